This is an optimization exercise on Yosys and OpenROAD, whose aim is small area, not a production implementation.
In this exercise RTL edits were held to simulation tests only and were not proved equivalent to the original.
Runs are listed by start time; runs that overlapped did not see each other's results, and the first one shown may already differ from the original design.
Some runs may be left out. An edit can pass the tests and still lose a function that they never use.

**run.sh**
```bash
#!/bin/bash
# synth_recipe.tcl (not shown) runs the flow's synth.tcl, then flattens the netlist and writes it again
# the make line also repeats each setting of config.mk as NAME=value (left out here)
make -C /OpenROAD-flow-scripts/flow DESIGN_CONFIG=/design/flow/config.mk WORK_HOME=/design/flow/orfs CLKGATE_MAP_FILE= SYNTH_SCRIPT=/design/flow/synth_recipe.tcl finish
```
**design.v**
```verilog
module rover_dff (
    input  wire clk,
    input  wire rst_n,
    input  wire d,
    output reg  q
);
  always @(posedge clk) begin
    if (!rst_n) q <= 1'b0;
    else        q <= d;
  end
endmodule
module mux_4bit #(
    parameter BITS = 8
) (
    input  wire [BITS-1:0] a,
    input  wire [BITS-1:0] b,
    input  wire [BITS-1:0] c,
    input  wire [BITS-1:0] d,
    input  wire [BITS-1:0] e,
    input  wire [BITS-1:0] f,
    input  wire [BITS-1:0] g,
    input  wire [3:0]      sel,
    output reg  [BITS-1:0] out
);
  always @(*) begin
    case (sel)
      4'b0000: out = a;
      4'b0001: out = b;
      4'b0010: out = c;
      4'b0011: out = d;
      4'b0100: out = e;
      4'b0101: out = f;
      4'b0110: out = g;
      default: out = {BITS{1'b0}};
    endcase
  end
endmodule
module heartbeat_counter (
    input  wire clk,
    input  wire rst_n,
    output wire counter_out
);
  reg [31:0] counter_data;
  always @(posedge clk) begin
    if (!rst_n) counter_data <= 32'd0;
    else        counter_data <= counter_data + 1'b1;
  end
  assign counter_out = counter_data[21];
endmodule
module pulse_width_measure #(
    parameter W = 20
) (
    input  wire         clk,
    input  wire         rst_n,
    input  wire         pulse_signal,
    output reg  [W-1:0] pulse_width
);
  localparam S_RESET = 2'd0, S_START = 2'd1, S_COUNT = 2'd2, S_STOP = 2'd3;
  reg  [1:0]   measurement_state;
  reg  [W-1:0] pulse_counter;
  wire         q1, q2;
  rover_dff inst_dff1 (.clk(clk), .rst_n(rst_n), .d(pulse_signal), .q(q1));
  rover_dff inst_dff2 (.clk(clk), .rst_n(rst_n), .d(q1),           .q(q2));
  always @(posedge clk) begin
    if (!rst_n) begin
      measurement_state <= S_RESET;
      pulse_counter     <= {W{1'b0}};
      pulse_width       <= {W{1'b0}};
    end else begin
      case (measurement_state)
        S_RESET: begin
          if (q1 && !q2) measurement_state <= S_START;
        end
        S_START: begin
          if (q1 && q2) measurement_state <= S_COUNT;
          pulse_counter <= {W{1'b0}};
        end
        S_COUNT: begin
          if (!q1 && q2) measurement_state <= S_STOP;
          pulse_counter <= pulse_counter + 1'b1;
        end
        default: begin  
          if (!q1 && !q2) measurement_state <= S_RESET;
          pulse_width <= pulse_counter + 1'b1;
        end
      endcase
    end
  end
endmodule
module pulse_width_measure_toggle #(
    parameter W = 20
) (
    input  wire         clk,
    input  wire         rst_n,
    input  wire         pulse_signal,
    output reg  [W-1:0] pulse_width,
    output reg          digital_output
);
  localparam S_RESET = 2'd0, S_START = 2'd1, S_COUNT = 2'd2, S_STOP = 2'd3;
  reg  [1:0]   measurement_state;
  reg  [W-1:0] pulse_counter;
  wire         q1, q2;
  rover_dff inst_dff1 (.clk(clk), .rst_n(rst_n), .d(pulse_signal), .q(q1));
  rover_dff inst_dff2 (.clk(clk), .rst_n(rst_n), .d(q1),           .q(q2));
  always @(posedge clk) begin
    if (!rst_n) begin
      measurement_state <= S_RESET;
      pulse_counter     <= {W{1'b0}};
      pulse_width       <= {W{1'b0}};
      digital_output    <= 1'b0;
    end else begin
      case (measurement_state)
        S_RESET: begin
          if (q1 && !q2) measurement_state <= S_START;
        end
        S_START: begin
          if (q1 && q2) measurement_state <= S_COUNT;
          pulse_counter <= {W{1'b0}};
        end
        S_COUNT: begin
          if (!q1 && q2) measurement_state <= S_STOP;
          pulse_counter <= pulse_counter + 1'b1;
        end
        default: begin  
          if (!q1 && !q2) measurement_state <= S_RESET;
          pulse_width    <= pulse_counter + 1'b1;
          digital_output <= (pulse_counter <= 75000);
        end
      endcase
    end
  end
endmodule
module he_counter #(
    parameter W = 16
) (
    input  wire         clk,
    input  wire         rst_n,
    input  wire         pulse_signal,
    output reg  [W-1:0] pulse_counts
);
  localparam S_RISING = 2'd0, S_HIGH = 2'd1, S_FALLING = 2'd2, S_LOW = 2'd3;
  reg  [1:0]   measurement_state;
  reg  [W-1:0] sig_pulse_counter;
  wire         q1, q2;
  rover_dff inst_dff1 (.clk(clk), .rst_n(rst_n), .d(pulse_signal), .q(q1));
  rover_dff inst_dff2 (.clk(clk), .rst_n(rst_n), .d(q1),           .q(q2));
  always @(posedge clk) begin
    if (!rst_n) begin
      measurement_state <= S_RISING;
      sig_pulse_counter <= {W{1'b0}};
      pulse_counts      <= {W{1'b0}};
    end else begin
      case (measurement_state)
        S_RISING: begin
          if (q1 && !q2) measurement_state <= S_HIGH;
        end
        S_HIGH: begin
          if (q1 && q2) begin
            measurement_state <= S_FALLING;
            sig_pulse_counter <= sig_pulse_counter + 1'b1;
            pulse_counts      <= sig_pulse_counter;
          end
        end
        S_FALLING: begin
          if (!q1 && q2) measurement_state <= S_LOW;
        end
        default: begin  
          if (!q1 && !q2) measurement_state <= S_RISING;
        end
      endcase
    end
  end
endmodule
module pwm #(
    parameter integer SYS_CLK         = 50000000,
    parameter integer PWM_FREQ        = 50,
    parameter integer BITS_RESOLUTION = 15
) (
    input  wire                       clk,
    input  wire                       rst_n,
    input  wire                       ena,
    input  wire [BITS_RESOLUTION-1:0] duty,
    output reg                        pwm_out
);
  localparam integer PERIOD = SYS_CLK / PWM_FREQ;
  localparam integer CW     = $clog2(PERIOD);
  localparam integer HW     = $clog2(PERIOD / 2 + 1);
  localparam integer PW     = BITS_RESOLUTION + CW;
  reg  [CW-1:0] count;
  reg  [HW-1:0] half_duty;
  wire [PW-1:0] duty_x_period = duty * PERIOD;
  always @(posedge clk) begin
    if (!rst_n) begin
      count     <= {CW{1'b0}};
      half_duty <= {HW{1'b0}};
      pwm_out   <= 1'b0;
    end else begin
      if (ena)
        half_duty <= duty_x_period >> (BITS_RESOLUTION + 1);
      if (count == PERIOD - 1)
        count <= {CW{1'b0}};
      else
        count <= count + 1'b1;
      if (count == half_duty)
        pwm_out <= 1'b0;
      else if (count == PERIOD - half_duty)
        pwm_out <= 1'b1;
    end
  end
endmodule
module rover_io (
    input  wire        clk,               
    input  wire        rst_n,             
    input  wire [5:0]  rc_in,             
    input  wire        hall_in,           
    input  wire [3:0]  dip_sw,            
    input  wire [15:0] steer_duty,        
    input  wire [14:0] throttle_duty,     
    input  wire [15:0] led_value,         
    output wire [19:0] pulse_width0,
    output wire [19:0] pulse_width1,
    output wire [19:0] pulse_width2,
    output wire [19:0] pulse_width3,
    output wire [19:0] pulse_width4,
    output wire [19:0] pulse_width5,
    output wire [15:0] hall_count,
    output wire        pwm_steering,
    output wire        pwm_throttle,
    output wire        digital_output1,
    output wire [7:0]  led
);
  wire       heartbeat;
  wire       pwm_steering_gen;
  wire       pwm_throttle_gen;
  wire [19:0] toggle_width_unused;
  he_counter #(.W(16)) inst_HE_sensor (
      .clk(clk), .rst_n(rst_n), .pulse_signal(hall_in), .pulse_counts(hall_count));
  mux_4bit #(.BITS(8)) inst_mux_LED (
      .a({1'b1, 1'b1, heartbeat, heartbeat, heartbeat, 1'b1, heartbeat, 1'b1}),
      .b(led_value[7:0]),
      .c(led_value[15:8]),
      .d({1'b1, 1'b1, heartbeat, heartbeat, heartbeat, 1'b1, heartbeat, 1'b1}),
      .e(steer_duty[7:0]),
      .f(steer_duty[15:8]),
      .g({hall_count[6:0], hall_in}),
      .sel(dip_sw),
      .out(led));
  mux_4bit #(.BITS(1)) inst_mux_steering (
      .a(pwm_steering_gen), .b(rc_in[3]), .c(1'b0), .d(1'b0),
      .e(pwm_steering_gen), .f(pwm_steering_gen), .g(1'b0),
      .sel(dip_sw), .out(pwm_steering));
  mux_4bit #(.BITS(1)) inst_mux_throttle (
      .a(pwm_throttle_gen), .b(rc_in[2]), .c(1'b0), .d(1'b0),
      .e(1'b0), .f(1'b0), .g(1'b0),
      .sel(dip_sw), .out(pwm_throttle));
  pwm #(.SYS_CLK(50000000), .PWM_FREQ(50), .BITS_RESOLUTION(15)) inst_pwmGen_steering (
      .clk(clk), .rst_n(rst_n), .ena(1'b1), .duty(steer_duty[14:0]),
      .pwm_out(pwm_steering_gen));
  pwm #(.SYS_CLK(50000000), .PWM_FREQ(50), .BITS_RESOLUTION(15)) inst_pwmGen_Throttle (
      .clk(clk), .rst_n(rst_n), .ena(1'b1), .duty(throttle_duty),
      .pwm_out(pwm_throttle_gen));
  heartbeat_counter inst_counter (.clk(clk), .rst_n(rst_n), .counter_out(heartbeat));
  pulse_width_measure #(.W(20)) inst_pwM1 (
      .clk(clk), .rst_n(rst_n), .pulse_signal(rc_in[0]), .pulse_width(pulse_width0));
  pulse_width_measure #(.W(20)) inst_pwM2 (
      .clk(clk), .rst_n(rst_n), .pulse_signal(rc_in[1]), .pulse_width(pulse_width1));
  pulse_width_measure #(.W(20)) inst_pwM3 (
      .clk(clk), .rst_n(rst_n), .pulse_signal(rc_in[2]), .pulse_width(pulse_width2));
  pulse_width_measure #(.W(20)) inst_pwM4 (
      .clk(clk), .rst_n(rst_n), .pulse_signal(rc_in[3]), .pulse_width(pulse_width3));
  pulse_width_measure #(.W(20)) inst_pwM5 (
      .clk(clk), .rst_n(rst_n), .pulse_signal(rc_in[4]), .pulse_width(pulse_width4));
  pulse_width_measure #(.W(20)) inst_pwM6 (
      .clk(clk), .rst_n(rst_n), .pulse_signal(rc_in[5]), .pulse_width(pulse_width5));
  pulse_width_measure_toggle #(.W(20)) inst_pwMt (
      .clk(clk), .rst_n(rst_n), .pulse_signal(rc_in[5]),
      .pulse_width(toggle_width_unused), .digital_output(digital_output1));
endmodule
```
**constraint.sdc**
```tcl
create_clock -name core_clock -period 20.0 [get_ports {clk}]
set_input_delay 4.0000 -clock core_clock [delete_from_list [all_inputs] [get_ports {clk}]]
set_output_delay 4.0000 -clock core_clock [all_outputs]
set_load 0.01 [all_outputs]
```
**config.mk**
```make
export PLATFORM = sky130hd
export DESIGN_NAME = rover_io
export DESIGN_NICKNAME = rover_io
export VERILOG_FILES = /design/flow/design.v
export SDC_FILE = /design/flow/constraint.sdc
export NUM_CORES = 4
export LEC_CHECK = 0
export CAP_MARGIN = 20
export CORE_MARGIN = 2
export CORE_UTILIZATION = 40
export SLEW_MARGIN = 20
```
==> results.toml, run 1 <==
[timing]
layout_setup_ws_ns = 9.58
fin_worst_skew_ns = 0.0346
slew_headroom = 0.250
fmax_mhz = 95.9
setup_tns_ns = 0
period_share = 0.521
rsz0062_at_grt = "false"
fin_crit_ns = 10.42
setup_viol_count_final = 0
final-max-slew-violation-count = 0
worst_pin_slew_ns = 1.12
hold_viol = 0

[synthesis]
synth_largest_area_cell = "dfxtp_1"
synthCells = 3146
synthArstFlopShare = 0
synth-seq-cells = 425
yosysMostFrequentCell = "nor2_1"
synth_top_area_frac = 0.320
ys_types = 79
synth_flop_cell = "dfxtp_1"
syn-num-nets = 3556
synth_edf_count = 0
synth_area_sq_um = 26600
synth.area.top_cells = "dfxtp_1, ha_1, fa_1"
yosysWarnings = 8
synthTopCellsByCount = "nor2_1, dfxtp_1, ha_1, inv_1, nand2_1"
avgSynthCellArea_sq_um = 8.45
yosysSeqAreaShare = 0.320

[clock_network]
cts_buffer_depth = 3
cts_max_level = 2
cts_tree = "done"
hold_buffers = 0
clkTransAtPathRegs_ns = 0.06
postCtsSetupBuffers = 0
clock-sinks = 425
cts_root_buffer = "clkbuf_16"
post_cts_resized = 0
numCtsBuffers = 50
clk_latency_ns = 0.60

[setup_path]
critPathKind = "input port to primary output"
reg2reg_depth = 8
crit_start = "dip_sw[2]"
cp.arrival_ns = 6.42
r2r_end = "inst_HE_sensor.sig_pulse_counter[15]"
worst-path-max-fanout = 28
critPathCaptureType = "primary output"
r2r_start = "inst_HE_sensor.measurement_state[1]"
reg2reg_setup_slack_ns = 17.18
crit_required_ns = 16.00
crit_end = "led[4]"
startpoint_type = "input port"

[die]
die_y_um = 262
core_sq_um = 65700
fp-row-count = 94
design.die.area_sq_um = 68500
ios = 207
initial_utilization = 0.404
die_w_um = 262

[final_layout]
multi_input_area_sq_um = 16600
seqCellArea_sq_um = 8510
num-nets-final = 3689
area_growth_pct = 17.1
num-fill-cells = 6458
final_area_sq_um = 31100
final_layout_size_suffix_gt1_frac = 0.0398
largest_reg_flops = 22
antenna_cells = 0
max_flop_register = "inst_counter.counter_data"

[min_path]
hold_path_class = "register to register"
min_path_cells = 1

[drt]
antenna_left = 0
vias = 21000
drt-pass1-iter-count = 5
drt_iter0_drc = 963
routed_via_density = 5.01
routed_wl_um = 58600
drc = 0
drt-wirelength-per-cell_um = 14.0

[global_route]
antenna_found_initial = 1
grt_pass1_vias = 19900
grt_max_degree = 167
grt_use_total = 0.170
overflow = 0
grt_pass1_wl_um = 98200

[run]
maxCapViolations = 0

[place]
routabilityCongestion = 0.852
placed_cell_area_sq_um = 29300
dp_slack_ns = 9.60
port_buffers = 206
dp.final_hpwl_um = 42100

[outcome]
outcome = "no timing/DRC/antenna violations"
-- worst min-delay path by stage --
stage | startpoint | endpoint | slack (ns)
finish | inst_counter.counter_data[0] | inst_counter.counter_data[0] | 0.44
global route | inst_HE_sensor.pulse_counts[9] | inst_HE_sensor.pulse_counts[9] | 0.48
CTS | inst_counter.counter_data[0] | inst_counter.counter_data[0] | 0.45
detailed placement | inst_counter.counter_data[0] | inst_counter.counter_data[0] | 0.44
global placement | inst_counter.counter_data[0] | inst_counter.counter_data[0] | 0.43
floorplan | inst_counter.counter_data[0] | inst_counter.counter_data[0] | 0.41
-- cell usage in the layout (no fill, tap or decap), types with 10 or more instances in the layout --
cell type	n
nor2_1	468
dfxtp_1	425
ha_1	252
inv_1	245
nand2_1	217
clkdlybuf4s50_1	205
a21oi_1	164
xor2_1	148
xnor2_1	139
nand3_1	126
a211oi_1	115
fa_1	98
o21ai_0	97
nor3_1	82
and3_1	51
clkbuf_16	50
and2_1	35
a22oi_1	30
nand4_1	27
mux2i_1	26
or3_1	22
nand2b_1	21
nor4_1	19
a21o_1	19
nor2b_1	18
clkbuf_8	13
a31oi_1	12
buf_4	12
nand3b_1	11
o22ai_1	11
clkinv_2	10
-- per-stage QoR --
stage / utilization / std cells / hold WS (ns)
final: 0.473 / 4183 / 0.438
after global routing: 0.473 / 4183 / 0.479
after CTS: 0.473 / 4183 / 0.445
after floorplan: - / 3146 / 0.413
after detailed placement: 0.445 / 4091 / 0.437
after global placement: 0.445 / 4091 / 0.427
-- kinds of logic (layout without fill, tap and decap cells) --
group	Yosys count	in the layout	synth area share
AO/OA/AOI/OAI	529	529	0.128
adder cells (fa/ha/maj)	350	350	0.192
multiplexers	31	31	0.0119
flip-flops	425	425	0.320
AND/OR/NAND/NOR	1141	1141	0.199
buffers and inverters	383	556	0.0546
XOR/XNOR	287	287	0.0946
-- per-layer routing --
layer | vias up | GRT usage | part of all wire
met5 | - | 0 | 0.00020
li1 | 11000 | - | -
met4 | 2 | 0.0407 | 0.017
met1 | 9685 | 0.238 | 0.50
met2 | 256 | 0.279 | 0.45
met3 | 64 | 0.0224 | 0.032
-- critical path, stage by stage --
cell and delay, ns:
clkdlybuf4s50_1 0.97, nor2b_1 0.52, a22o_1 0.21, nand2_1 0.05
o221ai_1 0.08, clkdlybuf4s50_1 0.59
-- area by class of cell --
class,count,area share
sequential,425,0.273
clock buffer,67,0.0464
multi-input combinational,2338,0.534
inverter,246,0.0299
tap,864,0.0347
clock inverter,25,0.0122
timing repair buffer,218,0.0690
Power of run 1 is not shown: the default activity estimate is doubtful for this run.
==> inputs of run 2 (changes only) <==
==> design.v (replaced) <==
module rover_dff (
    input  wire clk,
    input  wire rst_n,
    input  wire d,
    output reg  q
);
  always @(posedge clk) begin
    if (!rst_n) q <= 1'b0;
    else        q <= d;
  end
endmodule
module mux_4bit #(
    parameter BITS = 8
) (
    input  wire [BITS-1:0] a,
    input  wire [BITS-1:0] b,
    input  wire [BITS-1:0] c,
    input  wire [BITS-1:0] d,
    input  wire [BITS-1:0] e,
    input  wire [BITS-1:0] f,
    input  wire [BITS-1:0] g,
    input  wire [3:0]      sel,
    output reg  [BITS-1:0] out
);
  always @(*) begin
    case (sel)
      4'b0000: out = a;
      4'b0001: out = b;
      4'b0010: out = c;
      4'b0011: out = d;
      4'b0100: out = e;
      4'b0101: out = f;
      4'b0110: out = g;
      default: out = {BITS{1'b0}};
    endcase
  end
endmodule
module heartbeat_counter (
    input  wire clk,
    input  wire rst_n,
    output wire counter_out
);
  reg [21:0] counter_data;
  always @(posedge clk) begin
    if (!rst_n) counter_data <= 22'd0;
    else        counter_data <= counter_data + 1'b1;
  end
  assign counter_out = counter_data[21];
endmodule
module pulse_width_measure #(
    parameter W = 20
) (
    input  wire         clk,
    input  wire         rst_n,
    input  wire         pulse_signal,
    output reg  [W-1:0] pulse_width
);
  reg  [1:0]   st;
  reg  [W-1:0] cp;
  wire         q1, q2;
  rover_dff inst_dff1 (.clk(clk), .rst_n(rst_n), .d(pulse_signal), .q(q1));
  rover_dff inst_dff2 (.clk(clk), .rst_n(rst_n), .d(q1),           .q(q2));
  always @(posedge clk) begin
    if (!rst_n) st <= 2'b00;
    else case (st)
      2'b00: if (q1 && !q2)  st <= 2'b01;
      2'b01: if (q1 && q2)   st <= 2'b11;
      2'b11: if (!q1 && q2)  st <= 2'b10;
      default: if (!q1 && !q2) st <= 2'b00;
    endcase
  end
  always @(posedge clk) begin
    if (!st[1])     cp <= {{(W-1){1'b0}}, 1'b1};
    else if (st[0]) cp <= cp + 1'b1;
  end
  always @(posedge clk) begin
    if (!rst_n)              pulse_width <= {W{1'b0}};
    else if (st == 2'b10)    pulse_width <= cp;
  end
endmodule
module pulse_width_measure_toggle #(
    parameter W = 20
) (
    input  wire         clk,
    input  wire         rst_n,
    input  wire         pulse_signal,
    output reg  [W-1:0] pulse_width,
    output reg          digital_output
);
  reg  [1:0]   st;
  reg  [W-1:0] cp;
  wire         q1, q2;
  rover_dff inst_dff1 (.clk(clk), .rst_n(rst_n), .d(pulse_signal), .q(q1));
  rover_dff inst_dff2 (.clk(clk), .rst_n(rst_n), .d(q1),           .q(q2));
  always @(posedge clk) begin
    if (!rst_n) st <= 2'b00;
    else case (st)
      2'b00: if (q1 && !q2)  st <= 2'b01;
      2'b01: if (q1 && q2)   st <= 2'b11;
      2'b11: if (!q1 && q2)  st <= 2'b10;
      default: if (!q1 && !q2) st <= 2'b00;
    endcase
  end
  always @(posedge clk) begin
    if (!st[1])     cp <= {{(W-1){1'b0}}, 1'b1};
    else if (st[0]) cp <= cp + 1'b1;
  end
  always @(posedge clk) begin
    if (!rst_n) begin
      pulse_width    <= {W{1'b0}};
      digital_output <= 1'b0;
    end else if (st == 2'b10) begin
      pulse_width    <= cp;
      digital_output <= (cp != {W{1'b0}}) && (cp <= 75001);
    end
  end
endmodule
module he_counter #(
    parameter W = 16
) (
    input  wire         clk,
    input  wire         rst_n,
    input  wire         pulse_signal,
    output reg  [W-1:0] pulse_counts
);
  localparam S_RISING = 2'd0, S_HIGH = 2'd1, S_FALLING = 2'd3, S_LOW = 2'd2;
  reg  [1:0] measurement_state;
  reg        seen;
  wire       q1, q2;
  rover_dff inst_dff1 (.clk(clk), .rst_n(rst_n), .d(pulse_signal), .q(q1));
  rover_dff inst_dff2 (.clk(clk), .rst_n(rst_n), .d(q1),           .q(q2));
  always @(posedge clk) begin
    if (!rst_n) begin
      measurement_state <= S_RISING;
      seen              <= 1'b0;
      pulse_counts      <= {W{1'b0}};
    end else begin
      case (measurement_state)
        S_RISING: begin
          if (q1 && !q2) measurement_state <= S_HIGH;
        end
        S_HIGH: begin
          if (q1 && q2) begin
            measurement_state <= S_FALLING;
            seen              <= 1'b1;
            pulse_counts      <= pulse_counts + seen;
          end
        end
        S_FALLING: begin
          if (!q1 && q2) measurement_state <= S_LOW;
        end
        default: begin  
          if (!q1 && !q2) measurement_state <= S_RISING;
        end
      endcase
    end
  end
endmodule
module pwm_timebase (
    input  wire        clk,
    input  wire        rst_n,
    output wire [15:0] t,
    output wire        valid,    
    output wire        down      
);
  reg [15:0] T;
  reg [3:0]  hi;    
  reg [9:0]  lo;    
  reg        dn;
  wire up_wrap = (hi == 4'd0);
  wire dn_wrap = (hi == 4'd15) || (hi == 4'd14 && lo >= 10'd265);
  wire [10:0] lo_add = {1'b0, lo} + 11'd265;
  always @(posedge clk) begin
    if (!rst_n) begin
      T  <= 16'd1;
      hi <= 4'd14;
      lo <= 10'd265;
      dn <= 1'b0;
    end else if (!dn) begin
      if (up_wrap) begin
        T  <= T + 1'b1;
        lo <= lo_add[9:0];
        hi <= {3'b111, lo_add[10]};
      end else begin
        hi <= hi - 1'b1;
      end
      if (T[15] && hi == 4'd1) dn <= 1'b1;
    end else begin
      if (dn_wrap) begin
        T  <= T - 1'b1;
        lo <= lo - 10'd265;
        hi <= 4'd0;
      end else begin
        hi <= hi + 1'b1;
      end
      if (dn_wrap && T == 16'd1) dn <= 1'b0;
    end
  end
  assign t     = T;
  assign valid = (hi == 4'd0);
  assign down  = dn;
endmodule
module pwm #(
    parameter integer BITS_RESOLUTION = 15
) (
    input  wire                       clk,
    input  wire                       rst_n,
    input  wire [BITS_RESOLUTION-1:0] duty,
    input  wire [15:0]                t,
    input  wire                       valid,
    input  wire                       down,
    output reg                        pwm_out
);
  reg  nxt;   
  wire hit = valid && (t == {1'b0, duty});
  always @(posedge clk) begin
    if (!rst_n) begin
      nxt     <= 1'b0;
      pwm_out <= 1'b0;
    end else begin
      if (hit) nxt <= down;
      pwm_out <= nxt;
    end
  end
endmodule
module rover_io (
    input  wire        clk,               
    input  wire        rst_n,             
    input  wire [5:0]  rc_in,             
    input  wire        hall_in,           
    input  wire [3:0]  dip_sw,            
    input  wire [15:0] steer_duty,        
    input  wire [14:0] throttle_duty,     
    input  wire [15:0] led_value,         
    output wire [19:0] pulse_width0,
    output wire [19:0] pulse_width1,
    output wire [19:0] pulse_width2,
    output wire [19:0] pulse_width3,
    output wire [19:0] pulse_width4,
    output wire [19:0] pulse_width5,
    output wire [15:0] hall_count,
    output wire        pwm_steering,
    output wire        pwm_throttle,
    output wire        digital_output1,
    output wire [7:0]  led
);
  wire       heartbeat;
  wire       pwm_steering_gen;
  wire       pwm_throttle_gen;
  he_counter #(.W(16)) inst_HE_sensor (
      .clk(clk), .rst_n(rst_n), .pulse_signal(hall_in), .pulse_counts(hall_count));
  mux_4bit #(.BITS(8)) inst_mux_LED (
      .a({1'b1, 1'b1, heartbeat, heartbeat, heartbeat, 1'b1, heartbeat, 1'b1}),
      .b(led_value[7:0]),
      .c(led_value[15:8]),
      .d({1'b1, 1'b1, heartbeat, heartbeat, heartbeat, 1'b1, heartbeat, 1'b1}),
      .e(steer_duty[7:0]),
      .f(steer_duty[15:8]),
      .g({hall_count[6:0], hall_in}),
      .sel(dip_sw),
      .out(led));
  mux_4bit #(.BITS(1)) inst_mux_steering (
      .a(pwm_steering_gen), .b(rc_in[3]), .c(1'b0), .d(1'b0),
      .e(pwm_steering_gen), .f(pwm_steering_gen), .g(1'b0),
      .sel(dip_sw), .out(pwm_steering));
  mux_4bit #(.BITS(1)) inst_mux_throttle (
      .a(pwm_throttle_gen), .b(rc_in[2]), .c(1'b0), .d(1'b0),
      .e(1'b0), .f(1'b0), .g(1'b0),
      .sel(dip_sw), .out(pwm_throttle));
  wire [15:0] pwm_t;
  wire        pwm_valid, pwm_down;
  pwm_timebase inst_pwm_timebase (
      .clk(clk), .rst_n(rst_n), .t(pwm_t), .valid(pwm_valid), .down(pwm_down));
  pwm #(.BITS_RESOLUTION(15)) inst_pwmGen_steering (
      .clk(clk), .rst_n(rst_n), .duty(steer_duty[14:0]),
      .t(pwm_t), .valid(pwm_valid), .down(pwm_down), .pwm_out(pwm_steering_gen));
  pwm #(.BITS_RESOLUTION(15)) inst_pwmGen_Throttle (
      .clk(clk), .rst_n(rst_n), .duty(throttle_duty),
      .t(pwm_t), .valid(pwm_valid), .down(pwm_down), .pwm_out(pwm_throttle_gen));
  heartbeat_counter inst_counter (.clk(clk), .rst_n(rst_n), .counter_out(heartbeat));
  pulse_width_measure #(.W(20)) inst_pwM1 (
      .clk(clk), .rst_n(rst_n), .pulse_signal(rc_in[0]), .pulse_width(pulse_width0));
  pulse_width_measure #(.W(20)) inst_pwM2 (
      .clk(clk), .rst_n(rst_n), .pulse_signal(rc_in[1]), .pulse_width(pulse_width1));
  pulse_width_measure #(.W(20)) inst_pwM3 (
      .clk(clk), .rst_n(rst_n), .pulse_signal(rc_in[2]), .pulse_width(pulse_width2));
  pulse_width_measure #(.W(20)) inst_pwM4 (
      .clk(clk), .rst_n(rst_n), .pulse_signal(rc_in[3]), .pulse_width(pulse_width3));
  pulse_width_measure #(.W(20)) inst_pwM5 (
      .clk(clk), .rst_n(rst_n), .pulse_signal(rc_in[4]), .pulse_width(pulse_width4));
  pulse_width_measure_toggle #(.W(20)) inst_pwM6 (
      .clk(clk), .rst_n(rst_n), .pulse_signal(rc_in[5]),
      .pulse_width(pulse_width5), .digital_output(digital_output1));
endmodule
==> results.toml, run 2 <==
[die]
die_w_um = 200
die_y_um = 200
ios = 207
initial_utilization = 0.407
core_sq_um = 37800
fp-row-count = 71
design.die.area_sq_um = 40100

[place]
routabilityCongestion = 0.857
dp.cells = 2472
port_buffers = 206
dp_slack_ns = 8.79
dp.final_hpwl_um = 28000

[synthesis]
synth.area.top_cells = "dfxtp_1, nand2_1, a21oi_1"
synthTopCellsByCount = "nand2_1, dfxtp_1, a21oi_1, and2_1, clkbuf_1"
synthArstFlopShare = 0
synth_flop_cell = "dfxtp_1"
yosysWarnings = 9
syn-num-nets = 1941
synth-seq-cells = 343
synth_area_sq_um = 15400
synth_largest_area_cell = "dfxtp_1"
yosysSeqAreaShare = 0.446
ys_types = 63
synth_top_area_frac = 0.446
yosysMostFrequentCell = "nand2_1"
synthCells = 1855
synth_edf_count = 0
avgSynthCellArea_sq_um = 8.31

[drt]
drt_iter0_drc = 651
drc = 0
routed_via_density = 5.14
drt-pass1-iter-count = 5
vias = 13000
drt-wirelength-per-cell_um = 15.5
antenna_left = 0
routed_wl_um = 39400

[setup_path]
worst-path-max-fanout = 16
crit_path_frequent_cell = "clkdlybuf4s50_1"
startpoint_type = "input port"
r2r_end = "inst_pwm_timebase.lo[9]"
cp_slowest_stage_delay_ns = 0.78
cp_slowest_cell = "clkdlybuf4s50_1"
reg2reg_depth = 7
r2r_start = "inst_pwm_timebase.lo[0]"
critPathKind = "input port to primary output"
critPathCaptureType = "primary output"
cp.arrival_ns = 7.33
crit_required_ns = 16.00
crit_start = "dip_sw[1]"
crit_chain = "clkdlybuf4s50_1, nor2b_1, buf_4, nor3b_1, nor3_1, a211oi_1, clkdlybuf4s50_1"
reg2reg_setup_slack_ns = 17.28

[clock_network]
cts_max_level = 2
clock-sinks = 343
numCtsBuffers = 38
cts_root_buffer = "clkbuf_16"
clk_latency_ns = 0.53
cts_tree = "done"
post_cts_resized = 0
hold_buffers = 0
cts_buffer_depth = 3
clkTransAtPathRegs_ns = 0.06
postCtsSetupBuffers = 0

[min_path]
hold_path_end = "inst_pwmGen_Throttle.pwm_out"
min_path_cells = 1
hp-start = "inst_pwmGen_Throttle.nxt"
hold_path_class = "register to register"

[timing]
fin_worst_skew_ns = 0.0206
setup_viol_count_final = 0
rsz0062_at_grt = "false"
setup_tns_ns = 0
slew_headroom = 0.319
final-max-slew-violation-count = 0
period_share = 0.567
fmax_mhz = 88.2
layout_setup_ws_ns = 8.67
hold_viol = 0
worst_pin_slew_ns = 1.02
fin_crit_ns = 11.33

[final_layout]
max_flop_register = "inst_counter.counter_data"
largest_reg_flops = 22
layout_commonest_cell = "nand2_1"
num-fill-cells = 3677
final_cell_mix = "nand2_1, dfxtp_1, clkdlybuf4s50_1, a21oi_1, and2_1"
antenna_cells = 0
area_growth_pct = 23.0
final_layout_size_suffix_gt1_frac = 0.0415
finish.utilization = 0.501
num-nets-final = 2087
finalNonFillerCells = 2537

[global_route]
grt_max_degree = 95
grt_use_total = 0.191
antenna_found_initial = 1
overflow = 0
grt_pass1_vias = 12200
grt_pass1_wl_um = 63700

[run]
maxCapViolations = 0

[outcome]
outcome = "no timing/DRC/antenna violations"
run 2: cell types whose count changed after synthesis, moves of 58 or more:
cell | before | now
inv_1 | 246 | 40
a211oi_1 | 115 | 2
xor2_1 | 148 | 74
xnor2_1 | 139 | 81
ha_1 | 252 | 26
fa_1 | 98 | 0
and2_1 | 35 | 107
nand3_1 | 126 | 51
dfxtp_1 | 425 | 343
nand2_1 | 217 | 349
nor2_1 | 468 | 65
run 2: cell families after synthesis:
group,Yosys count,share of synthesized area
AOI/OAI and AO/OA,323,0.120
muxes,23,0.0153
and+or+nand+nor,835,0.273
DFF,343,0.446
adders and majority gates,26,0.0211
xor gates and xnor gates,155,0.0881
buffers and inverters,150,0.0372
run 2: per-stage QoR:
| stage | hold slack [ns] | area, sq um |
|---|---|---|
| 5_1_grt | 0.466 | 19000 |
| 4_1_cts | 0.440 | 19000 |
| 3_3_place_gp | 0.437 | 17800 |
| 3_5_place_dp | 0.438 | 17800 |
| 2_1_floorplan | 0.422 | 15400 |
| 6_report | 0.438 | 19000 |
run 2: worst max path at each step:
| stage | to | slack [ns] | cells after the start |
|---|---|---|---|
| finish | led[5] | 8.67 | 7 |
| global route | led[5] | 8.66 | 7 |
| CTS | led[5] | 8.78 | 7 |
| detailed placement | led[5] | 8.79 | 7 |
| global placement | led[5] | 8.76 | 7 |
| floorplan | led[5] | 10.90 | 5 |
run 2: routing by layer:
layer  track usage  part of all wire  routed length [um]
met2         0.322              0.47               18400
met3        0.0288             0.039                1520
met5             0           0.00033                  13
met1         0.248              0.46               18000
met4        0.0735             0.038                1500
run 2: critical path, delay by kind of cell:
| family | cells | cell delay [ns] |
|---|---|---|
| buffers and inverters | 3 | 1.64 |
| AND/OR/NAND/NOR | 3 | 1.14 |
| AO/OA/AOI/OAI | 1 | 0.55 |
run 2: area by class of cell:
cell class              instances  area (sq um)  share of cell area
inverters                      41           159             0.00838
well taps                     511           639              0.0337
clock buffers                  59          1160              0.0612
clock inverters                 6          33.8             0.00178
flip-flops and latches        343          6870               0.362
repair buffers                215          2120               0.112
multi-input cells            1362          7980               0.421
Power of run 2 is not shown: the default activity estimate is doubtful for this run.
==> inputs of run 3 (changes only) <==
--- a/design.v
+++ b/design.v
@@ -41,10 +41,20 @@
     output wire counter_out
 );
-  reg [21:0] counter_data;
+  reg [21:0] q;
+  reg [22:0] c;
+  reg [21:0] d;
+  integer i;
+  always @(*) begin
+    c[0] = 1'b1;
+    for (i = 0; i < 22; i = i + 1) begin
+      d[i]   = q[i] ^ c[i];
+      c[i+1] = q[i] & c[i];
+    end
+  end
   always @(posedge clk) begin
-    if (!rst_n) counter_data <= 22'd0;
-    else        counter_data <= counter_data + 1'b1;
+    if (!rst_n) q <= 22'd0;
+    else        q <= d;
   end
-  assign counter_out = counter_data[21];
+  assign counter_out = q[21];
 endmodule
 module pulse_width_measure #(
@@ -70,7 +80,17 @@
     endcase
   end
+  reg [W:0]   c;
+  reg [W-1:0] inc;
+  integer i;
+  always @(*) begin
+    c[0] = st[0];
+    for (i = 0; i < W; i = i + 1) begin
+      inc[i] = cp[i] ^ c[i];
+      c[i+1] = cp[i] & c[i];
+    end
+  end
   always @(posedge clk) begin
-    if (!st[1])     cp <= {{(W-1){1'b0}}, 1'b1};
-    else if (st[0]) cp <= cp + 1'b1;
+    if (!st[1]) cp <= {{(W-1){1'b0}}, 1'b1};
+    else        cp <= inc;
   end
   always @(posedge clk) begin
@@ -102,7 +122,24 @@
     endcase
   end
+  reg [W:0]   c;
+  reg [W-1:0] inc;
+  integer i;
+  always @(*) begin
+    c[0] = st[0];
+    for (i = 0; i < W; i = i + 1) begin
+      inc[i] = cp[i] ^ c[i];
+      c[i+1] = cp[i] & c[i];
+    end
+  end
   always @(posedge clk) begin
-    if (!st[1])     cp <= {{(W-1){1'b0}}, 1'b1};
-    else if (st[0]) cp <= cp + 1'b1;
+    if (!st[1]) cp <= {{(W-1){1'b0}}, 1'b1};
+    else        cp <= inc;
+  end
+  localparam [W-1:0] K = 75002;
+  reg lt;
+  always @(*) begin
+    lt = 1'b0;
+    for (i = 0; i < W; i = i + 1)
+      lt = K[i] ? (!cp[i] | lt) : (!cp[i] & lt);
   end
   always @(posedge clk) begin
@@ -112,5 +149,5 @@
     end else if (st == 2'b10) begin
       pulse_width    <= cp;
-      digital_output <= (cp != {W{1'b0}}) && (cp <= 75001);
+      digital_output <= (|cp) && lt;
     end
   end
@@ -130,4 +167,15 @@
   rover_dff inst_dff1 (.clk(clk), .rst_n(rst_n), .d(pulse_signal), .q(q1));
   rover_dff inst_dff2 (.clk(clk), .rst_n(rst_n), .d(q1),           .q(q2));
+  wire count = (measurement_state == S_HIGH) && q1 && q2;
+  reg [W:0]   c;
+  reg [W-1:0] nxt;
+  integer i;
+  always @(*) begin
+    c[0] = count & seen;
+    for (i = 0; i < W; i = i + 1) begin
+      nxt[i] = pulse_counts[i] ^ c[i];
+      c[i+1] = pulse_counts[i] & c[i];
+    end
+  end
   always @(posedge clk) begin
     if (!rst_n) begin
@@ -136,21 +184,11 @@
       pulse_counts      <= {W{1'b0}};
     end else begin
+      pulse_counts <= nxt;
+      if (count) seen <= 1'b1;
       case (measurement_state)
-        S_RISING: begin
-          if (q1 && !q2) measurement_state <= S_HIGH;
-        end
-        S_HIGH: begin
-          if (q1 && q2) begin
-            measurement_state <= S_FALLING;
-            seen              <= 1'b1;
-            pulse_counts      <= pulse_counts + seen;
-          end
-        end
-        S_FALLING: begin
-          if (!q1 && q2) measurement_state <= S_LOW;
-        end
-        default: begin  
-          if (!q1 && !q2) measurement_state <= S_RISING;
-        end
+        S_RISING:  if (q1 && !q2)  measurement_state <= S_HIGH;
+        S_HIGH:    if (q1 && q2)   measurement_state <= S_FALLING;
+        S_FALLING: if (!q1 && q2)  measurement_state <= S_LOW;
+        default:   if (!q1 && !q2) measurement_state <= S_RISING;
       endcase
     end
@@ -165,34 +203,59 @@
 );
   reg [15:0] T;
-  reg [3:0]  hi;    
-  reg [9:0]  lo;    
+  reg [3:0]  hi;
   reg        dn;
+  reg [9:0]  s1, lo;
+  reg [10:0] cy;
+  reg        lt_up, lt_dn;
+  integer i;
+  always @(*) begin
+    cy[0] = 1'b0;
+    for (i = 0; i < 10; i = i + 1) begin
+      if (i < 3) begin
+        s1[i]   = T[i];
+        cy[i+1] = 1'b0;
+      end else begin
+        s1[i]   = T[i] ^ T[i-3] ^ cy[i];
+        cy[i+1] = (T[i] & T[i-3]) | (T[i] & cy[i]) | (T[i-3] & cy[i]);
+      end
+    end
+    lo      = s1;
+    lo[8]   = s1[8] ^ T[0];
+    lo[9]   = s1[9] ^ T[1] ^ (s1[8] & T[0]);
+    lt_up = 1'b0;
+    lt_dn = 1'b0;
+    for (i = 0; i < 10; i = i + 1) begin
+      lt_up = (10'd759 >> i) & 1 ? (!lo[i] | lt_up) : (!lo[i] & lt_up);
+      lt_dn = (10'd265 >> i) & 1 ? (!lo[i] | lt_dn) : (!lo[i] & lt_dn);
+    end
+  end
+  wire f_up = !lt_up;    
+  wire f_dn = !lt_dn;    
   wire up_wrap = (hi == 4'd0);
-  wire dn_wrap = (hi == 4'd15) || (hi == 4'd14 && lo >= 10'd265);
-  wire [10:0] lo_add = {1'b0, lo} + 11'd265;
+  wire dn_wrap = (hi == 4'd15) || (hi == 4'd14 && f_dn);
+  wire wrap    = dn ? dn_wrap : up_wrap;
+  reg [16:0] tc;
+  reg [15:0] tn;
+  always @(*) begin
+    tc[0] = wrap;
+    for (i = 0; i < 16; i = i + 1) begin
+      tn[i]   = T[i] ^ tc[i];
+      tc[i+1] = (T[i] ^ dn) & tc[i];
+    end
+  end
   always @(posedge clk) begin
     if (!rst_n) begin
       T  <= 16'd1;
       hi <= 4'd14;
-      lo <= 10'd265;
       dn <= 1'b0;
-    end else if (!dn) begin
-      if (up_wrap) begin
-        T  <= T + 1'b1;
-        lo <= lo_add[9:0];
-        hi <= {3'b111, lo_add[10]};
-      end else begin
-        hi <= hi - 1'b1;
-      end
-      if (T[15] && hi == 4'd1) dn <= 1'b1;
     end else begin
-      if (dn_wrap) begin
-        T  <= T - 1'b1;
-        lo <= lo - 10'd265;
-        hi <= 4'd0;
+      T <= tn;
+      if (!dn) begin
+        hi <= up_wrap ? {3'b111, f_up} : hi - 1'b1;
+        if (T[15] && hi == 4'd1) dn <= 1'b1;
       end else begin
-        hi <= hi + 1'b1;
+        hi <= dn_wrap ? 4'd0 : hi + 1'b1;
+        if (dn_wrap && T == 16'd1) dn <= 1'b0;
       end
-      if (dn_wrap && T == 16'd1) dn <= 1'b0;
     end
   end
--- a/config.mk
+++ b/config.mk
@@ -8,4 +8,5 @@
 export CAP_MARGIN = 20
 export CORE_MARGIN = 2
-export CORE_UTILIZATION = 40
+export CORE_UTILIZATION = 65
+export CTS_BUF_LIST = sky130_fd_sc_hd__clkbuf_4
 export SLEW_MARGIN = 20
==> results.toml, run 3 <==
[final_layout]
max_flop_register = "inst_counter.q"
final_cell_mix = "dfxtp_1, nand2_1, clkdlybuf4s50_1, and2_1, ha_1"
final_area_sq_um = 17200
final_layout_size_suffix_gt1_frac = 0.0860
layout_commonest_cell = "dfxtp_1"
area_growth_pct = 22.3
num-nets-final = 1923
largest_reg_flops = 22

[die]
die_y_um = 151
ios = 207
die_w_um = 151
core_sq_um = 21200
initial_utilization = 0.665
design.die.area_sq_um = 22800
fp-row-count = 53

[setup_path]
worst-path-max-fanout = 17
cp.arrival_ns = 6.54
critPathKind = "input port to primary output"
startpoint_type = "input port"
critPathCaptureType = "primary output"
crit_required_ns = 16.00

[timing]
hold_viol = 0
rsz0062_at_grt = "false"
setup_viol_count_final = 0
final-max-slew-violation-count = 0
setup_tns_ns = 0
worst_pin_slew_ns = 0.951
period_share = 0.527
fin_crit_ns = 10.54
fin_worst_skew_ns = 0.0426
fmax_mhz = 94.9
slew_headroom = 0.366

[synthesis]
synth_top_area_frac = 0.474
synth-seq-cells = 333
synth_area_sq_um = 14100
synthTopCellsByCount = "dfxtp_1, nand2_1, and2_1, ha_1, a21oi_1"
synth_largest_area_cell = "dfxtp_1"
syn-num-nets = 1705
synthCells = 1481
yosysSeqAreaShare = 0.474
synthArstFlopShare = 0
yosysWarnings = 9
synth_flop_cell = "dfxtp_1"
avgSynthCellArea_sq_um = 9.50
synth.area.top_cells = "dfxtp_1, ha_1, and2_1"
synth_edf_count = 0
ys_types = 59
yosysMostFrequentCell = "dfxtp_1"

[drt]
routed_via_density = 5.34
routed_wl_um = 28700
drt-pass1-iter-count = 4
drt_iter0_drc = 425
drc = 0
vias = 10800
drt-wirelength-per-cell_um = 14.2
antenna_left = 0

[clock_network]
clk_latency_ns = 0.67
cts_root_buffer = "clkbuf_4"
post_cts_resized = 0
hold_buffers = 0
postCtsSetupBuffers = 0
numCtsBuffers = 85
cts_tree = "done"
clock-sinks = 333
clkTransAtPathRegs_ns = 0.06
cts_max_level = 3
cts_buffer_depth = 3

[global_route]
busiest_layer = "met2"
grt_pass1_vias = 10400
antenna_found_initial = 1
use_met2 = 0.451
met1_usage = 0.300
overflow = 0
grt_pass1_wl_um = 47300
grt_use_total = 0.254
grt_max_degree = 88
grt_util_met3 = 0.0602

[outcome]
outcome = "no timing/DRC/antenna violations"

[min_path]
hold_path_class = "register to register"

[place]
routabilityCongestion = 0.880
dp.final_hpwl_um = 19900
placed_cell_area_sq_um = 16200
port_buffers = 206

[run]
maxCapViolations = 0
-- run 3: changes by cell type after synthesis, sizes merged, moves of 22 or more --
cell | previous run | this run
ha | 26 | 159
nand2 | 349 | 263
and2 | 107 | 172
xor2 | 74 | 17
o21ai | 72 | 25
nand3 | 51 | 7
or3 | 43 | 1
xnor2 | 81 | 43
nand4 | 40 | 7
nor3 | 38 | 5
clkbuf | 99 | 74
a21oi | 173 | 151
-- run 3: final cells by class --
type | count | area (sq um)
Tap cell | 275 | 344
Antenna cell | 1 | 2.50
Clock inverter | 11 | 80.1
Clock buffer | 122 | 916
Sequential cell | 333 | 6670
Timing Repair Buffer | 217 | 2140
Inverter | 23 | 88.8
Fill cell | 1418 | 3960
Multi-Input combinational cell | 1039 | 6960
-- run 3: kinds of logic after synthesis --
logic type	share of synthesized area
AOI/OAI and AO/OA	0.0996
xor gates and xnor gates	0.0390
adders and majority gates	0.149
buffers and inverters	0.0311
DFF	0.474
muxes	0.0144
and+or+nand+nor	0.193
-- run 3: path summary, 6_finish.rpt --
check | start | to | slack [ns] | depth (start not counted)
hold reg to reg | inst_counter.q[0] | inst_counter.q[0] | 0.42 | 1
setup / recovery | dip_sw[2] | led[0] | 9.46 | 6
hold / removal | inst_counter.q[0] | inst_counter.q[0] | 0.42 | 1
setup reg to reg | inst_pwm_timebase.T[0] | inst_pwm_timebase.T[12] | 14.48 | 15
-- run 3: critical path, stage by stage --
cell             delay [ns]
clkdlybuf4s50_1        0.45
buf_4                  0.25
nor2b_1                0.65
a21oi_1                0.26
a211oi_1               0.32
clkdlybuf4s50_1        0.60
-- run 3: through the flow --
| step | util | setup slack, ns | hold slack, ns | std cells |
|---|---|---|---|---|
| after floorplan | - | 10.80 | 0.399 | 1481 |
| after global placement | 0.766 | 9.57 | 0.409 | 1887 |
| after detailed placement | 0.766 | 9.52 | 0.413 | 1887 |
| after CTS | 0.813 | 9.53 | 0.427 | 2020 |
| after global routing | 0.813 | 9.41 | 0.462 | 2021 |
| final | 0.813 | 9.46 | 0.421 | 2021 |
-- run 3: per-layer routing --
metal	wire, um	vias to the layer above	share of wire
met2	14300	285	0.50
met4	568	0	0.020
met3	1600	45	0.056
li1	-	5429	-
met5	0	-	0
met1	12200	5025	0.43
Power of run 3 is not shown: the default activity estimate is doubtful for this run.
==> inputs of run 4 (changes only) <==
--- a/config.mk
+++ b/config.mk
@@ -8,5 +8,4 @@
 export CAP_MARGIN = 20
 export CORE_MARGIN = 2
-export CORE_UTILIZATION = 65
-export CTS_BUF_LIST = sky130_fd_sc_hd__clkbuf_4
+export CORE_UTILIZATION = 40
 export SLEW_MARGIN = 20
==> results.toml, run 4 <==
[clock_network]
cts_max_level = 2
clkTransAtPathRegs_ns = 0.05
postCtsSetupBuffers = 0
cts_tree = "done"
cts_buffer_depth = 3
hold_buffers = 0
post_cts_resized = 0
cts_root_buffer = "clkbuf_16"
clock-sinks = 333
numCtsBuffers = 39
clk_latency_ns = 0.51

[final_layout]
antenna_cells = 0
final_cell_mix = "dfxtp_1, nand2_1, clkdlybuf4s50_1, and2_1, ha_1"
num-nets-final = 1875
area_growth_pct = 26.3
max_flop_register = "inst_counter.q"
layout_commonest_cell = "dfxtp_1"
final_layout_size_suffix_gt1_frac = 0.0482
largest_reg_flops = 22

[drt]
drt-wirelength-per-cell_um = 14.1
antenna_left = 0
drt_iter0_drc = 422
routed_wl_um = 30100
drc = 0
vias = 10300
drt-pass1-iter-count = 4
routed_via_density = 4.81

[timing]
fmax_mhz = 93.2
setup_tns_ns = 0
hold_viol = 0
rsz0062_at_grt = "false"
final-max-slew-violation-count = 0
setup_viol_count_final = 0
fin_worst_skew_ns = 0.00987
worst_pin_slew_ns = 1.09
slew_headroom = 0.272
period_share = 0.537
fin_crit_ns = 10.73

[setup_path]
crit_family = "buffers and inverters"
critPathCaptureType = "primary output"
path_depth = 7
crit_end = "led[3]"
reg2reg_setup_slack_ns = 14.45
startpoint_type = "input port"
reg2reg_depth = 15
cp.buffers_inverters = 2
worst-path-max-fanout = 25
crit_start = "dip_sw[0]"
crit_chain = "clkdlybuf4s50_1, nor2b_1, a211oi_1, a211oi_1, a31oi_1, o22ai_1, clkdlybuf4s50_1"
r2r_start = "inst_pwm_timebase.T[3]"
cp_slowest_cell = "clkdlybuf4s50_1"
cp_slowest_stage_delay_ns = 0.97
crit_required_ns = 16.00
r2r_end = "inst_pwm_timebase.T[12]"
critPathKind = "input port to primary output"
cp.arrival_ns = 6.73

[synthesis]
synth_flop_cell = "dfxtp_1"
syn-num-nets = 1705
synthTopCellsByCount = "dfxtp_1, nand2_1, and2_1, ha_1, a21oi_1"
synth_edf_count = 0
avgSynthCellArea_sq_um = 9.50
synthCells = 1481
synthArstFlopShare = 0
yosysMostFrequentCell = "dfxtp_1"
synth-seq-cells = 333
yosysSeqAreaShare = 0.474
synth.area.top_cells = "dfxtp_1, ha_1, and2_1"
synth_top_area_frac = 0.474
synth_largest_area_cell = "dfxtp_1"
synth_area_sq_um = 14100
ys_types = 59
yosysWarnings = 9

[die]
initial_utilization = 0.407
fp-row-count = 68
die_y_um = 192
ios = 207
die_w_um = 192
core_sq_um = 34500
design.die.area_sq_um = 36700

[global_route]
grt_use_total = 0.167
overflow = 0
grt_pass1_vias = 10200
antenna_found_initial = 0
grt_max_degree = 81
grt_pass1_wl_um = 50500

[min_path]
hold_path_class = "register to register"

[outcome]
outcome = "no timing/DRC/antenna violations"

[run]
maxCapViolations = 0

[place]
port_buffers = 206
dp.final_hpwl_um = 21200
routabilityCongestion = 0.859
[run 4: worst min-delay path by stage]
stage | cells past startpoint | endpoint | startpoint
after floorplan | 1 | inst_counter.q[0] | inst_counter.q[0]
after CTS | 1 | inst_counter.q[0] | inst_counter.q[0]
after global placement | 1 | inst_counter.q[0] | inst_counter.q[0]
after global routing | 1 | inst_counter.q[0] | inst_counter.q[0]
final | 1 | inst_counter.q[0] | inst_counter.q[0]
after detailed placement | 1 | inst_counter.q[0] | inst_counter.q[0]
[run 4: cell families after synthesis]
kind of cell    Yosys count  share of synthesized area
mux                      20                     0.0144
buf+inv                 109                     0.0311
fa+ha+maj               164                      0.149
flops                   333                      0.474
compound gates          238                     0.0996
xor+xnor                 61                     0.0390
simple gates            556                      0.193
[run 4: metal layers]
layer	global-route usage	share of wire	vias to the layer above
li1	-	-	5301
met3	0.0292	0.041	63
met4	0.0512	0.028	0
met5	0	0	-
met1	0.218	0.47	4737
met2	0.281	0.46	179
[run 4: layout make-up]
class                   count  area, sq um
clock inverters            12          175
repair buffers            215         2120
well taps                 455          569
multi-input cells        1039         6960
clock buffers              59         1170
fillers                  3261        16800
flip-flops and latches    333         6670
inverters                  23         88.8
[run 4: stage by stage]
stage	instance area, sq um	instances	setup WS [ns]	util	hold WS (ns)
floorplan	14100	1481	10.80	-	0.399
finish	17800	2136	9.27	0.514	0.420
global route	17800	2136	9.04	0.514	0.422
detailed placement	16400	2065	9.31	0.475	0.411
global placement	16400	2065	9.35	0.475	0.407
CTS	17800	2136	9.31	0.514	0.420
[run 4: worst reg2reg max path, stage by stage, from the launching register on]
cell and delay [ns]:
dfxtp_1 0.53, ha_1 0.22, inv_1 0.05, fa_1 0.45, fa_1 0.48, fa_1 0.48
fa_1 0.48, fa_1 0.56, inv_1 0.04, ha_1 0.20, xnor3_1 0.39, or3b_1 0.39
a21o_1 0.39, a211oi_2 0.31, or3b_1 0.37, a21oi_1 0.14
Power of run 4 is not shown: the default activity estimate is doubtful for this run.
==> inputs of run 5 (changes only) <==
==> flow/run.sh (new file) <==
#!/bin/bash
# Standard layout with smaller port buffers and a clock tree without dummy loads.
set -euo pipefail
bash standard.sh \
  "BUFFER_PORTS_ARGS=-buffer_cell sky130_fd_sc_hd__buf_1" \
  "CTS_ARGS=-sink_clustering_enable -repair_clock_nets -dont_use_dummy_load -buf_list sky130_fd_sc_hd__clkbuf_4" \
  finish > standard_flow.log 2>&1
==> standard.sh (new file) <==
#!/bin/bash
# synth_recipe.tcl (not shown) runs the flow's synth.tcl, then flattens the netlist and writes it again
# the make line also repeats each setting of config.mk as NAME=value (left out here)
make -C /OpenROAD-flow-scripts/flow DESIGN_CONFIG=/design/flow/config.mk WORK_HOME=/design/flow/orfs CLKGATE_MAP_FILE= SYNTH_SCRIPT=/design/flow/synth_recipe.tcl "${@:-finish}"
--- a/config.mk
+++ b/config.mk
@@ -8,4 +8,4 @@
 export CAP_MARGIN = 20
 export CORE_MARGIN = 2
-export CORE_UTILIZATION = 40
+export CORE_UTILIZATION = 65
 export SLEW_MARGIN = 20
removed: run.sh
==> results.toml, run 5 <==
[clock_network]
cts_buffer_depth = 3
cts_tree = "done"
clock-sinks = 333
cts_root_buffer = "clkbuf_4"
post_cts_resized = 0
clkTransAtPathRegs_ns = 0.06
cts_max_level = 3
clk_latency_ns = 0.64
hold_buffers = 0
numCtsBuffers = 83
postCtsSetupBuffers = 0

[timing]
whs_ns = 0.402
final-max-slew-violation-count = 0
rsz0062_at_grt = "false"
period_share = 0.486
setup_tns_ns = 0
worst_pin_slew_ns = 0.997
slew_headroom = 0.335
fin_worst_skew_ns = 0.0723
fin_crit_ns = 9.72
setup_viol_count_final = 0
fmax_mhz = 103
hold_viol = 0

[synthesis]
synth_largest_area_cell = "dfxtp_1"
synthTopCellsByCount = "dfxtp_1, nand2_1, and2_1, ha_1, a21oi_1"
ys_types = 59
synth.area.top_cells = "dfxtp_1, ha_1, and2_1"
synth-seq-cells = 333
yosysWarnings = 9
synth_edf_count = 0
synth_flop_cell = "dfxtp_1"
synth_top_area_frac = 0.474
synthCells = 1481
syn-num-nets = 1705
synth_area_sq_um = 14100
avgSynthCellArea_sq_um = 9.50
synthArstFlopShare = 0
yosysMostFrequentCell = "dfxtp_1"
yosysSeqAreaShare = 0.474

[drt]
drt-wirelength-per-cell_um = 13.5
drt-pass1-iter-count = 5
antenna_left = 0
vias = 10400
routed_via_density = 5.28
drc = 0
drt_iter0_drc = 422
routed_wl_um = 26700

[die]
core_sq_um = 21200
die_y_um = 151
initial_utilization = 0.665
design.die.area_sq_um = 22800
fp-row-count = 53
ios = 207
die_w_um = 151

[global_route]
grt_pass1_vias = 9719
grt_max_degree = 93
overflow = 0
grt_use_total = 0.236
grt_pass1_wl_um = 44000
antenna_found_initial = 1

[final_layout]
final_cell_mix = "dfxtp_1, nand2_1, buf_1, and2_1, ha_1"
layout_commonest_cell = "dfxtp_1"
num-fill-cells = 1737
area_growth_pct = 10.5
largest_reg_flops = 22
num-nets-final = 1921
final_layout_size_suffix_gt1_frac = 0.0619
final_area_sq_um = 15500
max_flop_register = "inst_counter.q"

[place]
routabilityCongestion = 0.895
dp.final_hpwl_um = 18700
placed_cell_area_sq_um = 14900
port_buffers = 206

[setup_path]
crit_path_frequent_cell = "buf_1"
cp_slowest_cell = "nor2b_1"
cp.arrival_ns = 5.72
startpoint_type = "input port"
crit_required_ns = 16.00
crit_chain = "buf_1, buf_4, nor2b_1, a21oi_1, a211oi_1, buf_1"
critPathCaptureType = "primary output"
critPathKind = "input port to primary output"
worst-path-max-fanout = 17
cp_slowest_stage_delay_ns = 0.63

[outcome]
outcome = "no timing/DRC/antenna violations"

[min_path]
hold_path_class = "register to register"

[run]
maxCapViolations = 0
[run 5: per-layer routing]
layer | GRT usage | up-vias | share of wire
met5 | 0 | - | 0
met3 | 0.0503 | 42 | 0.047
met4 | 0.0944 | 0 | 0.021
met2 | 0.401 | 243 | 0.48
met1 | 0.293 | 4754 | 0.45
li1 | - | 5376 | -
[run 5: metrics by stage]
step,util,cells,setup WS [ns]
floorplan,-,1481,10.80
global placement,0.705,1887,10.29
detailed placement,0.705,1887,10.31
CTS,0.735,1970,10.31
global route,0.735,1971,10.22
finish,0.735,1971,10.28
[run 5: worst max-delay path: cells and delay by family]
family	cells	cell delay, ns
buf+inv	3	0.50
simple gates	1	0.63
compound gates	2	0.58
[run 5: cell type report]
class / instances / area (sq um) / share of cell area
antenna: 1 / 2.50 / 0.000161
clock buffer: 83 / 623 / 0.0401
inverter: 23 / 88.8 / 0.00572
multi-input combinational: 1039 / 6960 / 0.448
sequential: 333 / 6670 / 0.429
tap: 275 / 344 / 0.0221
timing repair buffer: 217 / 857 / 0.0551
[run 5: worst paths after layout]
| kind | to | startpoint | cells after the start | slack [ns] |
|---|---|---|---|---|
| worst min register to register | inst_pwM2.pulse_width[16] | inst_pwM2.cp[16] | 2 | 0.40 |
| worst max-delay path | led[0] | dip_sw[2] | 6 | 10.28 |
| worst min-delay path | inst_pwM2.pulse_width[16] | inst_pwM2.cp[16] | 2 | 0.40 |
| worst max register to register | inst_pwm_timebase.T[12] | inst_pwm_timebase.T[0] | 15 | 14.54 |
[run 5: cell families after synthesis]
logic type	synth area share
mux	0.0144
flops	0.474
fa+ha+maj	0.149
buf+inv	0.0311
xor+xnor	0.0390
simple gates	0.193
compound gates	0.0996
Power of run 5 is not shown: the default activity estimate is doubtful for this run.
==> inputs of run 6 (changes only) <==
==> flow/run.sh (replaced) <==
#!/bin/bash
# Standard layout with smaller port buffers and a clock tree without dummy loads.
set -euo pipefail
bash standard.sh \
  "BUFFER_PORTS_ARGS=-buffer_cell sky130_fd_sc_hd__buf_1" \
  "CTS_ARGS=-sink_clustering_enable -repair_clock_nets -dont_use_dummy_load -buf_list sky130_fd_sc_hd__clkbuf_4 -sink_clustering_size 12 -sink_clustering_max_diameter 60" \
  finish > standard_flow.log 2>&1
==> results.toml, run 6 <==
[clock_network]
postCtsSetupBuffers = 0
cts_root_buffer = "clkbuf_4"
clk_latency_ns = 0.64
cts_tree = "done"
clock-sinks = 333
clkTransAtPathRegs_ns = 0.11
cts_buffer_depth = 3
post_cts_resized = 0
numCtsBuffers = 34
hold_buffers = 0
cts_max_level = 2

[synthesis]
synthSimpleGateAreaFrac = 0.193
synth_edf_count = 0
synthCells = 1481
synth_compound_area_frac = 0.0996
synth.area.top_cells = "dfxtp_1, ha_1, and2_1"
synth_flop_cell = "dfxtp_1"
yosysMostFrequentCell = "dfxtp_1"
avgSynthCellArea_sq_um = 9.50
ys_types = 59
synth_top_area_frac = 0.474
synth_largest_area_cell = "dfxtp_1"
synthTopCellsByCount = "dfxtp_1, nand2_1, and2_1, ha_1, a21oi_1"
synth_top_family_by_area = "simple AND/OR/NAND/NOR gates"
syn-num-nets = 1705
synthArstFlopShare = 0
synth_adder_area_share = 0.149
synth_mux_area_frac = 0.0144
yosysSeqAreaShare = 0.474
synth_area_sq_um = 14100
yosysWarnings = 9
synth-seq-cells = 333
synth-xor-area-share = 0.0390

[final_layout]
layout_commonest_cell = "dfxtp_1"
final_cell_mix = "dfxtp_1, nand2_1, buf_1, and2_1, ha_1"
max_flop_register = "inst_counter.q"
final_layout_size_suffix_gt1_frac = 0.0340
area_growth_pct = 7.89
num-nets-final = 1872
largest_reg_flops = 22

[timing]
final-max-slew-violation-count = 0
setup_tns_ns = 0
worst_pin_slew_ns = 1.01
layout_setup_ws_ns = 10.30
setup_viol_count_final = 0
period_share = 0.485
fin_crit_ns = 9.70
fmax_mhz = 103
fin_worst_skew_ns = 0.0756
rsz0062_at_grt = "false"
whs_ns = 0.414
hold_viol = 0
slew_headroom = 0.327

[global_route]
grt_pass1_wl_um = 43200
grt_pass1_vias = 9245
grt_use_total = 0.231
grt_max_degree = 93
overflow = 0
antenna_found_initial = 1

[outcome]
outcome = "no timing/DRC/antenna violations"

[die]
die_w_um = 151
core_sq_um = 21200
initial_utilization = 0.665
ios = 207
design.die.area_sq_um = 22800
fp-row-count = 53
die_y_um = 151

[setup_path]
startpoint_type = "input port"
critPathCaptureType = "primary output"
crit_required_ns = 16.00
critPathKind = "input port to primary output"
worst-path-max-fanout = 17
cp.arrival_ns = 5.70

[place]
dp_slack_ns = 10.31
routabilityCongestion = 0.895
port_buffers = 206
dp.final_hpwl_um = 18700

[drt]
antenna_left = 0
routed_wl_um = 26300
vias = 10200
drt-wirelength-per-cell_um = 13.7
drt-pass1-iter-count = 5
drc = 0
routed_via_density = 5.28
drt_iter0_drc = 400

[run]
maxCapViolations = 0

[min_path]
hold_path_class = "register to register"
-- run 6: cell counts after synthesis --
No cell type changed its count.
-- run 6: path summary, 6_finish.rpt --
kind                                              from                         to  slack [ns]  cells after the start
worst max register to register  inst_pwm_timebase.T[0]    inst_pwm_timebase.T[12]       14.50                     15
worst min register to register        inst_pwM5.cp[12]  inst_pwM5.pulse_width[12]        0.41                      2
worst max-delay path                         dip_sw[2]                     led[0]       10.30                      6
worst min-delay path                  inst_pwM5.cp[12]  inst_pwM5.pulse_width[12]        0.41                      2
-- run 6: final cells by class --
class                   instances  area (sq um)
multi-input cells            1039          6960
flip-flops and latches        333          6670
fillers                      1753          5980
repair buffers                217           857
well taps                     275           344
clock buffers                  34           255
inverters                      23          88.8
diodes                          1          2.50
-- run 6: cells by family after synthesis --
| kind of cell | after synthesis |
|---|---|
| buf+inv | 109 |
| flops | 333 |
| mux | 20 |
| compound gates | 238 |
| fa+ha+maj | 164 |
| xor+xnor | 61 |
| simple gates | 556 |
-- run 6: metrics by stage --
stage	utilization	cell area, sq um	std cells
3_5_place_dp	0.705	14900	1887
4_1_cts	0.717	15200	1921
2_1_floorplan	-	14100	1481
3_3_place_gp	0.705	14900	1887
5_1_grt	0.717	15200	1922
6_report	0.717	15200	1922
-- run 6: critical path, stage by stage --
cell and delay (ns):
buf_1 0.07, buf_4 0.24, nor2b_1 0.63, a21oi_1 0.27, a211oi_1 0.30, buf_1 0.19
-- run 6: metal layers --
metal  global-route usage  share of wire  vias to the layer above
li1                     -              -                     5265
met1                0.298           0.46                     4624
met2                0.394           0.47                      214
met5                    0              0                        -
met3               0.0407          0.045                       50
met4               0.0738          0.026                        0
Power of run 6 is not shown: the default activity estimate is doubtful for this run.
==> inputs of run 7 (changes only) <==
==> flow/run.sh (replaced) <==
#!/bin/bash
# The standard layout (standard.sh) with three changes:
#  - synthesis leaves adders to abc (no ADDER_MAP_FILE) and runs abc with the
#    area-oriented script flow/abc_area.script instead of ORFS's;
#  - ports are buffered with buf_1;
#  - the clock tree uses clkbuf_4 leaf clusters of 10 sinks and no dummy loads.
# Everything else (registers, floorplan, power grid, routing) is the standard flow.
# The output of the whole run goes to standard_flow.log; ORFS keeps each
# step's own log under orfs/logs/.
set -euo pipefail
W=$(pwd)
cat > "$W/area_synth.tcl" <<EOF
proc abc {args} {
  set i [lsearch -exact \$args -script]
  if { \$i >= 0 } { set args [lreplace \$args [expr {\$i + 1}] [expr {\$i + 1}] $W/flow/abc_area.script] }
  yosys abc {*}\$args
}
source $W/synth_recipe.tcl
EOF
bash standard.sh \
  "SYNTH_SCRIPT=$W/area_synth.tcl" \
  "ADDER_MAP_FILE=" \
  "BUFFER_PORTS_ARGS=-buffer_cell sky130_fd_sc_hd__buf_1" \
  "CTS_ARGS=-sink_clustering_enable -repair_clock_nets -dont_use_dummy_load -buf_list sky130_fd_sc_hd__clkbuf_4 -sink_clustering_size 10 -sink_clustering_max_diameter 60" \
  finish > standard_flow.log 2>&1
==> flow/abc_area.script (new file) <==
strash
balance
rewrite
refactor
balance
rewrite
rewrite -z
balance
refactor -z
rewrite -z
balance
&get -n
&st
&dch -f
&nf -a -R 1000
&put
strash
balance
rewrite
refactor
balance
rewrite
rewrite -z
balance
refactor -z
rewrite -z
balance
&get -n
&st
&dch -f
&nf -a -R 1000
&put
strash
balance
rewrite
refactor
balance
rewrite
rewrite -z
balance
refactor -z
rewrite -z
balance
&get -n
&st
&dch -f
&nf -a -R 1000
&put
strash
balance
rewrite
refactor
balance
rewrite
rewrite -z
balance
refactor -z
rewrite -z
balance
&get -n
&st
&dch -f
&nf -a -R 1000
&put
strash
balance
rewrite
refactor
balance
rewrite
rewrite -z
balance
refactor -z
rewrite -z
balance
&get -n
&st
&dch -f
&nf -a -R 1000
&put
==> results.toml, run 7 <==
[clock_network]
clk_latency_ns = 0.64
cts_max_level = 2
cts_root_buffer = "clkbuf_4"
post_cts_resized = 0
cts_buffer_depth = 3
clock-sinks = 333
numCtsBuffers = 39
hold_buffers = 0
cts_tree = "done"
clkTransAtPathRegs_ns = 0.10
postCtsSetupBuffers = 0

[die]
core_sq_um = 18700
fp-row-count = 50
die_y_um = 142
initial_utilization = 0.662
design.die.area_sq_um = 20200
ios = 207
die_w_um = 142

[timing]
rsz0062_at_grt = "false"
fin_crit_ns = 9.57
fin_worst_skew_ns = 0.0427
worst_pin_slew_ns = 1.07
slew_headroom = 0.285
fmax_mhz = 104
hold_viol = 0
setup_tns_ns = 0
setup_viol_count_final = 0
period_share = 0.479
final-max-slew-violation-count = 0

[setup_path]
critPathCaptureType = "primary output"
r2r_end = "inst_pwm_timebase.T[15]"
critPathKind = "input port to primary output"
reg2reg_setup_slack_ns = 14.39
reg2reg_depth = 25
cp.arrival_ns = 5.57
r2r_start = "inst_pwm_timebase.T[0]"
worst-path-max-fanout = 8
startpoint_type = "input port"
crit_required_ns = 16.00

[synthesis]
yosysSeqAreaShare = 0.538
synth_flop_cell = "dfxtp_1"
yosysMostFrequentCell = "dfxtp_1"
synth.area.top_cells = "dfxtp_1, o21ai_0, nor2_1"
synthTopCellsByCount = "dfxtp_1, nor2_1, o21ai_0, a21oi_1, and2_0"
synth_area_sq_um = 12400
avgSynthCellArea_sq_um = 8.58
synth_top_area_frac = 0.538
syn-num-nets = 1504
synth-seq-cells = 333
synth_largest_area_cell = "dfxtp_1"
synth_edf_count = 0
synthCells = 1444
ys_types = 43
yosysWarnings = 9
synthArstFlopShare = 0

[run]
maxCapViolations = 0

[min_path]
hold_path_class = "register to register"
hp-start = "inst_pwM4.cp[19]"
min_path_cells = 1
hold_path_end = "inst_pwM4.cp[19]"

[drt]
routed_via_density = 5.78
drt_iter0_drc = 676
vias = 11100
drc = 0
wl_met2_um = 13100
routed_wl_um = 27900
met3_length_um = 1720
wl_met1_um = 12400
top_layer = "met4"
drt-pass1-iter-count = 5
drt-wirelength-per-cell_um = 14.5
antenna_left = 0

[final_layout]
final_area_sq_um = 13800
final_cell_mix = "dfxtp_1, nor2_1, o21ai_0, buf_1, a21oi_1"
num-fill-cells = 1500
layout_commonest_cell = "dfxtp_1"
largest_reg_flops = 22
multi_input_area_sq_um = 5620
final_layout_size_suffix_gt1_frac = 0.0272
max_flop_register = "inst_counter.q"
area_growth_pct = 11.3
seqCellArea_sq_um = 6670
num-nets-final = 1753
finalNonFillerCells = 1926
finish.utilization = 0.737

[place]
dp.cells = 1886
dp.final_hpwl_um = 19100
placed_cell_area_sq_um = 13500
port_buffers = 206
routabilityCongestion = 0.953

[outcome]
outcome = "no timing/DRC/antenna violations"

[global_route]
grt_use_total = 0.271
grt_max_degree = 132
overflow = 0
grt_pass1_vias = 10100
antenna_found_initial = 1
grt_pass1_wl_um = 45700
-- run 7: cell types whose count changed after synthesis, sizes merged, moves of 47 or more --
cell / previous run / this run
nor2: 50 / 306
nand2: 263 / 34
o21ai: 25 / 250
ha: 159 / 0
and2: 172 / 61
clkbuf: 74 / 0
and3: 2 / 56
nor3: 5 / 52
-- run 7: logic make-up after synthesis --
| family | Yosys count | share of synthesized area |
|---|---|---|
| mux | 1 | 0.000808 |
| buf+inv | 29 | 0.00879 |
| compound gates | 465 | 0.206 |
| xor+xnor | 38 | 0.0269 |
| fa+ha+maj | 1 | 0.000808 |
| simple gates | 577 | 0.219 |
| flops | 333 | 0.538 |
-- run 7: per-stage QoR --
step | hold slack [ns] | worst slack (ns)
global placement | 0.437 | 10.30
floorplan | 0.414 | 10.91
detailed placement | 0.446 | 10.20
finish | 0.456 | 10.43
global route | 0.474 | 10.30
CTS | 0.461 | 10.19
-- run 7: worst max-delay path, cell delays in order --
cell,delay (ns)
buf_1,0.12
nand2b_1,0.20
nor3_1,0.67
a221oi_1,0.27
nand3_1,0.15
buf_1,0.16
-- run 7: layer usage --
layer	GRT usage	vias up
met3	0.0501	54
met4	0.101	0
met1	0.348	5117
met5	0	-
li1	-	5627
met2	0.458	325
-- run 7: cell type report --
cell class,instances,area share
antenna,1,0.000182
clock buffer,39,0.0212
inverter,29,0.00790
multi-input combinational,1082,0.408
sequential,333,0.484
tap,234,0.0212
timing repair buffer,208,0.0577
-- run 7: worst max-delay path by stage --
stage | slack [ns] | cells after the start | from | end
floorplan | 10.91 | 4 | dip_sw[1] | led[0]
global placement | 10.30 | 6 | dip_sw[1] | led[0]
detailed placement | 10.20 | 6 | dip_sw[1] | led[0]
CTS | 10.19 | 6 | dip_sw[1] | led[0]
global route | 10.30 | 6 | dip_sw[3] | led[1]
finish | 10.43 | 6 | dip_sw[3] | led[4]
Power of run 7 is not shown: the default activity estimate is doubtful for this run.
==> inputs of run 8 (changes only) <==
--- a/design.v
+++ b/design.v
@@ -41,20 +41,18 @@
     output wire counter_out
 );
-  reg [21:0] q;
-  reg [22:0] c;
-  reg [21:0] d;
-  integer i;
-  always @(*) begin
-    c[0] = 1'b1;
-    for (i = 0; i < 22; i = i + 1) begin
-      d[i]   = q[i] ^ c[i];
-      c[i+1] = q[i] & c[i];
-    end
-  end
+  reg  [20:0] s;
+  reg         hb;
+  wire        z  = (s[19:0] == 20'd0);
+  wire        fb = s[20] ^ s[18] ^ z;
   always @(posedge clk) begin
-    if (!rst_n) q <= 22'd0;
-    else        q <= d;
+    if (!rst_n) begin
+      s  <= 21'd0;
+      hb <= 1'b0;
+    end else begin
+      s  <= {s[19:0], fb};
+      hb <= hb ^ (s[20] & z);
+    end
   end
-  assign counter_out = q[21];
+  assign counter_out = hb;
 endmodule
 module pulse_width_measure #(
@@ -70,5 +68,7 @@
   wire         q1, q2;
   rover_dff inst_dff1 (.clk(clk), .rst_n(rst_n), .d(pulse_signal), .q(q1));
-  rover_dff inst_dff2 (.clk(clk), .rst_n(rst_n), .d(q1),           .q(q2));
+  reg q2_r;
+  always @(posedge clk) q2_r <= q1;
+  assign q2 = q2_r;
   always @(posedge clk) begin
     if (!rst_n) st <= 2'b00;
@@ -94,8 +94,7 @@
     else        cp <= inc;
   end
-  always @(posedge clk) begin
-    if (!rst_n)              pulse_width <= {W{1'b0}};
-    else if (st == 2'b10)    pulse_width <= cp;
-  end
+  wire ld = rst_n & st[1] & !st[0];
+  wire hd = rst_n & !(st[1] & !st[0]);
+  always @(posedge clk) pulse_width <= ({W{ld}} & cp) | ({W{hd}} & pulse_width);
 endmodule
 module pulse_width_measure_toggle #(
@@ -112,5 +111,7 @@
   wire         q1, q2;
   rover_dff inst_dff1 (.clk(clk), .rst_n(rst_n), .d(pulse_signal), .q(q1));
-  rover_dff inst_dff2 (.clk(clk), .rst_n(rst_n), .d(q1),           .q(q2));
+  reg q2_r;
+  always @(posedge clk) q2_r <= q1;
+  assign q2 = q2_r;
   always @(posedge clk) begin
     if (!rst_n) st <= 2'b00;
@@ -143,12 +144,9 @@
       lt = K[i] ? (!cp[i] | lt) : (!cp[i] & lt);
   end
+  wire ld = rst_n & st[1] & !st[0];
+  wire hd = rst_n & !(st[1] & !st[0]);
   always @(posedge clk) begin
-    if (!rst_n) begin
-      pulse_width    <= {W{1'b0}};
-      digital_output <= 1'b0;
-    end else if (st == 2'b10) begin
-      pulse_width    <= cp;
-      digital_output <= (|cp) && lt;
-    end
+    pulse_width    <= ({W{ld}} & cp) | ({W{hd}} & pulse_width);
+    digital_output <= (ld & (|cp) & lt) | (hd & digital_output);
   end
 endmodule
@@ -166,5 +164,7 @@
   wire       q1, q2;
   rover_dff inst_dff1 (.clk(clk), .rst_n(rst_n), .d(pulse_signal), .q(q1));
-  rover_dff inst_dff2 (.clk(clk), .rst_n(rst_n), .d(q1),           .q(q2));
+  reg q2_r;
+  always @(posedge clk) q2_r <= q1;
+  assign q2 = q2_r;
   wire count = (measurement_state == S_HIGH) && q1 && q2;
   reg [W:0]   c;
@@ -202,10 +202,10 @@
     output wire        down      
 );
-  reg [15:0] T;
-  reg [3:0]  hi;
+  reg [15:0] U;
+  reg [3:0]  x;
   reg        dn;
   reg [9:0]  s1, lo;
   reg [10:0] cy;
-  reg        lt_up, lt_dn;
+  reg        lt;
   integer i;
   always @(*) begin
@@ -213,53 +213,45 @@
     for (i = 0; i < 10; i = i + 1) begin
       if (i < 3) begin
-        s1[i]   = T[i];
+        s1[i]   = U[i];
         cy[i+1] = 1'b0;
       end else begin
-        s1[i]   = T[i] ^ T[i-3] ^ cy[i];
-        cy[i+1] = (T[i] & T[i-3]) | (T[i] & cy[i]) | (T[i-3] & cy[i]);
+        s1[i]   = U[i] ^ U[i-3] ^ cy[i];
+        cy[i+1] = (U[i] & U[i-3]) | (U[i] & cy[i]) | (U[i-3] & cy[i]);
       end
     end
-    lo      = s1;
-    lo[8]   = s1[8] ^ T[0];
-    lo[9]   = s1[9] ^ T[1] ^ (s1[8] & T[0]);
-    lt_up = 1'b0;
-    lt_dn = 1'b0;
-    for (i = 0; i < 10; i = i + 1) begin
-      lt_up = (10'd759 >> i) & 1 ? (!lo[i] | lt_up) : (!lo[i] & lt_up);
-      lt_dn = (10'd265 >> i) & 1 ? (!lo[i] | lt_dn) : (!lo[i] & lt_dn);
-    end
+    lo    = s1;
+    lo[8] = s1[8] ^ U[0];
+    lo[9] = s1[9] ^ U[1] ^ (s1[8] & U[0]);
+    lt = 1'b0;
+    for (i = 0; i < 10; i = i + 1)
+      lt = (10'd759 >> i) & 1 ? (!lo[i] | lt) : (!lo[i] & lt);
   end
-  wire f_up = !lt_up;    
-  wire f_dn = !lt_dn;    
-  wire up_wrap = (hi == 4'd0);
-  wire dn_wrap = (hi == 4'd15) || (hi == 4'd14 && f_dn);
-  wire wrap    = dn ? dn_wrap : up_wrap;
-  reg [16:0] tc;
-  reg [15:0] tn;
+  wire f = !lt;
+  wire last = (x[3:1] == 3'b111) && (x[0] == f);    
+  wire top  = U[15];                                
+  wire bot  = dn && (U == 16'd0) && (x == 4'd13);   
+  wire wrap = last | top;
+  reg [16:0] uc;
+  reg [15:0] un;
   always @(*) begin
-    tc[0] = wrap;
+    uc[0] = wrap;
     for (i = 0; i < 16; i = i + 1) begin
-      tn[i]   = T[i] ^ tc[i];
-      tc[i+1] = (T[i] ^ dn) & tc[i];
+      un[i]   = U[i] ^ uc[i];
+      uc[i+1] = (U[i] ^ dn) & uc[i];
     end
   end
   always @(posedge clk) begin
     if (!rst_n) begin
-      T  <= 16'd1;
-      hi <= 4'd14;
+      U  <= 16'd0;
+      x  <= 4'd1;
       dn <= 1'b0;
     end else begin
-      T <= tn;
-      if (!dn) begin
-        hi <= up_wrap ? {3'b111, f_up} : hi - 1'b1;
-        if (T[15] && hi == 4'd1) dn <= 1'b1;
-      end else begin
-        hi <= dn_wrap ? 4'd0 : hi + 1'b1;
-        if (dn_wrap && T == 16'd1) dn <= 1'b0;
-      end
+      U  <= un;
+      x  <= (wrap | bot) ? 4'd0 : x + 1'b1;
+      dn <= !bot & (dn | un[15]);
     end
   end
-  assign t     = T;
-  assign valid = (hi == 4'd0);
+  assign t     = U;
+  assign valid = dn ? last : (x == 4'd0);
   assign down  = dn;
 endmodule
==> results.toml, run 8 <==
[outcome]
outcome = "no timing/DRC/antenna violations"

[clock_network]
clk_latency_ns = 0.65
clkTransAtPathRegs_ns = 0.10
cts_max_level = 2
post_cts_resized = 0
clock-sinks = 333
cts_root_buffer = "clkbuf_4"
cts_tree = "done"
hold_buffers = 0
postCtsSetupBuffers = 0
cts_buffer_depth = 3
numCtsBuffers = 39

[setup_path]
critPathKind = "input port to primary output"
reg2reg_setup_slack_ns = 14.89
critPathCaptureType = "primary output"
cp.arrival_ns = 5.66
crit_end = "led[4]"
worst-path-max-fanout = 8
r2r_end = "inst_pwm_timebase.dn"
crit_start = "dip_sw[3]"
r2r_start = "inst_pwm_timebase.U[4]"
crit_required_ns = 16.00
startpoint_type = "input port"
reg2reg_depth = 24

[timing]
rsz0062_at_grt = "false"
fmax_mhz = 104
fin_worst_skew_ns = 0.0449
worst_pin_slew_ns = 0.872
period_share = 0.483
hold_viol = 0
final-max-slew-violation-count = 0
setup_tns_ns = 0
fin_crit_ns = 9.66
setup_viol_count_final = 0
slew_headroom = 0.414

[synthesis]
synth_edf_count = 0
yosysWarnings = 9
synth-seq-cells = 333
synth_area_sq_um = 11600
synth_flop_cell = "dfxtp_1"
ys_types = 40
synthCells = 1154
avgSynthCellArea_sq_um = 10.1
synthTopCellsByCount = "dfxtp_1, a21oi_1, a22o_1, o21ai_0, nor2_1"
synthArstFlopShare = 0
synth_largest_area_cell = "dfxtp_1"
syn-num-nets = 1214
yosysSeqAreaShare = 0.573
synth.area.top_cells = "dfxtp_1, a22o_1, a21oi_1"
yosysMostFrequentCell = "dfxtp_1"
synth_top_area_frac = 0.573

[place]
routabilityCongestion = 0.956
port_buffers = 206
dp.final_hpwl_um = 18100

[final_layout]
largest_reg_flops = 21
final_cell_mix = "dfxtp_1, buf_1, a21oi_1, a22o_1, o21ai_0"
layout_commonest_cell = "dfxtp_1"
final_layout_size_suffix_gt1_frac = 0.0391
num-nets-final = 1469
area_growth_pct = 12.4
max_flop_register = "inst_counter.s"

[global_route]
grt_pass1_wl_um = 42100
antenna_found_initial = 1
overflow = 0
grt_max_degree = 58
grt_use_total = 0.272
grt_pass1_vias = 9131

[drt]
drc = 0
routed_via_density = 5.99
drt_iter0_drc = 510
vias = 9782
drt-pass1-iter-count = 6
antenna_left = 0
drt-wirelength-per-cell_um = 16.1
routed_wl_um = 26300

[die]
fp-row-count = 48
die_w_um = 138
die_y_um = 138
initial_utilization = 0.668
core_sq_um = 17400
design.die.area_sq_um = 19000
ios = 207

[min_path]
hold_path_class = "register to register"
min_path_cells = 0

[run]
maxCapViolations = 0
==> run 8: changes by cell type in the layout (fill, tap and decap cells not counted), sizes merged, moves of 7 or more <==
cell	before	now
nor2	306	68
o21ai	250	109
a22o	2	122
a21oi	141	124
nor3	52	67
nor3b	13	0
nand2b	14	3
a221oi	11	2
o211ai	8	1
xor2	11	18
==> run 8: worst min path at each step <==
stage,slack (ns),end,startpoint
after floorplan,0.37,inst_pwM5.q2_r,inst_pwM5.inst_dff1.q
after detailed placement,0.38,inst_pwM1.q2_r,inst_pwM1.inst_dff1.q
after CTS,0.39,inst_pwM1.q2_r,inst_pwM1.inst_dff1.q
after global placement,0.38,inst_pwM1.q2_r,inst_pwM1.inst_dff1.q
after global routing,0.41,inst_pwM5.q2_r,inst_pwM5.inst_dff1.q
final,0.40,inst_pwM1.q2_r,inst_pwM1.inst_dff1.q
==> run 8: per-layer routing <==
| layer | track usage | wire, um | vias to the layer above |
|---|---|---|---|
| li1 | - | - | 4830 |
| met1 | 0.346 | 11600 | 4541 |
| met2 | 0.457 | 12300 | 340 |
| met3 | 0.0530 | 1610 | 71 |
| met4 | 0.105 | 779 | 0 |
| met5 | 0 | 0 | - |
==> run 8: final cells by class <==
| class | instances | area (sq um) |
|---|---|---|
| Tap cell | 225 | 282 |
| Clock buffer | 39 | 293 |
| Timing Repair Buffer | 214 | 835 |
| Sequential cell | 333 | 6670 |
| Inverter | 30 | 113 |
| Antenna cell | 1 | 2.50 |
| Multi-Input combinational cell | 791 | 4880 |
| Fill cell | 1320 | 4340 |
==> run 8: kinds of logic after synthesis <==
logic type               count (synthesis)  share of synthesized area
AO/OA/AOI/OAI                          417                      0.236
AND/OR/NAND/NOR                        328                      0.146
XOR/XNOR                                45                     0.0339
buffers and inverters                   30                    0.00968
adder cells (fa/ha/maj)                  1                   0.000861
flip-flops                             333                      0.573
==> run 8: critical path, stage by stage <==
cell and delay, ns:
buf_1 0.17, nand2b_1 0.23, nor3_1 0.68, a22oi_1 0.21, nand3_1 0.19, buf_1 0.17
==> run 8: through the flow <==
step,util,area [sq um],instances,hold slack (ns),setup WS (ns)
after CTS,0.750,13100,1632,0.393,10.03
after floorplan,-,11600,1154,0.370,10.90
final,0.751,13100,1633,0.397,10.34
after global placement,0.733,12800,1592,0.381,10.15
after global routing,0.751,13100,1633,0.412,10.23
after detailed placement,0.733,12800,1593,0.385,10.03
Power of run 8 is not shown: the default activity estimate is doubtful for this run.
==> inputs of run 9 (changes only) <==
--- a/design.v
+++ b/design.v
@@ -142,12 +142,10 @@
     lt = 1'b0;
     for (i = 0; i < W; i = i + 1)
-      lt = K[i] ? (!cp[i] | lt) : (!cp[i] & lt);
+      lt = K[i] ? (!pulse_width[i] | lt) : (!pulse_width[i] & lt);
+    digital_output = (|pulse_width) & lt;
   end
   wire ld = rst_n & st[1] & !st[0];
   wire hd = rst_n & !(st[1] & !st[0]);
-  always @(posedge clk) begin
-    pulse_width    <= ({W{ld}} & cp) | ({W{hd}} & pulse_width);
-    digital_output <= (ld & (|cp) & lt) | (hd & digital_output);
-  end
+  always @(posedge clk) pulse_width <= ({W{ld}} & cp) | ({W{hd}} & pulse_width);
 endmodule
 module he_counter #(
@@ -202,5 +200,5 @@
     output wire        down      
 );
-  reg [15:0] U;
+  reg [14:0] U;
   reg [3:0]  x;
   reg        dn;
@@ -228,29 +226,31 @@
   end
   wire f = !lt;
+  wire u0   = (U == 15'd0);
   wire last = (x[3:1] == 3'b111) && (x[0] == f);    
-  wire top  = U[15];                                
-  wire bot  = dn && (U == 16'd0) && (x == 4'd13);   
+  wire top  = u0 && (x == 4'd15);                   
+  wire bot  = dn && u0 && (x == 4'd13);             
   wire wrap = last | top;
-  reg [16:0] uc;
-  reg [15:0] un;
+  reg [15:0] uc;
+  reg [14:0] un;
   always @(*) begin
     uc[0] = wrap;
-    for (i = 0; i < 16; i = i + 1) begin
+    for (i = 0; i < 15; i = i + 1) begin
       un[i]   = U[i] ^ uc[i];
       uc[i+1] = (U[i] ^ dn) & uc[i];
     end
   end
+  wire reach_top = !dn && uc[15];    
   always @(posedge clk) begin
     if (!rst_n) begin
-      U  <= 16'd0;
+      U  <= 15'd0;
       x  <= 4'd1;
       dn <= 1'b0;
     end else begin
       U  <= un;
-      x  <= (wrap | bot) ? 4'd0 : x + 1'b1;
-      dn <= !bot & (dn | un[15]);
+      x  <= reach_top ? 4'd15 : (wrap | bot) ? 4'd0 : x + 1'b1;
+      dn <= !bot & (dn | reach_top);
     end
   end
-  assign t     = U;
+  assign t     = {1'b0, U};
   assign valid = dn ? last : (x == 4'd0);
   assign down  = dn;
==> results.toml, run 9 <==
[synthesis]
ys_types = 39
synthCells = 1162
synth_flop_cell = "dfxtp_1"
synth.area.top_cells = "dfxtp_1, a22o_1, a21oi_1"
synth_edf_count = 0
synthTopCellsByCount = "dfxtp_1, a21oi_1, a22o_1, o21ai_0, and2_0"
synth_area_sq_um = 11700
synth-seq-cells = 331
synthArstFlopShare = 0
yosysWarnings = 9
synth_largest_area_cell = "dfxtp_1"
synth_top_area_frac = 0.568
syn-num-nets = 1222
yosysMostFrequentCell = "dfxtp_1"
yosysSeqAreaShare = 0.568
avgSynthCellArea_sq_um = 10.0

[drt]
antenna_left = 0
drt_iter0_drc = 613
drt-wirelength-per-cell_um = 15.4
routed_via_density = 5.95
drc = 0
vias = 9752
routed_wl_um = 25200
drt-pass1-iter-count = 6

[setup_path]
cp.arrival_ns = 5.54
r2r_end = "inst_pwm_timebase.x[3]"
reg2reg_setup_slack_ns = 14.98
reg2reg_depth = 24
r2r_start = "inst_pwm_timebase.U[5]"
crit_required_ns = 16.00
critPathCaptureType = "primary output"
startpoint_type = "input port"
critPathKind = "input port to primary output"
worst-path-max-fanout = 8

[outcome]
outcome = "no timing/DRC/antenna violations"

[global_route]
grt_max_degree = 91
antenna_found_initial = 1
grt_pass1_vias = 8739
grt_pass1_wl_um = 40200
grt_use_total = 0.257
overflow = 0

[place]
port_buffers = 206
dp.final_hpwl_um = 17500
routabilityCongestion = 0.881

[die]
fp-row-count = 48
ios = 207
core_sq_um = 17400
design.die.area_sq_um = 19000
initial_utilization = 0.669
die_w_um = 138
die_y_um = 138

[timing]
fin_crit_ns = 9.54
setup_tns_ns = 0
fin_worst_skew_ns = 0.0734
rsz0062_at_grt = "false"
period_share = 0.477
hold_viol = 0
fmax_mhz = 105
slew_headroom = 0.380
setup_viol_count_final = 0
final-max-slew-violation-count = 0
worst_pin_slew_ns = 0.924

[clock_network]
clock-sinks = 331
postCtsSetupBuffers = 0
cts_max_level = 2
cts_buffer_depth = 3
numCtsBuffers = 39
cts_root_buffer = "clkbuf_4"
clkTransAtPathRegs_ns = 0.10
clk_latency_ns = 0.61
cts_tree = "done"
post_cts_resized = 0
hold_buffers = 0

[min_path]
hold_path_end = "inst_pwM2.q2_r"
min_path_cells = 0
hold_path_class = "register to register"
hp-start = "inst_pwM2.inst_dff1.q"

[final_layout]
num-nets-final = 1475
layout_commonest_cell = "dfxtp_1"
area_growth_pct = 12.1
final_cell_mix = "dfxtp_1, buf_1, a21oi_1, a22o_1, o21ai_0"
max_flop_register = "inst_counter.s"
largest_reg_flops = 21
final_layout_size_suffix_gt1_frac = 0.0340

[run]
maxCapViolations = 0
run 9: layout make-up:
| class | instances | area (sq um) |
|---|---|---|
| flip-flops and latches | 331 | 6630 |
| inverters | 35 | 131 |
| diodes | 1 | 2.50 |
| fillers | 1317 | 4350 |
| multi-input cells | 796 | 4910 |
| repair buffers | 212 | 820 |
| clock buffers | 39 | 293 |
| well taps | 225 | 282 |
run 9: critical path, stage by stage:
cell	delay (ns)
buf_1	0.13
nand2b_1	0.19
nor3_1	0.69
a222oi_1	0.26
nand2_1	0.11
buf_1	0.15
run 9: per-stage QoR:
step | utilization | instances | area [sq um] | worst slack (ns) | hold WS, ns
global placement | 0.733 | 1599 | 12800 | 10.42 | 0.380
floorplan | - | 1162 | 11700 | 10.94 | 0.371
CTS | 0.750 | 1638 | 13100 | 10.30 | 0.400
global route | 0.750 | 1639 | 13100 | 10.29 | 0.419
finish | 0.750 | 1639 | 13100 | 10.46 | 0.398
detailed placement | 0.733 | 1599 | 12800 | 10.29 | 0.386
run 9: worst max-delay path by stage:
stage                          from  endpoint  slack, ns  cells past startpoint
after floorplan           dip_sw[1]    led[1]      10.94                      4
after global placement    dip_sw[1]    led[1]      10.42                      6
after detailed placement  dip_sw[1]    led[3]      10.29                      6
after CTS                 dip_sw[1]    led[3]      10.30                      6
after global routing      dip_sw[3]    led[0]      10.29                      6
final                     dip_sw[3]    led[0]      10.46                      6
run 9: layer usage:
layer / wire (um) / global-route usage
met5: 0 / 0
met4: 562 / 0.0918
met3: 1700 / 0.0501
met2: 11900 / 0.424
met1: 11100 / 0.336
run 9: logic make-up after synthesis:
family,after synthesis,share of synthesized area
xor+xnor,35,0.0263
buf+inv,35,0.0113
compound gates,432,0.243
fa+ha+maj,1,0.000859
simple gates,327,0.150
flops,331,0.568
mux,1,0.000859
Power of run 9 is not shown: the default activity estimate is doubtful for this run.
==> inputs of run 10 (changes only) <==
--- a/flow/run.sh
+++ b/flow/run.sh
@@ -22,4 +22,4 @@
   "ADDER_MAP_FILE=" \
   "BUFFER_PORTS_ARGS=-buffer_cell sky130_fd_sc_hd__buf_1" \
-  "CTS_ARGS=-sink_clustering_enable -repair_clock_nets -dont_use_dummy_load -buf_list sky130_fd_sc_hd__clkbuf_4 -sink_clustering_size 10 -sink_clustering_max_diameter 60" \
+  "CTS_ARGS=-sink_clustering_enable -repair_clock_nets -dont_use_dummy_load -buf_list sky130_fd_sc_hd__clkbuf_8 -sink_clustering_size 18 -sink_clustering_max_diameter 60" \
   finish > standard_flow.log 2>&1
==> results.toml, run 10 <==
[min_path]
hold_path_class = "register to register"

[synthesis]
synth_compound_area_frac = 0.243
synth_top_family_by_area = "compound AO/OA/AOI/OAI gates"
yosysWarnings = 9
ys_types = 39
yosysSeqAreaShare = 0.568
synthSimpleGateAreaFrac = 0.150
synth_adder_area_share = 0.000859
synth-seq-cells = 331
synth_edf_count = 0
synthCells = 1162
yosysMostFrequentCell = "dfxtp_1"
synth-xor-area-share = 0.0263
synth_mux_area_frac = 0.000859
synth.area.top_cells = "dfxtp_1, a22o_1, a21oi_1"
synth_top_area_frac = 0.568
syn-num-nets = 1222
avgSynthCellArea_sq_um = 10.0
synth_area_sq_um = 11700
synth_largest_area_cell = "dfxtp_1"
synthTopCellsByCount = "dfxtp_1, a21oi_1, a22o_1, o21ai_0, and2_0"
synth_flop_cell = "dfxtp_1"
synthArstFlopShare = 0

[clock_network]
post_cts_resized = 0
cts_buffer_depth = 3
clock-sinks = 331
clkTransAtPathRegs_ns = 0.11
hold_buffers = 0
cts_tree = "done"
clk_latency_ns = 0.55
cts_max_level = 1
postCtsSetupBuffers = 0
cts_root_buffer = "clkbuf_8"
numCtsBuffers = 22

[setup_path]
crit_chain = "buf_1, nand2b_1, nor3_1, a222oi_1, nand2_1, buf_1"
worst-path-max-fanout = 8
cp.buffers_inverters = 2
crit_required_ns = 16.00
cp_slowest_stage_delay_ns = 0.66
critPathKind = "input port to primary output"
cp_slowest_cell = "nor3_1"
critPathCaptureType = "primary output"
crit_family = "simple AND/OR/NAND/NOR gates"
startpoint_type = "input port"
crit_path_frequent_cell = "buf_1"
cp.arrival_ns = 5.51

[die]
die_y_um = 138
ios = 207
fp-row-count = 48
die_w_um = 138
initial_utilization = 0.669
core_sq_um = 17400
design.die.area_sq_um = 19000

[timing]
worst_pin_slew_ns = 0.930
fin_crit_ns = 9.51
period_share = 0.476
setup_tns_ns = 0
whs_ns = 0.369
fmax_mhz = 105
slew_headroom = 0.377
rsz0062_at_grt = "false"
fin_worst_skew_ns = 0.0714
final-max-slew-violation-count = 0
setup_viol_count_final = 0
hold_viol = 0

[place]
dp.final_hpwl_um = 17500
placed_cell_area_sq_um = 12800
routabilityCongestion = 0.881
port_buffers = 206

[final_layout]
final_layout_size_suffix_gt1_frac = 0.0222
final_area_sq_um = 13100
largest_reg_flops = 21
num-nets-final = 1458
max_flop_register = "inst_counter.s"
antenna_cells = 0
finish.utilization = 0.751
layout_commonest_cell = "dfxtp_1"
area_growth_pct = 12.1
final_cell_mix = "dfxtp_1, buf_1, a21oi_1, a22o_1, o21ai_0"

[drt]
drt_iter0_drc = 605
antenna_left = 0
drt-pass1-iter-count = 7
drt-wirelength-per-cell_um = 15.4
vias = 9610
routed_via_density = 5.93
routed_wl_um = 25000
drc = 0

[global_route]
grt_pass1_vias = 8623
grt_max_degree = 91
grt_pass1_wl_um = 40000
overflow = 0
grt_use_total = 0.253
antenna_found_initial = 0

[outcome]
outcome = "no timing/DRC/antenna violations"

[run]
maxCapViolations = 0
run 10: cell types whose count changed in the layout (fill, tap and decap cells not counted):
cell      change
clkbuf_8     +22
diode_2       -1
clkbuf_4     -39
run 10: cells by family (layout without fill, tap and decap cells):
group           count (synthesis)  after routing
compound gates                432            432
xor+xnor                       35             35
fa+ha+maj                       1              1
buf+inv                        35            269
flops                         331            331
mux                             1              1
simple gates                  327            327
run 10: per-stage QoR:
step	setup slack (ns)	std cells
after floorplan	10.94	1162
after global placement	10.42	1599
after detailed placement	10.29	1599
after CTS	10.30	1621
after global routing	10.29	1621
final	10.49	1621
run 10: routing by layer:
metal  up-vias  wire (um)  global-route usage  part of all wire
li1       4812          -                   -                 -
met1      4435      11200               0.337              0.45
met2       312      11600               0.426              0.46
met3        51       1540              0.0373             0.062
met4         0        627              0.0822             0.025
met5         -          0                   0                 0
run 10: area by class of cell:
class                      count  area [sq um]
clock buffer                  22           303
tap                          225           282
inverter                      35           131
timing repair buffer         212           820
multi-input combinational    796          4910
fill                        1298          4350
sequential                   331          6630
run 10: final timing paths:
check,startpoint,to,slack [ns],cells past startpoint
min reg2reg,inst_pwM1.inst_dff1.q,inst_pwM1.q2_r,0.37,0
max reg2reg,inst_pwm_timebase.U[5],inst_pwm_timebase.x[3],15.02,24
min,inst_pwM1.inst_dff1.q,inst_pwM1.q2_r,0.37,0
max,dip_sw[3],led[2],10.49,6
run 10: worst register-to-register path: cells and delay by family (launching register included):
kind / cells / cell delay [ns]
simple gates: 13 / 2.56
compound gates: 7 / 1.05
flops: 1 / 0.67
xor+xnor: 4 / 0.66
Power of run 10 is not shown: the default activity estimate is doubtful for this run.
==> inputs of run 11 (changes only) <==
--- a/flow/run.sh
+++ b/flow/run.sh
@@ -22,4 +22,4 @@
   "ADDER_MAP_FILE=" \
   "BUFFER_PORTS_ARGS=-buffer_cell sky130_fd_sc_hd__buf_1" \
-  "CTS_ARGS=-sink_clustering_enable -repair_clock_nets -dont_use_dummy_load -buf_list sky130_fd_sc_hd__clkbuf_8 -sink_clustering_size 18 -sink_clustering_max_diameter 60" \
+  "CTS_ARGS=-sink_clustering_enable -repair_clock_nets -dont_use_dummy_load -buf_list sky130_fd_sc_hd__clkbuf_16 -sink_clustering_size 36 -sink_clustering_max_diameter 60" \
   finish > standard_flow.log 2>&1
==> results.toml, run 11 <==
[synthesis]
yosysWarnings = 9
synthTopCellsByCount = "dfxtp_1, a21oi_1, a22o_1, o21ai_0, and2_0"
synth_area_sq_um = 11700
synthArstFlopShare = 0
avgSynthCellArea_sq_um = 10.0
syn-num-nets = 1222
ys_types = 39
synth_flop_cell = "dfxtp_1"
yosysSeqAreaShare = 0.568
synth.area.top_cells = "dfxtp_1, a22o_1, a21oi_1"
synthCells = 1162
synth_edf_count = 0
synth_largest_area_cell = "dfxtp_1"
synth-seq-cells = 331
yosysMostFrequentCell = "dfxtp_1"
synth_top_area_frac = 0.568

[clock_network]
cts_buffer_depth = 3
hold_buffers = 0
cts_tree = "done"
numCtsBuffers = 17
clock-sinks = 331
postCtsSetupBuffers = 0
post_cts_resized = 0
clkTransAtPathRegs_ns = 0.06
cts_max_level = 1
cts_root_buffer = "clkbuf_16"
clk_latency_ns = 0.51

[final_layout]
multi_input_area_sq_um = 4910
seqCellArea_sq_um = 6630
area_growth_pct = 13.2
largest_reg_flops = 21
num-nets-final = 1453
layout_commonest_cell = "dfxtp_1"
final_cell_mix = "dfxtp_1, buf_1, a21oi_1, a22o_1, o21ai_0"
max_flop_register = "inst_counter.s"
finalNonFillerCells = 1616
num-fill-cells = 1262
final_layout_size_suffix_gt1_frac = 0.0187
antenna_cells = 0

[drt]
drt-wirelength-per-cell_um = 15.5
antenna_left = 0
drc = 0
vias = 9654
routed_wl_um = 25100
drt-pass1-iter-count = 7
routed_via_density = 5.97
drt_iter0_drc = 594

[setup_path]
critPathCaptureType = "primary output"
crit_required_ns = 16.00
cp.arrival_ns = 5.52
startpoint_type = "input port"
critPathKind = "input port to primary output"
worst-path-max-fanout = 8

[global_route]
grt_pass1_vias = 8668
grt_max_degree = 91
grt_use_total = 0.257
antenna_found_initial = 0
grt_pass1_wl_um = 40400
overflow = 0

[die]
core_sq_um = 17400
die_w_um = 138
fp-row-count = 48
design.die.area_sq_um = 19000
die_y_um = 138
initial_utilization = 0.669
ios = 207

[timing]
setup_viol_count_final = 0
hold_viol = 0
period_share = 0.476
final-max-slew-violation-count = 0
rsz0062_at_grt = "false"
whs_ns = 0.395
slew_headroom = 0.371
fin_worst_skew_ns = 0.0357
fin_crit_ns = 9.52
fmax_mhz = 105
worst_pin_slew_ns = 0.938
setup_tns_ns = 0

[outcome]
outcome = "no timing/DRC/antenna violations"

[place]
port_buffers = 206
dp.final_hpwl_um = 17500
dp.cells = 1599
routabilityCongestion = 0.881

[run]
maxCapViolations = 0

[min_path]
hold_path_class = "register to register"
## run 11: final timing paths
kind                               start                endpoint  slack, ns  cells past startpoint
setup / recovery               dip_sw[3]                  led[0]      10.48                      6
hold / removal     inst_pwM6.inst_dff1.q          inst_pwM6.q2_r       0.39                      0
setup reg to reg  inst_pwm_timebase.U[5]  inst_pwm_timebase.x[3]      15.00                     24
hold reg to reg    inst_pwM6.inst_dff1.q          inst_pwM6.q2_r       0.39                      0
## run 11: logic make-up (layout without fill, tap and decap cells)
family	count (synthesis)	after routing	synth area share
compound gates	432	432	0.243
xor+xnor	35	35	0.0263
fa+ha+maj	1	1	0.000859
buf+inv	35	264	0.0113
flops	331	331	0.568
mux	1	1	0.000859
simple gates	327	327	0.150
## run 11: critical path, stage by stage
cell	delay, ns
buf_1	0.13
nand2b_1	0.19
nor3_1	0.68
a222oi_1	0.26
nand2_1	0.11
buf_1	0.15
## run 11: layer usage
layer	vias up	routed length [um]	track usage
met5	-	0	0
li1	4804	-	-
met2	281	11900	0.435
met1	4518	11200	0.337
met4	0	628	0.0839
met3	51	1420	0.0384
## run 11: per-stage QoR
step	util	worst slack [ns]	cell area (sq um)
after global placement	0.733	10.42	12800
after global routing	0.758	10.29	13200
after floorplan	-	10.94	11700
after CTS	0.757	10.30	13200
final	0.758	10.48	13200
after detailed placement	0.733	10.29	12800
## run 11: area by class of cell
cell class,count,area share
Clock buffer,17,0.0322
Inverter,35,0.00996
Multi-Input combinational cell,796,0.372
Sequential cell,331,0.502
Tap cell,225,0.0213
Timing Repair Buffer,212,0.0621
Power of run 11 is not shown: the default activity estimate is doubtful for this run.
==> inputs of run 12 (changes only) <==
--- a/flow/run.sh
+++ b/flow/run.sh
@@ -22,4 +22,4 @@
   "ADDER_MAP_FILE=" \
   "BUFFER_PORTS_ARGS=-buffer_cell sky130_fd_sc_hd__buf_1" \
-  "CTS_ARGS=-sink_clustering_enable -repair_clock_nets -dont_use_dummy_load -buf_list sky130_fd_sc_hd__clkbuf_16 -sink_clustering_size 36 -sink_clustering_max_diameter 60" \
+  "CTS_ARGS=-sink_clustering_enable -repair_clock_nets -dont_use_dummy_load -buf_list sky130_fd_sc_hd__clkbuf_4 -sink_clustering_size 10 -sink_clustering_max_diameter 60" \
   finish > standard_flow.log 2>&1
--- a/config.mk
+++ b/config.mk
@@ -6,6 +6,6 @@
 export NUM_CORES = 4
 export LEC_CHECK = 0
-export CAP_MARGIN = 20
+export CAP_MARGIN = 0
 export CORE_MARGIN = 2
 export CORE_UTILIZATION = 65
-export SLEW_MARGIN = 20
+export SLEW_MARGIN = 0
==> results.toml, run 12 <==
[drt]
drt-wirelength-per-cell_um = 15.4
drc = 0
drt-pass1-iter-count = 5
antenna_left = 0
drt_iter0_drc = 603
routed_via_density = 5.94
vias = 9736
routed_wl_um = 25200

[synthesis]
avgSynthCellArea_sq_um = 10.0
synth_edf_count = 0
synth.area.top_cells = "dfxtp_1, a22o_1, a21oi_1"
synthTopCellsByCount = "dfxtp_1, a21oi_1, a22o_1, o21ai_0, and2_0"
ys_types = 39
synthCells = 1162
synth_flop_cell = "dfxtp_1"
yosysWarnings = 9
yosysSeqAreaShare = 0.568
synth_largest_area_cell = "dfxtp_1"
synth-seq-cells = 331
yosysMostFrequentCell = "dfxtp_1"
synthArstFlopShare = 0
synth_area_sq_um = 11700
syn-num-nets = 1222
synth_top_area_frac = 0.568

[setup_path]
cp_slowest_cell = "nor3_1"
critPathCaptureType = "primary output"
critPathKind = "input port to primary output"
r2r_end = "inst_pwm_timebase.x[3]"
startpoint_type = "input port"
crit_path_frequent_cell = "buf_1"
cp_slowest_stage_delay_ns = 0.83
cp.arrival_ns = 5.69
r2r_start = "inst_pwm_timebase.U[5]"
crit_required_ns = 16.00
crit_chain = "buf_1, nand2b_1, nor3_1, a22oi_1, nand3_1, buf_1"
crit_end = "led[1]"
worst-path-max-fanout = 10
reg2reg_setup_slack_ns = 15.00
reg2reg_depth = 24
crit_start = "dip_sw[1]"

[clock_network]
clkTransAtPathRegs_ns = 0.10
postCtsSetupBuffers = 0
hold_buffers = 0
cts_buffer_depth = 3
cts_root_buffer = "clkbuf_4"
post_cts_resized = 0
clk_latency_ns = 0.61
numCtsBuffers = 39
clock-sinks = 331
cts_max_level = 2
cts_tree = "done"

[final_layout]
final_cell_mix = "dfxtp_1, buf_1, a21oi_1, a22o_1, o21ai_0"
area_growth_pct = 12.0
num-nets-final = 1475
layout_commonest_cell = "dfxtp_1"
max_flop_register = "inst_counter.s"
largest_reg_flops = 21
final_layout_size_suffix_gt1_frac = 0.0333

[global_route]
grt_max_degree = 91
grt_pass1_vias = 8739
grt_pass1_wl_um = 40200
antenna_found_initial = 1
grt_use_total = 0.257
overflow = 0

[die]
die_w_um = 138
initial_utilization = 0.669
ios = 207
fp-row-count = 48
core_sq_um = 17400
design.die.area_sq_um = 19000
die_y_um = 138

[timing]
fin_crit_ns = 9.69
fmax_mhz = 103
period_share = 0.484
worst_pin_slew_ns = 1.07
setup_tns_ns = 0
hold_viol = 0
slew_headroom = 0.284
final-max-slew-violation-count = 0
setup_viol_count_final = 0
fin_worst_skew_ns = 0.0760
rsz0062_at_grt = "false"

[min_path]
hold_path_class = "register to register"

[place]
dp.final_hpwl_um = 17500
port_buffers = 206
routabilityCongestion = 0.881

[run]
maxCapViolations = 0

[outcome]
outcome = "no timing/DRC/antenna violations"
-- run 12: cell types whose count changed in the layout (fill, tap and decap cells not counted), sizes merged --
cell    delta
clkbuf    +22
diode      +1
-- run 12: worst max-delay path, delay by kind of cell --
kind	cells	cell delay, ns
buf+inv	2	0.28
simple gates	3	1.20
compound gates	1	0.21
-- run 12: worst min-delay path by stage --
stage               cells past startpoint              to                  start
floorplan                               0  inst_pwM1.q2_r  inst_pwM1.inst_dff1.q
global placement                        0  inst_pwM5.q2_r  inst_pwM5.inst_dff1.q
detailed placement                      0  inst_pwM6.q2_r  inst_pwM6.inst_dff1.q
CTS                                     0  inst_pwM2.q2_r  inst_pwM2.inst_dff1.q
global route                            0  inst_pwM2.q2_r  inst_pwM2.inst_dff1.q
finish                                  0  inst_pwM2.q2_r  inst_pwM2.inst_dff1.q
-- run 12: cells by family (layout without fill, tap and decap cells) --
group,count (synthesis),in the layout,share of synthesized area
compound gates,432,432,0.243
xor+xnor,35,35,0.0263
fa+ha+maj,1,1,0.000859
buf+inv,35,286,0.0113
flops,331,331,0.568
mux,1,1,0.000859
other cells,0,1,0
simple gates,327,327,0.150
-- run 12: final cells by class --
class,instances,area (sq um)
antenna,1,2.50
clock buffer,39,293
fill,1317,4360
inverter,35,131
multi-input combinational,796,4900
sequential,331,6630
tap,225,282
timing repair buffer,212,820
-- run 12: metal layers --
metal | share of wire | vias up | GRT usage
met3 | 0.068 | 53 | 0.0501
met1 | 0.44 | 4496 | 0.336
met4 | 0.022 | 0 | 0.0918
met5 | 0 | - | 0
met2 | 0.47 | 320 | 0.424
li1 | - | 4867 | -
-- run 12: stage by stage --
step / instances / hold slack, ns / instance area, sq um / setup slack [ns] / utilization
finish: 1639 / 0.398 / 13100 / 10.32 / 0.750
global route: 1639 / 0.419 / 13100 / 10.05 / 0.750
CTS: 1638 / 0.400 / 13100 / 10.30 / 0.750
detailed placement: 1599 / 0.386 / 12800 / 10.29 / 0.733
global placement: 1599 / 0.380 / 12800 / 10.42 / 0.733
floorplan: 1162 / 0.371 / 11700 / 10.94 / -
Power of run 12 is not shown: the default activity estimate is doubtful for this run.
==> inputs of run 13 (changes only) <==
--- a/flow/run.sh
+++ b/flow/run.sh
@@ -4,5 +4,5 @@
 #    area-oriented script flow/abc_area.script instead of ORFS's;
 #  - ports are buffered with buf_1;
-#  - the clock tree uses clkbuf_4 leaf clusters of 10 sinks and no dummy loads.
+#  - the clock tree uses clkbuf_8 leaf clusters of 18 sinks and no dummy loads.
 # Everything else (registers, floorplan, power grid, routing) is the standard flow.
 # The output of the whole run goes to standard_flow.log; ORFS keeps each
@@ -22,4 +22,4 @@
   "ADDER_MAP_FILE=" \
   "BUFFER_PORTS_ARGS=-buffer_cell sky130_fd_sc_hd__buf_1" \
-  "CTS_ARGS=-sink_clustering_enable -repair_clock_nets -dont_use_dummy_load -buf_list sky130_fd_sc_hd__clkbuf_4 -sink_clustering_size 10 -sink_clustering_max_diameter 60" \
+  "CTS_ARGS=-sink_clustering_enable -repair_clock_nets -dont_use_dummy_load -buf_list sky130_fd_sc_hd__clkbuf_8 -sink_clustering_size 18 -sink_clustering_max_diameter 60" \
   finish > standard_flow.log 2>&1
--- a/flow/abc_area.script
+++ b/flow/abc_area.script
@@ -79,2 +79,50 @@
 &nf -a -R 1000
 &put
+strash
+balance
+rewrite
+refactor
+balance
+rewrite
+rewrite -z
+balance
+refactor -z
+rewrite -z
+balance
+&get -n
+&st
+&dch -f
+&nf -a -R 1000
+&put
+strash
+balance
+rewrite
+refactor
+balance
+rewrite
+rewrite -z
+balance
+refactor -z
+rewrite -z
+balance
+&get -n
+&st
+&dch -f
+&nf -a -R 1000
+&put
+strash
+balance
+rewrite
+refactor
+balance
+rewrite
+rewrite -z
+balance
+refactor -z
+rewrite -z
+balance
+&get -n
+&st
+&dch -f
+&nf -a -R 1000
+&put
--- a/config.mk
+++ b/config.mk
@@ -6,6 +6,6 @@
 export NUM_CORES = 4
 export LEC_CHECK = 0
-export CAP_MARGIN = 0
+export CAP_MARGIN = 20
 export CORE_MARGIN = 2
-export CORE_UTILIZATION = 65
-export SLEW_MARGIN = 0
+export CORE_UTILIZATION = 80
+export SLEW_MARGIN = 20
==> results.toml, run 13 <==
[setup_path]
critPathKind = "input port to primary output"
crit_path_frequent_cell = "buf_1"
crit_end = "led[3]"
critPathCaptureType = "primary output"
crit_required_ns = 16.00
r2r_start = "inst_pwm_timebase.U[1]"
cp.arrival_ns = 5.70
crit_chain = "buf_1, nand2b_1, nor3_1, a222oi_1, nand3_1, buf_1"
reg2reg_setup_slack_ns = 14.36
cp_slowest_cell = "nor3_1"
startpoint_type = "input port"
crit_start = "dip_sw[0]"
r2r_end = "inst_pwm_timebase.x[2]"
reg2reg_depth = 23
worst-path-max-fanout = 5
cp_slowest_stage_delay_ns = 0.75

[place]
port_buffers = 206
routabilityCongestion = 0.944
dp_slack_ns = 10.16
dp.final_hpwl_um = 21000
placed_cell_area_sq_um = 12700

[clock_network]
cts_buffer_depth = 3
clock-sinks = 331
clk_latency_ns = 0.55
post_cts_resized = 0
numCtsBuffers = 22
hold_buffers = 0
cts_root_buffer = "clkbuf_8"
clkTransAtPathRegs_ns = 0.11
postCtsSetupBuffers = 0
cts_tree = "done"
cts_max_level = 1

[die]
fp-row-count = 43
ios = 207
die_w_um = 124
core_sq_um = 14000
initial_utilization = 0.827
design.die.area_sq_um = 15400
die_y_um = 124

[final_layout]
num-nets-final = 1446
layout_commonest_cell = "dfxtp_1"
area_growth_pct = 12.2
final_layout_size_suffix_gt1_frac = 0.0253
final_area_sq_um = 13000
largest_reg_flops = 21
finish.utilization = 0.928
max_flop_register = "inst_counter.s"
num-fill-cells = 530
antenna_cells = 0
final_cell_mix = "dfxtp_1, buf_1, a21oi_1, a22o_1, o21ai_0"

[synthesis]
syn-num-nets = 1211
avgSynthCellArea_sq_um = 10.0
synthTopCellsByCount = "dfxtp_1, a21oi_1, a22o_1, o21ai_0, nor2_1"
synthCells = 1151
yosysWarnings = 9
synth.area.top_cells = "dfxtp_1, a22o_1, a21oi_1"
ys_types = 39
synth-seq-cells = 331
synth_largest_area_cell = "dfxtp_1"
synth_top_area_frac = 0.573
synth_edf_count = 0
synth_flop_cell = "dfxtp_1"
yosysSeqAreaShare = 0.573
yosysMostFrequentCell = "dfxtp_1"
synthArstFlopShare = 0
synth_area_sq_um = 11600

[global_route]
grt_max_degree = 59
grt_pass1_wl_um = 53600
overflow = 0
grt_use_total = 0.414
grt_pass1_vias = 10500
antenna_found_initial = 0

[timing]
rsz0062_at_grt = "false"
hold_viol = 0
setup_tns_ns = 0
fmax_mhz = 103
layout_setup_ws_ns = 10.31
worst_pin_slew_ns = 0.941
fin_crit_ns = 9.70
slew_headroom = 0.368
setup_viol_count_final = 0
period_share = 0.485
final-max-slew-violation-count = 0
fin_worst_skew_ns = 0.0450

[run]
maxCapViolations = 0

[drt]
routed_wl_um = 33500
drt-pass1-iter-count = 8
vias = 11000
antenna_left = 0
drt-wirelength-per-cell_um = 21.4
routed_via_density = 7.02
drc = 0
drt_iter0_drc = 1768

[min_path]
hold_path_class = "register to register"

[outcome]
outcome = "no timing/DRC/antenna violations"
-- run 13: metal layers --
layer | routed length, um | global-route usage
met1 | 12000 | 0.507
met2 | 16500 | 0.722
met3 | 3360 | 0.0637
met5 | 0 | 0
met4 | 1680 | 0.191
-- run 13: layout make-up --
| cell class | count | area (sq um) | area share |
|---|---|---|---|
| Sequential cell | 331 | 6630 | 0.511 |
| Multi-Input combinational cell | 792 | 4900 | 0.377 |
| Timing Repair Buffer | 211 | 820 | 0.0632 |
| Clock buffer | 22 | 303 | 0.0233 |
| Tap cell | 180 | 225 | 0.0174 |
| Inverter | 28 | 105 | 0.00810 |
-- run 13: cell families (layout without fill, tap and decap cells) --
| logic type | after synthesis | count (layout) | share of synthesized area |
|---|---|---|---|
| AO/OA/AOI/OAI | 421 | 421 | 0.239 |
| XOR/XNOR | 40 | 40 | 0.0303 |
| adder cells (fa/ha/maj) | 1 | 1 | 0.000865 |
| buffers and inverters | 28 | 261 | 0.00909 |
| flip-flops | 331 | 331 | 0.573 |
| multiplexers | 1 | 1 | 0.000865 |
| AND/OR/NAND/NOR | 329 | 329 | 0.148 |
-- run 13: worst min-delay path by stage --
stage,start,endpoint,cells after the start
2_1_floorplan,inst_pwM5.inst_dff1.q,inst_pwM5.q2_r,0
3_3_place_gp,inst_pwM5.inst_dff1.q,inst_pwM5.q2_r,0
3_5_place_dp,inst_pwM1.inst_dff1.q,inst_pwM1.q2_r,0
4_1_cts,inst_pwM1.inst_dff1.q,inst_pwM1.q2_r,0
5_1_grt,inst_pwM1.inst_dff1.q,inst_pwM1.q2_r,0
6_report,inst_pwM1.inst_dff1.q,inst_pwM1.q2_r,0
-- run 13: metrics by stage --
step / instances / hold slack (ns)
after floorplan: 1151 / 0.370
after global placement: 1540 / 0.377
after detailed placement: 1542 / 0.385
after CTS: 1564 / 0.405
after global routing: 1564 / 0.413
final: 1564 / 0.407
-- run 13: critical path: cells and delay by family --
| kind | cells | cell delay, ns |
|---|---|---|
| buffers and inverters | 2 | 0.31 |
| AND/OR/NAND/NOR | 3 | 1.16 |
| AO/OA/AOI/OAI | 1 | 0.22 |
Power of run 13 is not shown: the default activity estimate is doubtful for this run.
==> inputs of run 14 (changes only) <==
--- a/config.mk
+++ b/config.mk
@@ -8,4 +8,4 @@
 export CAP_MARGIN = 20
 export CORE_MARGIN = 2
-export CORE_UTILIZATION = 80
+export CORE_UTILIZATION = 65
 export SLEW_MARGIN = 20
==> results.toml, run 14 <==
[synthesis]
synth_top_area_frac = 0.573
synthTopCellsByCount = "dfxtp_1, a21oi_1, a22o_1, o21ai_0, nor2_1"
synth_flop_cell = "dfxtp_1"
synth-seq-cells = 331
yosysSeqAreaShare = 0.573
yosysWarnings = 9
synthCells = 1151
yosysMostFrequentCell = "dfxtp_1"
synthArstFlopShare = 0
synth_area_sq_um = 11600
synth.area.top_cells = "dfxtp_1, a22o_1, a21oi_1"
avgSynthCellArea_sq_um = 10.0
synth_largest_area_cell = "dfxtp_1"
syn-num-nets = 1211
synth_edf_count = 0
ys_types = 39

[run]
maxCapViolations = 0

[timing]
final-max-slew-violation-count = 0
fin_crit_ns = 9.65
rsz0062_at_grt = "false"
fmax_mhz = 104
worst_pin_slew_ns = 0.977
layout_setup_ws_ns = 10.35
slew_headroom = 0.343
setup_tns_ns = 0
hold_viol = 0
fin_worst_skew_ns = 0.0318
period_share = 0.482
setup_viol_count_final = 0

[min_path]
hold_path_class = "register to register"

[die]
die_w_um = 137
die_y_um = 137
core_sq_um = 17400
ios = 207
initial_utilization = 0.666
fp-row-count = 48
design.die.area_sq_um = 18900

[clock_network]
cts_buffer_depth = 3
cts_root_buffer = "clkbuf_8"
hold_buffers = 0
postCtsSetupBuffers = 0
cts_max_level = 1
cts_tree = "done"
clk_latency_ns = 0.54
post_cts_resized = 0
numCtsBuffers = 22
clkTransAtPathRegs_ns = 0.10
clock-sinks = 331

[setup_path]
critPathCaptureType = "primary output"
crit_required_ns = 16.00
worst-path-max-fanout = 9
cp.arrival_ns = 5.65
startpoint_type = "input port"
critPathKind = "input port to primary output"

[final_layout]
final_cell_mix = "dfxtp_1, buf_1, a21oi_1, a22o_1, o21ai_0"
largest_reg_flops = 21
max_flop_register = "inst_counter.s"
final_layout_size_suffix_gt1_frac = 0.0267
layout_commonest_cell = "dfxtp_1"
finish.utilization = 0.751
area_growth_pct = 12.6
num-nets-final = 1449
antenna_cells = 0

[drt]
drt-pass1-iter-count = 6
drc = 0
drt-wirelength-per-cell_um = 16.2
vias = 9710
drt_iter0_drc = 724
routed_via_density = 6.02
routed_wl_um = 26200
antenna_left = 0

[place]
port_buffers = 206
dp_slack_ns = 10.39
routabilityCongestion = 0.933
dp.final_hpwl_um = 18400

[global_route]
grt_max_degree = 59
grt_use_total = 0.270
antenna_found_initial = 0
grt_pass1_wl_um = 41500
overflow = 0
grt_pass1_vias = 8561

[outcome]
outcome = "no timing/DRC/antenna violations"
[run 14: layout make-up]
class / instances / area, sq um
clock buffers: 22 / 303
fillers: 1317 / 4330
inverters: 28 / 105
multi-input cells: 792 / 4880
flip-flops and latches: 331 / 6630
well taps: 225 / 282
repair buffers: 214 / 835
[run 14: worst paths after layout]
kind	end	slack, ns	cells after the start	from
max reg2reg	inst_pwm_timebase.x[1]	14.70	23	inst_pwm_timebase.U[1]
min reg2reg	inst_pwM5.q2_r	0.40	0	inst_pwM5.inst_dff1.q
max	led[6]	10.35	6	dip_sw[1]
min	inst_pwM5.q2_r	0.40	0	inst_pwM5.inst_dff1.q
[run 14: critical path: stages]
cell and delay, ns:
buf_1 0.12, nand2b_1 0.20, nor2_1 0.63, a222oi_1 0.38, nand3_1 0.16, buf_1 0.16
[run 14: logic make-up after synthesis]
| group | synth area share |
|---|---|
| AOI/OAI and AO/OA | 0.239 |
| xor gates and xnor gates | 0.0303 |
| adders and majority gates | 0.000865 |
| buffers and inverters | 0.00909 |
| DFF | 0.573 |
| muxes | 0.000865 |
| and+or+nand+nor | 0.148 |
[run 14: per-layer routing]
layer	global-route usage	vias up	routed length [um]
li1	-	4774	-
met1	0.370	4541	11700
met2	0.435	339	11900
met3	0.0394	56	1860
met4	0.0991	0	776
met5	0	-	0
[run 14: stage by stage]
step                instances  hold WS [ns]  cell area, sq um
floorplan                1151         0.370             11600
global placement         1590         0.380             12700
detailed placement       1590         0.387             12700
CTS                      1612         0.402             13000
global route             1612         0.418             13000
finish                   1612         0.397             13000
Power of run 14 is not shown: the default activity estimate is doubtful for this run.
==> inputs of run 15 (changes only) <==
--- a/flow/run.sh
+++ b/flow/run.sh
@@ -22,4 +22,4 @@
   "ADDER_MAP_FILE=" \
   "BUFFER_PORTS_ARGS=-buffer_cell sky130_fd_sc_hd__buf_1" \
-  "CTS_ARGS=-sink_clustering_enable -repair_clock_nets -dont_use_dummy_load -buf_list sky130_fd_sc_hd__clkbuf_8 -sink_clustering_size 18 -sink_clustering_max_diameter 60" \
+  "CTS_ARGS=-sink_clustering_enable -repair_clock_nets -dont_use_dummy_load -buf_list sky130_fd_sc_hd__clkbuf_4 -sink_clustering_size 12 -sink_clustering_max_diameter 35" \
   finish > standard_flow.log 2>&1
==> results.toml, run 15 <==
[timing]
slew_headroom = 0.314
fin_crit_ns = 9.68
period_share = 0.484
final-max-slew-violation-count = 0
setup_tns_ns = 0
fin_worst_skew_ns = 0.0630
fmax_mhz = 103
rsz0062_at_grt = "false"
setup_viol_count_final = 0
hold_viol = 0
worst_pin_slew_ns = 1.02

[synthesis]
synth.area.top_cells = "dfxtp_1, a22o_1, a21oi_1"
synth_mux_area_frac = 0.000865
synth_adder_area_share = 0.000865
synth_top_family_by_area = "compound AO/OA/AOI/OAI gates"
synthCells = 1151
synthArstFlopShare = 0
yosysWarnings = 9
synth_flop_cell = "dfxtp_1"
yosysSeqAreaShare = 0.573
ys_types = 39
synthSimpleGateAreaFrac = 0.148
avgSynthCellArea_sq_um = 10.0
synth_edf_count = 0
syn-num-nets = 1211
synth_compound_area_frac = 0.239
synth-xor-area-share = 0.0303
synthTopCellsByCount = "dfxtp_1, a21oi_1, a22o_1, o21ai_0, nor2_1"
synth_top_area_frac = 0.573
synth-seq-cells = 331
yosysMostFrequentCell = "dfxtp_1"
synth_area_sq_um = 11600
synth_largest_area_cell = "dfxtp_1"

[final_layout]
final_layout_size_suffix_gt1_frac = 0.0398
num-fill-cells = 1335
multi_input_area_sq_um = 4880
final_cell_mix = "dfxtp_1, buf_1, a21oi_1, a22o_1, o21ai_0"
area_growth_pct = 12.7
max_flop_register = "inst_counter.s"
num-nets-final = 1468
largest_reg_flops = 21
layout_commonest_cell = "dfxtp_1"
seqCellArea_sq_um = 6630

[global_route]
grt_pass1_wl_um = 42000
grt_max_degree = 59
grt_pass1_vias = 8718
overflow = 0
antenna_found_initial = 1
grt_use_total = 0.276

[clock_network]
clk_latency_ns = 0.67
cts_buffer_depth = 3
hold_buffers = 0
cts_tree = "done"
postCtsSetupBuffers = 0
post_cts_resized = 0
clock-sinks = 331
cts_max_level = 2
cts_root_buffer = "clkbuf_4"
numCtsBuffers = 41
clkTransAtPathRegs_ns = 0.11

[drt]
wl_met2_um = 11900
drt-wirelength-per-cell_um = 16.3
routed_wl_um = 26600
drt-pass1-iter-count = 5
drc = 0
antenna_left = 0
vias = 9898
top_layer = "met4"
met3_length_um = 1990
wl_met1_um = 11800
drt_iter0_drc = 661
routed_via_density = 6.06

[setup_path]
critPathCaptureType = "primary output"
critPathKind = "input port to primary output"
worst-path-max-fanout = 5
startpoint_type = "input port"
cp.arrival_ns = 5.68
crit_required_ns = 16.00

[die]
fp-row-count = 48
ios = 207
die_w_um = 137
core_sq_um = 17400
initial_utilization = 0.666
die_y_um = 137
design.die.area_sq_um = 18900

[outcome]
outcome = "no timing/DRC/antenna violations"

[min_path]
hold_path_class = "register to register"

[place]
dp.final_hpwl_um = 18400
routabilityCongestion = 0.933
port_buffers = 206

[run]
maxCapViolations = 0
run 15: cell counts after synthesis:
No cell type changed its count.
run 15: cell families after synthesis:
logic type                 count (synthesis)
DFF                                      331
adders and majority gates                  1
muxes                                      1
buffers and inverters                     28
AOI/OAI and AO/OA                        421
xor gates and xnor gates                  40
and+or+nand+nor                          329
run 15: cell type report:
class                           count  area share
Antenna cell                        2    0.000384
Timing Repair Buffer              214      0.0640
Tap cell                          225      0.0216
Clock buffer                       41      0.0236
Multi-Input combinational cell    792       0.374
Sequential cell                   331       0.508
Inverter                           28     0.00806
run 15: stage by stage:
| stage | instances | utilization | worst slack, ns | hold WS (ns) | instance area, sq um |
|---|---|---|---|---|---|
| global route | 1632 | 0.751 | 10.16 | 0.381 | 13000 |
| CTS | 1631 | 0.751 | 10.38 | 0.376 | 13000 |
| finish | 1633 | 0.751 | 10.32 | 0.389 | 13000 |
| detailed placement | 1590 | 0.733 | 10.39 | 0.387 | 12700 |
| global placement | 1590 | 0.732 | 10.42 | 0.380 | 12700 |
| floorplan | 1151 | - | 10.89 | 0.370 | 11600 |
run 15: path summary, 6_finish.rpt:
kind / from / to / slack, ns / cells past startpoint
max: dip_sw[0] / led[4] / 10.32 / 6
min: inst_pwM4.inst_dff1.q / inst_pwM4.q2_r / 0.39 / 0
max reg2reg: inst_pwm_timebase.U[1] / inst_pwm_timebase.x[3] / 14.67 / 23
min reg2reg: inst_pwM4.inst_dff1.q / inst_pwM4.q2_r / 0.39 / 0
run 15: worst max-delay path: stages:
cell	delay, ns
buf_1	0.12
nand2b_1	0.21
nor3_1	0.80
a222oi_1	0.20
nand3_1	0.14
buf_1	0.21
run 15: metal layers:
| layer | vias to the layer above | GRT usage |
|---|---|---|
| met5 | - | 0 |
| met4 | 0 | 0.112 |
| met3 | 66 | 0.0585 |
| met2 | 371 | 0.434 |
| met1 | 4629 | 0.371 |
| li1 | 4832 | - |
Power of run 15 is not shown: the default activity estimate is doubtful for this run.
==> inputs of run 16 (changes only) <==
--- a/flow/run.sh
+++ b/flow/run.sh
@@ -22,4 +22,4 @@
   "ADDER_MAP_FILE=" \
   "BUFFER_PORTS_ARGS=-buffer_cell sky130_fd_sc_hd__buf_1" \
-  "CTS_ARGS=-sink_clustering_enable -repair_clock_nets -dont_use_dummy_load -buf_list sky130_fd_sc_hd__clkbuf_4 -sink_clustering_size 12 -sink_clustering_max_diameter 35" \
+  "CTS_ARGS=-sink_clustering_enable -repair_clock_nets -dont_use_dummy_load -buf_list sky130_fd_sc_hd__clkbuf_8 -sink_clustering_size 22 -sink_clustering_max_diameter 40" \
   finish > standard_flow.log 2>&1
==> results.toml, run 16 <==
[outcome]
outcome = "no timing/DRC/antenna violations"

[synthesis]
synth_top_family_by_area = "compound AO/OA/AOI/OAI gates"
synth_largest_area_cell = "dfxtp_1"
avgSynthCellArea_sq_um = 10.0
synthCells = 1151
syn-num-nets = 1211
synth-seq-cells = 331
synth_top_area_frac = 0.573
synth_flop_cell = "dfxtp_1"
synthSimpleGateAreaFrac = 0.148
synthArstFlopShare = 0
yosysSeqAreaShare = 0.573
synthTopCellsByCount = "dfxtp_1, a21oi_1, a22o_1, o21ai_0, nor2_1"
yosysWarnings = 9
synth_mux_area_frac = 0.000865
ys_types = 39
synth-xor-area-share = 0.0303
synth_edf_count = 0
synth_area_sq_um = 11600
synth_compound_area_frac = 0.239
synth_adder_area_share = 0.000865
synth.area.top_cells = "dfxtp_1, a22o_1, a21oi_1"
yosysMostFrequentCell = "dfxtp_1"

[clock_network]
cts_root_buffer = "clkbuf_8"
clkTransAtPathRegs_ns = 0.09
postCtsSetupBuffers = 0
cts_tree = "done"
numCtsBuffers = 36
clk_latency_ns = 0.54
cts_max_level = 2
cts_buffer_depth = 3
clock-sinks = 331
post_cts_resized = 0
hold_buffers = 0

[setup_path]
cp.arrival_ns = 5.74
crit_path_frequent_cell = "buf_1"
critPathCaptureType = "primary output"
critPathKind = "input port to primary output"
worst-path-max-fanout = 5
cp_slowest_cell = "nor3_1"
crit_chain = "buf_1, nand2b_1, nor3_1, a222oi_1, nand3_1, buf_1"
cp_slowest_stage_delay_ns = 0.85
crit_required_ns = 16.00
startpoint_type = "input port"

[final_layout]
multi_input_area_sq_um = 4880
largest_reg_flops = 21
num-nets-final = 1463
num-fill-cells = 1295
layout_commonest_cell = "dfxtp_1"
seqCellArea_sq_um = 6630
area_growth_pct = 14.3
final_cell_mix = "dfxtp_1, buf_1, a21oi_1, a22o_1, o21ai_0"
antenna_cells = 0
finish.utilization = 0.762
final_layout_size_suffix_gt1_frac = 0.0364
max_flop_register = "inst_counter.s"

[die]
initial_utilization = 0.666
die_w_um = 137
design.die.area_sq_um = 18900
core_sq_um = 17400
ios = 207
fp-row-count = 48
die_y_um = 137

[global_route]
use_met2 = 0.447
busiest_layer = "met2"
grt_pass1_vias = 8729
grt_use_total = 0.278
grt_util_met3 = 0.0545
grt_max_degree = 59
overflow = 0
grt_pass1_wl_um = 42300
met1_usage = 0.373
antenna_found_initial = 0

[timing]
setup_tns_ns = 0
slew_headroom = 0.266
final-max-slew-violation-count = 0
setup_viol_count_final = 0
fin_worst_skew_ns = 0.0494
fin_crit_ns = 9.74
rsz0062_at_grt = "false"
worst_pin_slew_ns = 1.09
period_share = 0.487
fmax_mhz = 103
hold_viol = 0

[drt]
vias = 9801
routed_wl_um = 26700
routed_via_density = 6.03
drt-wirelength-per-cell_um = 16.4
drt-pass1-iter-count = 6
antenna_left = 0
drc = 0
drt_iter0_drc = 777

[place]
dp.final_hpwl_um = 18400
port_buffers = 206
routabilityCongestion = 0.933

[run]
maxCapViolations = 0

[min_path]
hold_path_class = "register to register"
==> run 16: cell count changes in the layout (fill, tap and decap cells not counted), sizes merged <==
cell and delta:
diode -2, clkbuf -5
==> run 16: worst paths after layout <==
| check | cells past startpoint | slack (ns) | from | to |
|---|---|---|---|---|
| max | 6 | 10.26 | dip_sw[0] | led[4] |
| max reg2reg | 23 | 14.68 | inst_pwm_timebase.U[1] | inst_pwm_timebase.x[1] |
| min | 0 | 0.36 | inst_pwM2.inst_dff1.q | inst_pwM2.q2_r |
| min reg2reg | 0 | 0.36 | inst_pwM2.inst_dff1.q | inst_pwM2.q2_r |
==> run 16: worst max-delay path, delay by kind of cell <==
kind	cells	cell delay (ns)
buf+inv	2	0.33
compound gates	1	0.20
simple gates	3	1.21
==> run 16: layer usage <==
metal  wire [um]  part of all wire
met1       12000              0.45
met2       12200              0.46
met3        1790             0.067
met4         763             0.029
met5           0                 0
==> run 16: kinds of logic after synthesis <==
kind of cell             after synthesis
AO/OA/AOI/OAI                        421
XOR/XNOR                              40
adder cells (fa/ha/maj)                1
buffers and inverters                 28
flip-flops                           331
multiplexers                           1
AND/OR/NAND/NOR                      329
==> run 16: cell type report <==
type,count,area share
tap,225,0.0213
inverter,28,0.00795
sequential,331,0.501
timing repair buffer,214,0.0631
multi-input combinational,792,0.369
clock buffer,36,0.0375
==> run 16: metrics by stage <==
step                cell area (sq um)  cells  hold slack, ns  setup WS [ns]
global placement                12700   1590           0.380          10.42
detailed placement              12700   1590           0.387          10.39
floorplan                       11600   1151           0.370          10.89
CTS                             13200   1626           0.370          10.38
finish                          13200   1626           0.364          10.26
global route                    13200   1626           0.385          10.16
Power of run 16 is not shown: the default activity estimate is doubtful for this run.
==> inputs of run 17 (changes only) <==
--- a/flow/run.sh
+++ b/flow/run.sh
@@ -22,4 +22,4 @@
   "ADDER_MAP_FILE=" \
   "BUFFER_PORTS_ARGS=-buffer_cell sky130_fd_sc_hd__buf_1" \
-  "CTS_ARGS=-sink_clustering_enable -repair_clock_nets -dont_use_dummy_load -buf_list sky130_fd_sc_hd__clkbuf_8 -sink_clustering_size 22 -sink_clustering_max_diameter 40" \
+  "CTS_ARGS=-sink_clustering_enable -repair_clock_nets -dont_use_dummy_load -buf_list sky130_fd_sc_hd__clkbuf_8 -sink_clustering_size 18 -sink_clustering_max_diameter 60" \
   finish > standard_flow.log 2>&1
--- a/config.mk
+++ b/config.mk
@@ -9,3 +9,4 @@
 export CORE_MARGIN = 2
 export CORE_UTILIZATION = 65
+export GPL_TIMING_DRIVEN = 0
 export SLEW_MARGIN = 20
==> results.toml, run 17 <==
[outcome]
outcome = "no timing/DRC/antenna violations"

[die]
fp-row-count = 48
initial_utilization = 0.666
die_w_um = 137
die_y_um = 137
design.die.area_sq_um = 18900
ios = 207
core_sq_um = 17400

[setup_path]
crit_path_frequent_cell = "buf_1"
r2r_end = "inst_pwm_timebase.x[3]"
startpoint_type = "input port"
crit_family = "simple AND/OR/NAND/NOR gates"
crit_required_ns = 16.00
cp_slowest_cell = "nor3_1"
cp.buffers_inverters = 2
crit_chain = "buf_1, nand2b_1, nor3_1, a222oi_1, nand3_1, buf_1"
r2r_start = "inst_pwm_timebase.U[1]"
critPathCaptureType = "primary output"
reg2reg_setup_slack_ns = 14.81
critPathKind = "input port to primary output"
cp.arrival_ns = 5.74
path_depth = 6
reg2reg_depth = 23
worst-path-max-fanout = 5
cp_slowest_stage_delay_ns = 0.81

[timing]
setup_viol_count_final = 0
fmax_mhz = 103
rsz0062_at_grt = "false"
fin_crit_ns = 9.74
hold_viol = 0
period_share = 0.487
setup_tns_ns = 0
worst_pin_slew_ns = 1.04
fin_worst_skew_ns = 0.0407
slew_headroom = 0.300
final-max-slew-violation-count = 0

[clock_network]
cts_buffer_depth = 3
postCtsSetupBuffers = 0
post_cts_resized = 0
cts_max_level = 1
clkTransAtPathRegs_ns = 0.11
numCtsBuffers = 22
cts_root_buffer = "clkbuf_8"
clk_latency_ns = 0.54
clock-sinks = 331
hold_buffers = 0
cts_tree = "done"

[synthesis]
synth_compound_area_frac = 0.239
synth_flop_cell = "dfxtp_1"
yosysMostFrequentCell = "dfxtp_1"
synth.area.top_cells = "dfxtp_1, a22o_1, a21oi_1"
synth_edf_count = 0
yosysSeqAreaShare = 0.573
avgSynthCellArea_sq_um = 10.0
yosysWarnings = 9
synth-xor-area-share = 0.0303
synth-seq-cells = 331
syn-num-nets = 1211
synth_top_area_frac = 0.573
ys_types = 39
synthTopCellsByCount = "dfxtp_1, a21oi_1, a22o_1, o21ai_0, nor2_1"
synth_adder_area_share = 0.000865
synth_largest_area_cell = "dfxtp_1"
synth_area_sq_um = 11600
synthArstFlopShare = 0
synthCells = 1151
synth_mux_area_frac = 0.000865
synthSimpleGateAreaFrac = 0.148
synth_top_family_by_area = "compound AO/OA/AOI/OAI gates"

[min_path]
hp-start = "inst_pwM6.inst_dff1.q"
min_path_cells = 0
hold_path_class = "register to register"
hold_path_end = "inst_pwM6.q2_r"

[drt]
antenna_left = 0
routed_wl_um = 25900
routed_via_density = 6.03
drt-wirelength-per-cell_um = 16.1
vias = 9710
drc = 0
drt-pass1-iter-count = 5
drt_iter0_drc = 524

[final_layout]
largest_reg_flops = 21
layout_commonest_cell = "dfxtp_1"
area_growth_pct = 12.9
final_layout_size_suffix_gt1_frac = 0.0281
num-fill-cells = 1280
num-nets-final = 1448
final_cell_mix = "dfxtp_1, buf_1, a21oi_1, a22o_1, o21ai_0"
antenna_cells = 0
max_flop_register = "inst_counter.s"

[run]
maxCapViolations = 0

[place]
port_buffers = 206
dp.final_hpwl_um = 18500
routabilityCongestion = 0.920

[global_route]
grt_use_total = 0.265
grt_max_degree = 34
grt_pass1_vias = 8581
antenna_found_initial = 0
grt_pass1_wl_um = 40900
overflow = 0
## run 17: changes by cell type in the layout (fill, tap and decap cells not counted), sizes merged
cell,previous run,this run
clkbuf,37,22
## run 17: how the worst max path moves through the flow
stage              to  startpoint  slack (ns)
2_1_floorplan  led[7]   dip_sw[1]       10.89
3_3_place_gp   led[4]   dip_sw[1]        9.98
3_5_place_dp   led[6]   dip_sw[3]       10.14
4_1_cts        led[6]   dip_sw[3]       10.14
5_1_grt        led[5]   dip_sw[1]       10.20
6_report       led[5]   dip_sw[0]       10.26
## run 17: layout make-up
type,instances,area (sq um),share of cell area
clock buffer,22,303,0.0232
sequential,331,6630,0.507
inverter,28,106,0.00814
multi-input combinational,792,4880,0.373
timing repair buffer,213,866,0.0663
tap,225,282,0.0216
## run 17: through the flow
stage | setup WS, ns | cell area [sq um] | util | hold slack, ns | std cells
CTS | 10.14 | 13100 | 0.752 | 0.395 | 1611
detailed placement | 10.14 | 12800 | 0.735 | 0.383 | 1589
floorplan | 10.89 | 11600 | - | 0.370 | 1151
global placement | 9.98 | 12600 | 0.727 | 0.378 | 1582
finish | 10.26 | 13100 | 0.752 | 0.397 | 1611
global route | 10.20 | 13100 | 0.752 | 0.409 | 1611
## run 17: worst register-to-register path, stage by stage (launching register included)
cell,delay [ns]
dfxtp_1,0.64
o22ai_1,0.20
o211ai_1,0.21
o221ai_1,0.13
nand2_1,0.13
xor2_1,0.18
xnor2_1,0.18
nand2_1,0.10
xnor2_1,0.15
a31oi_1,0.23
nand2b_1,0.09
a21o_1,0.21
nand2_1,0.13
nand3_1,0.12
nor2_1,0.22
and3_1,0.23
nand2_1,0.13
a211oi_1,0.35
nand2_1,0.20
nor4_1,0.56
nand3_1,0.28
nor2_1,0.29
nor2_1,0.09
nor2_1,0.08
## run 17: layer usage
metal  up-vias  GRT usage  wire length [um]
li1       4783          -                 -
met1      4574      0.369             11800
met2       296      0.433             11800
met3        57     0.0408              1530
met4         0     0.0733               651
met5         -          0                 0
## run 17: cell families (layout without fill, tap and decap cells)
kind of cell | after synthesis | after routing
DFF | 331 | 331
AOI/OAI and AO/OA | 421 | 421
xor gates and xnor gates | 40 | 40
muxes | 1 | 1
and+or+nand+nor | 329 | 329
adders and majority gates | 1 | 1
buffers and inverters | 28 | 263
Power of run 17 is not shown: the default activity estimate is doubtful for this run.
==> inputs of run 18 (changes only) <==
--- a/config.mk
+++ b/config.mk
@@ -9,4 +9,4 @@
 export CORE_MARGIN = 2
 export CORE_UTILIZATION = 65
-export GPL_TIMING_DRIVEN = 0
+export PLACE_DENSITY = 0.85
 export SLEW_MARGIN = 20
==> results.toml, run 18 <==
[drt]
vias = 9686
drt-pass1-iter-count = 5
routed_wl_um = 25600
drt-wirelength-per-cell_um = 15.9
drc = 0
drt_iter0_drc = 642
routed_via_density = 6.01
antenna_left = 0

[setup_path]
cp.arrival_ns = 5.52
critPathCaptureType = "primary output"
startpoint_type = "input port"
reg2reg_depth = 23
reg2reg_setup_slack_ns = 14.98
r2r_end = "inst_pwm_timebase.x[3]"
critPathKind = "input port to primary output"
r2r_start = "inst_pwm_timebase.U[1]"
worst-path-max-fanout = 8
crit_required_ns = 16.00

[clock_network]
post_cts_resized = 0
clock-sinks = 331
numCtsBuffers = 23
cts_tree = "done"
cts_buffer_depth = 3
postCtsSetupBuffers = 0
cts_max_level = 1
hold_buffers = 0
clkTransAtPathRegs_ns = 0.10
clk_latency_ns = 0.55
cts_root_buffer = "clkbuf_8"

[synthesis]
syn-num-nets = 1211
synthCells = 1151
synth.area.top_cells = "dfxtp_1, a22o_1, a21oi_1"
synthTopCellsByCount = "dfxtp_1, a21oi_1, a22o_1, o21ai_0, nor2_1"
synth_flop_cell = "dfxtp_1"
synth-seq-cells = 331
synthArstFlopShare = 0
ys_types = 39
synth_edf_count = 0
yosysSeqAreaShare = 0.573
avgSynthCellArea_sq_um = 10.0
synth_area_sq_um = 11600
synth_largest_area_cell = "dfxtp_1"
synth_top_area_frac = 0.573
yosysMostFrequentCell = "dfxtp_1"
yosysWarnings = 9

[min_path]
min_path_cells = 0
hold_path_end = "inst_pwM6.q2_r"
hp-start = "inst_pwM6.inst_dff1.q"
hold_path_class = "register to register"

[timing]
fin_crit_ns = 9.52
slew_headroom = 0.386
rsz0062_at_grt = "false"
hold_viol = 0
fin_worst_skew_ns = 0.0532
fmax_mhz = 105
whs_ns = 0.402
setup_viol_count_final = 0
final-max-slew-violation-count = 0
setup_tns_ns = 0
worst_pin_slew_ns = 0.898
period_share = 0.476

[final_layout]
num-nets-final = 1449
area_growth_pct = 12.7
finish.utilization = 0.751
max_flop_register = "inst_counter.s"
antenna_cells = 0
num-fill-cells = 1270
final_cell_mix = "dfxtp_1, buf_1, a21oi_1, a22o_1, o21ai_0"
layout_commonest_cell = "dfxtp_1"
final_layout_size_suffix_gt1_frac = 0.0274
seqCellArea_sq_um = 6630
largest_reg_flops = 21
multi_input_area_sq_um = 4880

[global_route]
grt_pass1_vias = 8723
grt_max_degree = 59
overflow = 0
antenna_found_initial = 0
grt_use_total = 0.263
grt_pass1_wl_um = 41200

[die]
ios = 207
fp-row-count = 48
die_y_um = 137
design.die.area_sq_um = 18900
die_w_um = 137
core_sq_um = 17400
initial_utilization = 0.666

[place]
port_buffers = 206
routabilityCongestion = 0.869
dp.final_hpwl_um = 17800

[outcome]
outcome = "no timing/DRC/antenna violations"

[run]
maxCapViolations = 0
run 18: cell type report:
class | instances | area share
flip-flops and latches | 331 | 0.508
multi-input cells | 792 | 0.374
clock buffers | 23 | 0.0243
well taps | 225 | 0.0216
inverters | 28 | 0.00806
repair buffers | 213 | 0.0635
run 18: kinds of logic (layout without fill, tap and decap cells):
group,Yosys count,after routing,synth area share
fa+ha+maj,1,1,0.000865
xor+xnor,40,40,0.0303
flops,331,331,0.573
compound gates,421,421,0.239
mux,1,1,0.000865
simple gates,329,329,0.148
buf+inv,28,264,0.00909
run 18: stage by stage:
stage	instance area (sq um)	worst slack, ns	std cells
floorplan	11600	10.89	1151
global route	13000	10.37	1612
detailed placement	12700	10.23	1589
finish	13000	10.48	1612
CTS	13000	10.24	1612
global placement	12700	10.37	1589
run 18: layer usage:
layer  routed length, um  up-vias  GRT usage
li1                    -     4776          -
met1               11400     4548      0.350
met2               12000      317      0.441
met3                1650       45     0.0453
met4                 618        0     0.0750
met5                   0        -          0
run 18: critical path: stages:
cell and delay (ns):
buf_1 0.13, nand2b_1 0.19, nor3_1 0.65, a222oi_1 0.23, nand3_1 0.15, buf_1 0.16
run 18: worst max path at each step:
stage	slack, ns	to	start
4_1_cts	10.24	led[7]	dip_sw[1]
6_report	10.48	led[6]	dip_sw[3]
2_1_floorplan	10.89	led[7]	dip_sw[1]
3_3_place_gp	10.37	led[7]	dip_sw[1]
5_1_grt	10.37	led[6]	dip_sw[3]
3_5_place_dp	10.23	led[7]	dip_sw[1]
Power of run 18 is not shown: the default activity estimate is doubtful for this run.
==> inputs of run 19 (changes only) <==
--- a/flow/run.sh
+++ b/flow/run.sh
@@ -22,4 +22,4 @@
   "ADDER_MAP_FILE=" \
   "BUFFER_PORTS_ARGS=-buffer_cell sky130_fd_sc_hd__buf_1" \
-  "CTS_ARGS=-sink_clustering_enable -repair_clock_nets -dont_use_dummy_load -buf_list sky130_fd_sc_hd__clkbuf_8 -sink_clustering_size 18 -sink_clustering_max_diameter 60" \
+  "CTS_ARGS=-sink_clustering_enable -repair_clock_nets -dont_use_dummy_load -buf_list sky130_fd_sc_hd__clkbuf_4 -sink_clustering_size 11 -sink_clustering_max_diameter 60" \
   finish > standard_flow.log 2>&1
--- a/config.mk
+++ b/config.mk
@@ -9,4 +9,3 @@
 export CORE_MARGIN = 2
 export CORE_UTILIZATION = 65
-export PLACE_DENSITY = 0.85
 export SLEW_MARGIN = 20
==> results.toml, run 19 <==
[outcome]
outcome = "no timing/DRC/antenna violations"

[clock_network]
cts_buffer_depth = 3
numCtsBuffers = 36
clk_latency_ns = 0.64
postCtsSetupBuffers = 0
post_cts_resized = 0
cts_root_buffer = "clkbuf_4"
clock-sinks = 331
cts_max_level = 2
hold_buffers = 0
cts_tree = "done"
clkTransAtPathRegs_ns = 0.10

[synthesis]
yosysMostFrequentCell = "dfxtp_1"
avgSynthCellArea_sq_um = 10.0
synthArstFlopShare = 0
synth.area.top_cells = "dfxtp_1, a22o_1, a21oi_1"
synth_edf_count = 0
synth_top_area_frac = 0.573
synthCells = 1151
synth_flop_cell = "dfxtp_1"
syn-num-nets = 1211
ys_types = 39
synthTopCellsByCount = "dfxtp_1, a21oi_1, a22o_1, o21ai_0, nor2_1"
synth_largest_area_cell = "dfxtp_1"
synth-seq-cells = 331
yosysWarnings = 9
yosysSeqAreaShare = 0.573
synth_area_sq_um = 11600

[final_layout]
largest_reg_flops = 21
area_growth_pct = 12.4
num-fill-cells = 1343
num-nets-final = 1463
max_flop_register = "inst_counter.s"
layout_commonest_cell = "dfxtp_1"
final_cell_mix = "dfxtp_1, buf_1, a21oi_1, a22o_1, o21ai_0"
final_layout_size_suffix_gt1_frac = 0.0364

[timing]
fin_crit_ns = 9.73
rsz0062_at_grt = "false"
fin_worst_skew_ns = 0.0579
period_share = 0.486
setup_tns_ns = 0
hold_viol = 0
slew_headroom = 0.306
layout_setup_ws_ns = 10.27
worst_pin_slew_ns = 1.03
fmax_mhz = 103
setup_viol_count_final = 0
final-max-slew-violation-count = 0

[min_path]
hold_path_class = "register to register"

[drt]
routed_via_density = 6.01
drt-wirelength-per-cell_um = 16.2
drc = 0
drt-pass1-iter-count = 7
drt_iter0_drc = 749
vias = 9771
antenna_left = 0
routed_wl_um = 26400

[run]
maxCapViolations = 0

[setup_path]
cp_slowest_cell = "nor3_1"
crit_required_ns = 16.00
worst-path-max-fanout = 5
critPathCaptureType = "primary output"
cp_slowest_stage_delay_ns = 0.81
startpoint_type = "input port"
crit_path_frequent_cell = "buf_1"
r2r_end = "inst_pwm_timebase.x[1]"
reg2reg_setup_slack_ns = 14.66
critPathKind = "input port to primary output"
cp.arrival_ns = 5.73
reg2reg_depth = 23
crit_start = "dip_sw[0]"
crit_end = "led[4]"
crit_chain = "buf_1, nand2b_1, nor3_1, a222oi_1, nand3_1, buf_1"
r2r_start = "inst_pwm_timebase.U[1]"

[die]
die_y_um = 137
fp-row-count = 48
ios = 207
die_w_um = 137
core_sq_um = 17400
design.die.area_sq_um = 18900
initial_utilization = 0.666

[global_route]
grt_pass1_vias = 8643
grt_use_total = 0.275
antenna_found_initial = 1
grt_pass1_wl_um = 41800
overflow = 0
grt_max_degree = 59

[place]
dp.final_hpwl_um = 18400
routabilityCongestion = 0.933
port_buffers = 206
dp_slack_ns = 10.39
-- run 19: layout make-up --
| type | instances | area (sq um) | area share |
|---|---|---|---|
| flip-flops and latches | 331 | 6630 | 0.510 |
| multi-input cells | 792 | 4880 | 0.375 |
| well taps | 225 | 282 | 0.0217 |
| repair buffers | 214 | 835 | 0.0642 |
| clock buffers | 36 | 270 | 0.0208 |
| inverters | 28 | 105 | 0.00809 |
| diodes | 1 | 2.50 | 0.000193 |
-- run 19: worst min-delay path by stage --
stage | start | endpoint | cells after the start
floorplan | inst_pwM5.inst_dff1.q | inst_pwM5.q2_r | 0
global placement | inst_pwM5.inst_dff1.q | inst_pwM5.q2_r | 0
detailed placement | inst_pwM5.inst_dff1.q | inst_pwM5.q2_r | 0
finish | inst_pwM6.inst_dff1.q | inst_pwM6.q2_r | 0
global route | inst_pwM4.inst_dff1.q | inst_pwM4.q2_r | 0
CTS | inst_pwM5.inst_dff1.q | inst_pwM5.q2_r | 0
-- run 19: through the flow --
| step | hold slack [ns] | cells | util | cell area [sq um] |
|---|---|---|---|---|
| 6_report | 0.391 | 1627 | 0.749 | 13000 |
| 5_1_grt | 0.420 | 1627 | 0.749 | 13000 |
| 4_1_cts | 0.403 | 1626 | 0.748 | 13000 |
| 3_5_place_dp | 0.387 | 1590 | 0.733 | 12700 |
| 3_3_place_gp | 0.380 | 1590 | 0.732 | 12700 |
| 2_1_floorplan | 0.370 | 1151 | - | 11600 |
-- run 19: cell families after synthesis --
| family | after synthesis | synth area share |
|---|---|---|
| XOR/XNOR | 40 | 0.0303 |
| multiplexers | 1 | 0.000865 |
| buffers and inverters | 28 | 0.00909 |
| AND/OR/NAND/NOR | 329 | 0.148 |
| AO/OA/AOI/OAI | 421 | 0.239 |
| flip-flops | 331 | 0.573 |
| adder cells (fa/ha/maj) | 1 | 0.000865 |
-- run 19: per-layer routing --
layer | up-vias | share of wire | wire length, um | global-route usage
met1 | 4545 | 0.44 | 11700 | 0.371
met3 | 54 | 0.076 | 2020 | 0.0574
li1 | 4832 | - | - | -
met4 | 0 | 0.029 | 755 | 0.108
met5 | - | 0 | 0 | 0
met2 | 340 | 0.45 | 12000 | 0.436
-- run 19: worst max-delay path: cells and delay by family --
kind | cells | cell delay, ns
AND/OR/NAND/NOR | 3 | 1.18
AO/OA/AOI/OAI | 1 | 0.22
buffers and inverters | 2 | 0.33
Power of run 19 is not shown: the default activity estimate is doubtful for this run.
==> inputs of run 20 (changes only) <==
--- a/flow/run.sh
+++ b/flow/run.sh
@@ -4,5 +4,5 @@
 #    area-oriented script flow/abc_area.script instead of ORFS's;
 #  - ports are buffered with buf_1;
-#  - the clock tree uses clkbuf_8 leaf clusters of 18 sinks and no dummy loads.
+#  - the clock tree uses clkbuf_4 leaf clusters of 11 sinks and no dummy loads.
 # Everything else (registers, floorplan, power grid, routing) is the standard flow.
 # The output of the whole run goes to standard_flow.log; ORFS keeps each
--- a/config.mk
+++ b/config.mk
@@ -9,3 +9,4 @@
 export CORE_MARGIN = 2
 export CORE_UTILIZATION = 65
+export PLACE_DENSITY = 0.85
 export SLEW_MARGIN = 20
==> results.toml, run 20 <==
[synthesis]
synthCells = 1151
synthTopCellsByCount = "dfxtp_1, a21oi_1, a22o_1, o21ai_0, nor2_1"
synth_largest_area_cell = "dfxtp_1"
synth_top_area_frac = 0.573
synth-seq-cells = 331
synthArstFlopShare = 0
synth_edf_count = 0
yosysWarnings = 9
synth.area.top_cells = "dfxtp_1, a22o_1, a21oi_1"
syn-num-nets = 1211
yosysMostFrequentCell = "dfxtp_1"
avgSynthCellArea_sq_um = 10.0
yosysSeqAreaShare = 0.573
synth_area_sq_um = 11600
synth_flop_cell = "dfxtp_1"
ys_types = 39

[drt]
routed_via_density = 5.98
drt-pass1-iter-count = 5
drt-wirelength-per-cell_um = 15.9
drt_iter0_drc = 632
routed_wl_um = 25900
antenna_left = 0
vias = 9725
drc = 0

[clock_network]
clock-sinks = 331
cts_max_level = 2
hold_buffers = 0
numCtsBuffers = 36
post_cts_resized = 0
cts_tree = "done"
clk_latency_ns = 0.61
postCtsSetupBuffers = 0
cts_buffer_depth = 3
cts_root_buffer = "clkbuf_4"
clkTransAtPathRegs_ns = 0.11

[final_layout]
num-fill-cells = 1298
max_flop_register = "inst_counter.s"
num-nets-final = 1462
final_layout_size_suffix_gt1_frac = 0.0364
layout_commonest_cell = "dfxtp_1"
area_growth_pct = 12.3
largest_reg_flops = 21
final_cell_mix = "dfxtp_1, buf_1, a21oi_1, a22o_1, o21ai_0"

[die]
die_w_um = 137
initial_utilization = 0.666
core_sq_um = 17400
fp-row-count = 48
design.die.area_sq_um = 18900
die_y_um = 137
ios = 207

[global_route]
grt_pass1_vias = 8895
antenna_found_initial = 1
overflow = 0
grt_max_degree = 59
grt_pass1_wl_um = 41600
grt_use_total = 0.268

[timing]
slew_headroom = 0.383
hold_viol = 0
fmax_mhz = 105
layout_setup_ws_ns = 10.45
rsz0062_at_grt = "false"
fin_worst_skew_ns = 0.0750
period_share = 0.477
final-max-slew-violation-count = 0
setup_viol_count_final = 0
setup_tns_ns = 0
fin_crit_ns = 9.55
worst_pin_slew_ns = 0.902

[setup_path]
startpoint_type = "input port"
critPathCaptureType = "primary output"
cp.arrival_ns = 5.55
cp_slowest_cell = "nor3_1"
critPathKind = "input port to primary output"
reg2reg_setup_slack_ns = 14.97
crit_required_ns = 16.00
crit_path_frequent_cell = "buf_1"
crit_chain = "buf_1, nand2b_1, nor3_1, a222oi_1, nand3_1, buf_1"
worst-path-max-fanout = 8
cp_slowest_stage_delay_ns = 0.67

[min_path]
hold_path_class = "register to register"

[outcome]
outcome = "no timing/DRC/antenna violations"

[place]
dp.final_hpwl_um = 17800
port_buffers = 206
dp_slack_ns = 10.23
routabilityCongestion = 0.869

[run]
maxCapViolations = 0
## run 20: logic make-up (layout without fill, tap and decap cells)
group / Yosys count / after routing / synth area share
AOI/OAI and AO/OA: 421 / 421 / 0.239
DFF: 331 / 331 / 0.573
and+or+nand+nor: 329 / 329 / 0.148
xor gates and xnor gates: 40 / 40 / 0.0303
buffers and inverters: 28 / 277 / 0.00909
adders and majority gates: 1 / 1 / 0.000865
muxes: 1 / 1 / 0.000865
other: 0 / 1 / 0
## run 20: worst max-delay path: cells and delay by family
family                 cells  cell delay (ns)
and+or+nand+nor            3             1.02
AOI/OAI and AO/OA          1             0.24
buffers and inverters      2             0.29
## run 20: final cells by class
type	instances	area [sq um]	share of cell area
sequential	331	6630	0.510
inverter	28	105	0.00809
multi-input combinational	792	4880	0.375
clock buffer	36	270	0.0208
timing repair buffer	213	827	0.0637
antenna	1	2.50	0.000193
tap	225	282	0.0217
## run 20: layer usage
metal / GRT usage / routed length [um] / vias to the layer above
met2: 0.442 / 12000 / 335
met5: 0 / 0 / -
met1: 0.349 / 11300 / 4520
met4: 0.0951 / 708 / 0
li1: - / - / 4808
met3: 0.0556 / 1820 / 62
## run 20: worst paths after layout
check	endpoint	cells after the start	startpoint
setup / recovery	led[6]	6	dip_sw[3]
hold / removal	inst_pwM1.q2_r	0	inst_pwM1.inst_dff1.q
setup reg to reg	inst_pwm_timebase.x[2]	23	inst_pwm_timebase.U[1]
hold reg to reg	inst_pwM1.q2_r	0	inst_pwM1.inst_dff1.q
## run 20: stage by stage
stage | hold slack (ns) | std cells | util | cell area (sq um)
finish | 0.403 | 1626 | 0.748 | 13000
global route | 0.422 | 1626 | 0.748 | 13000
CTS | 0.411 | 1625 | 0.748 | 13000
detailed placement | 0.390 | 1589 | 0.732 | 12700
global placement | 0.383 | 1589 | 0.732 | 12700
floorplan | 0.370 | 1151 | - | 11600
Power of run 20 is not shown: the default activity estimate is doubtful for this run.

-- static timing again, ports no longer ideal --
Ports are ideal in the flow. The routed layouts listed here were re-timed in OpenROAD.
Step 1: set_driving_cell puts a clkbuf_16 on clk and a buf_2 on each other input, an assumption about the parent block.
Step 2 adds t to the input delays and takes it off the output delays; t is the mean of the earliest and latest rising clock arrival at the registers after step 1. Input paths then give back, and output paths get back, about the clock's delay inside the block.
Slacks: ideal ports / drivers / drivers and shift; pairs: ideal ports / drivers.
run | t (ns) | slack for setup (ns) | worst setup path after step 2 | latest minus earliest clock arrival (ns)
run 1 | 0.641 | 9.575 / 9.553 / 9.553 | input to output | 0.040 / 0.040
run 2 | 0.572 | 8.667 / 8.640 / 8.640 | input to output | 0.022 / 0.022
run 3 | 0.698 | 9.459 / 9.430 / 9.430 | input to output | 0.047 / 0.047
run 4 | 0.556 | 9.269 / 9.247 / 9.247 | input to output | 0.012 / 0.013
run 5 | 0.656 | 10.284 / 10.260 / 10.260 | input to output | 0.089 / 0.090
run 6 | 0.643 | 10.296 / 10.273 / 10.273 | input to output | 0.081 / 0.081
run 7 | 0.665 | 10.429 / 10.402 / 10.402 | input to output | 0.043 / 0.044
run 8 | 0.657 | 10.342 / 10.322 / 10.322 | input to output | 0.070 / 0.070
run 9 | 0.626 | 10.462 / 10.430 / 10.430 | input to output | 0.106 / 0.106
run 10 | 0.564 | 10.487 / 10.453 / 10.453 | input to output | 0.075 / 0.075
run 11 | 0.534 | 10.476 / 10.441 / 10.441 | input to output | 0.052 / 0.051
run 12 | 0.624 | 10.315 / 10.282 / 10.282 | input to output | 0.108 / 0.108
run 13 | 0.567 | 10.305 / 10.280 / 10.280 | input to output | 0.046 / 0.046
run 14 | 0.570 | 10.353 / 10.328 / 10.328 | input to output | 0.032 / 0.032
run 15 | 0.667 | 10.318 / 10.291 / 10.291 | input to output | 0.081 / 0.081
run 16 | 0.554 | 10.256 / 10.229 / 10.229 | input to output | 0.049 / 0.050
run 17 | 0.560 | 10.262 / 10.235 / 10.235 | input to output | 0.043 / 0.043
run 18 | 0.562 | 10.477 / 10.457 / 10.457 | input to output | 0.053 / 0.053
run 19 | 0.657 | 10.273 / 10.246 / 10.246 | input to output | 0.059 / 0.058
run 20 | 0.627 | 10.454 / 10.434 / 10.434 | input to output | 0.096 / 0.095
After both steps setup and hold are still met in every run listed. For run 11, which loses most, drivers alone change the setup slack by -0.035 ns; drivers and shift together by -0.035 ns.
